This is an optimization exercise on Yosys and OpenROAD, whose aim is small area, not a production implementation. Only simulation tests tie the RTL to the original design; equivalence was not proved. The runs stand in the order in which they began. Some may have run side by side, so a run need not build on the results above it, and the first need not be the original design. Not every run is shown, and edits may drop behaviour that the tests do not exercise.

==> design/flow/design.v <==
`timescale 1ns / 1ps
module sqrt_pipe (
    input wire clk,
    input wire reset,
    input wire [15:0] din,
    output wire [15:0] dout
    );
    reg [15:0] x_s   [1:8];    
    reg [9:0]  rem_s [1:8];    
    reg [7:0]  root_s[1:8];    
    reg [8:0]  result;
    integer i;
    reg [15:0] x_c;
    reg [9:0]  rem_c;
    reg [7:0]  root_c;
    reg [11:0] rem_n;
    reg [11:0] trial;
    always @(posedge clk) begin
        if (reset) begin
            for (i = 1; i <= 8; i = i + 1) begin
                x_s[i] <= 0;
                rem_s[i] <= 0;
                root_s[i] <= 0;
            end
            result <= 0;
        end else begin
            for (i = 0; i < 8; i = i + 1) begin
                if (i == 0) begin
                    x_c = din;
                    rem_c = 0;
                    root_c = 0;
                end else begin
                    x_c = x_s[i];
                    rem_c = rem_s[i];
                    root_c = root_s[i];
                end
                rem_n = {rem_c, x_c[15:14]};
                trial = {2'b00, root_c, 2'b01};
                if (rem_n >= trial) begin
                    rem_s[i+1] <= rem_n - trial;
                    root_s[i+1] <= {root_c[6:0], 1'b1};
                end else begin
                    rem_s[i+1] <= rem_n[9:0];
                    root_s[i+1] <= {root_c[6:0], 1'b0};
                end
                x_s[i+1] <= {x_c[13:0], 2'b00};
            end
            if (rem_s[8] > {2'b00, root_s[8]})
                result <= {1'b0, root_s[8]} + 9'd1;
            else
                result <= {1'b0, root_s[8]};
        end
    end
    assign dout = {7'b0000000, result};
endmodule
`timescale 1ns / 1ps
module threshold #(
    parameter N = 32,
    parameter K = 5  
    )
    (
    input wire clk,
    input wire reset,
    input wire [15:0] in_data,
    input wire f_compute,
    input wire ready,
    input wire rst,
    output reg valid,
    output reg [15:0] pos_threshold,
    output reg [15:0] neg_threshold,
    output wire [15:0] out_mean
    );
    localparam DATA_WIDTH = 16;
    localparam SQ_WIDTH = 2*DATA_WIDTH;  
    localparam ACC_WIDTH = DATA_WIDTH + $clog2(N);
    reg [DATA_WIDTH-1:0] data_buffer [0:N-1];
    reg [SQ_WIDTH-1:0] sq_diff_buffer [0:N-1];
    reg [ACC_WIDTH:0] acc;
    reg [SQ_WIDTH+$clog2(N):0] sq_acc;
    reg [$clog2(N)-1:0] pointer;
    integer index;
    reg [16:0] mean;
    wire [15:0] variance;
    wire [15:0]std;
    wire sqrt_in_valid;
    reg [3:0] r_latency;
    parameter LATENCY = 9;
    sqrt_pipe sqrt (
        .clk(clk),
        .reset(reset),
        .din(variance),  
        .dout(std)  
    );  
    wire [15:0] sample = in_data;
    wire [SQ_WIDTH-1:0] sq_diff = (in_data-mean)*(in_data-mean);
    always @(posedge clk) begin
        if (reset) begin
            acc <= 0;
            sq_acc <= 0;
            pointer <= 0;
            mean <= 0;
            r_latency <= 0;
            valid <= 0;
            pos_threshold <= 0;
            neg_threshold <= 0;
            for (index = 0; index < N; index = index + 1) begin
                data_buffer[index] <= 0;
                sq_diff_buffer[index] <= 0;
            end
        end else begin
        if (rst) begin
            acc <= 0;
            sq_acc <= 0;
            pointer <= 0;
        end
        if (f_compute) begin
            acc <= acc - data_buffer[pointer] + sample;
            sq_acc <= sq_acc - sq_diff_buffer[pointer] + sq_diff;
            data_buffer[pointer] <= sample;
            sq_diff_buffer[pointer] <= sq_diff;
            pointer <= (pointer +1 ) %N;
                mean <= acc>>$clog2(N);
                if (r_latency < LATENCY) begin
                 r_latency <= r_latency +1;
                end else begin
                    if ((std/2) != 0) begin
                        if ((mean + (K*std/2)) > 16'hFFFF) begin
                            pos_threshold <= 16'hFFFF;
                        end else begin
                            pos_threshold <= mean + (K*std/2);
                        end
                        if (K*(std/2) > mean) begin
                            neg_threshold <= mean - mean;
                        end else begin
                            neg_threshold <= mean - K*(std/2);
                        end
                        valid <= 1;
                    end else begin
                        pos_threshold <= mean + K;
                        neg_threshold <= mean - K;
                        valid <= 1;
                    end
               end
            end
        end
        end
    assign variance = sq_acc>>$clog2(N);
    assign out_mean = mean;
endmodule
`timescale 1ns / 1ps
module processing(
    input wire clk,
    input wire reset,
    input wire ready,
    input  wire [15:0] i_xadc,
    output reg [15:0] r_pos_threshold,
    output reg [15:0] r_neg_threshold,
    output reg [15:0] out_wave
    );
    wire threshold_valid;
    wire [15:0] pos_threshold;
    wire [15:0] neg_threshold;
    wire [15:0] in_mean;
    reg thresh_rst;
    reg [15:0] in_data;
    reg compute_thresh;
    threshold threshold (
    .clk(clk),
    .reset(reset),
    .in_data(in_data),
    .f_compute(compute_thresh),
    .ready(ready),
    .rst(thresh_rst),
    .valid(threshold_valid),
    .pos_threshold(pos_threshold),
    .neg_threshold(neg_threshold),
    .out_mean(in_mean)
    );
    parameter N = 32;
    parameter PEAK =64;
    parameter DELAY = 16;
    reg [$clog2(PEAK):0] peak_counter;
    reg rec_peak;
    reg [15:0] pos_thresh_delay_line [0:DELAY-1];
    reg [15:0] neg_thresh_delay_line [0:DELAY-1];
    reg [$clog2(DELAY):0] delay_ptr;
    localparam [1:0]
        init = 0,
        baseline = 1,
        peak = 2;
    reg [1:0] state;
    wire [15:0] delayed_pos_threshold = pos_thresh_delay_line[(delay_ptr + 1) % DELAY];
    wire [15:0] delayed_neg_threshold = neg_thresh_delay_line[(delay_ptr + 1) % DELAY];
    reg [$clog2(N):0] counter;
    integer i;
    always @(posedge clk) begin
        if (reset) begin
            peak_counter <= 0;
            thresh_rst <= 0;
            rec_peak <= 0;
            in_data <= 0;
            compute_thresh <= 0;
            delay_ptr <= 0;
            state <= init;
            counter <= 0;
            r_pos_threshold <= 0;
            r_neg_threshold <= 0;
            out_wave <= 0;
            for (i = 0; i < DELAY; i = i + 1) begin
                pos_thresh_delay_line[i] <= 0;
                neg_thresh_delay_line[i] <= 0;
            end
        end else begin
        case (state)
        init: begin
            if (counter < N) begin
                thresh_rst <= 0;
                if (ready) begin
                    in_data <= i_xadc;
                    compute_thresh <= 1;
                    pos_thresh_delay_line[delay_ptr] <= pos_threshold;
                    neg_thresh_delay_line[delay_ptr] <= neg_threshold;
                    delay_ptr <= (delay_ptr + 1) % DELAY;
                    counter <= counter + 1;
                    out_wave <= 16'b0;
                end
            end else begin
                if (ready) begin
                    in_data <= i_xadc;
                    compute_thresh <= 1;
                    pos_thresh_delay_line[delay_ptr] <= pos_threshold;
                    neg_thresh_delay_line[delay_ptr] <= neg_threshold;
                    r_pos_threshold <= delayed_pos_threshold;
                    r_neg_threshold <= delayed_neg_threshold;
                    delay_ptr <= (delay_ptr + 1) % DELAY;
                    out_wave <= 16'b0;
                    state <= baseline;
                end
            end
        end
        baseline: begin
            if (threshold_valid) begin
                if ((i_xadc < delayed_neg_threshold) || (i_xadc > delayed_pos_threshold)) begin
                    if (ready) begin
                        compute_thresh <= 0;
                        in_data <= in_mean;
                        out_wave <= i_xadc;
                        state <= peak;
                    end
                end else begin
                    if (ready) begin
                        compute_thresh <= 1;
                        in_data <= i_xadc;
                        r_pos_threshold <= delayed_pos_threshold;
                        r_neg_threshold <= delayed_neg_threshold;
                        pos_thresh_delay_line[delay_ptr] <= pos_threshold;
                        neg_thresh_delay_line[delay_ptr] <= neg_threshold;
                        delay_ptr <= (delay_ptr + 1) % DELAY;
                        out_wave <= 16'b0;
                    end
                end
            end
        end
        peak: begin
            if (peak_counter < PEAK) begin
                if (ready) begin
                    compute_thresh <= 0;
                    out_wave <= i_xadc;
                    in_data <= in_mean;
                    peak_counter <= peak_counter + 1 ;
                end
            end else if (threshold_valid) begin
                if ((i_xadc < delayed_neg_threshold) || (i_xadc > delayed_pos_threshold)) begin
                    if (ready) begin
                        compute_thresh <= 0;
                        in_data <= in_mean;
                        out_wave <= i_xadc;
                        peak_counter <= 0;
                    end
                end else if ((i_xadc < delayed_neg_threshold) && (i_xadc < delayed_pos_threshold)) begin
                    thresh_rst <= 1;
                    state <= init;
                    counter <= 0;
                end else if ((i_xadc > delayed_neg_threshold) && (i_xadc > delayed_pos_threshold)) begin
                    thresh_rst <= 1;
                    state <= init;
                    counter <= 0;
                end else begin
                    if (ready) begin
                        compute_thresh <= 1;
                        in_data <= i_xadc;
                        r_pos_threshold <= pos_threshold;
                        r_neg_threshold <= neg_threshold;
                        pos_thresh_delay_line[delay_ptr] <= pos_threshold;
                        neg_thresh_delay_line[delay_ptr] <= neg_threshold;
                        delay_ptr <= (delay_ptr + 1) % DELAY;
                        out_wave <= 16'b0;
                        state <= baseline;
                    end
                end
            end
        end
        endcase
        end
    end
endmodule
`timescale 1ns / 1ps
module adc_to_fifo(
    input wire clk,
    input wire rst,
    input wire ready,
    input wire [15:0] i_xadc,
    input wire i_dig,
    output reg [7:0] data_in,
    output reg write,
    input wire almost_full
    );
    reg [15:0] adc_sample;
    reg [15:0] post_sample;
    reg [15:0] negt_sample;
    reg [15:0] wave_sample;
    localparam [3:0]
        idle = 0,
        xadc_ready =1,
        start = 2,
        analog_msb = 3,
        analog_lsb = 4,
        post_msb = 5,
        post_lsb = 6,
        negt_msb = 7,
        negt_lsb = 8,
        wave_msb = 9,
        wave_lsb = 10,
        start_dig = 11,
        dig = 12
        ;
    reg [3:0] state;
    reg i_dig_sync_0;
    reg i_dig_sync_1;
    wire [15:0] pos_threshold;
    wire [15:0] neg_threshold;
    wire [15:0] wire_wave;
    processing processing (
        .clk(clk),
        .reset(rst),
        .ready(ready),
        .i_xadc({4'b0000, i_xadc[15:4]}),
        .r_pos_threshold(pos_threshold),
        .r_neg_threshold(neg_threshold),
        .out_wave(wire_wave)
    );
    always @(posedge clk) begin
        if (rst) begin
            i_dig_sync_0 <= 0;
            i_dig_sync_1 <= 0;
        end else begin
        i_dig_sync_0 <= i_dig;
        i_dig_sync_1 <= i_dig_sync_0;
        end
    end
    always @(posedge clk) begin
        if (rst) begin
            state <= idle;
            write <= 0;
            data_in <= 0;
            adc_sample <= 0;
            post_sample <= 0;
            negt_sample <= 0;
            wave_sample <= 0;
        end else begin
        write <= 0;
        case(state)
        idle: begin
            if (ready) begin
                state <= xadc_ready;
            end
        end
        xadc_ready: begin
            adc_sample <= {4'b0000, i_xadc[15:4]};
            post_sample <= pos_threshold; 
            negt_sample <= neg_threshold; 
            wave_sample <= wire_wave;
            state <= start;
        end
        start: begin
            if (!almost_full) begin
                data_in <= 8'hAA;
                write <= 1;
                state <= analog_msb;
            end
        end
        analog_msb: begin
            if (!almost_full) begin
                data_in <= adc_sample[15:8];
                write <= 1;
                state <= analog_lsb;
            end
        end
        analog_lsb: begin
            if (!almost_full) begin
                data_in <= adc_sample[7:0];
                write <= 1;
                state <= post_msb;
            end
        end
        post_msb: begin
            if (!almost_full) begin
                data_in <= post_sample[15:8];
                write <= 1;
                state <= post_lsb;
            end
        end
        post_lsb: begin
            if (!almost_full) begin
                data_in <= post_sample[7:0];
                write <= 1;
                state <= negt_msb;
            end
        end
         negt_msb: begin
            if (!almost_full) begin
                data_in <= negt_sample[15:8];
                write <= 1;
                state <= negt_lsb;
            end
        end
        negt_lsb: begin
            if (!almost_full) begin
                data_in <= negt_sample[7:0];
                write <= 1;
                state <= wave_msb;
            end
        end
        wave_msb: begin
            if (!almost_full) begin
                data_in <= wave_sample[15:8];
                write <= 1;
                state <= wave_lsb;
            end
        end
        wave_lsb: begin
            if (!almost_full) begin
                data_in <= wave_sample[7:0];
                write <= 1;
                state <= start_dig;
            end
        end
        start_dig: begin
            if (!almost_full) begin
                data_in <= 8'hBB;
                write <= 1;
                state <= dig;
            end
        end
        dig: begin
            if (!almost_full) begin
                data_in <= {7'b000000,i_dig_sync_1};
                write <= 1;
                state <= idle;
            end
        end
    endcase
        end
    end
endmodule
==> design/flow/run.sh <==
#!/bin/bash
# synth_recipe.tcl (not shown) runs the flow's synth.tcl, then flattens the netlist and writes it again
# the make line also repeats each setting of config.mk as NAME=value (left out here)
make -C /OpenROAD-flow-scripts/flow DESIGN_CONFIG=/design/flow/config.mk WORK_HOME=/design/flow/orfs CLKGATE_MAP_FILE= SYNTH_SCRIPT=/design/flow/synth_recipe.tcl finish
==> design/flow/config.mk <==
export PLATFORM = sky130hd
export DESIGN_NAME = adc_to_fifo
export DESIGN_NICKNAME = adc_to_fifo
export VERILOG_FILES = /design/flow/design.v
export SDC_FILE = /design/flow/constraint.sdc
export NUM_CORES = 4
export LEC_CHECK = 0
export CAP_MARGIN = 20
export CORE_MARGIN = 2
export CORE_UTILIZATION = 40
export PLACE_DENSITY = 0.6
export SLEW_MARGIN = 20
==> design/flow/constraint.sdc <==
create_clock -name core_clock -period 14.0 [get_ports {clk}]
set_input_delay 2.8000 -clock core_clock [delete_from_list [all_inputs] [get_ports {clk}]]
set_output_delay 2.8000 -clock core_clock [all_outputs]
set_load 0.01 [all_outputs]
==> results of run 1 <==
## cells in the final DEF (no fill, tap or decap), drive strengths merged, types with 64 or more instances in the layout
cell type	synthesis	final
nand2b	99	99
mux4	494	494
fa	181	181
dfxtp	441	441
o21ai	143	143
inv	466	465
and2	117	117
xor2	64	64
buf	99	175
clkinv	0	83
clkbuf	511	292
xnor2	123	123
nor2	1884	1884
and3	108	108
a21oi	228	228
ha	277	277
nand2	629	629
edfxtp	1664	1664
nor2b	90	90
a211oi	68	68
nor3	65	65
## kinds of logic after synthesis
kind of cell             Yosys count
buffers and inverters           1076
flip-flops                      2105
adder cells (fa/ha/maj)          458
multiplexers                     599
XOR/XNOR                         188
AO/OA/AOI/OAI                    740
other                              2
AND/OR/NAND/NOR                 3154
## final cells by class
type,instances,share of cell area [%]
flip-flops and latches,2105,51.99
inverters,466,1.546
clock inverters,97,0.9435
clock buffers,292,5.168
diodes,2,0.004424
well taps,3366,3.723
repair buffers,198,1.431
multi-input cells,5144,35.19
## state kept, by name, indices dropped and copies added, names as in the netlist, 6 cells and up, named ones only
signal	cells
processing.peak_counter	7
processing.threshold.sqrt.result	9
processing.threshold.sqrt.x_s	56
post_sample	16
processing.threshold.pos_threshold	16
processing.r_neg_threshold	16
processing.threshold.sqrt.rem_s	73
processing.threshold.mean	17
processing.threshold.sq_diff_buffer	640
wave_sample	16
processing.r_pos_threshold	16
processing.threshold.data_buffer	512
processing.threshold.neg_threshold	16
processing.threshold.sqrt.root_s	36
processing.in_data	16
data_in	8
negt_sample	16
adc_sample	12
processing.threshold.sq_acc	21
processing.counter	6
processing.threshold.acc	22
processing.pos_thresh_delay_line	256
processing.out_wave	16
processing.neg_thresh_delay_line	256
## final timing paths
kind | cells after the start | end | slack [ps] | startpoint
setup / recovery | 39 | processing.threshold.sq_acc[20]$_SDFFE_PP0N_ | 2800 | processing.threshold.mean[1]$_SDFFE_PP0P_
hold / removal | 2 | wave_sample[12]$_SDFFE_PP0P_ | 380 | processing.out_wave[12]$_SDFFE_PP0P_
setup reg to reg | 39 | processing.threshold.sq_acc[20]$_SDFFE_PP0N_ | 2800 | processing.threshold.mean[1]$_SDFFE_PP0P_
hold reg to reg | 2 | wave_sample[12]$_SDFFE_PP0P_ | 380 | processing.out_wave[12]$_SDFFE_PP0P_
## routing by layer
| layer | vias up | part of all wire, % |
|---|---|---|
| met5 | - | 0.016 |
| met4 | 6 | 3.3 |
| met3 | 477 | 8.7 |
| met2 | 2907 | 47 |
| met1 | 33460 | 41 |
| li1 | 28850 | - |
## worst max-delay path, delay by kind of cell (launching register included)
family / cells / cell delay (ps)
AOI/OAI and AO/OA: 11 / 2800
buffers and inverters: 8 / 1380
xor gates and xnor gates: 4 / 1330
adders and majority gates: 10 / 3880
and+or+nand+nor: 6 / 1030
DFF: 1 / 680
## through the flow
step	std cells	instance area, um2	utilization [%]
floorplan	8325	102000	-
global placement	11280	106200	41.81
detailed placement	11280	106200	41.81
CTS	11670	113100	44.53
global route	11670	113100	44.55
finish	11670	113100	44.55
==> results.sh, run 1 <==
export IMPL_yosys_top_cells_area="edfxtp_1, mux4_2, dfxtp_1, nor2_1, fa_1"
export IMPL_drt_iter0_markers=7425
export IMPL_syn_inst=8322
export IMPL_track_usage_pct=22.18
export IMPL_yosysMostFrequentCell="nor2_1"
export IMPL_worstMarginPinSlew_ps=1129
export IMPL_core_area_mm2=0.2539
export IMPL_numCtsBuffers=214
export IMPL_hpwlAfterDp_um=172500
export IMPL_fmax_ghz=0.08928
export IMPL_post_cts_buffers=0
export IMPL_ys_warnings_count=7
export IMPL_crit_path_frequent_cell="inv_1"
export IMPL_clock_sinks=2105
export IMPL_area_growth_pct=10.87
export IMPL_clock_root_buffer="clkbuf_16"
export IMPL_crit_slowest_cell="xor2_1"
export IMPL_seqCellArea_mm2=0.05882
export IMPL_synth_mux_area_share_pct=11.99
export IMPL_vias=65700
export IMPL_worstPathArrival_ps=11980
export IMPL_synth_compound_area_share_pct=4.684
export IMPL_synth_top_area_share_pct=48.97
export IMPL_clk_pin_slew_ps=70
export IMPL_synth_edff_count=1664
export IMPL_cts_tree="done"
export IMPL_synth_top_area_cell="edfxtp_1"
export IMPL_drc=0
export IMPL_post_route_period_util_pct=80.01
export IMPL_synth_ff_type="edfxtp_1"
export IMPL_gr_total_overflow=0
export IMPL_grt_first_pass_wirelength_um=426500
export IMPL_pin_count=30
export IMPL_grt_pass1_vias=65370
export IMPL_io_buffers=25
export IMPL_busiest_layer="met2"
export IMPL_min_path_type="reg -> reg"
export IMPL_met1_usage_pct=30.31
export IMPL_yosysUniqueCellTypes=86
export IMPL_post_drt_via_cell_ratio=5.630
export IMPL_critPathMaxStageDelay_ps=860
export IMPL_crit_required_ps=14780
export IMPL_antenna_found_initial=6
export IMPL_place_ws_ps=2724
export IMPL_cts_hold_buf=0
export IMPL_yosys_top_cells_count="nor2_1, edfxtp_1, nand2_1, clkbuf_1, mux4_2"
export IMPL_avgSynthCellArea_um2=12.26
export IMPL_wl_per_cell_um=24.85
export IMPL_fin_crit_ps=11200
export IMPL_synth_top_family_by_area="simple AND/OR/NAND/NOR gates"
export IMPL_syn_area_mm2=0.1020
export IMPL_fin_skew_ps=144.6
export IMPL_async_reset_ff_share_pct=0
export IMPL_met2_usage_pct=35.99
export IMPL_nNetsFinal=8608
export IMPL_htreeDepth=4
export IMPL_multi_input_area_mm2=0.03981
export IMPL_synth_simple_gate_area_share_pct=13.12
export IMPL_die_h_um=509.1
export IMPL_grt_start_max_net_pins=160
export IMPL_path_class="reg -> reg"
export IMPL_start_util_pct=40.18
export IMPL_startpoint_type="flop"
export IMPL_cp_max_fo=33
export IMPL_clock_latency_ps=910
export IMPL_tns_ps=0
export IMPL_hold_viol=0
export IMPL_fill_cells=22840
export IMPL_status="complete, no violations"
export IMPL_drt_total_wl_um=290000
export IMPL_place_gp_congestion=0.8738
export IMPL_first_pass_iters=6
export IMPL_seq_area_frac_synth_pct=57.63
export IMPL_fp_dieArea_mm2=0.2591
export IMPL_cts_buffer_depth=3
export IMPL_synth_seq_cells=2105
export IMPL_die_w_um=509.1
export IMPL_setup_violations_final=0
export IMPL_layout_drive_gt1_share_pct=13.61
export IMPL_drv_cap=0
export IMPL_num_rows=185
export IMPL_rsz0062_at_grt="no"
export IMPL_cts_resized=0
export IMPL_ant_nets=0
export IMPL_relSlewSlack_pct=23.96
export IMPL_synth_xor_area_share_pct=1.635
export IMPL_use_met3_pct=3.831
export IMPL_hold_slack_ps=380.2
export IMPL_end_kind="flop"
export IMPL_drv_slew=0
export IMPL_synthAdderAreaFrac_pct=6.948
export IMPL_setup_slack_ps=2799
Power of run 1 is not shown: default switching activity piles up to over one toggle a cycle in this logic, so the estimate is an artifact.
==> run 2: changes to the inputs <==
==> design/flow/design.v (replaced) <==
`timescale 1ns / 1ps
module sqrt_pipe (
    input wire clk,
    input wire [15:0] din,
    output wire [8:0] dout
    );
    integer i;
    reg [9:0]  rem_c;
    reg [7:0]  root_c;
    reg [11:0] rem_n;
    reg [11:0] trial;
    reg [8:0]  res;
    always @(*) begin
        rem_c = 0;
        root_c = 0;
        for (i = 7; i >= 0; i = i - 1) begin
            rem_n = {rem_c, din[2*i+1 -: 2]};
            trial = {2'b00, root_c, 2'b01};
            if (rem_n >= trial) begin
                rem_c = rem_n - trial;
                root_c = {root_c[6:0], 1'b1};
            end else begin
                rem_c = rem_n[9:0];
                root_c = {root_c[6:0], 1'b0};
            end
        end
        if (rem_c > {2'b00, root_c})
            res = {1'b0, root_c} + 9'd1;
        else
            res = {1'b0, root_c};
    end
    reg [9*9-1:0] dly;
    always @(posedge clk)
        dly <= {dly[8*9-1:0], res};
    assign dout = dly[9*9-1 -: 9];
endmodule
`timescale 1ns / 1ps
module threshold (
    input wire clk,
    input wire reset,
    input wire [11:0] in_data,
    input wire f_compute,
    output reg [11:0] t_mean,     
    output reg [8:0]  t_std       
    );
    localparam N = 32;
    localparam W = 24;
    reg [N*W-1:0] win;
    reg [16:0] acc;
    reg [20:0] sq_acc;
    reg [11:0] mean;
    reg [5:0]  pushes;            
    wire full = pushes[5];
    wire [11:0] x_out = full ? win[N*W-1 -: 12] : 12'd0;
    wire [11:0] a_out = full ? win[N*W-13 -: 12] : 12'd0;
    wire [12:0] diff = {1'b0, in_data} - {1'b0, mean};
    wire [11:0] a_in = diff[12] ? (~diff[11:0] + 12'd1) : diff[11:0];
    function [20:0] sqrow;
        input [11:0] a;
        input integer i;
        reg [23:0] r;
        begin
            r = 0;
            if (a[i]) r = ({12'd0, a} >> (i + 1) << (2 * i + 2)) | (24'd1 << (2 * i));
            sqrow = r[20:0];
        end
    endfunction
    wire [20:0] sq_in =
        sqrow(a_in, 0) + sqrow(a_in, 1) + sqrow(a_in, 2) + sqrow(a_in, 3) +
        sqrow(a_in, 4) + sqrow(a_in, 5) + sqrow(a_in, 6) + sqrow(a_in, 7) +
        sqrow(a_in, 8) + sqrow(a_in, 9) + sqrow(a_in, 10) + sqrow(a_in, 11);
    wire [20:0] sq_out =
        sqrow(a_out, 0) + sqrow(a_out, 1) + sqrow(a_out, 2) + sqrow(a_out, 3) +
        sqrow(a_out, 4) + sqrow(a_out, 5) + sqrow(a_out, 6) + sqrow(a_out, 7) +
        sqrow(a_out, 8) + sqrow(a_out, 9) + sqrow(a_out, 10) + sqrow(a_out, 11);
    wire [8:0] std;
    sqrt_pipe sqrt (
        .clk(clk),
        .din(sq_acc[20:5]),
        .dout(std)
    );
    always @(posedge clk) begin
        if (f_compute) begin
            win <= {win[(N-1)*W-1:0], in_data, a_in};
            t_mean <= mean;
            t_std <= std;
        end
    end
    always @(posedge clk) begin
        if (reset) begin
            acc <= 0;
            sq_acc <= 0;
            mean <= 0;
            pushes <= 0;
        end else if (f_compute) begin
            acc <= acc - {5'd0, x_out} + {5'd0, in_data};
            sq_acc <= sq_acc - sq_out + sq_in;
            mean <= acc[16:5];
            if (!full) pushes <= pushes + 1;
        end
    end
endmodule
`timescale 1ns / 1ps
module processing (
    input wire clk,
    input wire reset,
    input wire ready,
    input wire [11:0] x,
    output reg r_zero,            
    output reg [11:0] r_mean,
    output reg [8:0] r_std,
    output wire take              
    );
    localparam DL = 15;
    localparam DW = 21;
    localparam [1:0] INIT = 2'd0, BASE = 2'd1, PEAK = 2'd2;
    reg [1:0] state;
    reg [6:0] cnt;                
    reg compute;
    reg [11:0] in_data;
    wire [11:0] t_mean;
    wire [8:0]  t_std;
    threshold threshold (
        .clk(clk),
        .reset(reset),
        .in_data(in_data),
        .f_compute(compute),
        .t_mean(t_mean),
        .t_std(t_std)
    );
    reg [DL*DW-1:0] dl;
    wire [11:0] d_mean = dl[DL*DW-1 -: 12];
    wire [8:0]  d_std  = dl[DL*DW-13 -: 9];
    wire std_lt2 = (d_std[8:1] == 0);
    wire [9:0] p_off = {d_std, 1'b0} + {2'b00, d_std[8:1]};    
    wire [9:0] q_off = p_off - {8'd0, d_std[0], 1'b0};          
    wire [12:0] e = {1'b0, x} - {1'b0, d_mean};
    wire [11:0] mag = e[12] ? ~e[11:0] : e[11:0];
    wire [9:0] lim = std_lt2 ? 10'd5 : (e[12] ? q_off : p_off);
    wire wrap = std_lt2 && (d_mean < 12'd5);
    wire outside = wrap || ({mag, e[12]} > {2'b00, lim, 1'b0});
    wire push = ready && ((state == INIT) ||
                          (((state == BASE) || (state == PEAK && cnt[6])) && !outside));
    assign take = ready && (((state == BASE) && outside) ||
                            ((state == PEAK) && (!cnt[6] || outside)));
    always @(posedge clk) begin
        if (ready) in_data <= x;
        if (push) dl <= {dl[(DL-1)*DW-1:0], t_mean, t_std};
        if (ready && (state == PEAK) && cnt[6] && !outside) begin
            r_mean <= t_mean;
            r_std <= t_std;
        end else if (ready && ((state == INIT && cnt[5]) || (state == BASE && !outside))) begin
            r_mean <= d_mean;
            r_std <= d_std;
        end
    end
    always @(posedge clk) begin
        if (reset) begin
            state <= INIT;
            cnt <= 0;
            compute <= 0;
            r_zero <= 1;
        end else if (ready) begin
            case (state)
            INIT: begin
                compute <= 1;
                if (!cnt[5]) begin
                    cnt <= cnt + 1;
                end else begin
                    cnt <= 0;
                    r_zero <= 0;
                    state <= BASE;
                end
            end
            BASE: begin
                if (outside) begin
                    compute <= 0;
                    state <= PEAK;
                end
            end
            default: begin
                if (!cnt[6]) begin
                    cnt <= cnt + 1;
                end else if (outside) begin
                    cnt <= 0;
                end else begin
                    compute <= 1;
                    state <= BASE;
                end
            end
            endcase
        end
    end
endmodule
`timescale 1ns / 1ps
module adc_to_fifo(
    input wire clk,
    input wire rst,
    input wire ready,
    input wire [15:0] i_xadc,
    input wire i_dig,
    output reg [7:0] data_in,
    output reg write,
    input wire almost_full
    );
    reg [3:0] state;
    reg [11:0] adc_sample;
    reg [11:0] wave_sample;
    reg t_zero;
    reg [11:0] t_mean;
    reg [8:0] t_std;
    reg [2:0] dig_sync;
    wire r_zero;
    wire [11:0] r_mean;
    wire [8:0] r_std;
    wire take;
    processing processing (
        .clk(clk),
        .reset(rst),
        .ready(ready),
        .x(i_xadc[15:4]),
        .r_zero(r_zero),
        .r_mean(r_mean),
        .r_std(r_std),
        .take(take)
    );
    always @(posedge clk) begin
        dig_sync <= {dig_sync[1:0], i_dig};
        if (state == 4'd0 && ready)
            wave_sample <= take ? i_xadc[15:4] : 12'd0;
        if (state == 4'd1) begin
            adc_sample <= i_xadc[15:4];
            t_zero <= r_zero;
            t_mean <= r_mean;
            t_std <= r_std;
        end
    end
    always @(posedge clk) begin
        if (rst) begin
            state <= 0;
            write <= 0;
        end else begin
            write <= (state >= 4'd2) && !almost_full;
            if (state == 4'd0) begin
                if (ready) state <= 4'd1;
            end else if (state == 4'd1) begin
                state <= 4'd2;
            end else if (!almost_full) begin
                state <= (state == 4'd12) ? 4'd0 : state + 4'd1;
            end
        end
    end
    wire std_lt2 = (t_std[8:1] == 0);
    wire [9:0] p_off = {t_std, 1'b0} + {2'b00, t_std[8:1]};    
    wire [9:0] q_off = p_off - {8'd0, t_std[0], 1'b0};          
    wire lower = (state == 4'd8) || (state == 4'd9);
    wire [9:0] off = std_lt2 ? 10'd5 : (lower ? q_off : p_off);
    wire [13:0] sum = lower ? ({2'b00, t_mean} - {4'b0000, off})
                            : ({2'b00, t_mean} + {4'b0000, off});
    wire [15:0] thr = t_zero ? 16'd0 :
                      !sum[13] ? {2'b00, sum} :
                      std_lt2 ? {{2{sum[13]}}, sum} : 16'd0;
    always @(*) begin
        case (state)
        4'd3:  data_in = 8'hAA;
        4'd4:  data_in = {4'b0000, adc_sample[11:8]};
        4'd5:  data_in = adc_sample[7:0];
        4'd6:  data_in = thr[15:8];
        4'd7:  data_in = thr[7:0];
        4'd8:  data_in = thr[15:8];
        4'd9:  data_in = thr[7:0];
        4'd10: data_in = {4'b0000, wave_sample[11:8]};
        4'd11: data_in = wave_sample[7:0];
        4'd12: data_in = 8'hBB;
        default: data_in = {7'b0000000, dig_sync[2]};
        endcase
    end
endmodule
==> results.sh, run 2 <==
export IMPL_area_growth_pct=14.57
export IMPL_fin_crit_ps=13020
export IMPL_final_instance_count_excl_fill=5629
export IMPL_cts_tree="done"
export IMPL_relSlewSlack_pct=29.59
export IMPL_layout_drive_gt1_share_pct=11.21
export IMPL_die_w_um=372.4
export IMPL_nNetsFinal=4149
export IMPL_setup_violations_final=0
export IMPL_io_buffers=25
export IMPL_clock_latency_ps=760
export IMPL_worstPathArrival_ps=13640
export IMPL_tns_ps=0
export IMPL_crit_path_frequent_cell="ha_1"
export IMPL_final_common_cell="edfxtp_1"
export IMPL_clock_root_buffer="clkbuf_16"
export IMPL_min_path_type="reg -> reg"
export IMPL_die_h_um=372.4
export IMPL_htreeDepth=4
export IMPL_cts_buffer_depth=3
export IMPL_cp_depth=66
export IMPL_fp_dieArea_mm2=0.1387
export IMPL_critPathMaxStageDelay_ps=450
export IMPL_seq_area_frac_synth_pct=71.19
export IMPL_dp_cells=5381
export IMPL_synth_ff_type="edfxtp_1"
export IMPL_worstMarginPinSlew_ps=1056
export IMPL_crit_required_ps=14620
export IMPL_synth_top_area_cell="edfxtp_1"
export IMPL_post_drt_via_cell_ratio=4.795
export IMPL_largest_reg_flops=768
export IMPL_crit_family="compound AO/OA/AOI/OAI gates"
export IMPL_drc=0
export IMPL_drv_slew=0
export IMPL_synth_xor_area_share_pct=2.743
export IMPL_synthAdderAreaFrac_pct=10.93
export IMPL_avgSynthCellArea_um2=15.57
export IMPL_track_usage_pct=13.37
export IMPL_yosys_top_cells_area="edfxtp_1, ha_1, dfxtp_1, fa_1, inv_1"
export IMPL_first_pass_iters=5
export IMPL_pin_count=30
export IMPL_drv_cap=0
export IMPL_async_reset_ff_share_pct=0
export IMPL_worst_path_buf_inv=9
export IMPL_fill_cells=11670
export IMPL_grt_start_max_net_pins=197
export IMPL_end_kind="flop"
export IMPL_antenna_found_initial=5
export IMPL_numCtsBuffers=132
export IMPL_ys_warnings_count=4
export IMPL_dpl_instance_area_mm2=0.05775
export IMPL_synth_seq_cells=1339
export IMPL_cp_max_fo=9
export IMPL_synth_compound_area_share_pct=5.102
export IMPL_crit_slowest_cell="or3_4"
export IMPL_clk_pin_slew_ps=60
export IMPL_drt_total_wl_um=92760
export IMPL_wl_per_cell_um=16.48
export IMPL_synth_top_area_share_pct=65.43
export IMPL_drt_iter0_markers=2042
export IMPL_yosysUniqueCellTypes=92
export IMPL_fmax_ghz=0.07681
export IMPL_yosys_top_cells_count="edfxtp_1, inv_1, ha_1, nor2_1, nand2_1"
export IMPL_fin_skew_ps=49.85
export IMPL_hold_viol=0
export IMPL_hpwlAfterDp_um=61120
export IMPL_reg_top3="processing.threshold.win (768), processing.dl (315), processing.threshold.sqrt.dly (81)"
export IMPL_grt_first_pass_wirelength_um=143800
export IMPL_rr_worst_depth=66
export IMPL_ant_nets=0
export IMPL_synth_mux_area_share_pct=1.072
export IMPL_grt_pass1_vias=25990
export IMPL_synth_top_family_by_area="adder cells"
export IMPL_place_gp_congestion=0.8513
export IMPL_gr_total_overflow=0
export IMPL_yosysMostFrequentCell="edfxtp_1"
export IMPL_core_area_mm2=0.1351
export IMPL_synth_simple_gate_area_share_pct=6.075
export IMPL_final_core_util_pct=46.03
export IMPL_registers_top_by_ff_count="processing.threshold.win"
export IMPL_synth_edff_count=1183
export IMPL_num_rows=135
export IMPL_syn_inst=3487
export IMPL_status="complete, no violations"
export IMPL_layout_common_cells="edfxtp_1, inv_1, ha_1, nor2_1, nand2_1"
export IMPL_post_route_cell_area_mm2=0.06220
export IMPL_syn_area_mm2=0.05429
export IMPL_clock_sinks=1339
export IMPL_start_util_pct=40.18
export IMPL_post_route_period_util_pct=92.99
export IMPL_startpoint_type="flop"
export IMPL_vias=26990
export IMPL_hold_depth=0
export IMPL_path_class="reg -> reg"
-- run 2: cell types whose count changed after synthesis, sizes merged, moves of 88 or more --
cell	delta
inv	-127
mux4	-494
clkbuf	-448
edfxtp	-481
buf	-88
dfxtp	-285
nand2	-467
nor2	-1644
-- run 2: repair_timing --
| item | in CTS | in global routing |
|---|---|---|
| setup buffers | 0 | 3 |
| setup endpoints to repair | 0 | 9 |
| resized for setup | 0 | 32 |
| hold buffers | 0 | 0 |
-- run 2: kinds of logic after synthesis --
logic type	Yosys count
simple gates	687
fa+ha+maj	391
flops	1339
buf+inv	414
xor+xnor	170
mux	55
compound gates	431
-- run 2: routing by layer --
metal  GRT usage (%)  wire [um]  part of all wire (%)  vias up
met3           2.646       4041                   4.4      137
li1                -          -                     -    13040
met5               0          0                     0        -
met4           4.008       1677                   1.8        0
met1           19.83      45930                    50    13380
met2           19.86      41100                    44      436
-- run 2: cell type report --
cell class | count | area, um2 | share of cell area (%)
sequential | 1339 | 38650 | 62.14
tap | 1781 | 2228 | 3.582
timing repair buffer | 190 | 1545 | 2.484
clock inverter | 69 | 750.7 | 1.207
antenna | 2 | 5.005 | 0.008046
multi-input combinational | 1734 | 14230 | 22.88
inverter | 340 | 1279 | 2.056
clock buffer | 174 | 3511 | 5.644
-- run 2: final timing paths --
| check | startpoint | end | slack, ps |
|---|---|---|---|
| max reg2reg | processing.threshold.sq_acc[18]$_SDFFE_PP0P_ | processing.threshold.sqrt.dly[8]$_SDFF_PP0_ | 980 |
| min reg2reg | processing.threshold.sqrt.dly[57]$_DFF_P_ | processing.threshold.sqrt.dly[66]$_DFF_P_ | 310 |
| min | processing.threshold.sqrt.dly[57]$_DFF_P_ | processing.threshold.sqrt.dly[66]$_DFF_P_ | 310 |
| max | processing.threshold.sq_acc[18]$_SDFFE_PP0P_ | processing.threshold.sqrt.dly[8]$_SDFF_PP0_ | 980 |
-- run 2: stage by stage --
stage | hold WS, ps | worst slack [ps]
floorplan | 309.6 | 159.4
global placement | 310.1 | 451.3
detailed placement | 312.1 | 408.7
CTS | 302.6 | 291.0
global route | 314.2 | -34.24
finish | 305.5 | 981.6
Power of run 2 is left out for the same reason.
==> run 3: changes to the inputs <==
--- a/design/flow/design.v
+++ b/design/flow/design.v
@@ -4,35 +4,347 @@
     input wire [15:0] din,
     output wire [8:0] dout
     );
-    integer i;
-    reg [9:0]  rem_c;
-    reg [7:0]  root_c;
-    reg [11:0] rem_n;
-    reg [11:0] trial;
-    reg [8:0]  res;
-    always @(*) begin
-        rem_c = 0;
-        root_c = 0;
-        for (i = 7; i >= 0; i = i - 1) begin
-            rem_n = {rem_c, din[2*i+1 -: 2]};
-            trial = {2'b00, root_c, 2'b01};
-            if (rem_n >= trial) begin
-                rem_c = rem_n - trial;
-                root_c = {root_c[6:0], 1'b1};
-            end else begin
-                rem_c = rem_n[9:0];
-                root_c = {root_c[6:0], 1'b0};
-            end
-        end
-        if (rem_c > {2'b00, root_c})
-            res = {1'b0, root_c} + 9'd1;
-        else
-            res = {1'b0, root_c};
-    end
-    reg [9*9-1:0] dly;
+    wire s0_d0;
+    wire s0_b1;
+    wire s0_d1;
+    wire s0_b2;
+    wire s0_d2;
+    wire s0_b3;
+    wire s0_q;
+    wire s0_r0;
+    wire s0_r1;
+    wire s1_d0;
+    wire s1_b1;
+    wire s1_d1;
+    wire s1_b2;
+    wire s1_d2;
+    wire s1_b3;
+    wire s1_d3;
+    wire s1_b4;
+    wire s1_q;
+    wire s1_r0;
+    wire s1_r1;
+    wire s1_r2;
+    wire s2_d0;
+    wire s2_b1;
+    wire s2_d1;
+    wire s2_b2;
+    wire s2_d2;
+    wire s2_b3;
+    wire s2_d3;
+    wire s2_b4;
+    wire s2_d4;
+    wire s2_b5;
+    wire s2_q;
+    wire s2_r0;
+    wire s2_r1;
+    wire s2_r2;
+    wire s2_r3;
+    wire s3_d0;
+    wire s3_b1;
+    wire s3_d1;
+    wire s3_b2;
+    wire s3_d2;
+    wire s3_b3;
+    wire s3_d3;
+    wire s3_b4;
+    wire s3_d4;
+    wire s3_b5;
+    wire s3_d5;
+    wire s3_b6;
+    wire s3_q;
+    wire s3_r0;
+    wire s3_r1;
+    wire s3_r2;
+    wire s3_r3;
+    wire s3_r4;
+    wire s4_d0;
+    wire s4_b1;
+    wire s4_d1;
+    wire s4_b2;
+    wire s4_d2;
+    wire s4_b3;
+    wire s4_d3;
+    wire s4_b4;
+    wire s4_d4;
+    wire s4_b5;
+    wire s4_d5;
+    wire s4_b6;
+    wire s4_d6;
+    wire s4_b7;
+    wire s4_q;
+    wire s4_r0;
+    wire s4_r1;
+    wire s4_r2;
+    wire s4_r3;
+    wire s4_r4;
+    wire s4_r5;
+    wire s5_d0;
+    wire s5_b1;
+    wire s5_d1;
+    wire s5_b2;
+    wire s5_d2;
+    wire s5_b3;
+    wire s5_d3;
+    wire s5_b4;
+    wire s5_d4;
+    wire s5_b5;
+    wire s5_d5;
+    wire s5_b6;
+    wire s5_d6;
+    wire s5_b7;
+    wire s5_d7;
+    wire s5_b8;
+    wire s5_q;
+    wire s5_r0;
+    wire s5_r1;
+    wire s5_r2;
+    wire s5_r3;
+    wire s5_r4;
+    wire s5_r5;
+    wire s5_r6;
+    wire s6_d0;
+    wire s6_b1;
+    wire s6_d1;
+    wire s6_b2;
+    wire s6_d2;
+    wire s6_b3;
+    wire s6_d3;
+    wire s6_b4;
+    wire s6_d4;
+    wire s6_b5;
+    wire s6_d5;
+    wire s6_b6;
+    wire s6_d6;
+    wire s6_b7;
+    wire s6_d7;
+    wire s6_b8;
+    wire s6_d8;
+    wire s6_b9;
+    wire s6_q;
+    wire s6_r0;
+    wire s6_r1;
+    wire s6_r2;
+    wire s6_r3;
+    wire s6_r4;
+    wire s6_r5;
+    wire s6_r6;
+    wire s6_r7;
+    wire s7_d0;
+    wire s7_b1;
+    wire s7_d1;
+    wire s7_b2;
+    wire s7_d2;
+    wire s7_b3;
+    wire s7_d3;
+    wire s7_b4;
+    wire s7_d4;
+    wire s7_b5;
+    wire s7_d5;
+    wire s7_b6;
+    wire s7_d6;
+    wire s7_b7;
+    wire s7_d7;
+    wire s7_b8;
+    wire s7_d8;
+    wire s7_b9;
+    wire s7_d9;
+    wire s7_b10;
+    wire s7_q;
+    wire s7_r0;
+    wire s7_r1;
+    wire s7_r2;
+    wire s7_r3;
+    wire s7_r4;
+    wire s7_r5;
+    wire s7_r6;
+    wire s7_r7;
+    wire s7_r8;
+    wire rb1;
+    wire rb2;
+    wire rb3;
+    wire rb4;
+    wire rb5;
+    wire rb6;
+    wire rb7;
+    wire rb8;
+    wire rb9;
+    wire [15:0] v = din;
+    assign s0_d0 = v[14] ^ 1'b1 ^ 1'b0;
+    assign s0_b1 = (~v[14] & 1'b1) | (~(v[14] ^ 1'b1) & 1'b0);
+    assign s0_d1 = v[15] ^ 1'b0 ^ s0_b1;
+    assign s0_b2 = (~v[15] & 1'b0) | (~(v[15] ^ 1'b0) & s0_b1);
+    assign s0_d2 = 1'b0 ^ 1'b0 ^ s0_b2;
+    assign s0_b3 = (~1'b0 & 1'b0) | (~(1'b0 ^ 1'b0) & s0_b2);
+    assign s0_q = ~s0_b3;
+    assign s0_r0 = s0_q ? s0_d0 : v[14];
+    assign s0_r1 = s0_q ? s0_d1 : v[15];
+    assign s1_d0 = v[12] ^ 1'b1 ^ 1'b0;
+    assign s1_b1 = (~v[12] & 1'b1) | (~(v[12] ^ 1'b1) & 1'b0);
+    assign s1_d1 = v[13] ^ 1'b0 ^ s1_b1;
+    assign s1_b2 = (~v[13] & 1'b0) | (~(v[13] ^ 1'b0) & s1_b1);
+    assign s1_d2 = s0_r0 ^ s0_q ^ s1_b2;
+    assign s1_b3 = (~s0_r0 & s0_q) | (~(s0_r0 ^ s0_q) & s1_b2);
+    assign s1_d3 = s0_r1 ^ 1'b0 ^ s1_b3;
+    assign s1_b4 = (~s0_r1 & 1'b0) | (~(s0_r1 ^ 1'b0) & s1_b3);
+    assign s1_q = ~s1_b4;
+    assign s1_r0 = s1_q ? s1_d0 : v[12];
+    assign s1_r1 = s1_q ? s1_d1 : v[13];
+    assign s1_r2 = s1_q ? s1_d2 : s0_r0;
+    assign s2_d0 = v[10] ^ 1'b1 ^ 1'b0;
+    assign s2_b1 = (~v[10] & 1'b1) | (~(v[10] ^ 1'b1) & 1'b0);
+    assign s2_d1 = v[11] ^ 1'b0 ^ s2_b1;
+    assign s2_b2 = (~v[11] & 1'b0) | (~(v[11] ^ 1'b0) & s2_b1);
+    assign s2_d2 = s1_r0 ^ s1_q ^ s2_b2;
+    assign s2_b3 = (~s1_r0 & s1_q) | (~(s1_r0 ^ s1_q) & s2_b2);
+    assign s2_d3 = s1_r1 ^ s0_q ^ s2_b3;
+    assign s2_b4 = (~s1_r1 & s0_q) | (~(s1_r1 ^ s0_q) & s2_b3);
+    assign s2_d4 = s1_r2 ^ 1'b0 ^ s2_b4;
+    assign s2_b5 = (~s1_r2 & 1'b0) | (~(s1_r2 ^ 1'b0) & s2_b4);
+    assign s2_q = ~s2_b5;
+    assign s2_r0 = s2_q ? s2_d0 : v[10];
+    assign s2_r1 = s2_q ? s2_d1 : v[11];
+    assign s2_r2 = s2_q ? s2_d2 : s1_r0;
+    assign s2_r3 = s2_q ? s2_d3 : s1_r1;
+    assign s3_d0 = v[8] ^ 1'b1 ^ 1'b0;
+    assign s3_b1 = (~v[8] & 1'b1) | (~(v[8] ^ 1'b1) & 1'b0);
+    assign s3_d1 = v[9] ^ 1'b0 ^ s3_b1;
+    assign s3_b2 = (~v[9] & 1'b0) | (~(v[9] ^ 1'b0) & s3_b1);
+    assign s3_d2 = s2_r0 ^ s2_q ^ s3_b2;
+    assign s3_b3 = (~s2_r0 & s2_q) | (~(s2_r0 ^ s2_q) & s3_b2);
+    assign s3_d3 = s2_r1 ^ s1_q ^ s3_b3;
+    assign s3_b4 = (~s2_r1 & s1_q) | (~(s2_r1 ^ s1_q) & s3_b3);
+    assign s3_d4 = s2_r2 ^ s0_q ^ s3_b4;
+    assign s3_b5 = (~s2_r2 & s0_q) | (~(s2_r2 ^ s0_q) & s3_b4);
+    assign s3_d5 = s2_r3 ^ 1'b0 ^ s3_b5;
+    assign s3_b6 = (~s2_r3 & 1'b0) | (~(s2_r3 ^ 1'b0) & s3_b5);
+    assign s3_q = ~s3_b6;
+    assign s3_r0 = s3_q ? s3_d0 : v[8];
+    assign s3_r1 = s3_q ? s3_d1 : v[9];
+    assign s3_r2 = s3_q ? s3_d2 : s2_r0;
+    assign s3_r3 = s3_q ? s3_d3 : s2_r1;
+    assign s3_r4 = s3_q ? s3_d4 : s2_r2;
+    assign s4_d0 = v[6] ^ 1'b1 ^ 1'b0;
+    assign s4_b1 = (~v[6] & 1'b1) | (~(v[6] ^ 1'b1) & 1'b0);
+    assign s4_d1 = v[7] ^ 1'b0 ^ s4_b1;
+    assign s4_b2 = (~v[7] & 1'b0) | (~(v[7] ^ 1'b0) & s4_b1);
+    assign s4_d2 = s3_r0 ^ s3_q ^ s4_b2;
+    assign s4_b3 = (~s3_r0 & s3_q) | (~(s3_r0 ^ s3_q) & s4_b2);
+    assign s4_d3 = s3_r1 ^ s2_q ^ s4_b3;
+    assign s4_b4 = (~s3_r1 & s2_q) | (~(s3_r1 ^ s2_q) & s4_b3);
+    assign s4_d4 = s3_r2 ^ s1_q ^ s4_b4;
+    assign s4_b5 = (~s3_r2 & s1_q) | (~(s3_r2 ^ s1_q) & s4_b4);
+    assign s4_d5 = s3_r3 ^ s0_q ^ s4_b5;
+    assign s4_b6 = (~s3_r3 & s0_q) | (~(s3_r3 ^ s0_q) & s4_b5);
+    assign s4_d6 = s3_r4 ^ 1'b0 ^ s4_b6;
+    assign s4_b7 = (~s3_r4 & 1'b0) | (~(s3_r4 ^ 1'b0) & s4_b6);
+    assign s4_q = ~s4_b7;
+    assign s4_r0 = s4_q ? s4_d0 : v[6];
+    assign s4_r1 = s4_q ? s4_d1 : v[7];
+    assign s4_r2 = s4_q ? s4_d2 : s3_r0;
+    assign s4_r3 = s4_q ? s4_d3 : s3_r1;
+    assign s4_r4 = s4_q ? s4_d4 : s3_r2;
+    assign s4_r5 = s4_q ? s4_d5 : s3_r3;
+    reg [16:0] cut;
+    always @(posedge clk)
+        cut <= {v[5:0], {s4_r5, s4_r4, s4_r3, s4_r2, s4_r1, s4_r0}, {s0_q, s1_q, s2_q, s3_q, s4_q}};
+    wire [15:0] v2 = {10'd0, cut[16:11]};
+    assign s5_d0 = v2[4] ^ 1'b1 ^ 1'b0;
+    assign s5_b1 = (~v2[4] & 1'b1) | (~(v2[4] ^ 1'b1) & 1'b0);
+    assign s5_d1 = v2[5] ^ 1'b0 ^ s5_b1;
+    assign s5_b2 = (~v2[5] & 1'b0) | (~(v2[5] ^ 1'b0) & s5_b1);
+    assign s5_d2 = cut[5] ^ cut[0] ^ s5_b2;
+    assign s5_b3 = (~cut[5] & cut[0]) | (~(cut[5] ^ cut[0]) & s5_b2);
+    assign s5_d3 = cut[6] ^ cut[1] ^ s5_b3;
+    assign s5_b4 = (~cut[6] & cut[1]) | (~(cut[6] ^ cut[1]) & s5_b3);
+    assign s5_d4 = cut[7] ^ cut[2] ^ s5_b4;
+    assign s5_b5 = (~cut[7] & cut[2]) | (~(cut[7] ^ cut[2]) & s5_b4);
+    assign s5_d5 = cut[8] ^ cut[3] ^ s5_b5;
+    assign s5_b6 = (~cut[8] & cut[3]) | (~(cut[8] ^ cut[3]) & s5_b5);
+    assign s5_d6 = cut[9] ^ cut[4] ^ s5_b6;
+    assign s5_b7 = (~cut[9] & cut[4]) | (~(cut[9] ^ cut[4]) & s5_b6);
+    assign s5_d7 = cut[10] ^ 1'b0 ^ s5_b7;
+    assign s5_b8 = (~cut[10] & 1'b0) | (~(cut[10] ^ 1'b0) & s5_b7);
+    assign s5_q = ~s5_b8;
+    assign s5_r0 = s5_q ? s5_d0 : v2[4];
+    assign s5_r1 = s5_q ? s5_d1 : v2[5];
+    assign s5_r2 = s5_q ? s5_d2 : cut[5];
+    assign s5_r3 = s5_q ? s5_d3 : cut[6];
+    assign s5_r4 = s5_q ? s5_d4 : cut[7];
+    assign s5_r5 = s5_q ? s5_d5 : cut[8];
+    assign s5_r6 = s5_q ? s5_d6 : cut[9];
+    assign s6_d0 = v2[2] ^ 1'b1 ^ 1'b0;
+    assign s6_b1 = (~v2[2] & 1'b1) | (~(v2[2] ^ 1'b1) & 1'b0);
+    assign s6_d1 = v2[3] ^ 1'b0 ^ s6_b1;
+    assign s6_b2 = (~v2[3] & 1'b0) | (~(v2[3] ^ 1'b0) & s6_b1);
+    assign s6_d2 = s5_r0 ^ s5_q ^ s6_b2;
+    assign s6_b3 = (~s5_r0 & s5_q) | (~(s5_r0 ^ s5_q) & s6_b2);
+    assign s6_d3 = s5_r1 ^ cut[0] ^ s6_b3;
+    assign s6_b4 = (~s5_r1 & cut[0]) | (~(s5_r1 ^ cut[0]) & s6_b3);
+    assign s6_d4 = s5_r2 ^ cut[1] ^ s6_b4;
+    assign s6_b5 = (~s5_r2 & cut[1]) | (~(s5_r2 ^ cut[1]) & s6_b4);
+    assign s6_d5 = s5_r3 ^ cut[2] ^ s6_b5;
+    assign s6_b6 = (~s5_r3 & cut[2]) | (~(s5_r3 ^ cut[2]) & s6_b5);
+    assign s6_d6 = s5_r4 ^ cut[3] ^ s6_b6;
+    assign s6_b7 = (~s5_r4 & cut[3]) | (~(s5_r4 ^ cut[3]) & s6_b6);
+    assign s6_d7 = s5_r5 ^ cut[4] ^ s6_b7;
+    assign s6_b8 = (~s5_r5 & cut[4]) | (~(s5_r5 ^ cut[4]) & s6_b7);
+    assign s6_d8 = s5_r6 ^ 1'b0 ^ s6_b8;
+    assign s6_b9 = (~s5_r6 & 1'b0) | (~(s5_r6 ^ 1'b0) & s6_b8);
+    assign s6_q = ~s6_b9;
+    assign s6_r0 = s6_q ? s6_d0 : v2[2];
+    assign s6_r1 = s6_q ? s6_d1 : v2[3];
+    assign s6_r2 = s6_q ? s6_d2 : s5_r0;
+    assign s6_r3 = s6_q ? s6_d3 : s5_r1;
+    assign s6_r4 = s6_q ? s6_d4 : s5_r2;
+    assign s6_r5 = s6_q ? s6_d5 : s5_r3;
+    assign s6_r6 = s6_q ? s6_d6 : s5_r4;
+    assign s6_r7 = s6_q ? s6_d7 : s5_r5;
+    assign s7_d0 = v2[0] ^ 1'b1 ^ 1'b0;
+    assign s7_b1 = (~v2[0] & 1'b1) | (~(v2[0] ^ 1'b1) & 1'b0);
+    assign s7_d1 = v2[1] ^ 1'b0 ^ s7_b1;
+    assign s7_b2 = (~v2[1] & 1'b0) | (~(v2[1] ^ 1'b0) & s7_b1);
+    assign s7_d2 = s6_r0 ^ s6_q ^ s7_b2;
+    assign s7_b3 = (~s6_r0 & s6_q) | (~(s6_r0 ^ s6_q) & s7_b2);
+    assign s7_d3 = s6_r1 ^ s5_q ^ s7_b3;
+    assign s7_b4 = (~s6_r1 & s5_q) | (~(s6_r1 ^ s5_q) & s7_b3);
+    assign s7_d4 = s6_r2 ^ cut[0] ^ s7_b4;
+    assign s7_b5 = (~s6_r2 & cut[0]) | (~(s6_r2 ^ cut[0]) & s7_b4);
+    assign s7_d5 = s6_r3 ^ cut[1] ^ s7_b5;
+    assign s7_b6 = (~s6_r3 & cut[1]) | (~(s6_r3 ^ cut[1]) & s7_b5);
+    assign s7_d6 = s6_r4 ^ cut[2] ^ s7_b6;
+    assign s7_b7 = (~s6_r4 & cut[2]) | (~(s6_r4 ^ cut[2]) & s7_b6);
+    assign s7_d7 = s6_r5 ^ cut[3] ^ s7_b7;
+    assign s7_b8 = (~s6_r5 & cut[3]) | (~(s6_r5 ^ cut[3]) & s7_b7);
+    assign s7_d8 = s6_r6 ^ cut[4] ^ s7_b8;
+    assign s7_b9 = (~s6_r6 & cut[4]) | (~(s6_r6 ^ cut[4]) & s7_b8);
+    assign s7_d9 = s6_r7 ^ 1'b0 ^ s7_b9;
+    assign s7_b10 = (~s6_r7 & 1'b0) | (~(s6_r7 ^ 1'b0) & s7_b9);
+    assign s7_q = ~s7_b10;
+    assign s7_r0 = s7_q ? s7_d0 : v2[0];
+    assign s7_r1 = s7_q ? s7_d1 : v2[1];
+    assign s7_r2 = s7_q ? s7_d2 : s6_r0;
+    assign s7_r3 = s7_q ? s7_d3 : s6_r1;
+    assign s7_r4 = s7_q ? s7_d4 : s6_r2;
+    assign s7_r5 = s7_q ? s7_d5 : s6_r3;
+    assign s7_r6 = s7_q ? s7_d6 : s6_r4;
+    assign s7_r7 = s7_q ? s7_d7 : s6_r5;
+    assign s7_r8 = s7_q ? s7_d8 : s6_r6;
+    assign rb1 = (~s7_q & s7_r0) | (~(s7_q ^ s7_r0) & 1'b0);
+    assign rb2 = (~s6_q & s7_r1) | (~(s6_q ^ s7_r1) & rb1);
+    assign rb3 = (~s5_q & s7_r2) | (~(s5_q ^ s7_r2) & rb2);
+    assign rb4 = (~cut[0] & s7_r3) | (~(cut[0] ^ s7_r3) & rb3);
+    assign rb5 = (~cut[1] & s7_r4) | (~(cut[1] ^ s7_r4) & rb4);
+    assign rb6 = (~cut[2] & s7_r5) | (~(cut[2] ^ s7_r5) & rb5);
+    assign rb7 = (~cut[3] & s7_r6) | (~(cut[3] ^ s7_r6) & rb6);
+    assign rb8 = (~cut[4] & s7_r7) | (~(cut[4] ^ s7_r7) & rb7);
+    assign rb9 = (~1'b0 & s7_r8) | (~(1'b0 ^ s7_r8) & rb8);
+    wire up = rb9;
+    wire [8:0] res = {1'b0, {cut[4], cut[3], cut[2], cut[1], cut[0], s5_q, s6_q, s7_q}} + {8'd0, up};
+    reg [71:0] dly;
     always @(posedge clk)
-        dly <= {dly[8*9-1:0], res};
-    assign dout = dly[9*9-1 -: 9];
+        dly <= {dly[62:0], res};
+    assign dout = dly[71:63];
 endmodule
 `timescale 1ns / 1ps
 module threshold (
@@ -44,35 +356,48 @@
     output reg [8:0]  t_std       
     );
     localparam N = 32;
-    localparam W = 24;
+    localparam W = 21;
     reg [N*W-1:0] win;
     reg [16:0] acc;
     reg [20:0] sq_acc;
     reg [11:0] mean;
     reg [5:0]  pushes;            
     wire full = pushes[5];
-    wire [11:0] x_out = full ? win[N*W-1 -: 12] : 12'd0;
-    wire [11:0] a_out = full ? win[N*W-13 -: 12] : 12'd0;
-    wire [12:0] diff = {1'b0, in_data} - {1'b0, mean};
-    wire [11:0] a_in = diff[12] ? (~diff[11:0] + 12'd1) : diff[11:0];
-    function [20:0] sqrow;
-        input [11:0] a;
-        input integer i;
-        reg [23:0] r;
+    reg [11:0] m_old;             
+    wire [11:0] x_old = win[N*W-1 -: 12];
+    wire [8:0] dm_old = win[N*W-13 -: 9];
+    function [24:0] radd;
+        input [23:0] x;
+        input [23:0] y;
+        input ci;
+        integer i;
+        reg c;
         begin
-            r = 0;
-            if (a[i]) r = ({12'd0, a} >> (i + 1) << (2 * i + 2)) | (24'd1 << (2 * i));
-            sqrow = r[20:0];
+            c = ci;
+            for (i = 0; i < 24; i = i + 1) begin
+                radd[i] = x[i] ^ y[i] ^ c;
+                c = (x[i] & y[i]) | (c & (x[i] ^ y[i]));
+            end
+            radd[24] = c;
         end
     endfunction
-    wire [20:0] sq_in =
-        sqrow(a_in, 0) + sqrow(a_in, 1) + sqrow(a_in, 2) + sqrow(a_in, 3) +
-        sqrow(a_in, 4) + sqrow(a_in, 5) + sqrow(a_in, 6) + sqrow(a_in, 7) +
-        sqrow(a_in, 8) + sqrow(a_in, 9) + sqrow(a_in, 10) + sqrow(a_in, 11);
-    wire [20:0] sq_out =
-        sqrow(a_out, 0) + sqrow(a_out, 1) + sqrow(a_out, 2) + sqrow(a_out, 3) +
-        sqrow(a_out, 4) + sqrow(a_out, 5) + sqrow(a_out, 6) + sqrow(a_out, 7) +
-        sqrow(a_out, 8) + sqrow(a_out, 9) + sqrow(a_out, 10) + sqrow(a_out, 11);
+    wire [11:0] x_out = full ? x_old : 12'd0;
+    wire [24:0] d_out_s = radd({12'd0, x_out}, {12'hfff, ~m_old}, 1'b1);
+    wire [12:0] d_out = d_out_s[12:0];
+    wire [24:0] dm_in_s = radd({15'd0, acc[13:5]}, {15'h7fff, ~mean[8:0]}, 1'b1);
+    wire [8:0] dm_in = dm_in_s[8:0];
+    wire [24:0] d_in_s = radd({12'd0, in_data}, {12'hfff, ~mean}, 1'b1);
+    wire [12:0] d_in = d_in_s[12:0];
+    wire [24:0] acc_a = radd({7'd0, acc}, {12'd0, in_data}, 1'b0);
+    wire [24:0] acc_b = radd(acc_a[23:0], {12'hfff, ~x_out}, 1'b1);
+    wire [24:0] m_old_s = radd({12'd0, m_old}, {{15{dm_old[8]}}, dm_old}, 1'b0);
+    wire [20:0] sq_next;
+    sq_update squ (
+        .acc(sq_acc),
+        .din(d_in),
+        .dout(d_out),
+        .q(sq_next)
+    );
     wire [8:0] std;
     sqrt_pipe sqrt (
         .clk(clk),
@@ -81,7 +406,7 @@
     );
     always @(posedge clk) begin
         if (f_compute) begin
-            win <= {win[(N-1)*W-1:0], in_data, a_in};
+            win <= {win[(N-1)*W-1:0], in_data, dm_in};
             t_mean <= mean;
             t_std <= std;
         end
@@ -92,14 +417,736 @@
             sq_acc <= 0;
             mean <= 0;
             pushes <= 0;
+            m_old <= 0;
         end else if (f_compute) begin
-            acc <= acc - {5'd0, x_out} + {5'd0, in_data};
-            sq_acc <= sq_acc - sq_out + sq_in;
+            acc <= acc_b[16:0];
+            sq_acc <= sq_next;
             mean <= acc[16:5];
             if (!full) pushes <= pushes + 1;
+            else m_old <= m_old_s[11:0];
         end
     end
 endmodule
+module sq_update (
+    input wire [20:0] acc,
+    input wire [12:0] din,
+    input wire [12:0] dout,
+    output wire [20:0] q
+    );
+    wire s = dout[12];
+    wire [11:0] e = dout[11:0] ^ {12{s}};
+    wire t1;
+    wire t2;
+    wire t3;
+    wire t4;
+    wire t5;
+    wire t6;
+    wire t7;
+    wire t8;
+    wire t9;
+    wire t10;
+    wire t11;
+    wire t12;
+    wire t13;
+    wire t14;
+    wire t15;
+    wire t16;
+    wire t17;
+    wire t18;
+    wire t19;
+    wire t20;
+    wire t21;
+    wire t22;
+    wire t23;
+    wire t24;
+    wire t25;
+    wire t26;
+    wire t27;
+    wire t28;
+    wire t29;
+    wire t30;
+    wire t31;
+    wire t32;
+    wire t33;
+    wire t34;
+    wire t35;
+    wire t36;
+    wire t37;
+    wire t38;
+    wire t39;
+    wire t40;
+    wire t41;
+    wire t42;
+    wire t43;
+    wire t44;
+    wire t45;
+    wire t46;
+    wire t47;
+    wire t48;
+    wire t49;
+    wire t50;
+    wire t51;
+    wire t52;
+    wire t53;
+    wire t54;
+    wire t55;
+    wire t56;
+    wire t57;
+    wire t58;
+    wire t59;
+    wire t60;
+    wire t61;
+    wire t62;
+    wire t63;
+    wire t64;
+    wire t65;
+    wire t66;
+    wire t67;
+    wire t68;
+    wire t69;
+    wire t70;
+    wire t71;
+    wire t72;
+    wire t73;
+    wire t74;
+    wire t75;
+    wire t76;
+    wire t77;
+    wire t78;
+    wire t79;
+    wire t80;
+    wire t81;
+    wire t82;
+    wire t83;
+    wire t84;
+    wire t85;
+    wire t86;
+    wire t87;
+    wire t88;
+    wire t89;
+    wire t90;
+    wire t91;
+    wire t92;
+    wire t93;
+    wire t94;
+    wire t95;
+    wire t96;
+    wire t97;
+    wire t98;
+    wire t99;
+    wire t100;
+    wire t101;
+    wire t102;
+    wire t103;
+    wire t104;
+    wire t105;
+    wire t106;
+    wire t107;
+    wire t108;
+    wire t109;
+    wire t110;
+    wire t111;
+    wire t112;
+    wire t113;
+    wire t114;
+    wire t115;
+    wire t116;
+    wire t117;
+    wire t118;
+    wire t119;
+    wire t120;
+    wire t121;
+    wire t122;
+    wire t123;
+    wire t124;
+    wire t125;
+    wire t126;
+    wire t127;
+    wire t128;
+    wire t129;
+    wire t130;
+    wire t131;
+    wire t132;
+    wire t133;
+    wire t134;
+    wire t135;
+    wire t136;
+    wire t137;
+    wire t138;
+    wire t139;
+    wire t140;
+    wire t141;
+    wire t142;
+    wire t143;
+    wire t144;
+    wire t145;
+    wire t146;
+    wire t147;
+    wire t148;
+    wire t149;
+    wire t150;
+    wire t151;
+    wire t152;
+    wire t153;
+    wire t154;
+    wire t155;
+    wire t156;
+    wire t157;
+    wire t158;
+    wire t159;
+    wire t160;
+    wire t161;
+    wire t162;
+    wire t163;
+    wire t164;
+    wire t165;
+    wire t166;
+    wire t167;
+    wire t168;
+    wire t169;
+    wire t170;
+    wire t171;
+    wire t172;
+    wire t173;
+    wire t174;
+    wire t175;
+    wire t176;
+    wire t177;
+    wire t178;
+    wire t179;
+    wire t180;
+    wire t181;
+    wire t182;
+    wire t183;
+    wire t184;
+    wire t185;
+    wire t186;
+    wire t187;
+    wire t188;
+    wire t189;
+    wire t190;
+    wire t191;
+    wire t192;
+    wire t193;
+    wire t194;
+    wire t195;
+    wire t196;
+    wire t197;
+    wire t198;
+    wire t199;
+    wire t200;
+    wire t201;
+    wire t202;
+    wire t203;
+    wire t204;
+    wire t205;
+    wire t206;
+    wire t207;
+    wire t208;
+    wire t209;
+    wire t210;
+    wire t211;
+    wire t212;
+    wire t213;
+    wire t214;
+    wire t215;
+    wire t216;
+    wire t217;
+    wire t218;
+    wire t219;
+    wire t220;
+    wire t221;
+    wire t222;
+    wire t223;
+    wire t224;
+    wire t225;
+    wire t226;
+    wire t227;
+    wire t228;
+    wire t229;
+    wire t230;
+    wire t231;
+    wire t232;
+    wire t233;
+    wire t234;
+    wire t235;
+    wire t236;
+    wire t237;
+    wire t238;
+    wire t239;
+    wire t240;
+    wire t241;
+    wire t242;
+    wire t243;
+    wire t244;
+    wire t245;
+    wire t246;
+    wire t247;
+    wire t248;
+    wire t249;
+    wire t250;
+    wire t251;
+    wire t252;
+    wire t253;
+    wire t254;
+    wire t255;
+    wire t256;
+    wire t257;
+    wire t258;
+    wire t259;
+    wire t260;
+    wire t261;
+    wire t262;
+    wire t263;
+    wire t264;
+    wire t265;
+    wire t266;
+    wire t267;
+    wire t268;
+    wire t269;
+    wire t270;
+    wire t271;
+    wire t272;
+    wire t273;
+    wire t274;
+    wire t275;
+    wire t276;
+    wire t277;
+    wire t278;
+    wire t279;
+    wire t280;
+    wire t281;
+    wire t282;
+    wire t283;
+    wire t284;
+    wire t285;
+    wire t286;
+    wire t287;
+    wire t288;
+    wire t289;
+    wire t290;
+    wire t291;
+    wire t292;
+    wire t293;
+    wire t294;
+    wire t295;
+    wire t296;
+    wire t297;
+    wire t298;
+    wire t299;
+    wire t300;
+    wire t301;
+    wire t302;
+    wire t303;
+    wire t304;
+    wire t305;
+    wire t306;
+    wire t307;
+    wire t308;
+    wire t309;
+    wire t310;
+    wire t311;
+    wire t312;
+    wire t313;
+    wire t314;
+    wire t315;
+    wire t316;
+    wire t317;
+    wire t318;
+    wire t319;
+    wire t320;
+    wire t321;
+    wire t322;
+    wire t323;
+    wire t324;
+    wire t325;
+    wire t326;
+    wire t327;
+    wire t328;
+    wire t329;
+    wire t330;
+    wire t331;
+    wire t332;
+    wire t333;
+    wire t334;
+    wire t335;
+    wire t336;
+    wire t337;
+    wire t338;
+    wire t339;
+    wire t340;
+    wire t341;
+    wire t342;
+    wire t343;
+    wire t344;
+    wire t345;
+    wire t346;
+    wire t347;
+    wire t348;
+    wire t349;
+    wire t350;
+    wire t351;
+    wire t352;
+    wire t353;
+    wire t354;
+    assign t1 = (e[0] & e[9]) ^ (e[1] & e[8]);
+    assign t2 = (e[0] & e[9]) & (e[1] & e[8]);
+    assign t3 = (e[0] & e[10]) ^ (e[1] & e[9]);
+    assign t4 = (e[0] & e[10]) & (e[1] & e[9]);
+    assign t5 = (e[0] & e[11]) ^ (e[1] & e[10]) ^ (e[2] & e[9]);
+    assign t6 = ((e[0] & e[11]) & (e[1] & e[10])) | ((e[0] & e[11]) & (e[2] & e[9])) | ((e[1] & e[10]) & (e[2] & e[9]));
+    assign t7 = (e[3] & e[8]) ^ (e[4] & e[7]);
+    assign t8 = (e[3] & e[8]) & (e[4] & e[7]);
+    assign t9 = (e[1] & e[11]) ^ (e[2] & e[10]);
+    assign t10 = (e[1] & e[11]) & (e[2] & e[10]);
+    assign t11 = (e[2] & e[11]) ^ (e[3] & e[10]);
+    assign t12 = (e[2] & e[11]) & (e[3] & e[10]);
+    assign t13 = (e[0] & e[5]) ^ (e[1] & e[4]);
+    assign t14 = (e[0] & e[5]) & (e[1] & e[4]);
+    assign t15 = (e[0] & e[6]) ^ (e[1] & e[5]);
+    assign t16 = (e[0] & e[6]) & (e[1] & e[5]);
+    assign t17 = (e[0] & e[7]) ^ (e[1] & e[6]) ^ (e[2] & e[5]);
+    assign t18 = ((e[0] & e[7]) & (e[1] & e[6])) | ((e[0] & e[7]) & (e[2] & e[5])) | ((e[1] & e[6]) & (e[2] & e[5]));
+    assign t19 = (e[3] & e[4]) ^ e[4];
+    assign t20 = (e[3] & e[4]) & e[4];
+    assign t21 = (e[0] & e[8]) ^ (e[1] & e[7]) ^ (e[2] & e[6]);
+    assign t22 = ((e[0] & e[8]) & (e[1] & e[7])) | ((e[0] & e[8]) & (e[2] & e[6])) | ((e[1] & e[7]) & (e[2] & e[6]));
+    assign t23 = (e[3] & e[5]) ^ (s & e[8]);
+    assign t24 = (e[3] & e[5]) & (s & e[8]);
+    assign t25 = (e[2] & e[7]) ^ (e[3] & e[6]) ^ (e[4] & e[5]);
+    assign t26 = ((e[2] & e[7]) & (e[3] & e[6])) | ((e[2] & e[7]) & (e[4] & e[5])) | ((e[3] & e[6]) & (e[4] & e[5]));
+    assign t27 = e[5] ^ (s & e[9]) ^ t1;
+    assign t28 = (e[5] & (s & e[9])) | (e[5] & t1) | ((s & e[9]) & t1);
+    assign t29 = t2 ^ (e[2] & e[8]) ^ (e[3] & e[7]);
+    assign t30 = (t2 & (e[2] & e[8])) | (t2 & (e[3] & e[7])) | ((e[2] & e[8]) & (e[3] & e[7]));
+    assign t31 = (e[4] & e[6]) ^ (s & e[10]) ^ t3;
+    assign t32 = ((e[4] & e[6]) & (s & e[10])) | ((e[4] & e[6]) & t3) | ((s & e[10]) & t3);
+    assign t33 = t4 ^ (e[5] & e[6]) ^ e[6];
+    assign t34 = (t4 & (e[5] & e[6])) | (t4 & e[6]) | ((e[5] & e[6]) & e[6]);
+    assign t35 = (s & e[11]) ^ t5 ^ t7;
+    assign t36 = ((s & e[11]) & t5) | ((s & e[11]) & t7) | (t5 & t7);
+    assign t37 = t6 ^ t8 ^ (e[3] & e[9]);
+    assign t38 = (t6 & t8) | (t6 & (e[3] & e[9])) | (t8 & (e[3] & e[9]));
+    assign t39 = (e[4] & e[8]) ^ (e[5] & e[7]) ^ t9;
+    assign t40 = ((e[4] & e[8]) & (e[5] & e[7])) | ((e[4] & e[8]) & t9) | ((e[5] & e[7]) & t9);
+    assign t41 = t10 ^ (e[4] & e[9]) ^ (e[5] & e[8]);
+    assign t42 = (t10 & (e[4] & e[9])) | (t10 & (e[5] & e[8])) | ((e[4] & e[9]) & (e[5] & e[8]));
+    assign t43 = (e[6] & e[7]) ^ e[7] ^ t11;
+    assign t44 = ((e[6] & e[7]) & e[7]) | ((e[6] & e[7]) & t11) | (e[7] & t11);
+    assign t45 = t12 ^ (e[3] & e[11]) ^ (e[4] & e[10]);
+    assign t46 = (t12 & (e[3] & e[11])) | (t12 & (e[4] & e[10])) | ((e[3] & e[11]) & (e[4] & e[10]));
+    assign t47 = (e[5] & e[9]) ^ (e[6] & e[8]);
+    assign t48 = (e[5] & e[9]) & (e[6] & e[8]);
+    assign t49 = (e[4] & e[11]) ^ (e[5] & e[10]) ^ (e[6] & e[9]);
+    assign t50 = ((e[4] & e[11]) & (e[5] & e[10])) | ((e[4] & e[11]) & (e[6] & e[9])) | ((e[5] & e[10]) & (e[6] & e[9]));
+    assign t51 = (e[7] & e[8]) ^ e[8];
+    assign t52 = (e[7] & e[8]) & e[8];
+    assign t53 = (e[5] & e[11]) ^ (e[6] & e[10]);
+    assign t54 = (e[5] & e[11]) & (e[6] & e[10]);
+    assign t55 = (e[6] & e[11]) ^ (e[7] & e[10]);
+    assign t56 = (e[6] & e[11]) & (e[7] & e[10]);
+    assign t57 = (e[0] & e[3]) ^ (e[1] & e[2]);
+    assign t58 = (e[0] & e[3]) & (e[1] & e[2]);
+    assign t59 = (e[0] & e[4]) ^ (e[1] & e[3]);
+    assign t60 = (e[0] & e[4]) & (e[1] & e[3]);
+    assign t61 = (e[2] & e[3]) ^ e[3] ^ (s & e[5]);
+    assign t62 = ((e[2] & e[3]) & e[3]) | ((e[2] & e[3]) & (s & e[5])) | (e[3] & (s & e[5]));
+    assign t63 = t14 ^ (e[2] & e[4]) ^ (s & e[6]);
+    assign t64 = (t14 & (e[2] & e[4])) | (t14 & (s & e[6])) | ((e[2] & e[4]) & (s & e[6]));
+    assign t65 = t16 ^ (s & e[7]) ^ t17;
+    assign t66 = (t16 & (s & e[7])) | (t16 & t17) | ((s & e[7]) & t17);
+    assign t67 = t18 ^ t20 ^ t21;
+    assign t68 = (t18 & t20) | (t18 & t21) | (t20 & t21);
+    assign t69 = t22 ^ t24 ^ t25;
+    assign t70 = (t22 & t24) | (t22 & t25) | (t24 & t25);
+    assign t71 = t26 ^ t28 ^ t29;
+    assign t72 = (t26 & t28) | (t26 & t29) | (t28 & t29);
+    assign t73 = t30 ^ t32 ^ t33;
+    assign t74 = (t30 & t32) | (t30 & t33) | (t32 & t33);
+    assign t75 = t34 ^ t36 ^ t37;
+    assign t76 = (t34 & t36) | (t34 & t37) | (t36 & t37);
+    assign t77 = t38 ^ t40 ^ t41;
+    assign t78 = (t38 & t40) | (t38 & t41) | (t40 & t41);
+    assign t79 = t42 ^ t44 ^ t45;
+    assign t80 = (t42 & t44) | (t42 & t45) | (t44 & t45);
+    assign t81 = t46 ^ t48 ^ t49;
+    assign t82 = (t46 & t48) | (t46 & t49) | (t48 & t49);
+    assign t83 = t50 ^ t52 ^ (e[7] & e[9]);
+    assign t84 = (t50 & t52) | (t50 & (e[7] & e[9])) | (t52 & (e[7] & e[9]));
+    assign t85 = t54 ^ (e[8] & e[9]) ^ e[9];
+    assign t86 = (t54 & (e[8] & e[9])) | (t54 & e[9]) | ((e[8] & e[9]) & e[9]);
+    assign t87 = t56 ^ (e[7] & e[11]);
+    assign t88 = t56 & (e[7] & e[11]);
+    assign t89 = (e[8] & e[11]) ^ (e[9] & e[10]);
+    assign t90 = (e[8] & e[11]) & (e[9] & e[10]);
+    assign t91 = (e[0] & e[1]) ^ e[1];
+    assign t92 = (e[0] & e[1]) & e[1];
+    assign t93 = (e[0] & e[2]) ^ (s & e[2]);
+    assign t94 = (e[0] & e[2]) & (s & e[2]);
+    assign t95 = e[2] ^ (s & e[3]) ^ t57;
+    assign t96 = (e[2] & (s & e[3])) | (e[2] & t57) | ((s & e[3]) & t57);
+    assign t97 = t58 ^ (s & e[4]) ^ t59;
+    assign t98 = (t58 & (s & e[4])) | (t58 & t59) | ((s & e[4]) & t59);
+    assign t99 = t60 ^ t13 ^ t61;
+    assign t100 = (t60 & t13) | (t60 & t61) | (t13 & t61);
+    assign t101 = t62 ^ t15 ^ t63;
+    assign t102 = (t62 & t15) | (t62 & t63) | (t15 & t63);
+    assign t103 = t64 ^ t19 ^ t65;
+    assign t104 = (t64 & t19) | (t64 & t65) | (t19 & t65);
+    assign t105 = t66 ^ t23 ^ t67;
+    assign t106 = (t66 & t23) | (t66 & t67) | (t23 & t67);
+    assign t107 = t68 ^ t27 ^ t69;
+    assign t108 = (t68 & t27) | (t68 & t69) | (t27 & t69);
+    assign t109 = t70 ^ t31 ^ t71;
+    assign t110 = (t70 & t31) | (t70 & t71) | (t31 & t71);
+    assign t111 = t72 ^ t35 ^ t73;
+    assign t112 = (t72 & t35) | (t72 & t73) | (t35 & t73);
+    assign t113 = t74 ^ t39 ^ t75;
+    assign t114 = (t74 & t39) | (t74 & t75) | (t39 & t75);
+    assign t115 = t76 ^ t43 ^ t77;
+    assign t116 = (t76 & t43) | (t76 & t77) | (t43 & t77);
+    assign t117 = t78 ^ t47 ^ t79;
+    assign t118 = (t78 & t47) | (t78 & t79) | (t47 & t79);
+    assign t119 = t80 ^ t51 ^ t81;
+    assign t120 = (t80 & t51) | (t80 & t81) | (t51 & t81);
+    assign t121 = t82 ^ t53 ^ t83;
+    assign t122 = (t82 & t53) | (t82 & t83) | (t53 & t83);
+    assign t123 = t84 ^ t55 ^ t85;
+    assign t124 = (t84 & t55) | (t84 & t85) | (t55 & t85);
+    assign t125 = t86 ^ (e[8] & e[10]) ^ t87;
+    assign t126 = (t86 & (e[8] & e[10])) | (t86 & t87) | ((e[8] & e[10]) & t87);
+    assign t127 = t88 ^ e[10] ^ t89;
+    assign t128 = (t88 & e[10]) | (t88 & t89) | (e[10] & t89);
+    assign t129 = acc[12] ^ (din[0] & din[11]);
+    assign t130 = acc[12] & (din[0] & din[11]);
+    assign t131 = acc[13] ^ (din[1] & din[11]) ^ (din[2] & din[10]);
+    assign t132 = (acc[13] & (din[1] & din[11])) | (acc[13] & (din[2] & din[10])) | ((din[1] & din[11]) & (din[2] & din[10]));
+    assign t133 = acc[14] ^ (din[2] & din[11]) ^ (din[3] & din[10]);
+    assign t134 = (acc[14] & (din[2] & din[11])) | (acc[14] & (din[3] & din[10])) | ((din[2] & din[11]) & (din[3] & din[10]));
+    assign t135 = acc[6] ^ (din[0] & din[5]);
+    assign t136 = acc[6] & (din[0] & din[5]);
+    assign t137 = acc[7] ^ (din[0] & din[6]);
+    assign t138 = acc[7] & (din[0] & din[6]);
+    assign t139 = acc[8] ^ (din[0] & din[7]) ^ (din[1] & din[6]);
+    assign t140 = (acc[8] & (din[0] & din[7])) | (acc[8] & (din[1] & din[6])) | ((din[0] & din[7]) & (din[1] & din[6]));
+    assign t141 = (din[2] & din[5]) ^ (din[3] & din[4]);
+    assign t142 = (din[2] & din[5]) & (din[3] & din[4]);
+    assign t143 = acc[9] ^ (din[0] & din[8]) ^ (din[1] & din[7]);
+    assign t144 = (acc[9] & (din[0] & din[8])) | (acc[9] & (din[1] & din[7])) | ((din[0] & din[8]) & (din[1] & din[7]));
+    assign t145 = (din[2] & din[6]) ^ (din[3] & din[5]);
+    assign t146 = (din[2] & din[6]) & (din[3] & din[5]);
+    assign t147 = acc[10] ^ (din[0] & din[9]) ^ (din[1] & din[8]);
+    assign t148 = (acc[10] & (din[0] & din[9])) | (acc[10] & (din[1] & din[8])) | ((din[0] & din[9]) & (din[1] & din[8]));
+    assign t149 = (din[2] & din[7]) ^ (din[3] & din[6]) ^ (din[4] & din[5]);
+    assign t150 = ((din[2] & din[7]) & (din[3] & din[6])) | ((din[2] & din[7]) & (din[4] & din[5])) | ((din[3] & din[6]) & (din[4] & din[5]));
+    assign t151 = din[5] ^ ~t106;
+    assign t152 = din[5] & ~t106;
+    assign t153 = acc[11] ^ (din[0] & din[10]) ^ (din[1] & din[9]);
+    assign t154 = (acc[11] & (din[0] & din[10])) | (acc[11] & (din[1] & din[9])) | ((din[0] & din[10]) & (din[1] & din[9]));
+    assign t155 = (din[2] & din[8]) ^ (din[3] & din[7]) ^ (din[4] & din[6]);
+    assign t156 = ((din[2] & din[8]) & (din[3] & din[7])) | ((din[2] & din[8]) & (din[4] & din[6])) | ((din[3] & din[7]) & (din[4] & din[6]));
+    assign t157 = ~t108 ^ ~t109;
+    assign t158 = ~t108 & ~t109;
+    assign t159 = (din[1] & din[10]) ^ (din[2] & din[9]) ^ (din[3] & din[8]);
+    assign t160 = ((din[1] & din[10]) & (din[2] & din[9])) | ((din[1] & din[10]) & (din[3] & din[8])) | ((din[2] & din[9]) & (din[3] & din[8]));
+    assign t161 = (din[4] & din[7]) ^ (din[5] & din[6]) ^ din[6];
+    assign t162 = ((din[4] & din[7]) & (din[5] & din[6])) | ((din[4] & din[7]) & din[6]) | ((din[5] & din[6]) & din[6]);
+    assign t163 = ~t110 ^ ~t111 ^ t129;
+    assign t164 = (~t110 & ~t111) | (~t110 & t129) | (~t111 & t129);
+    assign t165 = t130 ^ (din[3] & din[9]) ^ (din[4] & din[8]);
+    assign t166 = (t130 & (din[3] & din[9])) | (t130 & (din[4] & din[8])) | ((din[3] & din[9]) & (din[4] & din[8]));
+    assign t167 = (din[5] & din[7]) ^ ~(din[12] & din[0]) ^ ~t112;
+    assign t168 = ((din[5] & din[7]) & ~(din[12] & din[0])) | ((din[5] & din[7]) & ~t112) | (~(din[12] & din[0]) & ~t112);
+    assign t169 = ~t113 ^ 1'b1 ^ t131;
+    assign t170 = (~t113 & 1'b1) | (~t113 & t131) | (1'b1 & t131);
+    assign t171 = t132 ^ (din[4] & din[9]) ^ (din[5] & din[8]);
+    assign t172 = (t132 & (din[4] & din[9])) | (t132 & (din[5] & din[8])) | ((din[4] & din[9]) & (din[5] & din[8]));
+    assign t173 = (din[6] & din[7]) ^ din[7] ^ ~(din[12] & din[1]);
+    assign t174 = ((din[6] & din[7]) & din[7]) | ((din[6] & din[7]) & ~(din[12] & din[1])) | (din[7] & ~(din[12] & din[1]));
+    assign t175 = ~t114 ^ ~t115 ^ t133;
+    assign t176 = (~t114 & ~t115) | (~t114 & t133) | (~t115 & t133);
+    assign t177 = t134 ^ acc[15] ^ (din[3] & din[11]);
+    assign t178 = (t134 & acc[15]) | (t134 & (din[3] & din[11])) | (acc[15] & (din[3] & din[11]));
+    assign t179 = (din[4] & din[10]) ^ (din[5] & din[9]) ^ (din[6] & din[8]);
+    assign t180 = ((din[4] & din[10]) & (din[5] & din[9])) | ((din[4] & din[10]) & (din[6] & din[8])) | ((din[5] & din[9]) & (din[6] & din[8]));
+    assign t181 = ~(din[12] & din[2]) ^ ~t116 ^ ~t117;
+    assign t182 = (~(din[12] & din[2]) & ~t116) | (~(din[12] & din[2]) & ~t117) | (~t116 & ~t117);
+    assign t183 = acc[16] ^ (din[4] & din[11]) ^ (din[5] & din[10]);
+    assign t184 = (acc[16] & (din[4] & din[11])) | (acc[16] & (din[5] & din[10])) | ((din[4] & din[11]) & (din[5] & din[10]));
+    assign t185 = (din[6] & din[9]) ^ (din[7] & din[8]) ^ din[8];
+    assign t186 = ((din[6] & din[9]) & (din[7] & din[8])) | ((din[6] & din[9]) & din[8]) | ((din[7] & din[8]) & din[8]);
+    assign t187 = ~(din[12] & din[3]) ^ ~t118 ^ ~t119;
+    assign t188 = (~(din[12] & din[3]) & ~t118) | (~(din[12] & din[3]) & ~t119) | (~t118 & ~t119);
+    assign t189 = acc[17] ^ (din[5] & din[11]) ^ (din[6] & din[10]);
+    assign t190 = (acc[17] & (din[5] & din[11])) | (acc[17] & (din[6] & din[10])) | ((din[5] & din[11]) & (din[6] & din[10]));
+    assign t191 = (din[7] & din[9]) ^ ~(din[12] & din[4]) ^ ~t120;
+    assign t192 = ((din[7] & din[9]) & ~(din[12] & din[4])) | ((din[7] & din[9]) & ~t120) | (~(din[12] & din[4]) & ~t120);
+    assign t193 = acc[18] ^ (din[6] & din[11]) ^ (din[7] & din[10]);
+    assign t194 = (acc[18] & (din[6] & din[11])) | (acc[18] & (din[7] & din[10])) | ((din[6] & din[11]) & (din[7] & din[10]));
+    assign t195 = (din[8] & din[9]) ^ din[9] ^ ~(din[12] & din[5]);
+    assign t196 = ((din[8] & din[9]) & din[9]) | ((din[8] & din[9]) & ~(din[12] & din[5])) | (din[9] & ~(din[12] & din[5]));
+    assign t197 = acc[19] ^ (din[7] & din[11]) ^ (din[8] & din[10]);
+    assign t198 = (acc[19] & (din[7] & din[11])) | (acc[19] & (din[8] & din[10])) | ((din[7] & din[11]) & (din[8] & din[10]));
+    assign t199 = acc[20] ^ (din[8] & din[11]) ^ (din[9] & din[10]);
+    assign t200 = (acc[20] & (din[8] & din[11])) | (acc[20] & (din[9] & din[10])) | ((din[8] & din[11]) & (din[9] & din[10]));
+    assign t201 = acc[2] ^ (din[0] & din[1]) ^ din[1];
+    assign t202 = (acc[2] & (din[0] & din[1])) | (acc[2] & din[1]) | ((din[0] & din[1]) & din[1]);
+    assign t203 = acc[3] ^ (din[0] & din[2]);
+    assign t204 = acc[3] & (din[0] & din[2]);
+    assign t205 = acc[4] ^ (din[0] & din[3]) ^ (din[1] & din[2]);
+    assign t206 = (acc[4] & (din[0] & din[3])) | (acc[4] & (din[1] & din[2])) | ((din[0] & din[3]) & (din[1] & din[2]));
+    assign t207 = din[2] ^ ~t94;
+    assign t208 = din[2] & ~t94;
+    assign t209 = acc[5] ^ (din[0] & din[4]) ^ (din[1] & din[3]);
+    assign t210 = (acc[5] & (din[0] & din[4])) | (acc[5] & (din[1] & din[3])) | ((din[0] & din[4]) & (din[1] & din[3]));
+    assign t211 = ~t96 ^ ~t97;
+    assign t212 = ~t96 & ~t97;
+    assign t213 = (din[1] & din[4]) ^ (din[2] & din[3]) ^ din[3];
+    assign t214 = ((din[1] & din[4]) & (din[2] & din[3])) | ((din[1] & din[4]) & din[3]) | ((din[2] & din[3]) & din[3]);
+    assign t215 = ~t98 ^ ~t99 ^ t135;
+    assign t216 = (~t98 & ~t99) | (~t98 & t135) | (~t99 & t135);
+    assign t217 = t136 ^ (din[1] & din[5]) ^ (din[2] & din[4]);
+    assign t218 = (t136 & (din[1] & din[5])) | (t136 & (din[2] & din[4])) | ((din[1] & din[5]) & (din[2] & din[4]));
+    assign t219 = ~t100 ^ ~t101 ^ t137;
+    assign t220 = (~t100 & ~t101) | (~t100 & t137) | (~t101 & t137);
+    assign t221 = t138 ^ din[4] ^ ~t102;
+    assign t222 = (t138 & din[4]) | (t138 & ~t102) | (din[4] & ~t102);
+    assign t223 = ~t103 ^ t139 ^ t141;
+    assign t224 = (~t103 & t139) | (~t103 & t141) | (t139 & t141);
+    assign t225 = t140 ^ t142 ^ ~t104;
+    assign t226 = (t140 & t142) | (t140 & ~t104) | (t142 & ~t104);
+    assign t227 = ~t105 ^ t143 ^ t145;
+    assign t228 = (~t105 & t143) | (~t105 & t145) | (t143 & t145);
+    assign t229 = t144 ^ t146 ^ ~t107;
+    assign t230 = (t144 & t146) | (t144 & ~t107) | (t146 & ~t107);
+    assign t231 = t147 ^ t149 ^ t151;
+    assign t232 = (t147 & t149) | (t147 & t151) | (t149 & t151);
+    assign t233 = t148 ^ t150 ^ t152;
+    assign t234 = (t148 & t150) | (t148 & t152) | (t150 & t152);
+    assign t235 = t153 ^ t155 ^ t157;
+    assign t236 = (t153 & t155) | (t153 & t157) | (t155 & t157);
+    assign t237 = t154 ^ t156 ^ t158;
+    assign t238 = (t154 & t156) | (t154 & t158) | (t156 & t158);
+    assign t239 = t159 ^ t161 ^ t163;
+    assign t240 = (t159 & t161) | (t159 & t163) | (t161 & t163);
+    assign t241 = t160 ^ t162 ^ t164;
+    assign t242 = (t160 & t162) | (t160 & t164) | (t162 & t164);
+    assign t243 = t165 ^ t167 ^ t169;
+    assign t244 = (t165 & t167) | (t165 & t169) | (t167 & t169);
+    assign t245 = t166 ^ t168 ^ t170;
+    assign t246 = (t166 & t168) | (t166 & t170) | (t168 & t170);
+    assign t247 = t171 ^ t173 ^ t175;
+    assign t248 = (t171 & t173) | (t171 & t175) | (t173 & t175);
+    assign t249 = t172 ^ t174 ^ t176;
+    assign t250 = (t172 & t174) | (t172 & t176) | (t174 & t176);
+    assign t251 = t177 ^ t179 ^ t181;
+    assign t252 = (t177 & t179) | (t177 & t181) | (t179 & t181);
+    assign t253 = t178 ^ t180 ^ t182;
+    assign t254 = (t178 & t180) | (t178 & t182) | (t180 & t182);
+    assign t255 = t183 ^ t185 ^ t187;
+    assign t256 = (t183 & t185) | (t183 & t187) | (t185 & t187);
+    assign t257 = t184 ^ t186 ^ t188;
+    assign t258 = (t184 & t186) | (t184 & t188) | (t186 & t188);
+    assign t259 = ~t121 ^ t189 ^ t191;
+    assign t260 = (~t121 & t189) | (~t121 & t191) | (t189 & t191);
+    assign t261 = t190 ^ t192 ^ ~t122;
+    assign t262 = (t190 & t192) | (t190 & ~t122) | (t192 & ~t122);
+    assign t263 = ~t123 ^ t193 ^ t195;
+    assign t264 = (~t123 & t193) | (~t123 & t195) | (t193 & t195);
+    assign t265 = t194 ^ t196 ^ ~(din[12] & din[6]);
+    assign t266 = (t194 & t196) | (t194 & ~(din[12] & din[6])) | (t196 & ~(din[12] & din[6]));
+    assign t267 = ~t124 ^ ~t125 ^ t197;
+    assign t268 = (~t124 & ~t125) | (~t124 & t197) | (~t125 & t197);
+    assign t269 = t198 ^ din[10] ^ ~(din[12] & din[7]);
+    assign t270 = (t198 & din[10]) | (t198 & ~(din[12] & din[7])) | (din[10] & ~(din[12] & din[7]));
+    assign t271 = ~t126 ^ ~t127 ^ t199;
+    assign t272 = (~t126 & ~t127) | (~t126 & t199) | (~t127 & t199);
+    assign t273 = acc[0] ^ din[0];
+    assign t274 = acc[0] & din[0];
+    assign t275 = ~(s & e[1]) ^ ~t91;
+    assign t276 = ~(s & e[1]) & ~t91;
+    assign t277 = t202 ^ ~t92 ^ ~t93;
+    assign t278 = (t202 & ~t92) | (t202 & ~t93) | (~t92 & ~t93);
+    assign t279 = t204 ^ ~t95 ^ t205;
+    assign t280 = (t204 & ~t95) | (t204 & t205) | (~t95 & t205);
+    assign t281 = t206 ^ t208 ^ t209;
+    assign t282 = (t206 & t208) | (t206 & t209) | (t208 & t209);
+    assign t283 = t210 ^ t212 ^ t213;
+    assign t284 = (t210 & t212) | (t210 & t213) | (t212 & t213);
+    assign t285 = t214 ^ t216 ^ t217;
+    assign t286 = (t214 & t216) | (t214 & t217) | (t216 & t217);
+    assign t287 = t218 ^ t220 ^ t221;
+    assign t288 = (t218 & t220) | (t218 & t221) | (t220 & t221);
+    assign t289 = t222 ^ t224 ^ t225;
+    assign t290 = (t222 & t224) | (t222 & t225) | (t224 & t225);
+    assign t291 = t226 ^ t228 ^ t229;
+    assign t292 = (t226 & t228) | (t226 & t229) | (t228 & t229);
+    assign t293 = t230 ^ t232 ^ t233;
+    assign t294 = (t230 & t232) | (t230 & t233) | (t232 & t233);
+    assign t295 = t234 ^ t236 ^ t237;
+    assign t296 = (t234 & t236) | (t234 & t237) | (t236 & t237);
+    assign t297 = t238 ^ t240 ^ t241;
+    assign t298 = (t238 & t240) | (t238 & t241) | (t240 & t241);
+    assign t299 = t242 ^ t244 ^ t245;
+    assign t300 = (t242 & t244) | (t242 & t245) | (t244 & t245);
+    assign t301 = t246 ^ t248 ^ t249;
+    assign t302 = (t246 & t248) | (t246 & t249) | (t248 & t249);
+    assign t303 = t250 ^ t252 ^ t253;
+    assign t304 = (t250 & t252) | (t250 & t253) | (t252 & t253);
+    assign t305 = t254 ^ t256 ^ t257;
+    assign t306 = (t254 & t256) | (t254 & t257) | (t256 & t257);
+    assign t307 = t258 ^ t260 ^ t261;
+    assign t308 = (t258 & t260) | (t258 & t261) | (t260 & t261);
+    assign t309 = t262 ^ t264 ^ t265;
+    assign t310 = (t262 & t264) | (t262 & t265) | (t264 & t265);
+    assign t311 = t266 ^ t268 ^ t269;
+    assign t312 = (t266 & t268) | (t266 & t269) | (t268 & t269);
+    assign t313 = ~e[0] ^ ~s;
+    assign t314 = ~e[0] & ~s;
+    assign t315 = t274 ^ acc[1] ^ ~(s & e[0]);
+    assign t316 = (t274 & acc[1]) | (t274 & ~(s & e[0])) | (acc[1] & ~(s & e[0]));
+    assign t317 = 1'b1 ^ t201 ^ t275;
+    assign t318 = (1'b1 & t201) | (1'b1 & t275) | (t201 & t275);
+    assign t319 = t276 ^ t203 ^ t277;
+    assign t320 = (t276 & t203) | (t276 & t277) | (t203 & t277);
+    assign t321 = t278 ^ t207 ^ t279;
+    assign t322 = (t278 & t207) | (t278 & t279) | (t207 & t279);
+    assign t323 = t280 ^ t211 ^ t281;
+    assign t324 = (t280 & t211) | (t280 & t281) | (t211 & t281);
+    assign t325 = t282 ^ t215 ^ t283;
+    assign t326 = (t282 & t215) | (t282 & t283) | (t215 & t283);
+    assign t327 = t284 ^ t219 ^ t285;
+    assign t328 = (t284 & t219) | (t284 & t285) | (t219 & t285);
+    assign t329 = t286 ^ t223 ^ t287;
+    assign t330 = (t286 & t223) | (t286 & t287) | (t223 & t287);
+    assign t331 = t288 ^ t227 ^ t289;
+    assign t332 = (t288 & t227) | (t288 & t289) | (t227 & t289);
+    assign t333 = t290 ^ t231 ^ t291;
+    assign t334 = (t290 & t231) | (t290 & t291) | (t231 & t291);
+    assign t335 = t292 ^ t235 ^ t293;
+    assign t336 = (t292 & t235) | (t292 & t293) | (t235 & t293);
+    assign t337 = t294 ^ t239 ^ t295;
+    assign t338 = (t294 & t239) | (t294 & t295) | (t239 & t295);
+    assign t339 = t296 ^ t243 ^ t297;
+    assign t340 = (t296 & t243) | (t296 & t297) | (t243 & t297);
+    assign t341 = t298 ^ t247 ^ t299;
+    assign t342 = (t298 & t247) | (t298 & t299) | (t247 & t299);
+    assign t343 = t300 ^ t251 ^ t301;
+    assign t344 = (t300 & t251) | (t300 & t301) | (t251 & t301);
+    assign t345 = t302 ^ t255 ^ t303;
+    assign t346 = (t302 & t255) | (t302 & t303) | (t255 & t303);
+    assign t347 = t304 ^ t259 ^ t305;
+    assign t348 = (t304 & t259) | (t304 & t305) | (t259 & t305);
+    assign t349 = t306 ^ t263 ^ t307;
+    assign t350 = (t306 & t263) | (t306 & t307) | (t263 & t307);
+    assign t351 = t308 ^ t267 ^ t309;
+    assign t352 = (t308 & t267) | (t308 & t309) | (t267 & t309);
+    assign t353 = t310 ^ t271 ^ t311;
+    assign t354 = (t310 & t271) | (t310 & t311) | (t271 & t311);
+    wire [20:0] ra = {t352, t350, t348, t346, t344, t342, t340, t338, t336, t334, t332, t330, t328, t326, t324, t322, t320, t318, t316, t314, t273};
+    wire [20:0] rb = {t353, t351, t349, t347, t345, t343, t341, t339, t337, t335, t333, t331, t329, t327, t325, t323, t321, t319, t317, t315, t313};
+    assign q = ra + rb;
+endmodule
 `timescale 1ns / 1ps
 module processing (
     input wire clk,
@@ -131,14 +1178,31 @@
     reg [DL*DW-1:0] dl;
     wire [11:0] d_mean = dl[DL*DW-1 -: 12];
     wire [8:0]  d_std  = dl[DL*DW-13 -: 9];
+    function [24:0] radd;
+        input [23:0] x;
+        input [23:0] y;
+        input ci;
+        integer i;
+        reg c;
+        begin
+            c = ci;
+            for (i = 0; i < 24; i = i + 1) begin
+                radd[i] = x[i] ^ y[i] ^ c;
+                c = (x[i] & y[i]) | (c & (x[i] ^ y[i]));
+            end
+            radd[24] = c;
+        end
+    endfunction
     wire std_lt2 = (d_std[8:1] == 0);
-    wire [9:0] p_off = {d_std, 1'b0} + {2'b00, d_std[8:1]};    
-    wire [9:0] q_off = p_off - {8'd0, d_std[0], 1'b0};          
-    wire [12:0] e = {1'b0, x} - {1'b0, d_mean};
-    wire [11:0] mag = e[12] ? ~e[11:0] : e[11:0];
-    wire [9:0] lim = std_lt2 ? 10'd5 : (e[12] ? q_off : p_off);
+    wire [24:0] e_s = radd({12'd0, x}, {12'hfff, ~d_mean}, 1'b1);
+    wire [12:0] e = e_s[12:0];                                  
+    wire [11:0] mag = e[11:0] ^ {12{e[12]}};
+    wire [24:0] off_s = radd({14'd0, d_std[8:1], ~e[12] & d_std[0], 1'b0},
+                             {16'd0, d_std[8:1]}, 1'b0);
+    wire [9:0] lim = std_lt2 ? 10'd5 : off_s[9:0];
     wire wrap = std_lt2 && (d_mean < 12'd5);
-    wire outside = wrap || ({mag, e[12]} > {2'b00, lim, 1'b0});
+    wire [24:0] cmp_s = radd({11'd0, 2'b00, lim, 1'b0}, {11'd0, ~mag, ~e[12]}, 1'b1);
+    wire outside = wrap || !cmp_s[13];
     wire push = ready && ((state == INIT) ||
                           (((state == BASE) || (state == PEAK && cnt[6])) && !outside));
     assign take = ready && (((state == BASE) && outside) ||
@@ -250,13 +1314,28 @@
             end
         end
     end
+    function [24:0] radd;
+        input [23:0] x;
+        input [23:0] y;
+        input ci;
+        integer i;
+        reg c;
+        begin
+            c = ci;
+            for (i = 0; i < 24; i = i + 1) begin
+                radd[i] = x[i] ^ y[i] ^ c;
+                c = (x[i] & y[i]) | (c & (x[i] ^ y[i]));
+            end
+            radd[24] = c;
+        end
+    endfunction
     wire std_lt2 = (t_std[8:1] == 0);
-    wire [9:0] p_off = {t_std, 1'b0} + {2'b00, t_std[8:1]};    
-    wire [9:0] q_off = p_off - {8'd0, t_std[0], 1'b0};          
     wire lower = (state == 4'd8) || (state == 4'd9);
-    wire [9:0] off = std_lt2 ? 10'd5 : (lower ? q_off : p_off);
-    wire [13:0] sum = lower ? ({2'b00, t_mean} - {4'b0000, off})
-                            : ({2'b00, t_mean} + {4'b0000, off});
+    wire [24:0] off_s = radd({14'd0, t_std[8:1], ~lower & t_std[0], 1'b0},
+                             {16'd0, t_std[8:1]}, 1'b0);
+    wire [9:0] off = std_lt2 ? 10'd5 : off_s[9:0];
+    wire [24:0] sum_s = radd({12'd0, t_mean}, {14'd0, off} ^ {24{lower}}, lower);
+    wire [13:0] sum = sum_s[13:0];
     wire [15:0] thr = t_zero ? 16'd0 :
                       !sum[13] ? {2'b00, sum} :
                       std_lt2 ? {{2{sum[13]}}, sum} : 16'd0;
==> design/flow/config.mk (replaced) <==
export PLATFORM = sky130hd
export DESIGN_NAME = adc_to_fifo
export DESIGN_NICKNAME = adc_to_fifo
export VERILOG_FILES = /design/flow/design.v
export SDC_FILE = /design/flow/constraint.sdc
export NUM_CORES = 4
export LEC_CHECK = 0
export ABC_AREA = 1
export CAP_MARGIN = 0
export CORE_MARGIN = 2
export CORE_UTILIZATION = 60
export CTS_BUF_LIST = sky130_fd_sc_hd__clkbuf_8
export CTS_CLUSTER_DIAMETER = 40
export CTS_CLUSTER_SIZE = 16
export PLACE_DENSITY = 0.7
export SLEW_MARGIN = 0
==> results.sh, run 3 <==
export IMPL_yosys_top_cells_count="edfxtp_1, inv_1, fa_1, nand2_1, nor2_1"
export IMPL_crit_slowest_cell="fa_1"
export IMPL_crit_path_frequent_cell="fa_1"
export IMPL_numCtsBuffers=139
export IMPL_hpwlAfterDp_um=52880
export IMPL_grt_pass1_vias=22970
export IMPL_ant_nets=0
export IMPL_area_growth_pct=9.662
export IMPL_clk_pin_slew_ps=90
export IMPL_registers_top_by_ff_count="processing.threshold.win"
export IMPL_cts_resized=0
export IMPL_htreeDepth=4
export IMPL_post_route_period_util_pct=88.46
export IMPL_synth_mux_area_share_pct=0.1836
export IMPL_clock_sinks=1263
export IMPL_wl_per_cell_um=18.41
export IMPL_synth_xor_area_share_pct=1.428
export IMPL_final_instance_count_excl_fill=4342
export IMPL_startpoint="processing.threshold.pushes[5]$_SDFFE_PP0P_"
export IMPL_pin_count=30
export IMPL_place_ws_ps=1272
export IMPL_fp_dieArea_mm2=0.08408
export IMPL_grt_first_pass_wirelength_um=126300
export IMPL_tns_ps=0
export IMPL_fin_skew_ps=46.57
export IMPL_crit_required_ps=14730
export IMPL_ys_warnings_count=4
export IMPL_largest_reg_flops=672
export IMPL_worstMarginPinSlew_ps=1114
export IMPL_path_class="reg -> reg"
export IMPL_rsz0062_at_grt="no"
export IMPL_startpoint_type="flop"
export IMPL_nNetsFinal=3551
export IMPL_worstPathArrival_ps=13110
export IMPL_layout_drive_gt1_share_pct=9.936
export IMPL_fin_crit_ps=12380
export IMPL_cts_hold_buf=0
export IMPL_synth_simple_gate_area_share_pct=4.095
export IMPL_synth_top_family_by_area="adder cells"
export IMPL_clock_root_buffer="clkbuf_8"
export IMPL_cp_max_fo=15
export IMPL_drv_slew=0
export IMPL_synth_compound_area_share_pct=3.241
export IMPL_async_reset_ff_share_pct=0
export IMPL_synth_ff_type="edfxtp_1"
export IMPL_drc=0
export IMPL_setup_slack_ps=1616
export IMPL_die_h_um=290.0
export IMPL_post_drt_via_cell_ratio=5.213
export IMPL_place_gp_congestion=0.8875
export IMPL_yosysUniqueCellTypes=57
export IMPL_syn_area_mm2=0.04907
export IMPL_synth_top_area_share_pct=66.53
export IMPL_fill_cells=5358
export IMPL_setup_violations_final=0
export IMPL_yosysMostFrequentCell="edfxtp_1"
export IMPL_cts_tree="done"
export IMPL_r2r_start="processing.threshold.pushes[5]$_SDFFE_PP0P_"
export IMPL_core_area_mm2=0.08081
export IMPL_relSlewSlack_pct=25.71
export IMPL_critPathMaxStageDelay_ps=550
export IMPL_avgSynthCellArea_um2=16.17
export IMPL_reg_top3="processing.threshold.win (672), processing.dl (315), processing.threshold.sqrt.dly (72)"
export IMPL_post_cts_buffers=0
export IMPL_yosys_top_cells_area="edfxtp_1, fa_1, dfxtp_1, inv_1, ha_1"
export IMPL_synth_edff_count=1087
export IMPL_seq_area_frac_synth_pct=73.71
export IMPL_hp_start="processing.threshold.sqrt.dly[28]$_DFF_P_"
export IMPL_synth_seq_cells=1263
export IMPL_start_util_pct=60.72
export IMPL_final_common_cell="edfxtp_1"
export IMPL_synthAdderAreaFrac_pct=13.06
export IMPL_fmax_ghz=0.08075
export IMPL_drt_total_wl_um=79950
export IMPL_gr_total_overflow=0
export IMPL_track_usage_pct=19.57
export IMPL_clock_latency_ps=800
export IMPL_vias=22630
export IMPL_io_buffers=25
export IMPL_syn_inst=3035
export IMPL_status="complete, no violations"
export IMPL_min_path_type="reg -> reg"
export IMPL_die_w_um=290.0
export IMPL_antenna_found_initial=2
export IMPL_drv_cap=0
export IMPL_hold_viol=0
export IMPL_drt_iter0_markers=1527
export IMPL_layout_common_cells="edfxtp_1, inv_1, fa_1, nand2_1, nor2_1"
export IMPL_grt_start_max_net_pins=215
export IMPL_synth_top_area_cell="edfxtp_1"
export IMPL_dp_cells=4084
export IMPL_end_kind="flop"
export IMPL_first_pass_iters=5
export IMPL_num_rows=104
export IMPL_cts_buffer_depth=3
## run 3: stage by stage
step	hold WS (ps)	cell area, um2	util, %
4_1_cts	322.0	53800	66.58
3_5_place_dp	312.1	50700	62.74
6_report	319.3	53810	66.59
5_1_grt	323.4	53810	66.59
3_3_place_gp	316.9	50700	62.74
2_1_floorplan	309.6	49180	-
## run 3: layout make-up
cell class / instances / area, um2 / share of cell area [%]
flip-flops and latches: 1263 / 36170 / 67.22
well taps: 1060 / 1326 / 2.465
clock buffers: 148 / 2037 / 3.786
multi-input cells: 1223 / 10890 / 20.23
inverters: 494 / 1867 / 3.469
diodes: 1 / 2.502 / 0.004651
clock inverters: 109 / 1065 / 1.979
repair buffers: 44 / 455.4 / 0.8464
## run 3: critical path, delay by kind of cell (launching register included)
family | cells | cell delay, ps
and+or+nand+nor | 7 | 1260
AOI/OAI and AO/OA | 2 | 360
adders and majority gates | 22 | 9410
DFF | 1 | 530
buffers and inverters | 6 | 780
## run 3: per-layer routing
layer | routed length, um | part of all wire [%] | global-route usage [%] | vias up
li1 | - | - | - | 10600
met1 | 37150 | 46 | 28.84 | 11310
met2 | 36590 | 46 | 29.72 | 563
met3 | 4141 | 5.2 | 3.638 | 164
met4 | 2078 | 2.6 | 7.076 | 0
met5 | 0 | 0 | 0 | -
## run 3: final timing paths
kind	depth (start not counted)	to	slack [ps]
worst max register to register	37	processing.threshold.sq_acc[19]$_SDFFE_PP0P_	1620
worst min-delay path	0	processing.threshold.sqrt.dly[37]$_DFF_P_	320
worst min register to register	0	processing.threshold.sqrt.dly[37]$_DFF_P_	320
worst max-delay path	37	processing.threshold.sq_acc[19]$_SDFFE_PP0P_	1620
## run 3: cells by family after synthesis
family                   Yosys count
XOR/XNOR                          80
flip-flops                      1263
buffers and inverters            549
AO/OA/AOI/OAI                    282
multiplexers                       9
adder cells (fa/ha/maj)          365
AND/OR/NAND/NOR                  487
Power of run 3 is not shown: the default activity estimate is doubtful for this run.
==> run 4: changes to the inputs <==
--- a/design/flow/config.mk
+++ b/design/flow/config.mk
@@ -9,8 +9,8 @@
 export CAP_MARGIN = 0
 export CORE_MARGIN = 2
 export CORE_UTILIZATION = 60
-export CTS_BUF_LIST = sky130_fd_sc_hd__clkbuf_8
-export CTS_CLUSTER_DIAMETER = 40
-export CTS_CLUSTER_SIZE = 16
+export CTS_BUF_LIST = sky130_fd_sc_hd__clkbuf_4
+export CTS_CLUSTER_DIAMETER = 30
+export CTS_CLUSTER_SIZE = 8
 export PLACE_DENSITY = 0.7
 export SLEW_MARGIN = 0
==> results.sh, run 4 <==
export IMPL_status="complete, no violations"
export IMPL_drc=0
export IMPL_fmax_ghz=0.08103
export IMPL_clock_root_buffer="clkbuf_4"
export IMPL_die_w_um=290.0
export IMPL_ys_warnings_count=4
export IMPL_cts_buffer_depth=3
export IMPL_yosysMostFrequentCell="edfxtp_1"
export IMPL_fill_cells=5493
export IMPL_final_common_cell="edfxtp_1"
export IMPL_synth_edff_count=1087
export IMPL_worstMarginPinSlew_ps=1206
export IMPL_post_cts_buffers=0
export IMPL_area_growth_pct=9.267
export IMPL_place_gp_congestion=0.8875
export IMPL_avgSynthCellArea_um2=16.17
export IMPL_seqCellArea_mm2=0.03617
export IMPL_tns_ps=0
export IMPL_rsz0062_at_grt="no"
export IMPL_cp_max_fo=15
export IMPL_gr_total_overflow=0
export IMPL_crit_path_frequent_cell="fa_1"
export IMPL_start_util_pct=60.72
export IMPL_crit_required_ps=15000
export IMPL_end_kind="flop"
export IMPL_critPathMaxStageDelay_ps=550
export IMPL_seq_area_frac_synth_pct=73.71
export IMPL_num_rows=104
export IMPL_grt_start_max_net_pins=215
export IMPL_track_usage_pct=19.81
export IMPL_pin_count=30
export IMPL_drt_iter0_markers=1702
export IMPL_first_pass_iters=5
export IMPL_worst_path_buf_inv=6
export IMPL_syn_area_mm2=0.04907
export IMPL_crit_family="adder cells"
export IMPL_registers_top_by_ff_count="processing.threshold.win"
export IMPL_yosysUniqueCellTypes=57
export IMPL_fin_crit_ps=12340
export IMPL_worstPathArrival_ps=13340
export IMPL_largest_reg_flops=672
export IMPL_startpoint_type="flop"
export IMPL_post_drt_via_cell_ratio=5.155
export IMPL_cts_tree="done"
export IMPL_core_area_mm2=0.08081
export IMPL_hold_viol=0
export IMPL_synth_ff_type="edfxtp_1"
export IMPL_layout_drive_gt1_share_pct=13.09
export IMPL_vias=23010
export IMPL_post_route_period_util_pct=88.15
export IMPL_layout_common_cells="edfxtp_1, inv_1, clkbuf_4, fa_1, nand2_1"
export IMPL_hpwlAfterDp_um=52880
export IMPL_clk_pin_slew_ps=80
export IMPL_fp_dieArea_mm2=0.08408
export IMPL_io_buffers=25
export IMPL_synth_seq_cells=1263
export IMPL_fin_skew_ps=92.28
export IMPL_syn_inst=3035
export IMPL_setup_violations_final=0
export IMPL_drv_slew=0
export IMPL_yosys_top_cells_count="edfxtp_1, inv_1, fa_1, nand2_1, nor2_1"
export IMPL_relSlewSlack_pct=19.60
export IMPL_clock_sinks=1263
export IMPL_cts_resized=0
export IMPL_grt_first_pass_wirelength_um=128100
export IMPL_antenna_found_initial=4
export IMPL_drv_cap=0
export IMPL_drt_total_wl_um=80510
export IMPL_synth_top_area_cell="edfxtp_1"
export IMPL_synth_top_area_share_pct=66.53
export IMPL_numCtsBuffers=209
export IMPL_async_reset_ff_share_pct=0
export IMPL_min_path_type="reg -> reg"
export IMPL_reg_top3="processing.threshold.win (672), processing.dl (315), processing.threshold.sqrt.dly (72)"
export IMPL_ant_nets=0
export IMPL_nNetsFinal=3621
export IMPL_yosys_top_cells_area="edfxtp_1, fa_1, dfxtp_1, inv_1, ha_1"
export IMPL_clock_latency_ps=1100
export IMPL_die_h_um=290.0
export IMPL_multi_input_area_mm2=0.01089
export IMPL_cts_hold_buf=0
export IMPL_grt_pass1_vias=23670
export IMPL_wl_per_cell_um=18.04
export IMPL_path_class="reg -> reg"
export IMPL_htreeDepth=4
export IMPL_crit_slowest_cell="fa_1"
[run 4: cell counts after synthesis]
Identical to the previous run, type by type.
[run 4: cell families (layout without fill, tap and decap cells)]
family / Yosys count / count (layout) / synth area share, %
AOI/OAI and AO/OA: 282 / 282 / 3.241
xor gates and xnor gates: 80 / 80 / 1.428
adders and majority gates: 365 / 365 / 13.06
buffers and inverters: 549 / 913 / 4.289
DFF: 1263 / 1263 / 73.71
muxes: 9 / 9 / 0.1836
other: 0 / 5 / 0
and+or+nand+nor: 487 / 487 / 4.095
[run 4: worst paths after layout]
kind | startpoint | to | slack, ps | cells after the start
max reg2reg | processing.threshold.pushes[5]$_SDFFE_PP0P_ | processing.threshold.sq_acc[19]$_SDFFE_PP0P_ | 1660 | 37
max | processing.threshold.pushes[5]$_SDFFE_PP0P_ | processing.threshold.sq_acc[19]$_SDFFE_PP0P_ | 1660 | 37
min reg2reg | processing.threshold.sqrt.dly[53]$_DFF_P_ | processing.threshold.sqrt.dly[62]$_DFF_P_ | 290 | 0
min | processing.threshold.sqrt.dly[53]$_DFF_P_ | processing.threshold.sqrt.dly[62]$_DFF_P_ | 290 | 0
[run 4: layer usage]
metal,up-vias,GRT usage (%),share of wire [%]
li1,10870,-,-
met1,11420,28.97,47
met2,564,29.68,46
met3,158,4.159,5.1
met4,0,7.787,2.5
met5,-,0,0
[run 4: stage by stage]
step                      setup WS (ps)  std cells  utilization, %  hold slack [ps]  instance area (um2)
after CTS                          1586       4459           66.33            283.9                53600
after global placement             1414       4084           62.74            316.9                50700
after detailed placement           1272       4084           62.74            312.1                50700
after floorplan                   -1696       3035               -            309.6                49180
final                              1659       4464           66.35            285.2                53610
after global routing               1046       4462           66.34            282.3                53610
[run 4: area by class of cell]
cell class / instances / share of cell area [%]
Inverter: 494 / 3.482
Clock inverter: 83 / 1.316
Antenna cell: 5 / 0.02334
Timing Repair Buffer: 44 / 0.8495
Clock buffer: 292 / 4.089
Multi-Input combinational cell: 1223 / 20.30
Sequential cell: 1263 / 67.46
Tap cell: 1060 / 2.474
[run 4: worst reg2reg max path, delay by kind of cell, from the launching register on]
| kind | cells | cell delay [ps] |
|---|---|---|
| flip-flops | 1 | 530 |
| adder cells (fa/ha/maj) | 22 | 9410 |
| AO/OA/AOI/OAI | 2 | 360 |
| AND/OR/NAND/NOR | 7 | 1260 |
| buffers and inverters | 6 | 760 |
Power of run 4 is not shown: the default activity estimate is doubtful for this run.
==> run 5: changes to the inputs <==
--- a/design/flow/config.mk
+++ b/design/flow/config.mk
@@ -9,8 +9,8 @@
 export CAP_MARGIN = 0
 export CORE_MARGIN = 2
 export CORE_UTILIZATION = 60
-export CTS_BUF_LIST = sky130_fd_sc_hd__clkbuf_4
-export CTS_CLUSTER_DIAMETER = 30
-export CTS_CLUSTER_SIZE = 8
+export CTS_BUF_LIST = sky130_fd_sc_hd__clkbuf_8
+export CTS_CLUSTER_DIAMETER = 50
+export CTS_CLUSTER_SIZE = 24
 export PLACE_DENSITY = 0.7
 export SLEW_MARGIN = 0
==> results.sh, run 5 <==
export IMPL_final_core_util_pct=65.98
export IMPL_worstPathArrival_ps=13100
export IMPL_fin_crit_ps=12440
export IMPL_layout_drive_gt1_share_pct=8.639
export IMPL_crit_path_end="processing.threshold.sq_acc[19]$_SDFFE_PP0P_"
export IMPL_end_kind="flop"
export IMPL_num_rows=104
export IMPL_rsz0062_at_grt="no"
export IMPL_drc=0
export IMPL_status="complete, no violations"
export IMPL_first_pass_iters=5
export IMPL_timing_rr_end="processing.threshold.sq_acc[19]$_SDFFE_PP0P_"
export IMPL_fin_skew_ps=69.84
export IMPL_syn_area_mm2=0.04907
export IMPL_clock_latency_ps=770
export IMPL_wl_per_cell_um=18.48
export IMPL_grt_start_max_net_pins=215
export IMPL_yosys_top_cells_area="edfxtp_1, fa_1, dfxtp_1, inv_1, ha_1"
export IMPL_hpwlAfterDp_um=52880
export IMPL_seq_area_frac_synth_pct=73.71
export IMPL_dp_cells=4084
export IMPL_cp_depth=37
export IMPL_cts_hold_buf=0
export IMPL_yosys_top_cells_count="edfxtp_1, inv_1, fa_1, nand2_1, nor2_1"
export IMPL_clk_pin_slew_ps=120
export IMPL_worstMarginPinSlew_ps=1190
export IMPL_antenna_found_initial=4
export IMPL_cts_resized=0
export IMPL_pin_count=30
export IMPL_syn_inst=3035
export IMPL_nNetsFinal=3514
export IMPL_crit_slowest_cell="dfxtp_1"
export IMPL_synth_top_area_cell="edfxtp_1"
export IMPL_critPathMaxStageDelay_ps=550
export IMPL_area_growth_pct=8.662
export IMPL_reg2reg_slack_ps=1560
export IMPL_reg_top3="processing.threshold.win (672), processing.dl (315), processing.threshold.sqrt.dly (72)"
export IMPL_gr_total_overflow=0
export IMPL_core_area_mm2=0.08081
export IMPL_post_cts_buffers=0
export IMPL_grt_pass1_vias=22630
export IMPL_crit_required_ps=14660
export IMPL_synth_seq_cells=1263
export IMPL_track_usage_pct=19.25
export IMPL_crit_family="adder cells"
export IMPL_fmax_ghz=0.08041
export IMPL_registers_top_by_ff_count="processing.threshold.win"
export IMPL_startpoint="processing.threshold.pushes[5]$_SDFFE_PP0P_"
export IMPL_htreeDepth=3
export IMPL_startpoint_type="flop"
export IMPL_avgSynthCellArea_um2=16.17
export IMPL_r2r_start="processing.threshold.pushes[5]$_SDFFE_PP0P_"
export IMPL_crit_path_frequent_cell="fa_1"
export IMPL_relSlewSlack_pct=20.64
export IMPL_synth_ff_type="edfxtp_1"
export IMPL_ant_nets=0
export IMPL_yosysMostFrequentCell="edfxtp_1"
export IMPL_grt_first_pass_wirelength_um=125200
export IMPL_cts_tree="done"
export IMPL_fill_cells=5386
export IMPL_ys_warnings_count=4
export IMPL_place_gp_congestion=0.8875
export IMPL_synth_top_area_share_pct=66.53
export IMPL_rr_worst_depth=37
export IMPL_clock_root_buffer="clkbuf_8"
export IMPL_synth_edff_count=1087
export IMPL_drv_slew=0
export IMPL_final_common_cell="edfxtp_1"
export IMPL_final_instance_count_excl_fill=4281
export IMPL_yosysUniqueCellTypes=57
export IMPL_cp_max_fo=15
export IMPL_min_path_type="reg -> reg"
export IMPL_die_h_um=290.0
export IMPL_clock_sinks=1263
export IMPL_hold_viol=0
export IMPL_layout_common_cells="edfxtp_1, inv_1, fa_1, nand2_1, nor2_1"
export IMPL_vias=22340
export IMPL_numCtsBuffers=102
export IMPL_drt_total_wl_um=79120
export IMPL_fp_dieArea_mm2=0.08408
export IMPL_async_reset_ff_share_pct=0
export IMPL_cts_buffer_depth=3
export IMPL_largest_reg_flops=672
export IMPL_post_route_period_util_pct=88.83
export IMPL_start_util_pct=60.72
export IMPL_post_drt_via_cell_ratio=5.217
export IMPL_worst_path_buf_inv=6
export IMPL_path_class="reg -> reg"
export IMPL_die_w_um=290.0
export IMPL_io_buffers=25
export IMPL_drv_cap=0
export IMPL_drt_iter0_markers=1773
export IMPL_setup_violations_final=0
run 5: metal layers:
metal  vias up  GRT usage, %  wire, um
met5         -             0         0
met4         0         5.501      1794
met3       138         3.462      3777
met2       496         29.41     36130
met1     11200         28.93     37420
li1      10510             -         -
run 5: worst min-delay path by stage:
| stage | endpoint | cells after the start | startpoint | slack [ps] |
|---|---|---|---|---|
| 2_1_floorplan | dig_sync[1]$_DFF_P_ | 0 | dig_sync[0]$_DFF_P_ | 310 |
| 3_3_place_gp | processing.threshold.sqrt.dly[44]$_DFF_P_ | 0 | processing.threshold.sqrt.dly[35]$_DFF_P_ | 320 |
| 3_5_place_dp | processing.threshold.sqrt.dly[12]$_DFF_P_ | 0 | processing.threshold.sqrt.dly[3]$_DFF_P_ | 310 |
| 4_1_cts | processing.threshold.sqrt.dly[11]$_DFF_P_ | 0 | processing.threshold.sqrt.dly[2]$_DFF_P_ | 300 |
| 5_1_grt | processing.threshold.sqrt.dly[23]$_DFF_P_ | 0 | processing.threshold.sqrt.dly[14]$_DFF_P_ | 300 |
| 6_report | processing.threshold.sqrt.dly[11]$_DFF_P_ | 0 | processing.threshold.sqrt.dly[2]$_DFF_P_ | 290 |
run 5: logic make-up (layout without fill, tap and decap cells):
logic type / after synthesis / after routing / share of synthesized area [%]
other: 0 / 3 / 0
flip-flops: 1263 / 1263 / 73.71
buffers and inverters: 549 / 732 / 4.289
AND/OR/NAND/NOR: 487 / 487 / 4.095
adder cells (fa/ha/maj): 365 / 365 / 13.06
AO/OA/AOI/OAI: 282 / 282 / 3.241
XOR/XNOR: 80 / 80 / 1.428
multiplexers: 9 / 9 / 0.1836
run 5: metrics by stage:
stage | setup WS (ps) | hold slack, ps | cell area [um2] | TNS [ps]
finish | 1564 | 294.6 | 53320 | 0
global route | 926.6 | 304.6 | 53310 | 0
CTS | 1484 | 300.8 | 53310 | 0
detailed placement | 1272 | 312.1 | 50700 | 0
global placement | 1414 | 316.9 | 50700 | 0
floorplan | -1696 | 309.6 | 49180 | -534350
run 5: final cells by class:
cell class	instances	area, um2	share of cell area (%)
well taps	1060	1326	2.488
repair buffers	44	455.4	0.8542
flip-flops and latches	1263	36170	67.84
clock buffers	107	1473	2.762
clock inverters	87	1134	2.126
inverters	494	1867	3.501
diodes	3	7.507	0.01408
multi-input cells	1223	10890	20.42
run 5: worst reg2reg max path, delay by kind of cell, from the launching register on:
family          cells  cell delay [ps]
compound gates      2              360
buf+inv             6              770
fa+ha+maj          22             9420
simple gates        7             1270
flops               1              550
Power of run 5 is not shown: the default activity estimate is doubtful for this run.
==> run 6: changes to the inputs <==
--- a/design/flow/design.v
+++ b/design/flow/design.v
@@ -433,8 +433,6 @@
     input wire [12:0] dout,
     output wire [20:0] q
     );
-    wire s = dout[12];
-    wire [11:0] e = dout[11:0] ^ {12{s}};
     wire t1;
     wire t2;
     wire t3;
@@ -767,384 +765,340 @@
     wire t330;
     wire t331;
     wire t332;
-    wire t333;
-    wire t334;
-    wire t335;
-    wire t336;
-    wire t337;
-    wire t338;
-    wire t339;
-    wire t340;
-    wire t341;
-    wire t342;
-    wire t343;
-    wire t344;
-    wire t345;
-    wire t346;
-    wire t347;
-    wire t348;
-    wire t349;
-    wire t350;
-    wire t351;
-    wire t352;
-    wire t353;
-    wire t354;
-    assign t1 = (e[0] & e[9]) ^ (e[1] & e[8]);
-    assign t2 = (e[0] & e[9]) & (e[1] & e[8]);
-    assign t3 = (e[0] & e[10]) ^ (e[1] & e[9]);
-    assign t4 = (e[0] & e[10]) & (e[1] & e[9]);
-    assign t5 = (e[0] & e[11]) ^ (e[1] & e[10]) ^ (e[2] & e[9]);
-    assign t6 = ((e[0] & e[11]) & (e[1] & e[10])) | ((e[0] & e[11]) & (e[2] & e[9])) | ((e[1] & e[10]) & (e[2] & e[9]));
-    assign t7 = (e[3] & e[8]) ^ (e[4] & e[7]);
-    assign t8 = (e[3] & e[8]) & (e[4] & e[7]);
-    assign t9 = (e[1] & e[11]) ^ (e[2] & e[10]);
-    assign t10 = (e[1] & e[11]) & (e[2] & e[10]);
-    assign t11 = (e[2] & e[11]) ^ (e[3] & e[10]);
-    assign t12 = (e[2] & e[11]) & (e[3] & e[10]);
-    assign t13 = (e[0] & e[5]) ^ (e[1] & e[4]);
-    assign t14 = (e[0] & e[5]) & (e[1] & e[4]);
-    assign t15 = (e[0] & e[6]) ^ (e[1] & e[5]);
-    assign t16 = (e[0] & e[6]) & (e[1] & e[5]);
-    assign t17 = (e[0] & e[7]) ^ (e[1] & e[6]) ^ (e[2] & e[5]);
-    assign t18 = ((e[0] & e[7]) & (e[1] & e[6])) | ((e[0] & e[7]) & (e[2] & e[5])) | ((e[1] & e[6]) & (e[2] & e[5]));
-    assign t19 = (e[3] & e[4]) ^ e[4];
-    assign t20 = (e[3] & e[4]) & e[4];
-    assign t21 = (e[0] & e[8]) ^ (e[1] & e[7]) ^ (e[2] & e[6]);
-    assign t22 = ((e[0] & e[8]) & (e[1] & e[7])) | ((e[0] & e[8]) & (e[2] & e[6])) | ((e[1] & e[7]) & (e[2] & e[6]));
-    assign t23 = (e[3] & e[5]) ^ (s & e[8]);
-    assign t24 = (e[3] & e[5]) & (s & e[8]);
-    assign t25 = (e[2] & e[7]) ^ (e[3] & e[6]) ^ (e[4] & e[5]);
-    assign t26 = ((e[2] & e[7]) & (e[3] & e[6])) | ((e[2] & e[7]) & (e[4] & e[5])) | ((e[3] & e[6]) & (e[4] & e[5]));
-    assign t27 = e[5] ^ (s & e[9]) ^ t1;
-    assign t28 = (e[5] & (s & e[9])) | (e[5] & t1) | ((s & e[9]) & t1);
-    assign t29 = t2 ^ (e[2] & e[8]) ^ (e[3] & e[7]);
-    assign t30 = (t2 & (e[2] & e[8])) | (t2 & (e[3] & e[7])) | ((e[2] & e[8]) & (e[3] & e[7]));
-    assign t31 = (e[4] & e[6]) ^ (s & e[10]) ^ t3;
-    assign t32 = ((e[4] & e[6]) & (s & e[10])) | ((e[4] & e[6]) & t3) | ((s & e[10]) & t3);
-    assign t33 = t4 ^ (e[5] & e[6]) ^ e[6];
-    assign t34 = (t4 & (e[5] & e[6])) | (t4 & e[6]) | ((e[5] & e[6]) & e[6]);
-    assign t35 = (s & e[11]) ^ t5 ^ t7;
-    assign t36 = ((s & e[11]) & t5) | ((s & e[11]) & t7) | (t5 & t7);
-    assign t37 = t6 ^ t8 ^ (e[3] & e[9]);
-    assign t38 = (t6 & t8) | (t6 & (e[3] & e[9])) | (t8 & (e[3] & e[9]));
-    assign t39 = (e[4] & e[8]) ^ (e[5] & e[7]) ^ t9;
-    assign t40 = ((e[4] & e[8]) & (e[5] & e[7])) | ((e[4] & e[8]) & t9) | ((e[5] & e[7]) & t9);
-    assign t41 = t10 ^ (e[4] & e[9]) ^ (e[5] & e[8]);
-    assign t42 = (t10 & (e[4] & e[9])) | (t10 & (e[5] & e[8])) | ((e[4] & e[9]) & (e[5] & e[8]));
-    assign t43 = (e[6] & e[7]) ^ e[7] ^ t11;
-    assign t44 = ((e[6] & e[7]) & e[7]) | ((e[6] & e[7]) & t11) | (e[7] & t11);
-    assign t45 = t12 ^ (e[3] & e[11]) ^ (e[4] & e[10]);
-    assign t46 = (t12 & (e[3] & e[11])) | (t12 & (e[4] & e[10])) | ((e[3] & e[11]) & (e[4] & e[10]));
-    assign t47 = (e[5] & e[9]) ^ (e[6] & e[8]);
-    assign t48 = (e[5] & e[9]) & (e[6] & e[8]);
-    assign t49 = (e[4] & e[11]) ^ (e[5] & e[10]) ^ (e[6] & e[9]);
-    assign t50 = ((e[4] & e[11]) & (e[5] & e[10])) | ((e[4] & e[11]) & (e[6] & e[9])) | ((e[5] & e[10]) & (e[6] & e[9]));
-    assign t51 = (e[7] & e[8]) ^ e[8];
-    assign t52 = (e[7] & e[8]) & e[8];
-    assign t53 = (e[5] & e[11]) ^ (e[6] & e[10]);
-    assign t54 = (e[5] & e[11]) & (e[6] & e[10]);
-    assign t55 = (e[6] & e[11]) ^ (e[7] & e[10]);
-    assign t56 = (e[6] & e[11]) & (e[7] & e[10]);
-    assign t57 = (e[0] & e[3]) ^ (e[1] & e[2]);
-    assign t58 = (e[0] & e[3]) & (e[1] & e[2]);
-    assign t59 = (e[0] & e[4]) ^ (e[1] & e[3]);
-    assign t60 = (e[0] & e[4]) & (e[1] & e[3]);
-    assign t61 = (e[2] & e[3]) ^ e[3] ^ (s & e[5]);
-    assign t62 = ((e[2] & e[3]) & e[3]) | ((e[2] & e[3]) & (s & e[5])) | (e[3] & (s & e[5]));
-    assign t63 = t14 ^ (e[2] & e[4]) ^ (s & e[6]);
-    assign t64 = (t14 & (e[2] & e[4])) | (t14 & (s & e[6])) | ((e[2] & e[4]) & (s & e[6]));
-    assign t65 = t16 ^ (s & e[7]) ^ t17;
-    assign t66 = (t16 & (s & e[7])) | (t16 & t17) | ((s & e[7]) & t17);
-    assign t67 = t18 ^ t20 ^ t21;
-    assign t68 = (t18 & t20) | (t18 & t21) | (t20 & t21);
-    assign t69 = t22 ^ t24 ^ t25;
-    assign t70 = (t22 & t24) | (t22 & t25) | (t24 & t25);
-    assign t71 = t26 ^ t28 ^ t29;
-    assign t72 = (t26 & t28) | (t26 & t29) | (t28 & t29);
-    assign t73 = t30 ^ t32 ^ t33;
-    assign t74 = (t30 & t32) | (t30 & t33) | (t32 & t33);
-    assign t75 = t34 ^ t36 ^ t37;
-    assign t76 = (t34 & t36) | (t34 & t37) | (t36 & t37);
-    assign t77 = t38 ^ t40 ^ t41;
-    assign t78 = (t38 & t40) | (t38 & t41) | (t40 & t41);
-    assign t79 = t42 ^ t44 ^ t45;
-    assign t80 = (t42 & t44) | (t42 & t45) | (t44 & t45);
-    assign t81 = t46 ^ t48 ^ t49;
-    assign t82 = (t46 & t48) | (t46 & t49) | (t48 & t49);
-    assign t83 = t50 ^ t52 ^ (e[7] & e[9]);
-    assign t84 = (t50 & t52) | (t50 & (e[7] & e[9])) | (t52 & (e[7] & e[9]));
-    assign t85 = t54 ^ (e[8] & e[9]) ^ e[9];
-    assign t86 = (t54 & (e[8] & e[9])) | (t54 & e[9]) | ((e[8] & e[9]) & e[9]);
-    assign t87 = t56 ^ (e[7] & e[11]);
-    assign t88 = t56 & (e[7] & e[11]);
-    assign t89 = (e[8] & e[11]) ^ (e[9] & e[10]);
-    assign t90 = (e[8] & e[11]) & (e[9] & e[10]);
-    assign t91 = (e[0] & e[1]) ^ e[1];
-    assign t92 = (e[0] & e[1]) & e[1];
-    assign t93 = (e[0] & e[2]) ^ (s & e[2]);
-    assign t94 = (e[0] & e[2]) & (s & e[2]);
-    assign t95 = e[2] ^ (s & e[3]) ^ t57;
-    assign t96 = (e[2] & (s & e[3])) | (e[2] & t57) | ((s & e[3]) & t57);
-    assign t97 = t58 ^ (s & e[4]) ^ t59;
-    assign t98 = (t58 & (s & e[4])) | (t58 & t59) | ((s & e[4]) & t59);
-    assign t99 = t60 ^ t13 ^ t61;
-    assign t100 = (t60 & t13) | (t60 & t61) | (t13 & t61);
-    assign t101 = t62 ^ t15 ^ t63;
-    assign t102 = (t62 & t15) | (t62 & t63) | (t15 & t63);
-    assign t103 = t64 ^ t19 ^ t65;
-    assign t104 = (t64 & t19) | (t64 & t65) | (t19 & t65);
-    assign t105 = t66 ^ t23 ^ t67;
-    assign t106 = (t66 & t23) | (t66 & t67) | (t23 & t67);
-    assign t107 = t68 ^ t27 ^ t69;
-    assign t108 = (t68 & t27) | (t68 & t69) | (t27 & t69);
-    assign t109 = t70 ^ t31 ^ t71;
-    assign t110 = (t70 & t31) | (t70 & t71) | (t31 & t71);
-    assign t111 = t72 ^ t35 ^ t73;
-    assign t112 = (t72 & t35) | (t72 & t73) | (t35 & t73);
-    assign t113 = t74 ^ t39 ^ t75;
-    assign t114 = (t74 & t39) | (t74 & t75) | (t39 & t75);
-    assign t115 = t76 ^ t43 ^ t77;
-    assign t116 = (t76 & t43) | (t76 & t77) | (t43 & t77);
-    assign t117 = t78 ^ t47 ^ t79;
-    assign t118 = (t78 & t47) | (t78 & t79) | (t47 & t79);
-    assign t119 = t80 ^ t51 ^ t81;
-    assign t120 = (t80 & t51) | (t80 & t81) | (t51 & t81);
-    assign t121 = t82 ^ t53 ^ t83;
-    assign t122 = (t82 & t53) | (t82 & t83) | (t53 & t83);
-    assign t123 = t84 ^ t55 ^ t85;
-    assign t124 = (t84 & t55) | (t84 & t85) | (t55 & t85);
-    assign t125 = t86 ^ (e[8] & e[10]) ^ t87;
-    assign t126 = (t86 & (e[8] & e[10])) | (t86 & t87) | ((e[8] & e[10]) & t87);
-    assign t127 = t88 ^ e[10] ^ t89;
-    assign t128 = (t88 & e[10]) | (t88 & t89) | (e[10] & t89);
-    assign t129 = acc[12] ^ (din[0] & din[11]);
-    assign t130 = acc[12] & (din[0] & din[11]);
-    assign t131 = acc[13] ^ (din[1] & din[11]) ^ (din[2] & din[10]);
-    assign t132 = (acc[13] & (din[1] & din[11])) | (acc[13] & (din[2] & din[10])) | ((din[1] & din[11]) & (din[2] & din[10]));
-    assign t133 = acc[14] ^ (din[2] & din[11]) ^ (din[3] & din[10]);
-    assign t134 = (acc[14] & (din[2] & din[11])) | (acc[14] & (din[3] & din[10])) | ((din[2] & din[11]) & (din[3] & din[10]));
-    assign t135 = acc[6] ^ (din[0] & din[5]);
-    assign t136 = acc[6] & (din[0] & din[5]);
-    assign t137 = acc[7] ^ (din[0] & din[6]);
-    assign t138 = acc[7] & (din[0] & din[6]);
-    assign t139 = acc[8] ^ (din[0] & din[7]) ^ (din[1] & din[6]);
-    assign t140 = (acc[8] & (din[0] & din[7])) | (acc[8] & (din[1] & din[6])) | ((din[0] & din[7]) & (din[1] & din[6]));
-    assign t141 = (din[2] & din[5]) ^ (din[3] & din[4]);
-    assign t142 = (din[2] & din[5]) & (din[3] & din[4]);
-    assign t143 = acc[9] ^ (din[0] & din[8]) ^ (din[1] & din[7]);
-    assign t144 = (acc[9] & (din[0] & din[8])) | (acc[9] & (din[1] & din[7])) | ((din[0] & din[8]) & (din[1] & din[7]));
-    assign t145 = (din[2] & din[6]) ^ (din[3] & din[5]);
-    assign t146 = (din[2] & din[6]) & (din[3] & din[5]);
-    assign t147 = acc[10] ^ (din[0] & din[9]) ^ (din[1] & din[8]);
-    assign t148 = (acc[10] & (din[0] & din[9])) | (acc[10] & (din[1] & din[8])) | ((din[0] & din[9]) & (din[1] & din[8]));
-    assign t149 = (din[2] & din[7]) ^ (din[3] & din[6]) ^ (din[4] & din[5]);
-    assign t150 = ((din[2] & din[7]) & (din[3] & din[6])) | ((din[2] & din[7]) & (din[4] & din[5])) | ((din[3] & din[6]) & (din[4] & din[5]));
-    assign t151 = din[5] ^ ~t106;
-    assign t152 = din[5] & ~t106;
-    assign t153 = acc[11] ^ (din[0] & din[10]) ^ (din[1] & din[9]);
-    assign t154 = (acc[11] & (din[0] & din[10])) | (acc[11] & (din[1] & din[9])) | ((din[0] & din[10]) & (din[1] & din[9]));
-    assign t155 = (din[2] & din[8]) ^ (din[3] & din[7]) ^ (din[4] & din[6]);
-    assign t156 = ((din[2] & din[8]) & (din[3] & din[7])) | ((din[2] & din[8]) & (din[4] & din[6])) | ((din[3] & din[7]) & (din[4] & din[6]));
-    assign t157 = ~t108 ^ ~t109;
-    assign t158 = ~t108 & ~t109;
-    assign t159 = (din[1] & din[10]) ^ (din[2] & din[9]) ^ (din[3] & din[8]);
-    assign t160 = ((din[1] & din[10]) & (din[2] & din[9])) | ((din[1] & din[10]) & (din[3] & din[8])) | ((din[2] & din[9]) & (din[3] & din[8]));
-    assign t161 = (din[4] & din[7]) ^ (din[5] & din[6]) ^ din[6];
-    assign t162 = ((din[4] & din[7]) & (din[5] & din[6])) | ((din[4] & din[7]) & din[6]) | ((din[5] & din[6]) & din[6]);
-    assign t163 = ~t110 ^ ~t111 ^ t129;
-    assign t164 = (~t110 & ~t111) | (~t110 & t129) | (~t111 & t129);
-    assign t165 = t130 ^ (din[3] & din[9]) ^ (din[4] & din[8]);
-    assign t166 = (t130 & (din[3] & din[9])) | (t130 & (din[4] & din[8])) | ((din[3] & din[9]) & (din[4] & din[8]));
-    assign t167 = (din[5] & din[7]) ^ ~(din[12] & din[0]) ^ ~t112;
-    assign t168 = ((din[5] & din[7]) & ~(din[12] & din[0])) | ((din[5] & din[7]) & ~t112) | (~(din[12] & din[0]) & ~t112);
-    assign t169 = ~t113 ^ 1'b1 ^ t131;
-    assign t170 = (~t113 & 1'b1) | (~t113 & t131) | (1'b1 & t131);
-    assign t171 = t132 ^ (din[4] & din[9]) ^ (din[5] & din[8]);
-    assign t172 = (t132 & (din[4] & din[9])) | (t132 & (din[5] & din[8])) | ((din[4] & din[9]) & (din[5] & din[8]));
-    assign t173 = (din[6] & din[7]) ^ din[7] ^ ~(din[12] & din[1]);
-    assign t174 = ((din[6] & din[7]) & din[7]) | ((din[6] & din[7]) & ~(din[12] & din[1])) | (din[7] & ~(din[12] & din[1]));
-    assign t175 = ~t114 ^ ~t115 ^ t133;
-    assign t176 = (~t114 & ~t115) | (~t114 & t133) | (~t115 & t133);
-    assign t177 = t134 ^ acc[15] ^ (din[3] & din[11]);
-    assign t178 = (t134 & acc[15]) | (t134 & (din[3] & din[11])) | (acc[15] & (din[3] & din[11]));
-    assign t179 = (din[4] & din[10]) ^ (din[5] & din[9]) ^ (din[6] & din[8]);
-    assign t180 = ((din[4] & din[10]) & (din[5] & din[9])) | ((din[4] & din[10]) & (din[6] & din[8])) | ((din[5] & din[9]) & (din[6] & din[8]));
-    assign t181 = ~(din[12] & din[2]) ^ ~t116 ^ ~t117;
-    assign t182 = (~(din[12] & din[2]) & ~t116) | (~(din[12] & din[2]) & ~t117) | (~t116 & ~t117);
-    assign t183 = acc[16] ^ (din[4] & din[11]) ^ (din[5] & din[10]);
-    assign t184 = (acc[16] & (din[4] & din[11])) | (acc[16] & (din[5] & din[10])) | ((din[4] & din[11]) & (din[5] & din[10]));
-    assign t185 = (din[6] & din[9]) ^ (din[7] & din[8]) ^ din[8];
-    assign t186 = ((din[6] & din[9]) & (din[7] & din[8])) | ((din[6] & din[9]) & din[8]) | ((din[7] & din[8]) & din[8]);
-    assign t187 = ~(din[12] & din[3]) ^ ~t118 ^ ~t119;
-    assign t188 = (~(din[12] & din[3]) & ~t118) | (~(din[12] & din[3]) & ~t119) | (~t118 & ~t119);
-    assign t189 = acc[17] ^ (din[5] & din[11]) ^ (din[6] & din[10]);
-    assign t190 = (acc[17] & (din[5] & din[11])) | (acc[17] & (din[6] & din[10])) | ((din[5] & din[11]) & (din[6] & din[10]));
-    assign t191 = (din[7] & din[9]) ^ ~(din[12] & din[4]) ^ ~t120;
-    assign t192 = ((din[7] & din[9]) & ~(din[12] & din[4])) | ((din[7] & din[9]) & ~t120) | (~(din[12] & din[4]) & ~t120);
-    assign t193 = acc[18] ^ (din[6] & din[11]) ^ (din[7] & din[10]);
-    assign t194 = (acc[18] & (din[6] & din[11])) | (acc[18] & (din[7] & din[10])) | ((din[6] & din[11]) & (din[7] & din[10]));
-    assign t195 = (din[8] & din[9]) ^ din[9] ^ ~(din[12] & din[5]);
-    assign t196 = ((din[8] & din[9]) & din[9]) | ((din[8] & din[9]) & ~(din[12] & din[5])) | (din[9] & ~(din[12] & din[5]));
-    assign t197 = acc[19] ^ (din[7] & din[11]) ^ (din[8] & din[10]);
-    assign t198 = (acc[19] & (din[7] & din[11])) | (acc[19] & (din[8] & din[10])) | ((din[7] & din[11]) & (din[8] & din[10]));
-    assign t199 = acc[20] ^ (din[8] & din[11]) ^ (din[9] & din[10]);
-    assign t200 = (acc[20] & (din[8] & din[11])) | (acc[20] & (din[9] & din[10])) | ((din[8] & din[11]) & (din[9] & din[10]));
-    assign t201 = acc[2] ^ (din[0] & din[1]) ^ din[1];
-    assign t202 = (acc[2] & (din[0] & din[1])) | (acc[2] & din[1]) | ((din[0] & din[1]) & din[1]);
-    assign t203 = acc[3] ^ (din[0] & din[2]);
-    assign t204 = acc[3] & (din[0] & din[2]);
-    assign t205 = acc[4] ^ (din[0] & din[3]) ^ (din[1] & din[2]);
-    assign t206 = (acc[4] & (din[0] & din[3])) | (acc[4] & (din[1] & din[2])) | ((din[0] & din[3]) & (din[1] & din[2]));
-    assign t207 = din[2] ^ ~t94;
-    assign t208 = din[2] & ~t94;
-    assign t209 = acc[5] ^ (din[0] & din[4]) ^ (din[1] & din[3]);
-    assign t210 = (acc[5] & (din[0] & din[4])) | (acc[5] & (din[1] & din[3])) | ((din[0] & din[4]) & (din[1] & din[3]));
-    assign t211 = ~t96 ^ ~t97;
-    assign t212 = ~t96 & ~t97;
-    assign t213 = (din[1] & din[4]) ^ (din[2] & din[3]) ^ din[3];
-    assign t214 = ((din[1] & din[4]) & (din[2] & din[3])) | ((din[1] & din[4]) & din[3]) | ((din[2] & din[3]) & din[3]);
-    assign t215 = ~t98 ^ ~t99 ^ t135;
-    assign t216 = (~t98 & ~t99) | (~t98 & t135) | (~t99 & t135);
-    assign t217 = t136 ^ (din[1] & din[5]) ^ (din[2] & din[4]);
-    assign t218 = (t136 & (din[1] & din[5])) | (t136 & (din[2] & din[4])) | ((din[1] & din[5]) & (din[2] & din[4]));
-    assign t219 = ~t100 ^ ~t101 ^ t137;
-    assign t220 = (~t100 & ~t101) | (~t100 & t137) | (~t101 & t137);
-    assign t221 = t138 ^ din[4] ^ ~t102;
-    assign t222 = (t138 & din[4]) | (t138 & ~t102) | (din[4] & ~t102);
-    assign t223 = ~t103 ^ t139 ^ t141;
-    assign t224 = (~t103 & t139) | (~t103 & t141) | (t139 & t141);
-    assign t225 = t140 ^ t142 ^ ~t104;
-    assign t226 = (t140 & t142) | (t140 & ~t104) | (t142 & ~t104);
-    assign t227 = ~t105 ^ t143 ^ t145;
-    assign t228 = (~t105 & t143) | (~t105 & t145) | (t143 & t145);
-    assign t229 = t144 ^ t146 ^ ~t107;
-    assign t230 = (t144 & t146) | (t144 & ~t107) | (t146 & ~t107);
-    assign t231 = t147 ^ t149 ^ t151;
-    assign t232 = (t147 & t149) | (t147 & t151) | (t149 & t151);
-    assign t233 = t148 ^ t150 ^ t152;
-    assign t234 = (t148 & t150) | (t148 & t152) | (t150 & t152);
-    assign t235 = t153 ^ t155 ^ t157;
-    assign t236 = (t153 & t155) | (t153 & t157) | (t155 & t157);
-    assign t237 = t154 ^ t156 ^ t158;
-    assign t238 = (t154 & t156) | (t154 & t158) | (t156 & t158);
-    assign t239 = t159 ^ t161 ^ t163;
-    assign t240 = (t159 & t161) | (t159 & t163) | (t161 & t163);
-    assign t241 = t160 ^ t162 ^ t164;
-    assign t242 = (t160 & t162) | (t160 & t164) | (t162 & t164);
-    assign t243 = t165 ^ t167 ^ t169;
-    assign t244 = (t165 & t167) | (t165 & t169) | (t167 & t169);
-    assign t245 = t166 ^ t168 ^ t170;
-    assign t246 = (t166 & t168) | (t166 & t170) | (t168 & t170);
-    assign t247 = t171 ^ t173 ^ t175;
-    assign t248 = (t171 & t173) | (t171 & t175) | (t173 & t175);
-    assign t249 = t172 ^ t174 ^ t176;
-    assign t250 = (t172 & t174) | (t172 & t176) | (t174 & t176);
-    assign t251 = t177 ^ t179 ^ t181;
-    assign t252 = (t177 & t179) | (t177 & t181) | (t179 & t181);
-    assign t253 = t178 ^ t180 ^ t182;
-    assign t254 = (t178 & t180) | (t178 & t182) | (t180 & t182);
-    assign t255 = t183 ^ t185 ^ t187;
-    assign t256 = (t183 & t185) | (t183 & t187) | (t185 & t187);
-    assign t257 = t184 ^ t186 ^ t188;
-    assign t258 = (t184 & t186) | (t184 & t188) | (t186 & t188);
-    assign t259 = ~t121 ^ t189 ^ t191;
-    assign t260 = (~t121 & t189) | (~t121 & t191) | (t189 & t191);
-    assign t261 = t190 ^ t192 ^ ~t122;
-    assign t262 = (t190 & t192) | (t190 & ~t122) | (t192 & ~t122);
-    assign t263 = ~t123 ^ t193 ^ t195;
-    assign t264 = (~t123 & t193) | (~t123 & t195) | (t193 & t195);
-    assign t265 = t194 ^ t196 ^ ~(din[12] & din[6]);
-    assign t266 = (t194 & t196) | (t194 & ~(din[12] & din[6])) | (t196 & ~(din[12] & din[6]));
-    assign t267 = ~t124 ^ ~t125 ^ t197;
-    assign t268 = (~t124 & ~t125) | (~t124 & t197) | (~t125 & t197);
-    assign t269 = t198 ^ din[10] ^ ~(din[12] & din[7]);
-    assign t270 = (t198 & din[10]) | (t198 & ~(din[12] & din[7])) | (din[10] & ~(din[12] & din[7]));
-    assign t271 = ~t126 ^ ~t127 ^ t199;
-    assign t272 = (~t126 & ~t127) | (~t126 & t199) | (~t127 & t199);
-    assign t273 = acc[0] ^ din[0];
-    assign t274 = acc[0] & din[0];
-    assign t275 = ~(s & e[1]) ^ ~t91;
-    assign t276 = ~(s & e[1]) & ~t91;
-    assign t277 = t202 ^ ~t92 ^ ~t93;
-    assign t278 = (t202 & ~t92) | (t202 & ~t93) | (~t92 & ~t93);
-    assign t279 = t204 ^ ~t95 ^ t205;
-    assign t280 = (t204 & ~t95) | (t204 & t205) | (~t95 & t205);
-    assign t281 = t206 ^ t208 ^ t209;
-    assign t282 = (t206 & t208) | (t206 & t209) | (t208 & t209);
-    assign t283 = t210 ^ t212 ^ t213;
-    assign t284 = (t210 & t212) | (t210 & t213) | (t212 & t213);
-    assign t285 = t214 ^ t216 ^ t217;
-    assign t286 = (t214 & t216) | (t214 & t217) | (t216 & t217);
-    assign t287 = t218 ^ t220 ^ t221;
-    assign t288 = (t218 & t220) | (t218 & t221) | (t220 & t221);
-    assign t289 = t222 ^ t224 ^ t225;
-    assign t290 = (t222 & t224) | (t222 & t225) | (t224 & t225);
-    assign t291 = t226 ^ t228 ^ t229;
-    assign t292 = (t226 & t228) | (t226 & t229) | (t228 & t229);
-    assign t293 = t230 ^ t232 ^ t233;
-    assign t294 = (t230 & t232) | (t230 & t233) | (t232 & t233);
-    assign t295 = t234 ^ t236 ^ t237;
-    assign t296 = (t234 & t236) | (t234 & t237) | (t236 & t237);
-    assign t297 = t238 ^ t240 ^ t241;
-    assign t298 = (t238 & t240) | (t238 & t241) | (t240 & t241);
-    assign t299 = t242 ^ t244 ^ t245;
-    assign t300 = (t242 & t244) | (t242 & t245) | (t244 & t245);
-    assign t301 = t246 ^ t248 ^ t249;
-    assign t302 = (t246 & t248) | (t246 & t249) | (t248 & t249);
-    assign t303 = t250 ^ t252 ^ t253;
-    assign t304 = (t250 & t252) | (t250 & t253) | (t252 & t253);
-    assign t305 = t254 ^ t256 ^ t257;
-    assign t306 = (t254 & t256) | (t254 & t257) | (t256 & t257);
-    assign t307 = t258 ^ t260 ^ t261;
-    assign t308 = (t258 & t260) | (t258 & t261) | (t260 & t261);
-    assign t309 = t262 ^ t264 ^ t265;
-    assign t310 = (t262 & t264) | (t262 & t265) | (t264 & t265);
-    assign t311 = t266 ^ t268 ^ t269;
-    assign t312 = (t266 & t268) | (t266 & t269) | (t268 & t269);
-    assign t313 = ~e[0] ^ ~s;
-    assign t314 = ~e[0] & ~s;
-    assign t315 = t274 ^ acc[1] ^ ~(s & e[0]);
-    assign t316 = (t274 & acc[1]) | (t274 & ~(s & e[0])) | (acc[1] & ~(s & e[0]));
-    assign t317 = 1'b1 ^ t201 ^ t275;
-    assign t318 = (1'b1 & t201) | (1'b1 & t275) | (t201 & t275);
-    assign t319 = t276 ^ t203 ^ t277;
-    assign t320 = (t276 & t203) | (t276 & t277) | (t203 & t277);
-    assign t321 = t278 ^ t207 ^ t279;
-    assign t322 = (t278 & t207) | (t278 & t279) | (t207 & t279);
-    assign t323 = t280 ^ t211 ^ t281;
-    assign t324 = (t280 & t211) | (t280 & t281) | (t211 & t281);
-    assign t325 = t282 ^ t215 ^ t283;
-    assign t326 = (t282 & t215) | (t282 & t283) | (t215 & t283);
-    assign t327 = t284 ^ t219 ^ t285;
-    assign t328 = (t284 & t219) | (t284 & t285) | (t219 & t285);
-    assign t329 = t286 ^ t223 ^ t287;
-    assign t330 = (t286 & t223) | (t286 & t287) | (t223 & t287);
-    assign t331 = t288 ^ t227 ^ t289;
-    assign t332 = (t288 & t227) | (t288 & t289) | (t227 & t289);
-    assign t333 = t290 ^ t231 ^ t291;
-    assign t334 = (t290 & t231) | (t290 & t291) | (t231 & t291);
-    assign t335 = t292 ^ t235 ^ t293;
-    assign t336 = (t292 & t235) | (t292 & t293) | (t235 & t293);
-    assign t337 = t294 ^ t239 ^ t295;
-    assign t338 = (t294 & t239) | (t294 & t295) | (t239 & t295);
-    assign t339 = t296 ^ t243 ^ t297;
-    assign t340 = (t296 & t243) | (t296 & t297) | (t243 & t297);
-    assign t341 = t298 ^ t247 ^ t299;
-    assign t342 = (t298 & t247) | (t298 & t299) | (t247 & t299);
-    assign t343 = t300 ^ t251 ^ t301;
-    assign t344 = (t300 & t251) | (t300 & t301) | (t251 & t301);
-    assign t345 = t302 ^ t255 ^ t303;
-    assign t346 = (t302 & t255) | (t302 & t303) | (t255 & t303);
-    assign t347 = t304 ^ t259 ^ t305;
-    assign t348 = (t304 & t259) | (t304 & t305) | (t259 & t305);
-    assign t349 = t306 ^ t263 ^ t307;
-    assign t350 = (t306 & t263) | (t306 & t307) | (t263 & t307);
-    assign t351 = t308 ^ t267 ^ t309;
-    assign t352 = (t308 & t267) | (t308 & t309) | (t267 & t309);
-    assign t353 = t310 ^ t271 ^ t311;
-    assign t354 = (t310 & t271) | (t310 & t311) | (t271 & t311);
-    wire [20:0] ra = {t352, t350, t348, t346, t344, t342, t340, t338, t336, t334, t332, t330, t328, t326, t324, t322, t320, t318, t316, t314, t273};
-    wire [20:0] rb = {t353, t351, t349, t347, t345, t343, t341, t339, t337, t335, t333, t331, t329, t327, t325, t323, t321, t319, t317, t315, t313};
+    assign t1 = acc[10] ^ (din[0] & din[9]);
+    assign t2 = acc[10] & (din[0] & din[9]);
+    assign t3 = acc[12] ^ (din[0] & din[11]) ^ (din[1] & din[10]);
+    assign t4 = (acc[12] & (din[0] & din[11])) | (acc[12] & (din[1] & din[10])) | ((din[0] & din[11]) & (din[1] & din[10]));
+    assign t5 = (din[2] & din[9]) ^ (din[3] & din[8]);
+    assign t6 = (din[2] & din[9]) & (din[3] & din[8]);
+    assign t7 = acc[13] ^ (din[1] & din[11]) ^ (din[2] & din[10]);
+    assign t8 = (acc[13] & (din[1] & din[11])) | (acc[13] & (din[2] & din[10])) | ((din[1] & din[11]) & (din[2] & din[10]));
+    assign t9 = (din[3] & din[9]) ^ (din[4] & din[8]);
+    assign t10 = (din[3] & din[9]) & (din[4] & din[8]);
+    assign t11 = acc[14] ^ (din[2] & din[11]) ^ (din[3] & din[10]);
+    assign t12 = (acc[14] & (din[2] & din[11])) | (acc[14] & (din[3] & din[10])) | ((din[2] & din[11]) & (din[3] & din[10]));
+    assign t13 = (din[4] & din[9]) ^ (din[5] & din[8]) ^ (din[6] & din[7]);
+    assign t14 = ((din[4] & din[9]) & (din[5] & din[8])) | ((din[4] & din[9]) & (din[6] & din[7])) | ((din[5] & din[8]) & (din[6] & din[7]));
+    assign t15 = acc[6] ^ (din[0] & din[5]);
+    assign t16 = acc[6] & (din[0] & din[5]);
+    assign t17 = acc[8] ^ (din[0] & din[7]) ^ (din[1] & din[6]);
+    assign t18 = (acc[8] & (din[0] & din[7])) | (acc[8] & (din[1] & din[6])) | ((din[0] & din[7]) & (din[1] & din[6]));
+    assign t19 = (din[2] & din[5]) ^ (din[3] & din[4]);
+    assign t20 = (din[2] & din[5]) & (din[3] & din[4]);
+    assign t21 = acc[9] ^ (din[0] & din[8]) ^ (din[1] & din[7]);
+    assign t22 = (acc[9] & (din[0] & din[8])) | (acc[9] & (din[1] & din[7])) | ((din[0] & din[8]) & (din[1] & din[7]));
+    assign t23 = (din[2] & din[6]) ^ (din[3] & din[5]);
+    assign t24 = (din[2] & din[6]) & (din[3] & din[5]);
+    assign t25 = (din[1] & din[8]) ^ (din[2] & din[7]) ^ (din[3] & din[6]);
+    assign t26 = ((din[1] & din[8]) & (din[2] & din[7])) | ((din[1] & din[8]) & (din[3] & din[6])) | ((din[2] & din[7]) & (din[3] & din[6]));
+    assign t27 = (din[4] & din[5]) ^ din[5] ^ ~(dout[0] & dout[9]);
+    assign t28 = ((din[4] & din[5]) & din[5]) | ((din[4] & din[5]) & ~(dout[0] & dout[9])) | (din[5] & ~(dout[0] & dout[9]));
+    assign t29 = ~(dout[1] & dout[8]) ^ ~(dout[2] & dout[7]) ^ ~(dout[3] & dout[6]);
+    assign t30 = (~(dout[1] & dout[8]) & ~(dout[2] & dout[7])) | (~(dout[1] & dout[8]) & ~(dout[3] & dout[6])) | (~(dout[2] & dout[7]) & ~(dout[3] & dout[6]));
+    assign t31 = t2 ^ acc[11] ^ (din[0] & din[10]);
+    assign t32 = (t2 & acc[11]) | (t2 & (din[0] & din[10])) | (acc[11] & (din[0] & din[10]));
+    assign t33 = (din[1] & din[9]) ^ (din[2] & din[8]) ^ (din[3] & din[7]);
+    assign t34 = ((din[1] & din[9]) & (din[2] & din[8])) | ((din[1] & din[9]) & (din[3] & din[7])) | ((din[2] & din[8]) & (din[3] & din[7]));
+    assign t35 = (din[4] & din[6]) ^ ~(dout[0] & dout[10]) ^ ~(dout[1] & dout[9]);
+    assign t36 = ((din[4] & din[6]) & ~(dout[0] & dout[10])) | ((din[4] & din[6]) & ~(dout[1] & dout[9])) | (~(dout[0] & dout[10]) & ~(dout[1] & dout[9]));
+    assign t37 = ~(dout[2] & dout[8]) ^ ~(dout[3] & dout[7]);
+    assign t38 = ~(dout[2] & dout[8]) & ~(dout[3] & dout[7]);
+    assign t39 = (din[4] & din[7]) ^ (din[5] & din[6]) ^ din[6];
+    assign t40 = ((din[4] & din[7]) & (din[5] & din[6])) | ((din[4] & din[7]) & din[6]) | ((din[5] & din[6]) & din[6]);
+    assign t41 = ~(dout[0] & dout[11]) ^ ~(dout[1] & dout[10]) ^ ~(dout[2] & dout[9]);
+    assign t42 = (~(dout[0] & dout[11]) & ~(dout[1] & dout[10])) | (~(dout[0] & dout[11]) & ~(dout[2] & dout[9])) | (~(dout[1] & dout[10]) & ~(dout[2] & dout[9]));
+    assign t43 = ~(dout[3] & dout[8]) ^ ~(dout[4] & dout[7]) ^ ~(dout[5] & dout[6]);
+    assign t44 = (~(dout[3] & dout[8]) & ~(dout[4] & dout[7])) | (~(dout[3] & dout[8]) & ~(dout[5] & dout[6])) | (~(dout[4] & dout[7]) & ~(dout[5] & dout[6]));
+    assign t45 = ~dout[6] ^ 1'b1 ^ t3;
+    assign t46 = (~dout[6] & 1'b1) | (~dout[6] & t3) | (1'b1 & t3);
+    assign t47 = t4 ^ t6 ^ (din[5] & din[7]);
+    assign t48 = (t4 & t6) | (t4 & (din[5] & din[7])) | (t6 & (din[5] & din[7]));
+    assign t49 = ~(din[12] & din[0]) ^ ~(dout[1] & dout[11]) ^ ~(dout[2] & dout[10]);
+    assign t50 = (~(din[12] & din[0]) & ~(dout[1] & dout[11])) | (~(din[12] & din[0]) & ~(dout[2] & dout[10])) | (~(dout[1] & dout[11]) & ~(dout[2] & dout[10]));
+    assign t51 = ~(dout[3] & dout[9]) ^ ~(dout[4] & dout[8]) ^ ~(dout[5] & dout[7]);
+    assign t52 = (~(dout[3] & dout[9]) & ~(dout[4] & dout[8])) | (~(dout[3] & dout[9]) & ~(dout[5] & dout[7])) | (~(dout[4] & dout[8]) & ~(dout[5] & dout[7]));
+    assign t53 = (dout[12] & dout[0]) ^ 1'b1 ^ t7;
+    assign t54 = ((dout[12] & dout[0]) & 1'b1) | ((dout[12] & dout[0]) & t7) | (1'b1 & t7);
+    assign t55 = t8 ^ t10 ^ din[7];
+    assign t56 = (t8 & t10) | (t8 & din[7]) | (t10 & din[7]);
+    assign t57 = ~(din[12] & din[1]) ^ ~(dout[2] & dout[11]) ^ ~(dout[3] & dout[10]);
+    assign t58 = (~(din[12] & din[1]) & ~(dout[2] & dout[11])) | (~(din[12] & din[1]) & ~(dout[3] & dout[10])) | (~(dout[2] & dout[11]) & ~(dout[3] & dout[10]));
+    assign t59 = ~(dout[4] & dout[9]) ^ ~(dout[5] & dout[8]) ^ ~(dout[6] & dout[7]);
+    assign t60 = (~(dout[4] & dout[9]) & ~(dout[5] & dout[8])) | (~(dout[4] & dout[9]) & ~(dout[6] & dout[7])) | (~(dout[5] & dout[8]) & ~(dout[6] & dout[7]));
+    assign t61 = ~dout[7] ^ (dout[12] & dout[1]) ^ t11;
+    assign t62 = (~dout[7] & (dout[12] & dout[1])) | (~dout[7] & t11) | ((dout[12] & dout[1]) & t11);
+    assign t63 = t12 ^ t14 ^ acc[15];
+    assign t64 = (t12 & t14) | (t12 & acc[15]) | (t14 & acc[15]);
+    assign t65 = (din[3] & din[11]) ^ (din[4] & din[10]) ^ (din[5] & din[9]);
+    assign t66 = ((din[3] & din[11]) & (din[4] & din[10])) | ((din[3] & din[11]) & (din[5] & din[9])) | ((din[4] & din[10]) & (din[5] & din[9]));
+    assign t67 = (din[6] & din[8]) ^ ~(din[12] & din[2]) ^ ~(dout[3] & dout[11]);
+    assign t68 = ((din[6] & din[8]) & ~(din[12] & din[2])) | ((din[6] & din[8]) & ~(dout[3] & dout[11])) | (~(din[12] & din[2]) & ~(dout[3] & dout[11]));
+    assign t69 = ~(dout[4] & dout[10]) ^ ~(dout[5] & dout[9]) ^ ~(dout[6] & dout[8]);
+    assign t70 = (~(dout[4] & dout[10]) & ~(dout[5] & dout[9])) | (~(dout[4] & dout[10]) & ~(dout[6] & dout[8])) | (~(dout[5] & dout[9]) & ~(dout[6] & dout[8]));
+    assign t71 = acc[16] ^ (din[4] & din[11]) ^ (din[5] & din[10]);
+    assign t72 = (acc[16] & (din[4] & din[11])) | (acc[16] & (din[5] & din[10])) | ((din[4] & din[11]) & (din[5] & din[10]));
+    assign t73 = (din[6] & din[9]) ^ (din[7] & din[8]) ^ din[8];
+    assign t74 = ((din[6] & din[9]) & (din[7] & din[8])) | ((din[6] & din[9]) & din[8]) | ((din[7] & din[8]) & din[8]);
+    assign t75 = ~(din[12] & din[3]) ^ ~(dout[4] & dout[11]) ^ ~(dout[5] & dout[10]);
+    assign t76 = (~(din[12] & din[3]) & ~(dout[4] & dout[11])) | (~(din[12] & din[3]) & ~(dout[5] & dout[10])) | (~(dout[4] & dout[11]) & ~(dout[5] & dout[10]));
+    assign t77 = ~(dout[6] & dout[9]) ^ ~(dout[7] & dout[8]) ^ ~dout[8];
+    assign t78 = (~(dout[6] & dout[9]) & ~(dout[7] & dout[8])) | (~(dout[6] & dout[9]) & ~dout[8]) | (~(dout[7] & dout[8]) & ~dout[8]);
+    assign t79 = acc[17] ^ (din[5] & din[11]) ^ (din[6] & din[10]);
+    assign t80 = (acc[17] & (din[5] & din[11])) | (acc[17] & (din[6] & din[10])) | ((din[5] & din[11]) & (din[6] & din[10]));
+    assign t81 = (din[7] & din[9]) ^ ~(din[12] & din[4]) ^ ~(dout[5] & dout[11]);
+    assign t82 = ((din[7] & din[9]) & ~(din[12] & din[4])) | ((din[7] & din[9]) & ~(dout[5] & dout[11])) | (~(din[12] & din[4]) & ~(dout[5] & dout[11]));
+    assign t83 = acc[18] ^ (din[6] & din[11]) ^ (din[7] & din[10]);
+    assign t84 = (acc[18] & (din[6] & din[11])) | (acc[18] & (din[7] & din[10])) | ((din[6] & din[11]) & (din[7] & din[10]));
+    assign t85 = (din[8] & din[9]) ^ din[9] ^ ~(din[12] & din[5]);
+    assign t86 = ((din[8] & din[9]) & din[9]) | ((din[8] & din[9]) & ~(din[12] & din[5])) | (din[9] & ~(din[12] & din[5]));
+    assign t87 = acc[4] ^ (din[0] & din[3]) ^ (din[1] & din[2]);
+    assign t88 = (acc[4] & (din[0] & din[3])) | (acc[4] & (din[1] & din[2])) | ((din[0] & din[3]) & (din[1] & din[2]));
+    assign t89 = acc[5] ^ (din[0] & din[4]);
+    assign t90 = acc[5] & (din[0] & din[4]);
+    assign t91 = (din[1] & din[4]) ^ (din[2] & din[3]) ^ din[3];
+    assign t92 = ((din[1] & din[4]) & (din[2] & din[3])) | ((din[1] & din[4]) & din[3]) | ((din[2] & din[3]) & din[3]);
+    assign t93 = ~(dout[0] & dout[5]) ^ ~(dout[1] & dout[4]) ^ ~(dout[2] & dout[3]);
+    assign t94 = (~(dout[0] & dout[5]) & ~(dout[1] & dout[4])) | (~(dout[0] & dout[5]) & ~(dout[2] & dout[3])) | (~(dout[1] & dout[4]) & ~(dout[2] & dout[3]));
+    assign t95 = t16 ^ acc[7] ^ (din[0] & din[6]);
+    assign t96 = (t16 & acc[7]) | (t16 & (din[0] & din[6])) | (acc[7] & (din[0] & din[6]));
+    assign t97 = (din[1] & din[5]) ^ (din[2] & din[4]) ^ ~(dout[0] & dout[6]);
+    assign t98 = ((din[1] & din[5]) & (din[2] & din[4])) | ((din[1] & din[5]) & ~(dout[0] & dout[6])) | ((din[2] & din[4]) & ~(dout[0] & dout[6]));
+    assign t99 = ~(dout[1] & dout[5]) ^ ~(dout[2] & dout[4]);
+    assign t100 = ~(dout[1] & dout[5]) & ~(dout[2] & dout[4]);
+    assign t101 = din[4] ^ ~(dout[0] & dout[7]) ^ ~(dout[1] & dout[6]);
+    assign t102 = (din[4] & ~(dout[0] & dout[7])) | (din[4] & ~(dout[1] & dout[6])) | (~(dout[0] & dout[7]) & ~(dout[1] & dout[6]));
+    assign t103 = ~(dout[2] & dout[5]) ^ ~(dout[3] & dout[4]) ^ ~dout[4];
+    assign t104 = (~(dout[2] & dout[5]) & ~(dout[3] & dout[4])) | (~(dout[2] & dout[5]) & ~dout[4]) | (~(dout[3] & dout[4]) & ~dout[4]);
+    assign t105 = 1'b1 ^ t17 ^ t19;
+    assign t106 = (1'b1 & t17) | (1'b1 & t19) | (t17 & t19);
+    assign t107 = t18 ^ t20 ^ ~(dout[0] & dout[8]);
+    assign t108 = (t18 & t20) | (t18 & ~(dout[0] & dout[8])) | (t20 & ~(dout[0] & dout[8]));
+    assign t109 = ~(dout[1] & dout[7]) ^ ~(dout[2] & dout[6]) ^ ~(dout[3] & dout[5]);
+    assign t110 = (~(dout[1] & dout[7]) & ~(dout[2] & dout[6])) | (~(dout[1] & dout[7]) & ~(dout[3] & dout[5])) | (~(dout[2] & dout[6]) & ~(dout[3] & dout[5]));
+    assign t111 = 1'b1 ^ t21 ^ t23;
+    assign t112 = (1'b1 & t21) | (1'b1 & t23) | (t21 & t23);
+    assign t113 = t22 ^ t24 ^ ~(dout[4] & dout[5]);
+    assign t114 = (t22 & t24) | (t22 & ~(dout[4] & dout[5])) | (t24 & ~(dout[4] & dout[5]));
+    assign t115 = ~dout[5] ^ 1'b1 ^ t1;
+    assign t116 = (~dout[5] & 1'b1) | (~dout[5] & t1) | (1'b1 & t1);
+    assign t117 = t25 ^ t27 ^ t29;
+    assign t118 = (t25 & t27) | (t25 & t29) | (t27 & t29);
+    assign t119 = t26 ^ t28 ^ t30;
+    assign t120 = (t26 & t28) | (t26 & t30) | (t28 & t30);
+    assign t121 = ~(dout[4] & dout[6]) ^ 1'b1 ^ t31;
+    assign t122 = (~(dout[4] & dout[6]) & 1'b1) | (~(dout[4] & dout[6]) & t31) | (1'b1 & t31);
+    assign t123 = t33 ^ t35 ^ t37;
+    assign t124 = (t33 & t35) | (t33 & t37) | (t35 & t37);
+    assign t125 = t32 ^ t34 ^ t36;
+    assign t126 = (t32 & t34) | (t32 & t36) | (t34 & t36);
+    assign t127 = t38 ^ t5 ^ t39;
+    assign t128 = (t38 & t5) | (t38 & t39) | (t5 & t39);
+    assign t129 = t41 ^ t43 ^ t45;
+    assign t130 = (t41 & t43) | (t41 & t45) | (t43 & t45);
+    assign t131 = t40 ^ t42 ^ t44;
+    assign t132 = (t40 & t42) | (t40 & t44) | (t42 & t44);
+    assign t133 = t46 ^ t9 ^ t47;
+    assign t134 = (t46 & t9) | (t46 & t47) | (t9 & t47);
+    assign t135 = t49 ^ t51 ^ t53;
+    assign t136 = (t49 & t51) | (t49 & t53) | (t51 & t53);
+    assign t137 = t48 ^ t50 ^ t52;
+    assign t138 = (t48 & t50) | (t48 & t52) | (t50 & t52);
+    assign t139 = t54 ^ t13 ^ t55;
+    assign t140 = (t54 & t13) | (t54 & t55) | (t13 & t55);
+    assign t141 = t57 ^ t59 ^ t61;
+    assign t142 = (t57 & t59) | (t57 & t61) | (t59 & t61);
+    assign t143 = t56 ^ t58 ^ t60;
+    assign t144 = (t56 & t58) | (t56 & t60) | (t58 & t60);
+    assign t145 = t62 ^ (dout[12] & dout[2]) ^ t63;
+    assign t146 = (t62 & (dout[12] & dout[2])) | (t62 & t63) | ((dout[12] & dout[2]) & t63);
+    assign t147 = t65 ^ t67 ^ t69;
+    assign t148 = (t65 & t67) | (t65 & t69) | (t67 & t69);
+    assign t149 = t64 ^ t66 ^ t68;
+    assign t150 = (t64 & t66) | (t64 & t68) | (t66 & t68);
+    assign t151 = t70 ^ (dout[12] & dout[3]) ^ t71;
+    assign t152 = (t70 & (dout[12] & dout[3])) | (t70 & t71) | ((dout[12] & dout[3]) & t71);
+    assign t153 = t73 ^ t75 ^ t77;
+    assign t154 = (t73 & t75) | (t73 & t77) | (t75 & t77);
+    assign t155 = t72 ^ t74 ^ t76;
+    assign t156 = (t72 & t74) | (t72 & t76) | (t74 & t76);
+    assign t157 = t78 ^ ~(dout[6] & dout[10]) ^ ~(dout[7] & dout[9]);
+    assign t158 = (t78 & ~(dout[6] & dout[10])) | (t78 & ~(dout[7] & dout[9])) | (~(dout[6] & dout[10]) & ~(dout[7] & dout[9]));
+    assign t159 = (dout[12] & dout[4]) ^ t79 ^ t81;
+    assign t160 = ((dout[12] & dout[4]) & t79) | ((dout[12] & dout[4]) & t81) | (t79 & t81);
+    assign t161 = t80 ^ t82 ^ ~(dout[6] & dout[11]);
+    assign t162 = (t80 & t82) | (t80 & ~(dout[6] & dout[11])) | (t82 & ~(dout[6] & dout[11]));
+    assign t163 = ~(dout[7] & dout[10]) ^ ~(dout[8] & dout[9]) ^ ~dout[9];
+    assign t164 = (~(dout[7] & dout[10]) & ~(dout[8] & dout[9])) | (~(dout[7] & dout[10]) & ~dout[9]) | (~(dout[8] & dout[9]) & ~dout[9]);
+    assign t165 = (dout[12] & dout[5]) ^ t83 ^ t85;
+    assign t166 = ((dout[12] & dout[5]) & t83) | ((dout[12] & dout[5]) & t85) | (t83 & t85);
+    assign t167 = t84 ^ t86 ^ acc[19];
+    assign t168 = (t84 & t86) | (t84 & acc[19]) | (t86 & acc[19]);
+    assign t169 = (din[7] & din[11]) ^ (din[8] & din[10]) ^ ~(din[12] & din[6]);
+    assign t170 = ((din[7] & din[11]) & (din[8] & din[10])) | ((din[7] & din[11]) & ~(din[12] & din[6])) | ((din[8] & din[10]) & ~(din[12] & din[6]));
+    assign t171 = ~(dout[7] & dout[11]) ^ ~(dout[8] & dout[10]) ^ (dout[12] & dout[6]);
+    assign t172 = (~(dout[7] & dout[11]) & ~(dout[8] & dout[10])) | (~(dout[7] & dout[11]) & (dout[12] & dout[6])) | (~(dout[8] & dout[10]) & (dout[12] & dout[6]));
+    assign t173 = acc[20] ^ (din[8] & din[11]) ^ (din[9] & din[10]);
+    assign t174 = (acc[20] & (din[8] & din[11])) | (acc[20] & (din[9] & din[10])) | ((din[8] & din[11]) & (din[9] & din[10]));
+    assign t175 = din[10] ^ ~(din[12] & din[7]) ^ ~(dout[8] & dout[11]);
+    assign t176 = (din[10] & ~(din[12] & din[7])) | (din[10] & ~(dout[8] & dout[11])) | (~(din[12] & din[7]) & ~(dout[8] & dout[11]));
+    assign t177 = ~(dout[9] & dout[10]) ^ ~dout[10] ^ (dout[12] & dout[7]);
+    assign t178 = (~(dout[9] & dout[10]) & ~dout[10]) | (~(dout[9] & dout[10]) & (dout[12] & dout[7])) | (~dout[10] & (dout[12] & dout[7]));
+    assign t179 = acc[2] ^ (din[0] & din[1]) ^ din[1];
+    assign t180 = (acc[2] & (din[0] & din[1])) | (acc[2] & din[1]) | ((din[0] & din[1]) & din[1]);
+    assign t181 = acc[3] ^ (din[0] & din[2]);
+    assign t182 = acc[3] & (din[0] & din[2]);
+    assign t183 = din[2] ^ ~(dout[0] & dout[3]) ^ ~(dout[1] & dout[2]);
+    assign t184 = (din[2] & ~(dout[0] & dout[3])) | (din[2] & ~(dout[1] & dout[2])) | (~(dout[0] & dout[3]) & ~(dout[1] & dout[2]));
+    assign t185 = ~dout[2] ^ 1'b1;
+    assign t186 = ~dout[2] & 1'b1;
+    assign t187 = t88 ^ (din[1] & din[3]) ^ ~(dout[0] & dout[4]);
+    assign t188 = (t88 & (din[1] & din[3])) | (t88 & ~(dout[0] & dout[4])) | ((din[1] & din[3]) & ~(dout[0] & dout[4]));
+    assign t189 = ~(dout[1] & dout[3]) ^ 1'b1 ^ t89;
+    assign t190 = (~(dout[1] & dout[3]) & 1'b1) | (~(dout[1] & dout[3]) & t89) | (1'b1 & t89);
+    assign t191 = t90 ^ ~dout[3] ^ 1'b1;
+    assign t192 = (t90 & ~dout[3]) | (t90 & 1'b1) | (~dout[3] & 1'b1);
+    assign t193 = t15 ^ t91 ^ t93;
+    assign t194 = (t15 & t91) | (t15 & t93) | (t91 & t93);
+    assign t195 = t92 ^ t94 ^ 1'b1;
+    assign t196 = (t92 & t94) | (t92 & 1'b1) | (t94 & 1'b1);
+    assign t197 = t95 ^ t97 ^ t99;
+    assign t198 = (t95 & t97) | (t95 & t99) | (t97 & t99);
+    assign t199 = t96 ^ t98 ^ t100;
+    assign t200 = (t96 & t98) | (t96 & t100) | (t98 & t100);
+    assign t201 = t101 ^ t103 ^ t105;
+    assign t202 = (t101 & t103) | (t101 & t105) | (t103 & t105);
+    assign t203 = t102 ^ t104 ^ t106;
+    assign t204 = (t102 & t104) | (t102 & t106) | (t104 & t106);
+    assign t205 = t107 ^ t109 ^ t111;
+    assign t206 = (t107 & t109) | (t107 & t111) | (t109 & t111);
+    assign t207 = t108 ^ t110 ^ t112;
+    assign t208 = (t108 & t110) | (t108 & t112) | (t110 & t112);
+    assign t209 = t113 ^ t115 ^ t117;
+    assign t210 = (t113 & t115) | (t113 & t117) | (t115 & t117);
+    assign t211 = t114 ^ t116 ^ t118;
+    assign t212 = (t114 & t116) | (t114 & t118) | (t116 & t118);
+    assign t213 = t119 ^ t121 ^ t123;
+    assign t214 = (t119 & t121) | (t119 & t123) | (t121 & t123);
+    assign t215 = t120 ^ t122 ^ t124;
+    assign t216 = (t120 & t122) | (t120 & t124) | (t122 & t124);
+    assign t217 = t125 ^ t127 ^ t129;
+    assign t218 = (t125 & t127) | (t125 & t129) | (t127 & t129);
+    assign t219 = t126 ^ t128 ^ t130;
+    assign t220 = (t126 & t128) | (t126 & t130) | (t128 & t130);
+    assign t221 = t131 ^ t133 ^ t135;
+    assign t222 = (t131 & t133) | (t131 & t135) | (t133 & t135);
+    assign t223 = t132 ^ t134 ^ t136;
+    assign t224 = (t132 & t134) | (t132 & t136) | (t134 & t136);
+    assign t225 = t137 ^ t139 ^ t141;
+    assign t226 = (t137 & t139) | (t137 & t141) | (t139 & t141);
+    assign t227 = t138 ^ t140 ^ t142;
+    assign t228 = (t138 & t140) | (t138 & t142) | (t140 & t142);
+    assign t229 = t143 ^ t145 ^ t147;
+    assign t230 = (t143 & t145) | (t143 & t147) | (t145 & t147);
+    assign t231 = t144 ^ t146 ^ t148;
+    assign t232 = (t144 & t146) | (t144 & t148) | (t146 & t148);
+    assign t233 = t149 ^ t151 ^ t153;
+    assign t234 = (t149 & t151) | (t149 & t153) | (t151 & t153);
+    assign t235 = t150 ^ t152 ^ t154;
+    assign t236 = (t150 & t152) | (t150 & t154) | (t152 & t154);
+    assign t237 = t155 ^ t157 ^ t159;
+    assign t238 = (t155 & t157) | (t155 & t159) | (t157 & t159);
+    assign t239 = t156 ^ t158 ^ t160;
+    assign t240 = (t156 & t158) | (t156 & t160) | (t158 & t160);
+    assign t241 = t161 ^ t163 ^ t165;
+    assign t242 = (t161 & t163) | (t161 & t165) | (t163 & t165);
+    assign t243 = t162 ^ t164 ^ t166;
+    assign t244 = (t162 & t164) | (t162 & t166) | (t164 & t166);
+    assign t245 = t167 ^ t169 ^ t171;
+    assign t246 = (t167 & t169) | (t167 & t171) | (t169 & t171);
+    assign t247 = t168 ^ t170 ^ t172;
+    assign t248 = (t168 & t170) | (t168 & t172) | (t170 & t172);
+    assign t249 = t173 ^ t175 ^ t177;
+    assign t250 = (t173 & t175) | (t173 & t177) | (t175 & t177);
+    assign t251 = acc[0] ^ din[0];
+    assign t252 = acc[0] & din[0];
+    assign t253 = ~(dout[0] & dout[1]) ^ ~dout[1];
+    assign t254 = ~(dout[0] & dout[1]) & ~dout[1];
+    assign t255 = t180 ^ ~(dout[0] & dout[2]) ^ 1'b1;
+    assign t256 = (t180 & ~(dout[0] & dout[2])) | (t180 & 1'b1) | (~(dout[0] & dout[2]) & 1'b1);
+    assign t257 = t182 ^ t87 ^ t183;
+    assign t258 = (t182 & t87) | (t182 & t183) | (t87 & t183);
+    assign t259 = t184 ^ t186 ^ t187;
+    assign t260 = (t184 & t186) | (t184 & t187) | (t186 & t187);
+    assign t261 = t188 ^ t190 ^ t191;
+    assign t262 = (t188 & t190) | (t188 & t191) | (t190 & t191);
+    assign t263 = t192 ^ t194 ^ t195;
+    assign t264 = (t192 & t194) | (t192 & t195) | (t194 & t195);
+    assign t265 = t196 ^ t198 ^ t199;
+    assign t266 = (t196 & t198) | (t196 & t199) | (t198 & t199);
+    assign t267 = t200 ^ t202 ^ t203;
+    assign t268 = (t200 & t202) | (t200 & t203) | (t202 & t203);
+    assign t269 = t204 ^ t206 ^ t207;
+    assign t270 = (t204 & t206) | (t204 & t207) | (t206 & t207);
+    assign t271 = t208 ^ t210 ^ t211;
+    assign t272 = (t208 & t210) | (t208 & t211) | (t210 & t211);
+    assign t273 = t212 ^ t214 ^ t215;
+    assign t274 = (t212 & t214) | (t212 & t215) | (t214 & t215);
+    assign t275 = t216 ^ t218 ^ t219;
+    assign t276 = (t216 & t218) | (t216 & t219) | (t218 & t219);
+    assign t277 = t220 ^ t222 ^ t223;
+    assign t278 = (t220 & t222) | (t220 & t223) | (t222 & t223);
+    assign t279 = t224 ^ t226 ^ t227;
+    assign t280 = (t224 & t226) | (t224 & t227) | (t226 & t227);
+    assign t281 = t228 ^ t230 ^ t231;
+    assign t282 = (t228 & t230) | (t228 & t231) | (t230 & t231);
+    assign t283 = t232 ^ t234 ^ t235;
+    assign t284 = (t232 & t234) | (t232 & t235) | (t234 & t235);
+    assign t285 = t236 ^ t238 ^ t239;
+    assign t286 = (t236 & t238) | (t236 & t239) | (t238 & t239);
+    assign t287 = t240 ^ t242 ^ t243;
+    assign t288 = (t240 & t242) | (t240 & t243) | (t242 & t243);
+    assign t289 = t244 ^ t246 ^ t247;
+    assign t290 = (t244 & t246) | (t244 & t247) | (t246 & t247);
+    assign t291 = ~dout[0] ^ 1'b1;
+    assign t292 = ~dout[0] & 1'b1;
+    assign t293 = t252 ^ acc[1] ^ 1'b1;
+    assign t294 = (t252 & acc[1]) | (t252 & 1'b1) | (acc[1] & 1'b1);
+    assign t295 = 1'b1 ^ t179 ^ t253;
+    assign t296 = (1'b1 & t179) | (1'b1 & t253) | (t179 & t253);
+    assign t297 = t254 ^ t181 ^ t255;
+    assign t298 = (t254 & t181) | (t254 & t255) | (t181 & t255);
+    assign t299 = t256 ^ t185 ^ t257;
+    assign t300 = (t256 & t185) | (t256 & t257) | (t185 & t257);
+    assign t301 = t258 ^ t189 ^ t259;
+    assign t302 = (t258 & t189) | (t258 & t259) | (t189 & t259);
+    assign t303 = t260 ^ t193 ^ t261;
+    assign t304 = (t260 & t193) | (t260 & t261) | (t193 & t261);
+    assign t305 = t262 ^ t197 ^ t263;
+    assign t306 = (t262 & t197) | (t262 & t263) | (t197 & t263);
+    assign t307 = t264 ^ t201 ^ t265;
+    assign t308 = (t264 & t201) | (t264 & t265) | (t201 & t265);
+    assign t309 = t266 ^ t205 ^ t267;
+    assign t310 = (t266 & t205) | (t266 & t267) | (t205 & t267);
+    assign t311 = t268 ^ t209 ^ t269;
+    assign t312 = (t268 & t209) | (t268 & t269) | (t209 & t269);
+    assign t313 = t270 ^ t213 ^ t271;
+    assign t314 = (t270 & t213) | (t270 & t271) | (t213 & t271);
+    assign t315 = t272 ^ t217 ^ t273;
+    assign t316 = (t272 & t217) | (t272 & t273) | (t217 & t273);
+    assign t317 = t274 ^ t221 ^ t275;
+    assign t318 = (t274 & t221) | (t274 & t275) | (t221 & t275);
+    assign t319 = t276 ^ t225 ^ t277;
+    assign t320 = (t276 & t225) | (t276 & t277) | (t225 & t277);
+    assign t321 = t278 ^ t229 ^ t279;
+    assign t322 = (t278 & t229) | (t278 & t279) | (t229 & t279);
+    assign t323 = t280 ^ t233 ^ t281;
+    assign t324 = (t280 & t233) | (t280 & t281) | (t233 & t281);
+    assign t325 = t282 ^ t237 ^ t283;
+    assign t326 = (t282 & t237) | (t282 & t283) | (t237 & t283);
+    assign t327 = t284 ^ t241 ^ t285;
+    assign t328 = (t284 & t241) | (t284 & t285) | (t241 & t285);
+    assign t329 = t286 ^ t245 ^ t287;
+    assign t330 = (t286 & t245) | (t286 & t287) | (t245 & t287);
+    assign t331 = t288 ^ t249 ^ t289;
+    assign t332 = (t288 & t249) | (t288 & t289) | (t249 & t289);
+    wire [20:0] ra = {t330, t328, t326, t324, t322, t320, t318, t316, t314, t312, t310, t308, t306, t304, t302, t300, t298, t296, t294, t292, t251};
+    wire [20:0] rb = {t331, t329, t327, t325, t323, t321, t319, t317, t315, t313, t311, t309, t307, t305, t303, t301, t299, t297, t295, t293, t291};
     assign q = ra + rb;
 endmodule
 `timescale 1ns / 1ps
--- a/design/flow/config.mk
+++ b/design/flow/config.mk
@@ -9,8 +9,8 @@
 export CAP_MARGIN = 0
 export CORE_MARGIN = 2
 export CORE_UTILIZATION = 60
-export CTS_BUF_LIST = sky130_fd_sc_hd__clkbuf_8
-export CTS_CLUSTER_DIAMETER = 50
-export CTS_CLUSTER_SIZE = 24
+export CTS_BUF_LIST = sky130_fd_sc_hd__clkbuf_16
+export CTS_CLUSTER_DIAMETER = 60
+export CTS_CLUSTER_SIZE = 30
 export PLACE_DENSITY = 0.7
 export SLEW_MARGIN = 0
==> results.sh, run 6 <==
export IMPL_status="complete, no violations"
export IMPL_critPathMaxStageDelay_ps=610
export IMPL_synth_ff_type="edfxtp_1"
export IMPL_relSlewSlack_pct=19.55
export IMPL_track_usage_pct=19.76
export IMPL_gr_total_overflow=0
export IMPL_rsz0062_at_grt="no"
export IMPL_drc=0
export IMPL_cts_hold_buf=0
export IMPL_syn_inst=2968
export IMPL_antenna_found_initial=1
export IMPL_yosysUniqueCellTypes=53
export IMPL_start_util_pct=60.49
export IMPL_drt_total_wl_um=79340
export IMPL_io_buffers=25
export IMPL_clock_sinks=1263
export IMPL_crit_path_frequent_cell="fa_2"
export IMPL_grt_start_max_net_pins=222
export IMPL_fin_crit_ps=12160
export IMPL_cts_tree="done"
export IMPL_nNetsFinal=3399
export IMPL_core_area_mm2=0.08029
export IMPL_fin_skew_ps=33.03
export IMPL_clock_latency_ps=640
export IMPL_syn_area_mm2=0.04857
export IMPL_drt_iter0_markers=1885
export IMPL_async_reset_ff_share_pct=0
export IMPL_end_kind="flop"
export IMPL_cts_buffer_depth=3
export IMPL_seq_area_frac_synth_pct=74.46
export IMPL_fmax_ghz=0.08221
export IMPL_path_class="in -> reg"
export IMPL_numCtsBuffers=71
export IMPL_die_h_um=288.5
export IMPL_avgSynthCellArea_um2=16.36
export IMPL_hold_slack_ps=309.0
export IMPL_yosys_top_cells_area="edfxtp_1, fa_1, dfxtp_1, inv_1, ha_1"
export IMPL_n_antenna_cell=0
export IMPL_hpwlAfterDp_um=52160
export IMPL_layout_common_cells="edfxtp_1, inv_1, nand2_1, fa_1, nor2_1"
export IMPL_crit_required_ps=14270
export IMPL_clock_root_buffer="clkbuf_16"
export IMPL_wl_per_cell_um=19.10
export IMPL_fp_dieArea_mm2=0.08324
export IMPL_htreeDepth=3
export IMPL_area_growth_pct=9.009
export IMPL_setup_violations_final=0
export IMPL_crit_family="adder cells"
export IMPL_yosys_top_cells_count="edfxtp_1, inv_1, fa_1, nand2_1, nor2_1"
export IMPL_synth_edff_count=1087
export IMPL_clk_pin_slew_ps=100
export IMPL_synth_top_area_share_pct=67.21
export IMPL_ys_warnings_count=4
export IMPL_registers_top_by_ff_count="processing.threshold.win"
export IMPL_cp_max_fo=133
export IMPL_worstPathArrival_ps=12430
export IMPL_grt_pass1_vias=22390
export IMPL_die_w_um=288.5
export IMPL_post_cts_buffers=0
export IMPL_synth_top_area_cell="edfxtp_1"
export IMPL_place_gp_congestion=0.8697
export IMPL_drv_slew=0
export IMPL_ant_nets=0
export IMPL_worst_path_buf_inv=10
export IMPL_multi_input_area_mm2=0.01053
export IMPL_min_path_type="reg -> reg"
export IMPL_vias=21900
export IMPL_reg_top3="processing.threshold.win (672), processing.dl (315), processing.threshold.sqrt.dly (72)"
export IMPL_crit_slowest_cell="clkdlybuf4s50_1"
export IMPL_post_drt_via_cell_ratio=5.274
export IMPL_num_rows=104
export IMPL_grt_first_pass_wirelength_um=124900
export IMPL_startpoint_type="input pin"
export IMPL_pin_count=30
export IMPL_seqCellArea_mm2=0.03617
export IMPL_layout_drive_gt1_share_pct=6.919
export IMPL_hold_viol=0
export IMPL_worstMarginPinSlew_ps=1205
export IMPL_drv_cap=0
export IMPL_largest_reg_flops=672
export IMPL_cts_resized=0
export IMPL_fill_cells=5441
export IMPL_yosysMostFrequentCell="edfxtp_1"
export IMPL_synth_seq_cells=1263
export IMPL_first_pass_iters=5
export IMPL_post_route_period_util_pct=86.88
export IMPL_final_common_cell="edfxtp_1"
==> run 6: layout make-up <==
type,instances,share of cell area (%)
multi-input combinational,1186,19.88
clock inverter,56,1.524
clock buffer,76,3.592
timing repair buffer,44,0.8366
tap,1060,2.505
sequential,1263,68.32
inverter,468,3.342
==> run 6: logic make-up after synthesis <==
kind of cell | Yosys count | share of synthesized area (%)
AO/OA/AOI/OAI | 267 | 3.138
XOR/XNOR | 78 | 1.407
adder cells (fa/ha/maj) | 344 | 12.65
buffers and inverters | 519 | 4.058
flip-flops | 1263 | 74.46
multiplexers | 9 | 0.1855
AND/OR/NAND/NOR | 488 | 4.099
==> run 6: path summary, 6_finish.rpt <==
check | startpoint | end | slack (ps) | depth (start not counted)
setup / recovery | i_xadc[4] | processing.dl[6]$_DFFE_PP_ | 1840 | 38
setup reg to reg | processing.threshold.sqrt.cut[15]$_DFF_P_ | processing.threshold.sqrt.dly[6]$_DFF_P_ | 2220 | 47
hold reg to reg | processing.threshold.sqrt.dly[49]$_DFF_P_ | processing.threshold.sqrt.dly[58]$_DFF_P_ | 310 | 0
hold / removal | processing.threshold.sqrt.dly[49]$_DFF_P_ | processing.threshold.sqrt.dly[58]$_DFF_P_ | 310 | 0
==> run 6: through the flow <==
step | cell area [um2] | util [%] | setup TNS [ps] | worst slack, ps | instances
finish | 52940 | 65.94 | 0 | 1836 | 4153
floorplan | 48680 | - | -1294800 | -4110 | 2968
CTS | 52940 | 65.94 | 0 | 1827 | 4153
detailed placement | 50230 | 62.57 | 0 | 1203 | 4021
global route | 52940 | 65.94 | 0 | 1288 | 4153
global placement | 50230 | 62.57 | 0 | 1377 | 4021
==> run 6: worst reg2reg max path, delay by kind of cell, from the launching register on <==
family	cells	cell delay (ps)
xor+xnor	2	320
fa+ha+maj	20	7570
simple gates	8	1540
compound gates	9	1310
buf+inv	8	630
flops	1	310
==> run 6: layer usage <==
layer	up-vias	part of all wire (%)	GRT usage [%]	wire length, um
li1	10220	-	-	-
met1	11100	46	29.86	36850
met2	480	47	31.05	37190
met3	99	4.8	2.717	3785
met4	0	1.9	4.806	1506
met5	-	0	0	0
Power of run 6 is not shown: the default activity estimate is doubtful for this run.
==> run 7: changes to the inputs <==
--- a/design/flow/config.mk
+++ b/design/flow/config.mk
@@ -10,7 +10,7 @@
 export CORE_MARGIN = 2
 export CORE_UTILIZATION = 60
 export CTS_BUF_LIST = sky130_fd_sc_hd__clkbuf_16
-export CTS_CLUSTER_DIAMETER = 60
-export CTS_CLUSTER_SIZE = 30
+export CTS_CLUSTER_DIAMETER = 45
+export CTS_CLUSTER_SIZE = 40
 export PLACE_DENSITY = 0.7
 export SLEW_MARGIN = 0
==> results.sh, run 7 <==
export IMPL_status="complete, no violations"
export IMPL_synth_ff_type="edfxtp_1"
export IMPL_post_cts_buffers=0
export IMPL_final_common_cell="edfxtp_1"
export IMPL_synth_seq_cells=1263
export IMPL_first_pass_iters=6
export IMPL_cts_resized=0
export IMPL_fill_cells=5294
export IMPL_hpwlAfterDp_um=52160
export IMPL_antenna_found_initial=0
export IMPL_seqCellArea_mm2=0.03617
export IMPL_area_growth_pct=11.63
export IMPL_drv_slew=0
export IMPL_fp_dieArea_mm2=0.08324
export IMPL_drt_iter0_markers=1882
export IMPL_crit_required_ps=14310
export IMPL_crit_path_frequent_cell="fa_2"
export IMPL_startpoint_type="input pin"
export IMPL_post_route_period_util_pct=86.21
export IMPL_clock_root_buffer="clkbuf_16"
export IMPL_relSlewSlack_pct=19.97
export IMPL_post_drt_via_cell_ratio=5.276
export IMPL_start_util_pct=60.49
export IMPL_multi_input_area_mm2=0.01053
export IMPL_crit_slowest_cell="clkdlybuf4s50_1"
export IMPL_cts_tree="done"
export IMPL_htreeDepth=3
export IMPL_ant_nets=0
export IMPL_grt_start_max_net_pins=222
export IMPL_yosys_top_cells_count="edfxtp_1, inv_1, fa_1, nand2_1, nor2_1"
export IMPL_grt_pass1_vias=22850
export IMPL_seq_area_frac_synth_pct=74.46
export IMPL_final_core_util_pct=67.52
export IMPL_worstPathArrival_ps=12380
export IMPL_nNetsFinal=3436
export IMPL_cp_max_fo=133
export IMPL_synth_top_area_cell="edfxtp_1"
export IMPL_pin_count=30
export IMPL_num_rows=104
export IMPL_yosysUniqueCellTypes=53
export IMPL_syn_area_mm2=0.04857
export IMPL_clock_latency_ps=690
export IMPL_wl_per_cell_um=19.04
export IMPL_hold_viol=0
export IMPL_cts_hold_buf=0
export IMPL_critPathMaxStageDelay_ps=610
export IMPL_ys_warnings_count=4
export IMPL_core_area_mm2=0.08029
export IMPL_gr_total_overflow=0
export IMPL_fin_skew_ps=47.15
export IMPL_cts_buffer_depth=3
export IMPL_synth_edff_count=1087
export IMPL_place_gp_congestion=0.8697
export IMPL_rsz0062_at_grt="no"
export IMPL_fin_crit_ps=12070
export IMPL_yosys_top_cells_area="edfxtp_1, fa_1, dfxtp_1, inv_1, ha_1"
export IMPL_clock_sinks=1263
export IMPL_drv_cap=0
export IMPL_drc=0
export IMPL_grt_first_pass_wirelength_um=126900
export IMPL_synth_top_area_share_pct=67.21
export IMPL_layout_common_cells="edfxtp_1, inv_1, nand2_1, fa_1, nor2_1"
export IMPL_worstMarginPinSlew_ps=1199
export IMPL_numCtsBuffers=108
export IMPL_yosysMostFrequentCell="edfxtp_1"
export IMPL_drt_total_wl_um=80510
export IMPL_reg_top3="processing.threshold.win (672), processing.dl (315), processing.threshold.sqrt.dly (72)"
export IMPL_end_kind="flop"
export IMPL_avgSynthCellArea_um2=16.36
export IMPL_largest_reg_flops=672
export IMPL_async_reset_ff_share_pct=0
export IMPL_die_h_um=288.5
export IMPL_registers_top_by_ff_count="processing.threshold.win"
export IMPL_die_w_um=288.5
export IMPL_clk_pin_slew_ps=80
export IMPL_min_path_type="reg -> reg"
export IMPL_layout_drive_gt1_share_pct=8.841
export IMPL_path_class="in -> reg"
export IMPL_worst_path_buf_inv=10
export IMPL_vias=22310
export IMPL_crit_family="adder cells"
export IMPL_track_usage_pct=20.07
export IMPL_syn_inst=2968
export IMPL_setup_violations_final=0
export IMPL_fmax_ghz=0.08285
export IMPL_io_buffers=25
## run 7: cell counts after synthesis
Identical to the previous run, type by type.
## run 7: area by class of cell
cell class / count / share of cell area [%]
timing repair buffer: 44 / 0.8170
tap: 1060 / 2.446
sequential: 1263 / 66.72
clock buffer: 111 / 5.124
inverter: 468 / 3.263
multi-input combinational: 1186 / 19.42
clock inverter: 95 / 2.213
antenna: 1 / 0.004616
## run 7: path summary, 6_finish.rpt
path | start | to | slack [ps] | depth (start not counted)
worst max-delay path | i_xadc[4] | processing.dl[84]$_DFFE_PP_ | 1930 | 38
worst min-delay path | processing.threshold.sqrt.dly[2]$_DFF_P_ | processing.threshold.sqrt.dly[11]$_DFF_P_ | 300 | 0
worst max register to register | processing.threshold.sqrt.cut[15]$_DFF_P_ | processing.threshold.sqrt.dly[6]$_DFF_P_ | 2270 | 47
worst min register to register | processing.threshold.sqrt.dly[2]$_DFF_P_ | processing.threshold.sqrt.dly[11]$_DFF_P_ | 300 | 0
## run 7: per-layer routing
| layer | share of wire [%] | vias to the layer above | track usage (%) | wire, um |
|---|---|---|---|---|
| met2 | 47 | 484 | 31.37 | 37910 |
| met5 | 0 | - | 0 | 0 |
| met1 | 46 | 11340 | 30.06 | 36950 |
| met4 | 2.5 | 0 | 5.544 | 1996 |
| met3 | 4.5 | 136 | 2.962 | 3660 |
| li1 | - | 10350 | - | - |
## run 7: kinds of logic after synthesis
| logic type | share of synthesized area [%] |
|---|---|
| compound gates | 3.138 |
| xor+xnor | 1.407 |
| mux | 0.1855 |
| buf+inv | 4.058 |
| simple gates | 4.099 |
| flops | 74.46 |
| fa+ha+maj | 12.65 |
## run 7: through the flow
step	hold WS (ps)	setup WS [ps]	setup TNS (ps)	instances	instance area (um2)
2_1_floorplan	309.6	-4110	-1294800	2968	48680
3_3_place_gp	311.6	1377	0	4021	50230
3_5_place_dp	312.1	1203	0	4021	50230
4_1_cts	303.5	1901	0	4227	54210
5_1_grt	314.5	1363	0	4227	54210
6_report	301.5	1931	0	4228	54210
Power of run 7 is not shown: the default activity estimate is doubtful for this run.
==> run 8: changes to the inputs <==
--- a/design/flow/config.mk
+++ b/design/flow/config.mk
@@ -9,8 +9,8 @@
 export CAP_MARGIN = 0
 export CORE_MARGIN = 2
 export CORE_UTILIZATION = 60
-export CTS_BUF_LIST = sky130_fd_sc_hd__clkbuf_16
+export CTS_BUF_LIST = sky130_fd_sc_hd__clkbuf_8
 export CTS_CLUSTER_DIAMETER = 45
-export CTS_CLUSTER_SIZE = 40
+export CTS_CLUSTER_SIZE = 20
 export PLACE_DENSITY = 0.7
 export SLEW_MARGIN = 0
==> results.sh, run 8 <==
export IMPL_hold_viol=0
export IMPL_synth_seq_cells=1263
export IMPL_highest_layer="met4"
export IMPL_first_pass_iters=5
export IMPL_grt_pass1_vias=22560
export IMPL_grt_start_max_net_pins=222
export IMPL_drt_total_wl_um=78830
export IMPL_hold_slack_ps=332.9
export IMPL_clock_root_buffer="clkbuf_8"
export IMPL_syn_area_mm2=0.04857
export IMPL_drv_slew=0
export IMPL_gr_total_overflow=0
export IMPL_yosys_top_cells_count="edfxtp_1, inv_1, fa_1, nand2_1, nor2_1"
export IMPL_cp_max_fo=133
export IMPL_nNetsFinal=3436
export IMPL_critPathMaxStageDelay_ps=610
export IMPL_synth_top_area_share_pct=67.21
export IMPL_cts_resized=0
export IMPL_met3_length_um=4029
export IMPL_relSlewSlack_pct=18.32
export IMPL_startpoint_type="input pin"
export IMPL_ys_warnings_count=4
export IMPL_synth_edff_count=1087
export IMPL_drv_cap=0
export IMPL_final_common_cell="edfxtp_1"
export IMPL_fp_dieArea_mm2=0.08324
export IMPL_antenna_found_initial=2
export IMPL_hpwlAfterDp_um=52160
export IMPL_clk_pin_slew_ps=100
export IMPL_end_kind="flop"
export IMPL_path_class="in -> reg"
export IMPL_synth_top_area_cell="edfxtp_1"
export IMPL_cts_hold_buf=0
export IMPL_area_growth_pct=8.865
export IMPL_num_rows=104
export IMPL_numCtsBuffers=108
export IMPL_cts_tree="done"
export IMPL_layout_common_cells="edfxtp_1, inv_1, nand2_1, fa_1, nor2_1"
export IMPL_die_w_um=288.5
export IMPL_min_path_type="reg -> reg"
export IMPL_drt_iter0_markers=1736
export IMPL_post_route_period_util_pct=85.69
export IMPL_clock_sinks=1263
export IMPL_yosys_top_cells_area="edfxtp_1, fa_1, dfxtp_1, inv_1, ha_1"
export IMPL_fin_skew_ps=51.38
export IMPL_wl_met2_um=36500
export IMPL_crit_slowest_cell="clkdlybuf4s50_1"
export IMPL_start_util_pct=60.49
export IMPL_wl_per_cell_um=18.65
export IMPL_post_drt_via_cell_ratio=5.240
export IMPL_cts_buffer_depth=3
export IMPL_vias=22160
export IMPL_registers_top_by_ff_count="processing.threshold.win"
export IMPL_yosysMostFrequentCell="edfxtp_1"
export IMPL_worstMarginPinSlew_ps=1224
export IMPL_place_gp_congestion=0.8697
export IMPL_fin_crit_ps=12000
export IMPL_worstPathArrival_ps=12370
export IMPL_io_buffers=25
export IMPL_post_cts_buffers=0
export IMPL_crit_required_ps=14370
export IMPL_rsz0062_at_grt="no"
export IMPL_drc=0
export IMPL_largest_reg_flops=672
export IMPL_yosysUniqueCellTypes=53
export IMPL_htreeDepth=3
export IMPL_core_area_mm2=0.08029
export IMPL_pin_count=30
export IMPL_status="complete, no violations"
export IMPL_ant_nets=0
export IMPL_fmax_ghz=0.08336
export IMPL_async_reset_ff_share_pct=0
export IMPL_track_usage_pct=19.57
export IMPL_die_h_um=288.5
export IMPL_seq_area_frac_synth_pct=74.46
export IMPL_setup_violations_final=0
export IMPL_crit_path_frequent_cell="fa_2"
export IMPL_reg_top3="processing.threshold.win (672), processing.dl (315), processing.threshold.sqrt.dly (72)"
export IMPL_syn_inst=2968
export IMPL_clock_latency_ps=760
export IMPL_drt_met1_wl_um=36390
export IMPL_avgSynthCellArea_um2=16.36
export IMPL_synth_ff_type="edfxtp_1"
export IMPL_layout_drive_gt1_share_pct=8.999
export IMPL_grt_first_pass_wirelength_um=123900
[run 8: cell families (layout without fill, tap and decap cells)]
logic type,Yosys count,count (layout),synth area share (%)
DFF,1263,1263,74.46
buffers and inverters,519,718,4.058
and+or+nand+nor,488,488,4.099
adders and majority gates,344,344,12.65
AOI/OAI and AO/OA,267,267,3.138
xor gates and xnor gates,78,78,1.407
muxes,9,9,0.1855
other,0,1,0
[run 8: per-stage QoR]
| stage | cell area [um2] | setup slack, ps | std cells | TNS, ps | util, % |
|---|---|---|---|---|---|
| 6_report | 52870 | 2004 | 4228 | 0 | 65.85 |
| 5_1_grt | 52870 | 1373 | 4228 | 0 | 65.85 |
| 4_1_cts | 52870 | 2007 | 4227 | 0 | 65.85 |
| 3_5_place_dp | 50230 | 1203 | 4021 | 0 | 62.57 |
| 3_3_place_gp | 50230 | 1377 | 4021 | 0 | 62.57 |
| 2_1_floorplan | 48680 | -4110 | 2968 | -1294800 | - |
[run 8: layout make-up]
cell class / instances / area [um2]
well taps: 1060 / 1326
fillers: 5479 / 27420
clock buffers: 110 / 1514
diodes: 1 / 2.502
flip-flops and latches: 1263 / 36170
multi-input cells: 1186 / 10530
repair buffers: 44 / 442.9
clock inverters: 96 / 1122
inverters: 468 / 1769
[run 8: final timing paths]
path,start,endpoint,slack (ps),cells past startpoint
setup / recovery,i_xadc[4],processing.dl[84]$_DFFE_PP_,2000,38
hold / removal,processing.threshold.sqrt.dly[30]$_DFF_P_,processing.threshold.sqrt.dly[39]$_DFF_P_,330,0
setup reg to reg,processing.threshold.sqrt.cut[15]$_DFF_P_,processing.threshold.sqrt.dly[6]$_DFF_P_,2280,47
hold reg to reg,processing.threshold.sqrt.dly[30]$_DFF_P_,processing.threshold.sqrt.dly[39]$_DFF_P_,330,0
[run 8: critical path: cells and delay by family]
family                     cells  cell delay, ps
buffers and inverters         10            1910
and+or+nand+nor                5             470
adders and majority gates     21            6630
xor gates and xnor gates       1             150
AOI/OAI and AO/OA              1             250
[run 8: layer usage]
metal  vias to the layer above  global-route usage (%)
met2                       507                   30.36
met3                       135                   3.009
met4                         0                   5.337
met1                     11190                   29.49
met5                         -                       0
li1                      10330                       -
Power of run 8 is not shown: the default activity estimate is doubtful for this run.
==> run 9: changes to the inputs <==
--- a/design/flow/design.v
+++ b/design/flow/design.v
@@ -356,7 +356,7 @@
     output reg [8:0]  t_std       
     );
     localparam N = 32;
-    localparam W = 21;
+    localparam W = 20;
     reg [N*W-1:0] win;
     reg [16:0] acc;
     reg [20:0] sq_acc;
@@ -365,7 +365,9 @@
     wire full = pushes[5];
     reg [11:0] m_old;             
     wire [11:0] x_old = win[N*W-1 -: 12];
-    wire [8:0] dm_old = win[N*W-13 -: 9];
+    wire [7:0] dm_old8 = win[N*W-13 -: 8];
+    reg prev_msb;                 
+    wire [8:0] dm_old = {(dm_old8 == 8'h80) ? ~prev_msb : dm_old8[7], dm_old8};
     function [24:0] radd;
         input [23:0] x;
         input [23:0] y;
@@ -406,7 +408,7 @@
     );
     always @(posedge clk) begin
         if (f_compute) begin
-            win <= {win[(N-1)*W-1:0], in_data, dm_in};
+            win <= {win[(N-1)*W-1:0], in_data, dm_in[7:0]};
             t_mean <= mean;
             t_std <= std;
         end
@@ -423,7 +425,10 @@
             sq_acc <= sq_next;
             mean <= acc[16:5];
             if (!full) pushes <= pushes + 1;
-            else m_old <= m_old_s[11:0];
+            else begin
+                m_old <= m_old_s[11:0];
+                prev_msb <= x_old[11];
+            end
         end
     end
 endmodule
==> results.sh, run 9 <==
export IMPL_yosys_top_cells_count="edfxtp_1, inv_1, fa_1, nand2_1, nor2_1"
export IMPL_registers_top_by_ff_count="processing.threshold.win"
export IMPL_track_usage_pct=19.18
export IMPL_path_class="in -> reg"
export IMPL_antenna_found_initial=2
export IMPL_core_area_mm2=0.07874
export IMPL_io_buffers=25
export IMPL_hold_viol=0
export IMPL_die_w_um=285.4
export IMPL_area_growth_pct=8.845
export IMPL_num_rows=103
export IMPL_seq_area_frac_synth_pct=74.18
export IMPL_cts_buffer_depth=3
export IMPL_syn_inst=2914
export IMPL_crit_required_ps=14400
export IMPL_largest_reg_flops=640
export IMPL_cts_resized=0
export IMPL_layout_drive_gt1_share_pct=8.638
export IMPL_crit_slowest_cell="clkdlybuf4s50_1"
export IMPL_rsz0062_at_grt="no"
export IMPL_ant_nets=0
export IMPL_yosysMostFrequentCell="edfxtp_1"
export IMPL_drc=0
export IMPL_synth_edff_count=1056
export IMPL_post_cts_buffers=0
export IMPL_crit_path_frequent_cell="fa_2"
export IMPL_post_drt_via_cell_ratio=5.230
export IMPL_grt_first_pass_wirelength_um=120400
export IMPL_gr_total_overflow=0
export IMPL_setup_violations_final=0
export IMPL_startpoint_type="input pin"
export IMPL_drt_total_wl_um=76310
export IMPL_avgSynthCellArea_um2=16.30
export IMPL_clock_root_buffer="clkbuf_8"
export IMPL_hold_slack_ps=281.7
export IMPL_fp_dieArea_mm2=0.08143
export IMPL_nNetsFinal=3385
export IMPL_place_ws_ps=1205
export IMPL_die_h_um=285.4
export IMPL_hp_start="processing.threshold.sqrt.dly[7]$_DFF_P_"
export IMPL_cp_max_fo=113
export IMPL_post_route_cell_area_mm2=0.05170
export IMPL_status="complete, no violations"
export IMPL_crit_family="adder cells"
export IMPL_startpoint="i_xadc[4]"
export IMPL_first_pass_iters=8
export IMPL_synth_seq_cells=1232
export IMPL_wl_per_cell_um=18.32
export IMPL_setup_slack_ps=1959
export IMPL_grt_start_max_net_pins=196
export IMPL_syn_area_mm2=0.04750
export IMPL_cts_tree="done"
export IMPL_pin_count=30
export IMPL_layout_common_cells="edfxtp_1, inv_1, nand2_1, fa_1, nor2_1"
export IMPL_min_path_type="reg -> reg"
export IMPL_clock_latency_ps=750
export IMPL_hpwlAfterDp_um=49750
export IMPL_worst_path_buf_inv=11
export IMPL_grt_pass1_vias=22060
export IMPL_synth_top_area_cell="edfxtp_1"
export IMPL_numCtsBuffers=111
export IMPL_end_kind="flop"
export IMPL_async_reset_ff_share_pct=0
export IMPL_r2r_start="processing.threshold.sqrt.cut[15]$_DFF_P_"
export IMPL_fill_cells=5371
export IMPL_synth_ff_type="edfxtp_1"
export IMPL_post_route_period_util_pct=86.01
export IMPL_relSlewSlack_pct=22.81
export IMPL_drv_slew=0
export IMPL_fin_skew_ps=70.68
export IMPL_clk_pin_slew_ps=100
export IMPL_final_instance_count_excl_fill=4166
export IMPL_fmax_ghz=0.08305
export IMPL_seqCellArea_mm2=0.03524
export IMPL_synth_top_area_share_pct=66.76
export IMPL_worstPathArrival_ps=12450
export IMPL_final_common_cell="edfxtp_1"
export IMPL_drv_cap=0
export IMPL_place_gp_congestion=0.8938
export IMPL_critPathMaxStageDelay_ps=630
export IMPL_yosys_top_cells_area="edfxtp_1, fa_1, dfxtp_1, inv_1, ha_1"
export IMPL_multi_input_area_mm2=0.01048
export IMPL_dp_cells=3958
export IMPL_dpl_instance_area_mm2=0.04918
export IMPL_start_util_pct=60.32
export IMPL_drt_iter0_markers=1649
export IMPL_fin_crit_ps=12040
export IMPL_reg_top3="processing.threshold.win (640), processing.dl (315), processing.threshold.sqrt.dly (72)"
export IMPL_cts_hold_buf=0
export IMPL_worstMarginPinSlew_ps=1158
export IMPL_clock_sinks=1232
export IMPL_yosysUniqueCellTypes=48
export IMPL_vias=21790
export IMPL_htreeDepth=3
export IMPL_ys_warnings_count=4
-- run 9: cell count changes after synthesis, moves of 3 or more --
cell,delta
a21oi_2,-10
clkbuf_1,-4
nand4_1,+3
a21oi_1,+9
buf_1,+3
o21ai_2,-4
inv_1,-20
o31ai_1,-3
edfxtp_1,-31
mux2_1,+5
nand3_1,-4
buf_4,-3
nor2_1,+5
-- run 9: worst paths after layout --
path	endpoint	slack [ps]	cells after the start
min reg2reg	processing.threshold.sqrt.dly[16]$_DFF_P_	280	0
min	processing.threshold.sqrt.dly[16]$_DFF_P_	280	0
max	processing.dl[26]$_DFFE_PP_	1960	40
max reg2reg	processing.threshold.sqrt.dly[7]$_DFF_P_	2200	46
-- run 9: logic make-up (layout without fill, tap and decap cells) --
kind of cell / Yosys count / in the layout / share of synthesized area, %
other: 0 / 2 / 0
flip-flops: 1232 / 1232 / 74.18
multiplexers: 14 / 14 / 0.3082
XOR/XNOR: 79 / 79 / 1.457
AO/OA/AOI/OAI: 264 / 264 / 3.129
adder cells (fa/ha/maj): 343 / 343 / 12.89
buffers and inverters: 499 / 699 / 3.970
AND/OR/NAND/NOR: 483 / 483 / 4.070
-- run 9: final cells by class --
cell class	count	area share, %
multi-input combinational	1183	20.27
antenna	2	0.009680
inverter	451	3.298
sequential	1232	68.15
clock buffer	113	3.008
tap	1050	2.541
timing repair buffer	42	0.8518
clock inverter	93	1.868
-- run 9: through the flow --
| stage | setup TNS [ps] | util (%) |
|---|---|---|
| 2_1_floorplan | -1288020 | - |
| 3_3_place_gp | 0 | 62.45 |
| 3_5_place_dp | 0 | 62.45 |
| 4_1_cts | 0 | 65.65 |
| 5_1_grt | 0 | 65.66 |
| 6_report | 0 | 65.66 |
-- run 9: layer usage --
metal | global-route usage [%] | wire, um | up-vias
met5 | 0 | 0 | -
met2 | 29.17 | 34740 | 488
li1 | - | - | 10160
met4 | 5.746 | 1991 | 0
met3 | 3.360 | 3961 | 144
met1 | 28.92 | 35620 | 11000
Power of run 9 is not shown: the default activity estimate is doubtful for this run.
==> run 10: changes to the inputs <==
--- a/design/flow/config.mk
+++ b/design/flow/config.mk
@@ -8,9 +8,9 @@
 export ABC_AREA = 1
 export CAP_MARGIN = 0
 export CORE_MARGIN = 2
-export CORE_UTILIZATION = 60
+export CORE_UTILIZATION = 75
 export CTS_BUF_LIST = sky130_fd_sc_hd__clkbuf_8
 export CTS_CLUSTER_DIAMETER = 45
 export CTS_CLUSTER_SIZE = 20
-export PLACE_DENSITY = 0.7
+export PLACE_DENSITY = 0.85
 export SLEW_MARGIN = 0
==> results.sh, run 10 <==
export IMPL_status="complete, no violations"
export IMPL_grt_start_max_net_pins=196
export IMPL_antenna_found_initial=5
export IMPL_startpoint="processing.threshold.sqrt.cut[15]$_DFF_P_"
export IMPL_post_route_period_util_pct=90.30
export IMPL_clk_pin_slew_ps=110
export IMPL_vias=22950
export IMPL_gr_total_overflow=0
export IMPL_crit_path_frequent_cell="fa_1"
export IMPL_drt_iter0_markers=2359
export IMPL_clock_sinks=1232
export IMPL_end_kind="flop"
export IMPL_dp_cells=3757
export IMPL_final_instance_count_excl_fill=3960
export IMPL_synth_top_area_cell="edfxtp_1"
export IMPL_cts_tree="done"
export IMPL_cts_resized=0
export IMPL_synth_top_family_by_area="adder cells"
export IMPL_crit_required_ps=14660
export IMPL_yosysMostFrequentCell="edfxtp_1"
export IMPL_wl_per_cell_um=22.31
export IMPL_die_h_um=255.7
export IMPL_tns_ps=0
export IMPL_synth_simple_gate_area_share_pct=4.070
export IMPL_yosysUniqueCellTypes=48
export IMPL_core_area_mm2=0.06285
export IMPL_cts_hold_buf=0
export IMPL_drt_total_wl_um=88360
export IMPL_synth_ff_type="edfxtp_1"
export IMPL_rsz0062_at_grt="no"
export IMPL_largest_reg_flops=640
export IMPL_clock_root_buffer="clkbuf_8"
export IMPL_post_route_cell_area_mm2=0.05145
export IMPL_pin_count=30
export IMPL_drv_slew=0
export IMPL_synth_top_area_share_pct=66.76
export IMPL_synth_mux_area_share_pct=0.3082
export IMPL_first_pass_iters=6
export IMPL_post_drt_via_cell_ratio=5.796
export IMPL_cts_buffer_depth=3
export IMPL_place_gp_congestion=0.8878
export IMPL_cp_max_fo=12
export IMPL_fmax_ghz=0.07910
export IMPL_die_w_um=255.7
export IMPL_avgSynthCellArea_um2=16.30
export IMPL_fp_dieArea_mm2=0.06536
export IMPL_r2r_start="processing.threshold.sqrt.cut[15]$_DFF_P_"
export IMPL_final_common_cell="edfxtp_1"
export IMPL_reg_top3="processing.threshold.win (640), processing.dl (315), processing.threshold.sqrt.dly (72)"
export IMPL_synth_seq_cells=1232
export IMPL_registers_top_by_ff_count="processing.threshold.win"
export IMPL_htreeDepth=3
export IMPL_timing_rr_end="processing.threshold.sqrt.dly[8]$_DFF_P_"
export IMPL_fin_skew_ps=60.79
export IMPL_hold_depth=0
export IMPL_io_buffers=25
export IMPL_layout_common_cells="edfxtp_1, inv_1, nand2_1, fa_1, nor2_1"
export IMPL_dpl_instance_area_mm2=0.04892
export IMPL_num_rows=92
export IMPL_worstPathArrival_ps=13300
export IMPL_rr_worst_depth=47
export IMPL_worstMarginPinSlew_ps=1120
export IMPL_relSlewSlack_pct=25.31
export IMPL_numCtsBuffers=106
export IMPL_path_class="reg -> reg"
export IMPL_whs_endpoint="processing.threshold.sqrt.dly[70]$_DFF_P_"
export IMPL_synth_xor_area_share_pct=1.457
export IMPL_setup_violations_final=0
export IMPL_nNetsFinal=3383
export IMPL_clock_latency_ps=780
export IMPL_fin_crit_ps=12640
export IMPL_grt_first_pass_wirelength_um=134800
export IMPL_grt_pass1_vias=23860
export IMPL_async_reset_ff_share_pct=0
export IMPL_synth_compound_area_share_pct=3.129
export IMPL_seq_area_frac_synth_pct=74.18
export IMPL_drv_cap=0
export IMPL_hp_start="processing.threshold.sqrt.dly[61]$_DFF_P_"
export IMPL_min_path_type="reg -> reg"
export IMPL_area_growth_pct=8.316
export IMPL_startpoint_type="flop"
export IMPL_ant_nets=0
export IMPL_layout_drive_gt1_share_pct=8.513
export IMPL_syn_inst=2914
export IMPL_critPathMaxStageDelay_ps=650
export IMPL_start_util_pct=75.58
export IMPL_hold_viol=0
export IMPL_crit_slowest_cell="nor2_2"
export IMPL_hpwlAfterDp_um=58650
export IMPL_yosys_top_cells_area="edfxtp_1, fa_1, dfxtp_1, inv_1, ha_1"
export IMPL_drc=0
export IMPL_synth_edff_count=1056
export IMPL_track_usage_pct=27.71
export IMPL_yosys_top_cells_count="edfxtp_1, inv_1, fa_1, nand2_1, nor2_1"
export IMPL_synthAdderAreaFrac_pct=12.89
export IMPL_post_cts_buffers=0
export IMPL_reg2reg_slack_ps=1360
export IMPL_syn_area_mm2=0.04750
export IMPL_ys_warnings_count=4
[run 10: final cells by class]
class | instances | area, um2
clock buffer | 110 | 1514
clock inverter | 92 | 1016
timing repair buffer | 45 | 437.9
fill | 2988 | 11400
multi-input combinational | 1183 | 10480
inverter | 451 | 1705
tap | 846 | 1059
sequential | 1232 | 35240
antenna | 1 | 2.502
[run 10: worst max path at each step]
stage                                                to  slack, ps  cells after the start
6_report       processing.threshold.sqrt.dly[8]$_DFF_P_       1360                     47
3_5_place_dp                processing.dl[17]$_DFFE_PP_       1210                     38
4_1_cts        processing.threshold.sqrt.dly[8]$_DFF_P_       1530                     46
5_1_grt        processing.threshold.sqrt.dly[8]$_DFF_P_        740                     46
2_1_floorplan                processing.dl[0]$_DFFE_PP_      -4090                     38
3_3_place_gp                 processing.dl[7]$_DFFE_PP_       1390                     40
[run 10: critical path: cells and delay by family (launching register included)]
family	cells	cell delay [ps]
adder cells (fa/ha/maj)	18	7350
AND/OR/NAND/NOR	11	2410
flip-flops	1	320
buffers and inverters	7	740
XOR/XNOR	2	360
AO/OA/AOI/OAI	9	1340
[run 10: kinds of logic (layout without fill, tap and decap cells)]
family	after synthesis	in the layout
compound gates	264	264
xor+xnor	79	79
fa+ha+maj	343	343
buf+inv	499	698
flops	1232	1232
mux	14	14
other cells	0	1
simple gates	483	483
[run 10: through the flow]
step / setup WS [ps] / hold slack, ps / utilization (%)
floorplan: -4089 / 309.6 / -
global placement: 1393 / 310.6 / 77.83
detailed placement: 1206 / 312.1 / 77.83
CTS: 1528 / 332.6 / 81.86
global route: 743.8 / 330.1 / 81.86
finish: 1357 / 330.2 / 81.86
[run 10: per-layer routing]
metal  wire length (um)  vias to the layer above  track usage (%)
li1                   -                    10140                -
met1              34940                    11560            38.28
met2              43740                      964            45.16
met3               5883                      284            4.744
met4               3756                        6            11.21
met5                 38                        -                0
Power of run 10 is not shown: default switching activity piles up to over one toggle a cycle in this logic, so the estimate is an artifact.
==> run 11: changes to the inputs <==
--- a/design/flow/config.mk
+++ b/design/flow/config.mk
@@ -8,9 +8,9 @@
 export ABC_AREA = 1
 export CAP_MARGIN = 0
 export CORE_MARGIN = 2
-export CORE_UTILIZATION = 75
+export CORE_UTILIZATION = 60
 export CTS_BUF_LIST = sky130_fd_sc_hd__clkbuf_8
-export CTS_CLUSTER_DIAMETER = 45
-export CTS_CLUSTER_SIZE = 20
-export PLACE_DENSITY = 0.85
+export CTS_CLUSTER_DIAMETER = 60
+export CTS_CLUSTER_SIZE = 18
+export PLACE_DENSITY = 0.7
 export SLEW_MARGIN = 0
==> results.sh, run 11 <==
export IMPL_grt_start_max_net_pins=196
export IMPL_startpoint_type="input pin"
export IMPL_worstPathArrival_ps=12460
export IMPL_rsz0062_at_grt="no"
export IMPL_post_cts_buffers=0
export IMPL_pin_count=30
export IMPL_final_common_cell="edfxtp_1"
export IMPL_area_growth_pct=7.347
export IMPL_drt_total_wl_um=76040
export IMPL_track_usage_pct=19.13
export IMPL_post_route_cell_area_mm2=0.05099
export IMPL_drt_iter0_markers=1761
export IMPL_crit_required_ps=14380
export IMPL_hpwlAfterDp_um=49750
export IMPL_gr_total_overflow=0
export IMPL_syn_area_mm2=0.04750
export IMPL_dp_cells=3958
export IMPL_fin_crit_ps=12080
export IMPL_cts_tree="done"
export IMPL_vias=21590
export IMPL_min_path_type="reg -> reg"
export IMPL_crit_path_frequent_cell="fa_2"
export IMPL_die_h_um=285.4
export IMPL_htreeDepth=3
export IMPL_cts_buffer_depth=3
export IMPL_timing_rr_end="processing.threshold.sqrt.dly[7]$_DFF_P_"
export IMPL_ys_warnings_count=4
export IMPL_clock_root_buffer="clkbuf_8"
export IMPL_drv_cap=0
export IMPL_layout_common_cells="edfxtp_1, inv_1, nand2_1, fa_1, nor2_1"
export IMPL_ant_nets=0
export IMPL_registers_top_by_ff_count="processing.threshold.win"
export IMPL_multi_input_area_mm2=0.01048
export IMPL_post_route_period_util_pct=86.28
export IMPL_num_rows=103
export IMPL_clock_latency_ps=750
export IMPL_numCtsBuffers=88
export IMPL_synth_top_area_cell="edfxtp_1"
export IMPL_dpl_instance_area_mm2=0.04918
export IMPL_start_util_pct=60.32
export IMPL_nNetsFinal=3362
export IMPL_core_area_mm2=0.07874
export IMPL_syn_inst=2914
export IMPL_post_drt_via_cell_ratio=5.247
export IMPL_reg2reg_slack_ps=2210
export IMPL_seq_area_frac_synth_pct=74.18
export IMPL_io_buffers=25
export IMPL_grt_pass1_vias=21880
export IMPL_place_gp_congestion=0.8938
export IMPL_fill_cells=5378
export IMPL_yosys_top_cells_count="edfxtp_1, inv_1, fa_1, nand2_1, nor2_1"
export IMPL_clk_pin_slew_ps=100
export IMPL_yosys_top_cells_area="edfxtp_1, fa_1, dfxtp_1, inv_1, ha_1"
export IMPL_final_instance_count_excl_fill=4115
export IMPL_r2r_start="processing.threshold.sqrt.cut[15]$_DFF_P_"
export IMPL_reg_top3="processing.threshold.win (640), processing.dl (315), processing.threshold.sqrt.dly (72)"
export IMPL_die_w_um=285.4
export IMPL_hold_viol=0
export IMPL_worstMarginPinSlew_ps=1165
export IMPL_end_kind="flop"
export IMPL_path_class="in -> reg"
export IMPL_fmax_ghz=0.08279
export IMPL_rr_worst_depth=46
export IMPL_setup_violations_final=0
export IMPL_drc=0
export IMPL_fin_skew_ps=45.63
export IMPL_synth_seq_cells=1232
export IMPL_hp_start="processing.threshold.sqrt.dly[16]$_DFF_P_"
export IMPL_grt_first_pass_wirelength_um=119800
export IMPL_synth_edff_count=1056
export IMPL_fp_dieArea_mm2=0.08143
export IMPL_cts_hold_buf=0
export IMPL_yosysUniqueCellTypes=48
export IMPL_largest_reg_flops=640
export IMPL_layout_drive_gt1_share_pct=6.364
export IMPL_clock_sinks=1232
export IMPL_seqCellArea_mm2=0.03524
export IMPL_synth_top_area_share_pct=66.76
export IMPL_async_reset_ff_share_pct=0
export IMPL_antenna_found_initial=4
export IMPL_wl_per_cell_um=18.48
export IMPL_first_pass_iters=5
export IMPL_whs_endpoint="processing.threshold.sqrt.dly[25]$_DFF_P_"
export IMPL_yosysMostFrequentCell="edfxtp_1"
export IMPL_synth_ff_type="edfxtp_1"
export IMPL_relSlewSlack_pct=22.37
export IMPL_drv_slew=0
export IMPL_cp_max_fo=113
export IMPL_avgSynthCellArea_um2=16.30
export IMPL_cts_resized=0
export IMPL_hold_depth=0
export IMPL_status="complete, no violations"
export IMPL_critPathMaxStageDelay_ps=620
export IMPL_crit_slowest_cell="clkdlybuf4s50_1"
[run 11: cell count changes in the layout (fill, tap and decap cells not counted), moves of 3 or more]
cell / previous run / this run
inv_6: 24 / 5
inv_1: 446 / 471
clkbuf_8: 110 / 89
clkinvlp_4: 10 / 0
clkinv_4: 3 / 6
clkinv_8: 13 / 5
buf_4: 17 / 12
inv_8: 9 / 4
inv_12: 7 / 4
clkinv_1: 7 / 3
[run 11: worst max-delay path, delay by kind of cell]
kind / cells / cell delay, ps
adders and majority gates: 21 / 6660
AOI/OAI and AO/OA: 1 / 310
buffers and inverters: 11 / 1990
and+or+nand+nor: 7 / 580
[run 11: through the flow]
step	setup WS, ps	utilization [%]	setup TNS (ps)	hold WS (ps)
floorplan	-4089	-	-1288020	309.6
global placement	1354	62.45	0	309.6
finish	1921	64.76	0	329.2
detailed placement	1205	62.45	0	312.1
CTS	1970	64.75	0	329.6
global route	1322	64.76	0	329.7
[run 11: worst max-delay path by stage]
stage | start | depth (start not counted) | endpoint | slack (ps)
final | i_xadc[4] | 40 | processing.dl[101]$_DFFE_PP_ | 1920
after floorplan | i_xadc[4] | 38 | processing.dl[0]$_DFFE_PP_ | -4090
after CTS | i_xadc[4] | 40 | processing.dl[101]$_DFFE_PP_ | 1970
after global placement | i_xadc[4] | 40 | processing.dl[5]$_DFFE_PP_ | 1350
after global routing | processing.threshold.sqrt.cut[15]$_DFF_P_ | 46 | processing.threshold.sqrt.dly[7]$_DFF_P_ | 1320
after detailed placement | i_xadc[4] | 40 | processing.dl[80]$_DFFE_PP_ | 1200
[run 11: kinds of logic after synthesis]
logic type	synth area share, %
compound gates	3.129
mux	0.3082
buf+inv	3.970
simple gates	4.070
xor+xnor	1.457
flops	74.18
fa+ha+maj	12.89
[run 11: layout make-up]
type                    instances  area share (%)
multi-input cells            1183           20.55
flip-flops and latches       1232           69.11
clock buffers                  89           2.402
inverters                     451           3.345
clock inverters                67           1.151
repair buffers                 42          0.8637
diodes                          1        0.004908
well taps                    1050           2.576
[run 11: routing by layer]
layer / vias up / wire length (um) / GRT usage [%]
li1: 10060 / - / -
met5: - / 13 / 0
met4: 2 / 1821 / 6.217
met2: 454 / 34460 / 29.06
met3: 126 / 3701 / 2.928
met1: 10950 / 36040 / 28.95
Power of run 11 is not shown: the default activity estimate is doubtful for this run.
==> run 12: changes to the inputs <==
--- a/design/flow/config.mk
+++ b/design/flow/config.mk
@@ -10,7 +10,7 @@
 export CORE_MARGIN = 2
 export CORE_UTILIZATION = 60
 export CTS_BUF_LIST = sky130_fd_sc_hd__clkbuf_8
-export CTS_CLUSTER_DIAMETER = 60
+export CTS_CLUSTER_DIAMETER = 75
 export CTS_CLUSTER_SIZE = 18
 export PLACE_DENSITY = 0.7
 export SLEW_MARGIN = 0
==> results.sh, run 12 <==
export IMPL_status="complete, no violations"
export IMPL_worstPathArrival_ps=12440
export IMPL_async_reset_ff_share_pct=0
export IMPL_final_common_cell="edfxtp_1"
export IMPL_ys_warnings_count=4
export IMPL_critPathMaxStageDelay_ps=620
export IMPL_nNetsFinal=3354
export IMPL_post_drt_via_cell_ratio=5.292
export IMPL_drv_slew=0
export IMPL_core_area_mm2=0.07874
export IMPL_gr_total_overflow=0
export IMPL_yosys_top_cells_area="edfxtp_1, fa_1, dfxtp_1, inv_1, ha_1"
export IMPL_yosys_top_cells_count="edfxtp_1, inv_1, fa_1, nand2_1, nor2_1"
export IMPL_yosysMostFrequentCell="edfxtp_1"
export IMPL_die_w_um=285.4
export IMPL_r2r_start="processing.threshold.sqrt.cut[15]$_DFF_P_"
export IMPL_syn_area_mm2=0.04750
export IMPL_fin_crit_ps=12090
export IMPL_synth_top_area_cell="edfxtp_1"
export IMPL_track_usage_pct=19.07
export IMPL_hpwlAfterDp_um=49750
export IMPL_hold_viol=0
export IMPL_dp_cells=3958
export IMPL_seq_area_frac_synth_pct=74.18
export IMPL_synth_edff_count=1056
export IMPL_rsz0062_at_grt="no"
export IMPL_reg2reg_slack_ps=2190
export IMPL_setup_violations_final=0
export IMPL_grt_start_max_net_pins=196
export IMPL_clock_latency_ps=730
export IMPL_pin_count=30
export IMPL_cts_buffer_depth=3
export IMPL_fin_skew_ps=67.87
export IMPL_largest_reg_flops=640
export IMPL_vias=21630
export IMPL_first_pass_iters=5
export IMPL_drt_total_wl_um=75960
export IMPL_drv_cap=0
export IMPL_crit_required_ps=14350
export IMPL_seqCellArea_mm2=0.03524
export IMPL_synth_top_area_share_pct=66.76
export IMPL_cp_max_fo=113
export IMPL_yosysUniqueCellTypes=48
export IMPL_layout_common_cells="edfxtp_1, inv_1, nand2_1, fa_1, nor2_1"
export IMPL_clk_pin_slew_ps=100
export IMPL_clock_root_buffer="clkbuf_8"
export IMPL_fmax_ghz=0.08273
export IMPL_num_rows=103
export IMPL_numCtsBuffers=80
export IMPL_area_growth_pct=6.464
export IMPL_antenna_found_initial=2
export IMPL_startpoint_type="input pin"
export IMPL_path_class="in -> reg"
export IMPL_start_util_pct=60.32
export IMPL_registers_top_by_ff_count="processing.threshold.win"
export IMPL_min_path_type="reg -> reg"
export IMPL_avgSynthCellArea_um2=16.30
export IMPL_cts_resized=0
export IMPL_grt_pass1_vias=21800
export IMPL_final_instance_count_excl_fill=4086
export IMPL_clock_sinks=1232
export IMPL_tns_ps=0
export IMPL_grt_first_pass_wirelength_um=119700
export IMPL_place_gp_congestion=0.8938
export IMPL_cts_tree="done"
export IMPL_io_buffers=25
export IMPL_htreeDepth=3
export IMPL_timing_rr_end="processing.threshold.sqrt.dly[7]$_DFF_P_"
export IMPL_reg_top3="processing.threshold.win (640), processing.dl (315), processing.threshold.sqrt.dly (72)"
export IMPL_worstMarginPinSlew_ps=1158
export IMPL_hp_start="processing.threshold.sqrt.dly[57]$_DFF_P_"
export IMPL_fill_cells=5469
export IMPL_synth_ff_type="edfxtp_1"
export IMPL_drc=0
export IMPL_cts_hold_buf=0
export IMPL_whs_endpoint="processing.threshold.sqrt.dly[66]$_DFF_P_"
export IMPL_post_cts_buffers=0
export IMPL_die_h_um=285.4
export IMPL_crit_path_frequent_cell="fa_2"
export IMPL_crit_slowest_cell="clkdlybuf4s50_1"
export IMPL_rr_worst_depth=46
export IMPL_ant_nets=0
export IMPL_layout_drive_gt1_share_pct=5.570
export IMPL_multi_input_area_mm2=0.01048
export IMPL_syn_inst=2914
export IMPL_post_route_period_util_pct=86.34
export IMPL_hold_depth=0
export IMPL_wl_per_cell_um=18.59
export IMPL_synth_seq_cells=1232
export IMPL_relSlewSlack_pct=22.78
export IMPL_drt_iter0_markers=1812
export IMPL_end_kind="flop"
export IMPL_fp_dieArea_mm2=0.08143
==> run 12: cell type report <==
class / count / area share (%)
clock inverters: 44 / 0.5171
multi-input cells: 1183 / 20.72
well taps: 1050 / 2.598
repair buffers: 42 / 0.8709
inverters: 451 / 3.372
diodes: 2 / 0.009897
flip-flops and latches: 1232 / 69.68
clock buffers: 82 / 2.232
==> run 12: cell families after synthesis <==
logic type | after synthesis | share of synthesized area, %
buf+inv | 499 | 3.970
fa+ha+maj | 343 | 12.89
simple gates | 483 | 4.070
flops | 1232 | 74.18
mux | 14 | 0.3082
xor+xnor | 79 | 1.457
compound gates | 264 | 3.129
==> run 12: metal layers <==
| metal | up-vias | track usage [%] | wire length [um] |
|---|---|---|---|
| met5 | - | 0 | 0 |
| met1 | 10990 | 28.94 | 35520 |
| li1 | 10010 | - | - |
| met2 | 491 | 28.99 | 34510 |
| met3 | 128 | 3.176 | 4190 |
| met4 | 0 | 5.615 | 1743 |
==> run 12: worst max-delay path: cells and delay by family <==
family | cells | cell delay [ps]
simple gates | 7 | 570
buf+inv | 11 | 2000
fa+ha+maj | 21 | 6610
compound gates | 1 | 320
==> run 12: how the worst max path moves through the flow <==
| stage | start | slack, ps | to | cells after the start |
|---|---|---|---|---|
| 5_1_grt | processing.threshold.sqrt.cut[15]$_DFF_P_ | 1320 | processing.threshold.sqrt.dly[7]$_DFF_P_ | 46 |
| 3_3_place_gp | i_xadc[4] | 1350 | processing.dl[5]$_DFFE_PP_ | 40 |
| 4_1_cts | i_xadc[4] | 1960 | processing.dl[80]$_DFFE_PP_ | 40 |
| 6_report | i_xadc[4] | 1910 | processing.dl[83]$_DFFE_PP_ | 40 |
| 3_5_place_dp | i_xadc[4] | 1200 | processing.dl[80]$_DFFE_PP_ | 40 |
| 2_1_floorplan | i_xadc[4] | -4090 | processing.dl[0]$_DFFE_PP_ | 38 |
==> run 12: through the flow <==
| stage | cell area, um2 | setup WS (ps) | utilization, % | hold WS (ps) |
|---|---|---|---|---|
| 2_1_floorplan | 47620 | -4089 | - | 309.6 |
| 3_3_place_gp | 49180 | 1354 | 62.45 | 309.6 |
| 4_1_cts | 50570 | 1961 | 64.22 | 297.2 |
| 6_report | 50570 | 1912 | 64.22 | 312.1 |
| 3_5_place_dp | 49180 | 1205 | 62.45 | 312.1 |
| 5_1_grt | 50570 | 1319 | 64.22 | 314.6 |
Power of run 12 is not shown: the default activity estimate is doubtful for this run.
==> run 13: changes to the inputs <==
--- a/design/flow/config.mk
+++ b/design/flow/config.mk
@@ -12,5 +12,6 @@
 export CTS_BUF_LIST = sky130_fd_sc_hd__clkbuf_8
 export CTS_CLUSTER_DIAMETER = 75
 export CTS_CLUSTER_SIZE = 18
+export GPL_TIMING_DRIVEN = 0
 export PLACE_DENSITY = 0.7
 export SLEW_MARGIN = 0
==> results.sh, run 13 <==
export IMPL_hold_viol=0
export IMPL_async_reset_ff_share_pct=0
export IMPL_gr_total_overflow=0
export IMPL_crit_required_ps=14430
export IMPL_pin_count=30
export IMPL_path_class="in -> reg"
export IMPL_ys_warnings_count=4
export IMPL_cp_max_fo=22
export IMPL_clock_sinks=1232
export IMPL_start_util_pct=60.32
export IMPL_min_path_type="reg -> reg"
export IMPL_vias=22050
export IMPL_grt_first_pass_wirelength_um=125900
export IMPL_synth_top_area_share_pct=66.76
export IMPL_avgSynthCellArea_um2=16.30
export IMPL_antenna_found_initial=2
export IMPL_cts_tree="done"
export IMPL_largest_reg_flops=640
export IMPL_hold_depth=0
export IMPL_synth_ff_type="edfxtp_1"
export IMPL_area_growth_pct=8.084
export IMPL_clock_root_buffer="clkbuf_8"
export IMPL_seq_area_frac_synth_pct=74.18
export IMPL_worstMarginPinSlew_ps=1075
export IMPL_yosysUniqueCellTypes=48
export IMPL_status="complete, no violations"
export IMPL_reg_top3="processing.threshold.win (640), processing.dl (315), processing.threshold.sqrt.dly (72)"
export IMPL_timing_rr_end="processing.threshold.sqrt.dly[7]$_DFF_P_"
export IMPL_hpwlAfterDp_um=55260
export IMPL_num_rows=103
export IMPL_final_common_cell="edfxtp_1"
export IMPL_grt_pass1_vias=22490
export IMPL_ant_nets=0
export IMPL_reg2reg_slack_ps=2410
export IMPL_syn_area_mm2=0.04750
export IMPL_drc=0
export IMPL_fill_cells=5399
export IMPL_setup_violations_final=0
export IMPL_fp_dieArea_mm2=0.08143
export IMPL_synth_top_area_cell="edfxtp_1"
export IMPL_synth_edff_count=1056
export IMPL_die_w_um=285.4
export IMPL_relSlewSlack_pct=28.35
export IMPL_layout_common_cells="edfxtp_1, inv_1, nand2_1, fa_1, nor2_1"
export IMPL_end_kind="flop"
export IMPL_htreeDepth=3
export IMPL_critPathMaxStageDelay_ps=650
export IMPL_fin_skew_ps=43.42
export IMPL_clk_pin_slew_ps=110
export IMPL_io_buffers=25
export IMPL_cts_buffer_depth=3
export IMPL_drt_iter0_markers=1809
export IMPL_post_cts_buffers=0
export IMPL_r2r_start="processing.threshold.sqrt.cut[15]$_DFF_P_"
export IMPL_grt_start_max_net_pins=83
export IMPL_place_gp_congestion=0.9034
export IMPL_worstPathArrival_ps=13680
export IMPL_drv_cap=0
export IMPL_yosys_top_cells_count="edfxtp_1, inv_1, fa_1, nand2_1, nor2_1"
export IMPL_crit_slowest_cell="clkdlybuf4s50_1"
export IMPL_cts_hold_buf=0
export IMPL_syn_inst=2914
export IMPL_registers_top_by_ff_count="processing.threshold.win"
export IMPL_startpoint_type="input pin"
export IMPL_yosysMostFrequentCell="edfxtp_1"
export IMPL_numCtsBuffers=80
export IMPL_synth_seq_cells=1232
export IMPL_nNetsFinal=3415
export IMPL_hp_start="processing.threshold.sqrt.dly[55]$_DFF_P_"
export IMPL_fmax_ghz=0.07545
export IMPL_wl_per_cell_um=19.23
export IMPL_die_h_um=285.4
export IMPL_core_area_mm2=0.07874
export IMPL_layout_drive_gt1_share_pct=6.060
export IMPL_crit_path_frequent_cell="fa_2"
export IMPL_whs_endpoint="processing.threshold.sqrt.dly[64]$_DFF_P_"
export IMPL_yosys_top_cells_area="edfxtp_1, fa_1, dfxtp_1, inv_1, ha_1"
export IMPL_tns_ps=0
export IMPL_cts_resized=0
export IMPL_fin_crit_ps=13250
export IMPL_clock_latency_ps=740
export IMPL_rr_worst_depth=45
export IMPL_post_drt_via_cell_ratio=5.289
export IMPL_rsz0062_at_grt="no"
export IMPL_first_pass_iters=6
export IMPL_track_usage_pct=20.34
export IMPL_drt_total_wl_um=80190
export IMPL_drv_slew=0
export IMPL_post_route_period_util_pct=94.66
-- run 13: cell counts after synthesis --
No cell type changed its count.
-- run 13: logic make-up (layout without fill, tap and decap cells) --
kind of cell,after synthesis,count (layout),share of synthesized area (%)
flops,1232,1232,74.18
simple gates,483,483,4.070
buf+inv,499,704,3.970
other cells,0,1,0
fa+ha+maj,343,343,12.89
xor+xnor,79,79,1.457
mux,14,14,0.3082
compound gates,264,264,3.129
-- run 13: critical path: cells and delay by family --
| kind | cells | cell delay, ps |
|---|---|---|
| AND/OR/NAND/NOR | 5 | 410 |
| buffers and inverters | 20 | 3340 |
| AO/OA/AOI/OAI | 1 | 350 |
| adder cells (fa/ha/maj) | 21 | 6540 |
| XOR/XNOR | 1 | 180 |
-- run 13: worst max-delay path by stage --
stage                   start                            to  cells after the start
floorplan           i_xadc[4]    processing.dl[0]$_DFFE_PP_                     38
global placement    i_xadc[4]  processing.dl[281]$_DFFE_PP_                     37
detailed placement  i_xadc[4]  processing.dl[231]$_DFFE_PP_                     48
CTS                 i_xadc[4]  processing.dl[231]$_DFFE_PP_                     48
global route        i_xadc[4]  processing.dl[231]$_DFFE_PP_                     48
finish              i_xadc[4]  processing.dl[231]$_DFFE_PP_                     48
-- run 13: metal layers --
metal / global-route usage (%) / share of wire (%) / up-vias
li1: - / - / 10170
met1: 30.78 / 47 / 11220
met2: 31.23 / 45 / 530
met3: 3.184 / 5.0 / 128
met4: 5.851 / 2.5 / 2
met5: 0 / 0.016 / -
-- run 13: cell type report --
| class | instances | area, um2 | area share [%] |
|---|---|---|---|
| clock buffers | 83 | 1142 | 2.225 |
| repair buffers | 55 | 885.9 | 1.725 |
| inverters | 451 | 1705 | 3.322 |
| multi-input cells | 1183 | 10480 | 20.42 |
| well taps | 1050 | 1314 | 2.559 |
| plain buffers | 48 | 200.2 | 0.3899 |
| diodes | 1 | 2.502 | 0.004874 |
| clock inverters | 67 | 369.1 | 0.7189 |
| flip-flops and latches | 1232 | 35240 | 68.63 |
-- run 13: per-stage QoR --
| stage | hold slack, ps | std cells | setup WS (ps) | utilization, % | instance area (um2) |
|---|---|---|---|---|---|
| floorplan | 309.6 | 2914 | -4089 | - | 47620 |
| global placement | 309.8 | 3989 | -7327 | 62.46 | 49180 |
| detailed placement | 312.1 | 4019 | -63.01 | 63.28 | 49830 |
| CTS | 306.2 | 4169 | 727.5 | 65.20 | 51340 |
| global route | 325.5 | 4170 | 357.5 | 65.20 | 51340 |
| finish | 309.1 | 4170 | 747.0 | 65.20 | 51340 |
Power of run 13 is not shown: the default activity estimate is doubtful for this run.
==> run 14: changes to the inputs <==
--- a/design/flow/config.mk
+++ b/design/flow/config.mk
@@ -12,6 +12,7 @@
 export CTS_BUF_LIST = sky130_fd_sc_hd__clkbuf_8
 export CTS_CLUSTER_DIAMETER = 75
 export CTS_CLUSTER_SIZE = 18
+export GPL_ROUTABILITY_DRIVEN = 0
 export GPL_TIMING_DRIVEN = 0
 export PLACE_DENSITY = 0.7
 export SLEW_MARGIN = 0
==> results.sh, run 14 <==
export IMPL_antenna_found_initial=3
export IMPL_synth_top_area_share_pct=66.76
export IMPL_worstPathArrival_ps=13420
export IMPL_registers_top_by_ff_count="processing.threshold.win"
export IMPL_hpwlAfterDp_um=52860
export IMPL_end_kind="flop"
export IMPL_cts_tree="done"
export IMPL_multi_input_area_mm2=0.01048
export IMPL_ys_warnings_count=4
export IMPL_post_cts_buffers=0
export IMPL_yosys_top_cells_area="edfxtp_1, fa_1, dfxtp_1, inv_1, ha_1"
export IMPL_numCtsBuffers=82
export IMPL_worstMarginPinSlew_ps=1139
export IMPL_cts_resized=0
export IMPL_clk_pin_slew_ps=110
export IMPL_fin_crit_ps=12990
export IMPL_drv_slew=0
export IMPL_clock_sinks=1232
export IMPL_clock_latency_ps=730
export IMPL_crit_slowest_cell="a221oi_4"
export IMPL_critPathMaxStageDelay_ps=670
export IMPL_start_util_pct=60.32
export IMPL_ant_nets=0
export IMPL_min_path_type="reg -> reg"
export IMPL_pin_count=30
export IMPL_wl_per_cell_um=18.45
export IMPL_num_rows=103
export IMPL_final_common_cell="edfxtp_1"
export IMPL_yosys_top_cells_count="edfxtp_1, inv_1, fa_1, nand2_1, nor2_1"
export IMPL_vias=22240
export IMPL_drt_iter0_markers=1782
export IMPL_crit_required_ps=14430
export IMPL_place_ws_ps=199.2
export IMPL_cts_hold_buf=0
export IMPL_final_instance_count_excl_fill=4173
export IMPL_nNetsFinal=3418
export IMPL_synth_top_area_cell="edfxtp_1"
export IMPL_drv_cap=0
export IMPL_syn_inst=2914
export IMPL_dp_cells=4020
export IMPL_drt_total_wl_um=76990
export IMPL_setup_violations_final=0
export IMPL_grt_pass1_vias=22640
export IMPL_startpoint_type="input pin"
export IMPL_htreeDepth=3
export IMPL_area_growth_pct=8.124
export IMPL_path_class="in -> reg"
export IMPL_syn_area_mm2=0.04750
export IMPL_yosysUniqueCellTypes=48
export IMPL_die_w_um=285.4
export IMPL_synth_ff_type="edfxtp_1"
export IMPL_fp_dieArea_mm2=0.08143
export IMPL_tns_ps=0
export IMPL_gr_total_overflow=0
export IMPL_fmax_ghz=0.07696
export IMPL_rsz0062_at_grt="no"
export IMPL_clock_root_buffer="clkbuf_8"
export IMPL_grt_first_pass_wirelength_um=121800
export IMPL_fill_cells=5275
export IMPL_reg_top3="processing.threshold.win (640), processing.dl (315), processing.threshold.sqrt.dly (72)"
export IMPL_seq_area_frac_synth_pct=74.18
export IMPL_synth_edff_count=1056
export IMPL_drc=0
export IMPL_core_area_mm2=0.07874
export IMPL_yosysMostFrequentCell="edfxtp_1"
export IMPL_die_h_um=285.4
export IMPL_crit_path_frequent_cell="fa_2"
export IMPL_rr_worst_depth=46
export IMPL_layout_common_cells="edfxtp_1, inv_1, nand2_1, fa_1, nor2_1"
export IMPL_first_pass_iters=6
export IMPL_post_drt_via_cell_ratio=5.330
export IMPL_synth_seq_cells=1232
export IMPL_fin_skew_ps=61.40
export IMPL_cts_buffer_depth=3
export IMPL_io_buffers=25
export IMPL_hold_depth=0
export IMPL_relSlewSlack_pct=24.08
export IMPL_layout_drive_gt1_share_pct=6.150
export IMPL_hold_viol=0
export IMPL_cp_max_fo=21
export IMPL_post_route_period_util_pct=92.82
export IMPL_avgSynthCellArea_um2=16.30
export IMPL_async_reset_ff_share_pct=0
export IMPL_largest_reg_flops=640
export IMPL_track_usage_pct=19.34
export IMPL_setup_slack_ps=1006
export IMPL_grt_start_max_net_pins=83
export IMPL_seqCellArea_mm2=0.03524
export IMPL_status="complete, no violations"
run 14: cell count changes in the layout (fill, tap and decap cells not counted), sizes merged:
cell / before / now
clkinvlp: 1 / 3
buf: 39 / 40
clkbuf: 122 / 123
clkinv: 4 / 5
inv: 512 / 510
run 14: cell families after synthesis:
| logic type | synth area share [%] |
|---|---|
| DFF | 74.18 |
| xor gates and xnor gates | 1.457 |
| and+or+nand+nor | 4.070 |
| buffers and inverters | 3.970 |
| adders and majority gates | 12.89 |
| muxes | 0.3082 |
| AOI/OAI and AO/OA | 3.129 |
run 14: metrics by stage:
stage,util [%],area [um2],hold slack [ps]
floorplan,-,47620,309.6
global placement,62.46,49180,309.7
detailed placement,63.27,49820,312.1
CTS,65.22,51360,308.6
global route,65.22,51360,320.5
finish,65.22,51360,321.0
run 14: final timing paths:
| check | start | endpoint | slack, ps |
|---|---|---|---|
| worst max-delay path | i_xadc[4] | processing.dl[168]$_DFFE_PP_ | 1010 |
| worst min-delay path | dig_sync[1]$_DFF_P_ | dig_sync[2]$_DFF_P_ | 320 |
| worst max register to register | processing.threshold.sqrt.cut[15]$_DFF_P_ | processing.threshold.sqrt.dly[7]$_DFF_P_ | 2420 |
| worst min register to register | dig_sync[1]$_DFF_P_ | dig_sync[2]$_DFF_P_ | 320 |
run 14: critical path: cells and delay by family:
family,cells,cell delay (ps)
AND/OR/NAND/NOR,7,460
buffers and inverters,18,2810
adder cells (fa/ha/maj),21,6600
AO/OA/AOI/OAI,1,670
run 14: routing by layer:
metal,up-vias,share of wire (%),track usage [%]
li1,10190,-,-
met1,11190,45,28.54
met2,691,45,29.82
met3,169,6.3,3.304
met4,2,3.2,6.505
met5,-,0.017,0
run 14: final cells by class:
type / count / area share (%)
antenna: 1 / 0.004872
buffer: 48 / 0.3898
clock buffer: 84 / 2.251
clock inverter: 68 / 0.7430
inverter: 451 / 3.321
multi-input combinational: 1183 / 20.41
sequential: 1232 / 68.61
tap: 1050 / 2.558
timing repair buffer: 56 / 1.710
Power of run 14 is not shown: the default activity estimate is doubtful for this run.

[static timing again, ports no longer ideal]
Ports are ideal in the flow. The routed layouts listed here were re-timed in OpenROAD. Step 1 sets driving cells, clkbuf_16 on the clock port and buf_2 on the other inputs (assumed; they add their load-dependent delay and slew). Step 2 moves the port delays by t, midway between the first and last clock arrival at a register: inputs arrive t later, outputs are due t later. That takes back most of the time a late clock gives input paths. a / b / c = ideal ports / drivers / drivers and shift; a / b = the first two.
run	shift t [ns]	setup slack, ns	worst setup path at the end	worst register clock-pin slew, ns	worst slew at a driven data input, ns
run 1	0.931	2.799 / 2.799 / 2.799	register to register	0.07 / 0.07	0.11
run 2	0.806	0.982 / 0.982 / 0.982	register to register	0.07 / 0.07	0.04
run 3	0.835	1.616 / 1.616 / 1.317	input to register	0.09 / 0.09	0.05
run 4	1.118	1.659 / 1.659 / 1.277	input to register	0.10 / 0.10	0.06
run 5	0.793	1.564 / 1.564 / 1.332	input to register	0.12 / 0.12	0.06
run 6	0.695	1.836 / 1.879 / 1.184	input to register	0.11 / 0.11	0.04
run 7	0.732	1.931 / 1.972 / 1.241	input to register	0.08 / 0.08	0.04
run 8	0.803	2.004 / 2.045 / 1.241	input to register	0.11 / 0.11	0.04
run 9	0.782	1.959 / 1.990 / 1.208	input to register	0.11 / 0.11	0.05
run 10	0.812	1.357 / 1.357 / 1.135	input to register	0.12 / 0.12	0.04
run 11	0.784	1.921 / 1.949 / 1.165	input to register	0.11 / 0.11	0.05
run 12	0.754	1.912 / 1.940 / 1.185	input to register	0.12 / 0.12	0.05
run 13	0.778	0.747 / 0.781 / 0.002	input to register	0.11 / 0.11	0.11
run 14	0.763	1.006 / 1.045 / 0.282	input to register	0.11 / 0.11	0.11
After both steps setup and hold are still met in every run listed. For run 8, which loses most, drivers alone change the setup slack by +0.041 ns; drivers and shift together by -0.763 ns.
